Source: an optimization exercise on an open RTL-to-GDS flow (aim: small area). Production flows keep margins and buffers that such runs may drop. RTL that was checked went through simulation tests only; none was proved equivalent to the original. Order is by start time. A run may have started before the one above it ended, and the first run may already hold edits. Some runs may be left out. An edit can pass the tests and still lose a function that they never use. The RTL of runs 1 to 7 was laid out without a check of its function. The clock port is modelled as an ideal driver; clocking choices that lean on that would not hold on a real chip. Power figures rest on the tool's default switching activity, not on a simulated workload.

===== design.v =====
`default_nettype none
module processor( input         clk, reset,
                  output [31:0] PC,
                  input  [31:0] instruction,
                  output        WE,
                  output [31:0] address_to_mem,
                  output [31:0] data_to_mem,
                  input  [31:0] data_from_mem
                );
	wire branchJalr_w, branchJal_w, branchBeq_w, branchBne_w, regWrite_w, memToReg_w, memWrite_w, aluSrc_w, auiControl_w;
	wire[2:0] immControl_w;
	wire[3:0] aluControl_w;
	wire[31:0] immOp_w;
	wire[31:0] srcA_w, srcB_w;
	wire[31:0] rs2_w;
	wire zero_w;
	wire[31:0] aluOut_w;
	wire[31:0] wd3_w;
	wire[31:0] pc_plus_4_w, pc_plus_imm_w;
	wire[31:0] branchmux_to_datamux_w;
	wire[31:0] PCn_w, PC_w;
	wire[31:0] auimuxout_w;
	control_unit CONTROL_UNIT(instruction, branchJalr_w, branchJal_w, branchBeq_w, branchBne_w, regWrite_w, memToReg_w, 					  memWrite_w, aluSrc_w, auiControl_w,aluControl_w, immControl_w);
	imm_decoder IMM_DECODER( instruction[31:7], immControl_w, immOp_w);
	mux2_1 ALU_MUX(rs2_w, immOp_w, aluSrc_w, srcB_w);
	ALU ALU_3000(srcA_w, srcB_w, aluControl_w, zero_w, aluOut_w);
	GPR_set GPR_SET(instruction[19:15], instruction[24:20], instruction[11:7], wd3_w, regWrite_w, srcA_w, rs2_w, clk);
	assign address_to_mem = auimuxout_w;
	assign data_to_mem = rs2_w;
	assign WE = memWrite_w;
	mux2_1 BRANCH_WRITE_MUX(auimuxout_w, pc_plus_4_w, branchJalr_w | branchJal_w, branchmux_to_datamux_w);
	mux2_1 DATA_MUX(branchmux_to_datamux_w, data_from_mem, memToReg_w, wd3_w);
	mux2_1 AUIPC_MUX(aluOut_w, pc_plus_imm_w, auiControl_w, auimuxout_w);
	mux3_1 PC_MUX(pc_plus_4_w, aluOut_w, pc_plus_imm_w, (branchBeq_w & zero_w) | (branchBne_w & ~zero_w) | branchJal_w, branchJalr_w, PCn_w);
	pc_passer PC_PASSER(PCn_w, clk, reset, PC_w);
	assign PC = PC_w;
	adder_4 PC_4_ADDER(PC_w, pc_plus_4_w);
	adder_32 PC_IMM_ADDER(immOp_w, PC_w, pc_plus_imm_w);
endmodule
`default_nettype wire
module mux2_1(input[31:0] d0, d1,input s, output[31:0] y);
  assign y = s ? d1 : d0;
endmodule
module mux3_1(input[31:0] d0, d1, d2, input s1, s0, output[31:0] y);
	wire[31:0] w0;
	mux2_1 A(d0, d2, s1, w0);
	mux2_1 B(w0, d1, s0, y);
endmodule 
module GPR_set(input[4:0] a1, a2, a3, input[31:0] wd3, input we3, output reg[31:0] rd1, rd2, input clk);
	reg [31:0] regs[31:0];
	always@(*) begin	
		rd1 = (a1 == 0) ? 32'b0 : regs[a1];
		rd2 = (a2 == 0) ? 32'b0 : regs[a2];
	end
	always@(posedge clk) begin
		if(we3) regs[a3]<=wd3;	
	end
endmodule
module adder_32(input[31:0] a1, a2, output [31:0] y);
	assign y = a1 + a2;
endmodule
module adder_4(input[31:0] a1, output [31:0] y);
	assign y = a1 + 4;
endmodule
module ALU(input signed [31:0] srcA, srcB, input[3:0] ALUControl, output reg zero, output reg[31:0] ALUOut);
	always@(*) begin
		case(ALUControl)
			4'b0000:  ALUOut = srcA + srcB;
			4'b0001:  ALUOut = srcA - srcB;
			4'b0010:  ALUOut = (srcA < srcB) ? 1 : 0 ;
			4'b0011:  ALUOut = srcA & srcB;
			4'b0100:  ALUOut = { srcA[31:24] + srcB[31:24], srcA[23:16] + srcB[23:16], srcA[15:8] + srcB[15:8], srcA[7:0] + srcB[7:0]};
			4'b0101:  ALUOut = { srcB[31:12], 12'b0};
			4'b0110:  ALUOut = srcA << srcB[4:0];
			4'b0111:  ALUOut = ( $unsigned(srcA) >> (srcB[4:0]) );
			4'b1000:  ALUOut = ( $signed(srcA) >>> (srcB[4:0]) );
		default:
			ALUOut = 32'b11111111111111111111111111111111;
		endcase
		if(ALUOut == 0) zero = 1;
		else zero = 0;
	end
endmodule
module imm_decoder(input[31:7] imm, input[2:0] immControl, output reg[31:0] immOp);
	always@(*) begin
		case(immControl)
			3'b000: immOp = { {20{imm[31]}}, imm[31:20] };
			3'b001: immOp = { {20{imm[31]}}, imm[31:25], imm[11:7] };
			3'b010: immOp = { {19{imm[31]}}, imm[31], imm[7], imm[30:25], imm[11:8], 1'b0 };
			3'b011: immOp = { imm[31:12], 12'b0 };
			3'b100: immOp = { {11{imm[31]}}, imm[31], imm[19:12], imm[20], imm[30:21], 1'b0 };
		default:
			immOp = 32'b0;
		endcase
	end
endmodule
module control_unit(input[31:0] instr, output reg branchJalr, branchJal, branchBeq, branchBne, regWrite, memToReg, memWrite, aluSrc, auiControl_w 						,output reg[3:0] aluControl, output reg[2:0] immControl);
	always@(*)begin
		immControl = 3'b111;
		aluSrc = 0;
		aluControl = 4'b0000;
		memWrite = 0;
		memToReg = 0;
		regWrite = 0;
		branchBeq = 0;
		branchBne = 0;
		branchJal = 0;
		branchJalr = 0;
		auiControl_w = 0;
		case(instr[6:0])
			7'b0110011: begin
				case(instr[14:12])
					3'b000: begin
						case(instr[31:25])
							7'b0000000: begin
								immControl = 3'b000;
								aluSrc = 0;
								aluControl = 4'b0000;
								memWrite = 0;
								memToReg = 0;
								regWrite = 1;
								branchBeq = 0;
								branchJal = 0;
								branchJalr = 0;
								auiControl_w = 0;
							end
							7'b0100000: begin
								immControl = 3'b000;
								aluSrc = 0;
								aluControl = 4'b0001;
								memWrite = 0;
								memToReg = 0;
								regWrite = 1;
								branchBeq = 0;
								branchJal = 0;
								branchJalr = 0;
								auiControl_w = 0;
							end
						default: immControl = 3'b111;
						endcase
					end
					3'b111: begin
						immControl = 3'b000;
						aluSrc = 0;
						aluControl = 4'b0011;
						memWrite = 0;
						memToReg = 0;
						regWrite = 1;
						branchBeq = 0;
						branchJal = 0;
						branchJalr = 0;
						auiControl_w = 0;
					end
					3'b010: begin
						immControl = 3'b000;
						aluSrc = 0;
						aluControl = 4'b0010;
						memWrite = 0;
						memToReg = 0;
						regWrite = 1;
						branchBeq = 0;
						branchJal = 0;
						branchJalr = 0;
						auiControl_w = 0;
					end
					3'b001: begin
						immControl = 3'b000;
						aluSrc = 0;
						aluControl = 4'b0110;
						memWrite = 0;
						memToReg = 0;
						regWrite = 1;
						branchBeq = 0;
						branchJal = 0;
						branchJalr = 0;
						auiControl_w = 0;
					end
					3'b101: begin
						case(instr[31:25])
							7'b0000000: begin
								immControl = 3'b000;
								aluSrc = 0;
								aluControl = 4'b0111;
								memWrite = 0;
								memToReg = 0;
								regWrite = 1;
								branchBeq = 0;
								branchJal = 0;
								branchJalr = 0;
								auiControl_w = 0;
							end
							7'b0100000: begin
								immControl = 3'b000;
								aluSrc = 0;
								aluControl = 4'b1000;
								memWrite = 0;
								memToReg = 0;
								regWrite = 1;
								branchBeq = 0;
								branchJal = 0;
								branchJalr = 0;
								auiControl_w = 0;
							end
						default: immControl = 3'b111;
						endcase
					end
				default: immControl = 3'b111;
				endcase
			end
			7'b0010011: begin
				immControl = 3'b000;
				aluSrc = 1;
				aluControl = 4'b0000;
				memWrite = 0;
				memToReg = 0;
				regWrite = 1;
				branchBeq = 0;
				branchJal = 0;
				branchJalr = 0;
				auiControl_w = 0;
				case(instr[14:12])
					3'b001: aluControl = 4'b0110;
					3'b101: begin
						case(instr[31:25])
							7'b0000000: aluControl = 4'b0111;
							7'b0100000: aluControl = 4'b1000;
						default: regWrite = 0;
						endcase
					end
				default: ;
				endcase
			end
			7'b0000011: begin
				immControl = 3'b000;
				aluSrc = 1;
				aluControl = 4'b0000;
				memWrite = 0;
				memToReg = 1;
				regWrite = 1;
				branchBeq = 0;
				branchJal = 0;
				branchJalr = 0;
				auiControl_w = 0;
			end
			7'b1100111: begin
				immControl = 3'b000;
				aluSrc = 1;
				aluControl = 4'b0000;
				memWrite = 0;
				memToReg = 0;
				regWrite = 1;
				branchBeq = 0;
				branchJal = 0;
				branchJalr = 1;
				auiControl_w = 0;
			end
			7'b1100011: begin
				immControl = 3'b010;
				aluSrc = 0;
				aluControl = 4'b0001;
				memWrite = 0;
				memToReg = 0;
				regWrite = 0;
				branchBeq = (instr[14:12] != 3'b001);
				branchBne = (instr[14:12] == 3'b001);
				branchJal = 0;
				branchJalr = 0;
				auiControl_w = 0;
			end
			7'b0100011: begin
				immControl = 3'b001;
				aluSrc = 1;
				aluControl = 4'b0000;
				memWrite = 1;
				memToReg = 1;
				regWrite = 0;
				branchBeq = 0;
				branchJal = 0;
				branchJalr = 0;
				auiControl_w = 0;
			end
			7'b0110111: begin
				immControl = 3'b011;
				aluSrc = 1;
				aluControl = 4'b0101;
				memWrite = 0;
				memToReg = 0;
				regWrite = 1;
				branchBeq = 0;
				branchJal = 0;
				branchJalr = 0;
				auiControl_w = 0;	
			end
			7'b1101111: begin
				immControl = 3'b100;
				aluSrc = 0;
				aluControl = 4'b0000;
				memWrite = 0;
				memToReg = 0;
				regWrite = 1;
				branchBeq = 0;
				branchJal = 1;
				branchJalr = 0;
				auiControl_w = 0;
			end
			7'b0001011: begin
				immControl = 3'b000;
				aluSrc = 0;
				aluControl = 4'b0100;
				memWrite = 0;
				memToReg = 0;
				regWrite = 1;
				branchBeq = 0;
				branchJal = 0;
				branchJalr = 0;
				auiControl_w = 0;
			end
			7'b0010111: begin
				immControl = 3'b011;
				aluSrc = 1;
				aluControl = 4'b0100;
				memWrite = 0;
				memToReg = 0;
				regWrite = 1;
				branchBeq = 0;
				branchJal = 0;
				branchJalr = 0;
				auiControl_w = 1;
			end
		default: immControl = 3'b111;	
		endcase
	end
endmodule
module pc_passer(input[31:0] PCn, input clk, input reset, output reg[31:0] PC);
	always@(posedge clk) begin
		if(reset == 1) PC <= 32'b0;
		else PC <= PCn;
	end
endmodule

===== run.sh =====
#!/bin/bash
# synth_recipe.tcl (not shown) runs the flow's synth.tcl, then flattens the netlist and writes it again
# the make line also repeats each setting of config.mk as NAME=value (left out here)
make -C /OpenROAD-flow-scripts/flow DESIGN_CONFIG=/design/flow/config.mk WORK_HOME=/design/flow/orfs CLKGATE_MAP_FILE= SYNTH_SCRIPT=/design/flow/synth_recipe.tcl finish

===== config.mk =====
export PLATFORM = sky130hd
export DESIGN_NAME = processor
export DESIGN_NICKNAME = processor
export VERILOG_FILES = /design/flow/design.v
export SDC_FILE = /design/flow/constraint.sdc
export NUM_CORES = 8
export LEC_CHECK = 0
export CAP_MARGIN = 20
export CORE_MARGIN = 2
export CORE_UTILIZATION = 40
export PLACE_DENSITY = 0.6
export SETUP_SLACK_MARGIN = 0.5
export SLEW_MARGIN = 20

===== constraint.sdc =====
create_clock -name core_clock -period 10.0 [get_ports {clk}]
set_input_delay 2.0000 -clock core_clock [delete_from_list [all_inputs] [get_ports {clk}]]
set_output_delay 2.0000 -clock core_clock [all_outputs]
set_load 0.01 [all_outputs]

==> summary.txt, run 1 <==
Job
  • Max-Cap Viols: 0

Placement
  • I/O Buffers: 162
  • DP Area: 72500 um2
  • RePlAce Congestion: 1.02
  • Placement Setup Slack: -0.577 ns
  • Hpwl dp: 192 mm

Detailed routing
  • Pre-antenna DRT Iters: 7
  • Avg WL per Cell: ~35 um
  • DRC viols: 0
  • Via density per instance: ~6.5
  • Post-route antenna net violation count: 0
  • DR iter-0 viols: 6284
  • Routed WL: 269 mm
  • Via count: just under 50000

Cells and area
  • Post-route design area: ~78000 um2
  • NumNets Final: approximately 5600
  • Layout area overhead: 25.6%
  • Most frequent cells in the layout: edfxtp_1 (1024), buf_4 (832), mux4_2 (485)
  • Register area: around 31000 um2
  • Footprint of the multi-input gates: between 30000 and 40000 um2
  • Layout cells sized above 1: 0.359
  • Fillers: 13100
  • Most common cell after layout, fill and taps aside: edfxtp_1

Synth
  • Seq/Total Area, Yosys: 0.503
  • Ys async rst share: 0
  • Ys Warns: 5
  • EDFF count, synth: 1024
  • Synth cell types: 113
  • Syn Inst Count: ~4600
  • Cell area after synthesis: 62400 um2
  • Mean Syn Cell Area: roughly 14 um2
  • Synth Register Bits: 1056
  • Synth Flop Type: edfxtp_1

Setup path
  • Worst-path fanout max: 8
  • Type of origin of the critical path: input pin
  • Worst path required time: around 8 ns
  • CP delay by family, top: compound AO/OA/AOI/OAI gates
  • CP peak stage delay: about 0.5 ns
  • Crit path DAT: approximately 7.4 ns
  • Worst setup path class: in2out
  • Crit path max-delay cell type: mux4_2
  • Most frequent CP cell: buf_4
  • CP Capture Type: output pin
  • CP Buf/Inv Count: 10

Clock tree
  • Worst-Skew Late Latency: around 0.75 ns
  • CTS Buf Count: between 100 and 150
  • CTS tree: yes
  • Clock slew at reported path FFs: approximately 0.060 ns
  • Hold buffers post-CTS: 0
  • Root Buffer: clkbuf_16
  • CTS max path bufs: 3
  • Sink Count: roughly 1100
  • H-tree Lvls: 3

Timing
  • Pins Over Slew Limit: 0
  • RSZ-0062 raised after global routing: true
  • FMAX: approximately 110 MHz
  • Clock Skew: about 0.084 ns
  • Final Hold Fails: 0
  • Hold WS: around 0.75 ns
  • Setup violations, final: 0
  • Max-slew headroom: 0.184
  • Tightest Pin Transition: between 1 and 1.5 ns
  • Setup TNS: 0 ns
  • Worst setup margin: roughly 0.56 ns
  • Final period utilization: 0.944
  • Final Critical Period: between 9 and 10 ns

Global routing
  • Vias in the first global route: approximately 48000
  • Tot GR Track Use: 0.333
  • Largest net degree at the start of global routing: 63
  • Initial antenna violation count: 13
  • Global route overflow: 0
  • Global-route wire length before repair: about 370 mm

Min path
  • Hold Crit Class: reg2reg

Floorplan
  • DIE WIDTH: between 300 and 400 um
  • # rows: around 140
  • Die area: 159000 um2
  • Core area: ~150000 um2
  • IO Pins: around 160
  • Die boundary height: 399 um
  • Starting Density: 0.404

Power and ir drop
  • Pwr per Cell Area: 180 nW/um2
  • Leakage: ~0.028 uW
  • Peak VDD IR: 0.173 mV
  • Power Total: approximately 14000 uW

Status
  • Outcome: no timing/DRC/antenna violations
==> through the flow <==
step / util / std cells
after floorplan: - / 4555
after global placement: 0.470 / 7287
after detailed placement: 0.470 / 7287
after CTS: 0.500 / 7520
after global routing: 0.508 / 7572
final: 0.508 / 7574
==> synth_stat cells, types with 17 or more instances <==
library cell / count / area (um2)
dfxtp_1: 32 / 641
nand3_1: 65 / 325
o22ai_1: 62 / 388
o31ai_1: 17 / 128
o221ai_1: 47 / 412
a31oi_1: 32 / 200
buf_6: 22 / 248
and3_1: 32 / 200
ha_1: 97 / 1210
nor2_1: 291 / 1090
and2_1: 20 / 125
nand2b_1: 22 / 138
o21ai_0: 139 / 696
a211oi_1: 64 / 480
a22oi_1: 43 / 323
xor2_1: 28 / 245
nor2b_1: 78 / 488
mux2_2: 28 / 315
nor3_1: 51 / 255
inv_1: 94 / 353
edfxtp_1: 1024 / 30700
clkbuf_1: 165 / 619
buf_2: 83 / 415
xnor2_1: 61 / 534
buf_4: 20 / 150
o211ai_1: 34 / 255
nor4b_2: 24 / 360
a21o_1: 68 / 510
a21oi_1: 245 / 1230
nand2_1: 301 / 1130
buf_1: 37 / 139
mux2i_1: 298 / 2980
mux4_2: 485 / 10900
a211o_1: 69 / 604
==> what timing repair did <==
item,4_1_cts,5_1_grt
pin swaps,45,87
endpoints found under the setup margin,27,28
gates cloned,0,4
buffers inserted,25,46
resized for setup,207,190
==> layout make-up <==
| type | instances | area share |
|---|---|---|
| antenna | 3 | 0.0000958 |
| clock buffer | 138 | 0.0381 |
| clock inverter | 70 | 0.00983 |
| inverter | 100 | 0.00482 |
| multi-input combinational | 3051 | 0.387 |
| sequential | 1056 | 0.400 |
| tap | 2044 | 0.0326 |
| timing repair buffer | 1112 | 0.127 |
==> worst register-to-register path, delay by kind of cell, from the launching register on <==
family | cells | cell delay, ns
flops | 1 | 0.39
fa+ha+maj | 2 | 0.44
simple gates | 8 | 1.86
compound gates | 10 | 2.15
xor+xnor | 1 | 0.16
buf+inv | 8 | 1.24
mux | 2 | 0.94
==> path summary, 6_finish.rpt <==
check,from,end,slack [ns],depth (start not counted)
setup / recovery,instruction[20],address_to_mem[31],0.56,28
setup reg to reg,GPR_SET.regs[2][0],PC_PASSER.PC[0],2.81,31
hold reg to reg,PC_PASSER.PC[31],PC_PASSER.PC[31],0.75,3
hold / removal,PC_PASSER.PC[31],PC_PASSER.PC[31],0.75,3
==> per-layer routing <==
layer,vias to the layer above,global-route usage,share of wire
met1,25100,0.436,0.38
met5,-,0,0.00038
met4,16,0.163,0.058
met2,2941,0.525,0.46
met3,647,0.0729,0.10
li1,20200,-,-
==> sequential cells by signal (all words and copies together) (netlist names) <==
name and cells:
PC_PASSER.PC 32, GPR_SET.regs 1024
==> report_power, final <==
part | total [uW] | internal (uW) | switching, uW
Clock | 4280 | 2460 | 1820
Sequential | 5420 | 5410 | 10.3
Combinational | 4390 | 1690 | 2700
Total | 14100 | 9560 | 4530
==> cell families after synthesis <==
group	synth area share
fa+ha+maj	0.0214
xor+xnor	0.0125
mux	0.231
simple gates	0.0827
compound gates	0.113
flops	0.503
buf+inv	0.0367
==> run 2: changes to the inputs <==
==> design.v (replaced) <==
`default_nettype none
module processor( input         clk, reset,
                  output [31:0] PC,
                  input  [31:0] instruction,
                  output        WE,
                  output [31:0] address_to_mem,
                  output [31:0] data_to_mem,
                  input  [31:0] data_from_mem
                );
	wire [31:0] I = instruction;
	wire [6:0]  op = I[6:0];
	wire [2:0]  f3 = I[14:12];
	wire isOP     = (op == 7'b0110011);
	wire isOPIMM  = (op == 7'b0010011);
	wire isLOAD   = (op == 7'b0000011);
	wire isSTORE  = (op == 7'b0100011);
	wire isBRANCH = (op == 7'b1100011);
	wire isJAL    = (op == 7'b1101111);
	wire isJALR   = (op == 7'b1100111);
	wire isLUI    = (op == 7'b0110111);
	wire isAUIPC  = (op == 7'b0010111);
	wire isQB     = (op == 7'b0001011);
	wire f7zero = (I[31:25] == 7'b0000000);
	wire f7sub  = (I[31:25] == 7'b0100000);
	wire f7ok   = f7zero | f7sub;
	wire opValid = (f3 == 3'b001) | (f3 == 3'b010) | (f3 == 3'b111) |
	               (((f3 == 3'b000) | (f3 == 3'b101)) & f7ok);
	wire opimmValid = (f3 != 3'b101) | f7ok;
	wire regWrite = (isOP & opValid) | (isOPIMM & opimmValid) | isLOAD | isJAL |
	                isJALR | isLUI | isAUIPC | isQB;
	wire isShift = (isOP | isOPIMM) & (f3[1:0] == 2'b01);      
	wire isSlt   = isOP & (f3 == 3'b010);
	wire isAnd   = isOP & (f3 == 3'b111);
	wire isLink  = isJAL | isJALR;
	wire useSum  = ~(isShift | isSlt | isAnd | isLink | isLOAD);
	wire [31:0] immI = {{20{I[31]}}, I[31:20]};
	wire [31:0] immS = {{20{I[31]}}, I[31:25], I[11:7]};
	wire [31:0] immB = {{19{I[31]}}, I[31], I[7], I[30:25], I[11:8], 1'b0};
	wire [31:0] immU = {I[31:12], 12'b0};
	wire [31:0] immJ = {{11{I[31]}}, I[31], I[19:12], I[20], I[30:21], 1'b0};
	wire [31:0] imm = isSTORE ? immS :
	                  isBRANCH ? immB :
	                  isJAL ? immJ :
	                  (isLUI | isAUIPC) ? immU : immI;
	reg p;
	always @(posedge clk) p <= ~p;
	wire [31:0] wd;
	wire [31:0] x = wd ^ {32{p}};
	reg  [31:0] rf [1:31];
	wire [31:1] we, sel1, sel2;
	rf_dec DEC_W (I[11:7],  regWrite, we);
	rf_dec DEC_1 (I[19:15], 1'b1,     sel1);
	rf_dec DEC_2 (I[24:20], 1'b1,     sel2);
	genvar r, b;
	generate
		for (r = 1; r < 32; r = r + 1) begin : g_rf
			wire wen_r = ~we[r];
			wire [31:0] d_r;
			for (b = 0; b < 32; b = b + 1) begin : g_bit
				rf_nxt NXT (rf[r][b], x[b], we[r], wen_r, d_r[b]);
			end
			always @(posedge clk) rf[r] <= d_r;
		end
	endgenerate
	wire pc1 = p & (I[19:15] != 5'd0);
	wire pc2 = p & (I[24:20] != 5'd0);
	wire [31:0] rdata1, rdata2;
	generate
		for (b = 0; b < 32; b = b + 1) begin : g_rd
			wire [31:1] col;
			for (r = 1; r < 32; r = r + 1) begin : g_col
				assign col[r] = rf[r][b];
			end
			rf_rmux RM1 (col, sel1, pc1, rdata1[b]);
			rf_rmux RM2 (col, sel2, pc2, rdata2[b]);
		end
	endgenerate
	reg  [31:0] PCr;
	wire selPC  = isBRANCH | isJAL | isAUIPC;
	wire selRS1 = ~(selPC | isLUI);
	wire useRs2 = isOP | isQB;
	wire sub    = isOP & (I[13] | I[30]);
	wire [31:0] A = selPC ? PCr : (selRS1 ? rdata1 : 32'b0);
	wire [31:0] B = useRs2 ? (rdata2 ^ {32{sub}}) : imm;
	wire [31:0] sum;
	add32 ADD (A, B, sub, isQB, sum);
	wire lt = (rdata1[31] ^ rdata2[31]) ? rdata1[31] : sum[31];
	wire eq = (rdata1 == rdata2);
	wire [4:0] shamt = isOPIMM ? I[24:20] : rdata2[4:0];
	wire left  = ~f3[2];
	wire fill  = I[30] & rdata1[31] & ~left;
	wire [31:0] shin;
	generate
		for (b = 0; b < 32; b = b + 1) begin : g_rev_in
			assign shin[b] = left ? rdata1[31-b] : rdata1[b];
		end
	endgenerate
	wire [31:0] sh0 = shamt[0] ? {fill, shin[31:1]} : shin;
	wire [31:0] sh1 = shamt[1] ? {{2{fill}}, sh0[31:2]} : sh0;
	wire [31:0] sh2 = shamt[2] ? {{4{fill}}, sh1[31:4]} : sh1;
	wire [31:0] sh3 = shamt[3] ? {{8{fill}}, sh2[31:8]} : sh2;
	wire [31:0] sh4 = shamt[4] ? {{16{fill}}, sh3[31:16]} : sh3;
	wire [31:0] shrev;
	generate
		for (b = 0; b < 32; b = b + 1) begin : g_rev_out
			assign shrev[b] = sh4[31-b];
		end
	endgenerate
	wire [31:0] pc4 = {PCr[31:2] + 30'd1, PCr[1:0]};
	wire shR = isShift & ~left;
	wire shL = isShift & left;
	assign wd = ({32{useSum}} & sum) |
	            ({32{shR}} & sh4) |
	            ({32{shL}} & shrev) |
	            ({32{isAnd}} & (rdata1 & rdata2)) |
	            {31'b0, isSlt & lt} |
	            ({32{isLink}} & pc4) |
	            ({32{isLOAD}} & data_from_mem);
	wire taken = isLink | (isBRANCH & (eq ^ (f3 == 3'b001)));
	always @(posedge clk) begin
		if (reset) PCr <= 32'b0;
		else PCr <= taken ? sum : pc4;
	end
	assign PC = PCr;
	assign WE = isSTORE;
	assign address_to_mem = sum;
	assign data_to_mem = rdata2;
endmodule
module rf_nxt(input s, x, we, wen, output d);
	assign d = ~((wen | x) & (we | s));
endmodule
module rf_dec(input [4:0] a, input en, output [31:1] y);
	genvar r;
	generate
		for (r = 1; r < 32; r = r + 1) begin : g
			assign y[r] = en & (a == r);
		end
	endgenerate
endmodule
module rf_rmux(input [31:1] d, input [31:1] sel, input pc, output y);
	assign y = (|(d & sel)) ^ pc;
endmodule
module add32(input [31:0] a, input [31:0] b, input cin, input kill, output [31:0] s);
	wire [31:0] p = a ^ b;
	wire [31:0] g = a & b;
	wire [31:0] gp, pp;
	genvar i;
	generate
		for (i = 0; i < 32; i = i + 1) begin : g_in
			if (i == 7 || i == 15 || i == 23) begin : cut
				assign gp[i] = g[i] & ~kill;
				assign pp[i] = p[i] & ~kill;
			end else if (i == 0) begin : c0
				assign gp[i] = g[i] | (p[i] & cin);
				assign pp[i] = p[i];
			end else begin : n
				assign gp[i] = g[i];
				assign pp[i] = p[i];
			end
		end
	endgenerate
	reg [31:0] G, P;
	integer k, lvl, step;
	always @(*) begin
		G = gp; P = pp;
		for (lvl = 0; lvl < 5; lvl = lvl + 1) begin
			step = 1 << lvl;
			for (k = 0; k < 32; k = k + 1)
				if ((k % (2*step)) == (2*step - 1)) begin
					G[k] = G[k] | (P[k] & G[k-step]);
					P[k] = P[k] & P[k-step];
				end
		end
		for (lvl = 3; lvl >= 0; lvl = lvl - 1) begin
			step = 1 << lvl;
			for (k = 0; k < 32; k = k + 1)
				if ((k % (2*step)) == (step - 1) && k >= 2*step) begin
					G[k] = G[k] | (P[k] & G[k-step]);
					P[k] = P[k] & P[k-step];
				end
		end
	end
	assign s = p ^ {G[30:0], cin};
endmodule
`default_nettype wire
--- a/config.mk
+++ b/config.mk
@@ -13 +13,2 @@
 export SLEW_MARGIN = 20
+export SYNTH_HIERARCHICAL = 1
==> run 2 against run 1 <==
Total power is 15% lower; non-clock buffer count is 311 lower; flip-flop and latch count is 31 lower; global-route usage is 7.9 points higher; synthesized area is 23% lower; clock-buffer cell count is 11 higher; first-iteration DRC count is 37% higher; fmax hardly changed; combinational power is 41% lower; clock skew is 0.0045 ns lower.
==> summary.txt, run 2 <==
Setup path
  • Type of origin of the critical path: input pin (unchanged)
  • Most frequent CP cell: buf_4 (unchanged)
  • CP Capture Type: output pin (unchanged)
  • Crit path max-delay cell type: clkdlybuf4s50_1 (was mux4_2)
  • Worst setup path class: in2out (unchanged)
  • Worst path required time: 8.00 ns (about the same)
  • Crit path DAT: 7.44 ns (about the same)
  • CP peak stage delay: 0.46 ns (was 0.49 ns)
  • Worst-path fanout max: 32 (was 8)

Timing
  • Final Hold Fails: 0 (unchanged)
  • Setup violations, final: 0 (unchanged)
  • Pins Over Slew Limit: 0 (unchanged)
  • Final period utilization: 0.944 (about the same)
  • Setup TNS: 0 ns (unchanged)
  • Tightest Pin Transition: 1.21 ns (was 1.22 ns)
  • FMAX: 106 MHz (about the same)
  • Final Critical Period: 9.44 ns (about the same)
  • RSZ-0062 raised after global routing: false (was true)
  • Clock Skew: 0.0791 ns (was 0.0837 ns)
  • Max-slew headroom: 0.192 (was 0.184)
  • Hold WS: 0.472 ns (was 0.754 ns)

Detailed routing
  • DR iter-0 viols: 8586 (was 6284)
  • Post-route antenna net violation count: 0 (unchanged)
  • Pre-antenna DRT Iters: 10 (was 7)
  • Avg WL per Cell: 36.5 um (was 35.5 um)
  • DRC viols: 0 (unchanged)
  • Routed WL: 262 mm (was 269 mm)
  • Via density per instance: 7.35 (was 6.46)
  • Via count: 52800 (was 49000)

Global routing
  • Global route overflow: 0 (unchanged)
  • Tot GR Track Use: 0.412 (was 0.333)
  • Initial antenna violation count: 4 (was 13)
  • Vias in the first global route: 49100 (was 48000)
  • Largest net degree at the start of global routing: 68 (was 63)
  • Global-route wire length before repair: 367 mm (was 372 mm)

Floorplan
  • Starting Density: 0.404 (about the same)
  • IO Pins: 163 (unchanged)
  • Die boundary height: 350 um (was 399 um)
  • DIE WIDTH: 350 um (was 399 um)
  • # rows: 126 (was 144)
  • Die area: 122000 um2 (was 159000 um2)
  • Core area: 118000 um2 (was 154000 um2)

Placement
  • RePlAce Congestion: 1.05 (was 1.02)
  • Hpwl dp: 170 mm (was 192 mm)
  • Placed insts: 6924 (was 7287)
  • I/O Buffers: 162 (unchanged)

Power and ir drop
  • Peak VDD IR: 0.158 mV (was 0.173 mV)
  • Internal: 8070 uW (was 9560 uW)
  • Switching Power: 3890 uW (was 4530 uW)
  • Pwr per Cell Area: 191 nW/um2 (was 180 nW/um2)
  • Logic pwr share: 0.217 (was 0.311)
  • Clock share of power: 0.378 (was 0.304)
  • Seq pwr share: 0.405 (was 0.385)
  • Net Sw Frac: 0.325 (was 0.322)
  • Leakage: 0.0227 uW (was 0.0283 uW)

Cells and area
  • Post-Layout Cell Count: 7179 (was 7574)
  • Largest Register: rf (was GPR_SET.regs)
  • Most frequent cells in the layout: dfxtp_1 (1024), o22ai_1 (1002), a22oi_1 (529) (was edfxtp_1 (1024), buf_4 (832), mux4_2 (485))
  • Largest register FFs: 992 (was 1024)
  • Most common cell after layout, fill and taps aside: dfxtp_1 (was edfxtp_1)
  • Layout area overhead: 30.7% (was 25.6%)
  • Layout cells sized above 1: 0.242 (was 0.359)
  • NumNets Final: 5691 (was 5603)
  • Fillers: 10700 (was 13100)
  • Largest regs: rf (992), PCr (32), p (1) (was GPR_SET.regs (1024), PC_PASSER.PC (32))

Synth
  • Largest cells by area after synthesis: dfxtp_1 (43%), o22ai_1 (13%), a22oi_1 (8.3%) (was edfxtp_1 (49%), mux4_2 (18%), mux2i_1 (4.8%))
  • Synth top area share: 0.429 (was 0.493)
  • Synth cell types: 94 (was 113)
  • Seq/Total Area, Yosys: 0.429 (was 0.503)
  • Syn Inst Count: 4715 (was 4555)
  • Synth Flop Type: dfxtp_1 (was edfxtp_1)
  • Cell area after synthesis: 47800 um2 (was 62400 um2)
  • Commonest cells in the netlist: dfxtp_1 (1025), o22ai_1 (1004), a22oi_1 (529) (was edfxtp_1 (1024), mux4_2 (485), nand2_1 (301))
  • Mean Syn Cell Area: 10.1 um2 (was 13.7 um2)
  • Yosys top cell by area: dfxtp_1 (was edfxtp_1)
  • Most common cell in the netlist: dfxtp_1 (was edfxtp_1)
  • Ys async rst share: 0 (unchanged)
  • EDFF count, synth: 0 (was 1024)
  • Ys Warns: 10 (was 5)
  • Synth Register Bits: 1025 (was 1056)

Status
  • Outcome: no timing/DRC/antenna violations (unchanged)

Min path
  • Hold Crit Class: reg2reg (unchanged)

Clock tree
  • Root Buffer: clkbuf_16 (unchanged)
  • Clock slew at reported path FFs: 0.06 ns (about the same)
  • CTS tree: yes (unchanged)
  • Hold buffers post-CTS: 0 (unchanged)
  • CTS Buf Count: 109 (was 113)
  • H-tree Lvls: 3 (unchanged)
  • CTS max path bufs: 3 (unchanged)
  • Sink Count: 1025 (was 1056)
  • Worst-Skew Late Latency: 0.80 ns (was 0.75 ns)

Job
  • Max-Cap Viols: 0 (unchanged)
[run 2: changes by cell type after synthesis, sizes merged, moves of 102 or more]
cell    previous run  this run
edfxtp          1024         0
dfxtp             32      1025
o22ai             62      1004
a22oi             43       529
mux4             485        16
mux2i            305        40
a22o               6       241
a221oi            18       221
nand2            302       102
nand4             14       207
a21oi            246        90
buf              181        42
clkbuf           167        65
[run 2: cells by family after synthesis]
family	synth area share
buffers and inverters	0.0143
muxes	0.0209
xor gates and xnor gates	0.0319
other	0.0000785
DFF	0.429
and+or+nand+nor	0.0903
AOI/OAI and AO/OA	0.390
adders and majority gates	0.0233
[run 2: cell type report]
| type | instances | area [um2] | share of cell area |
|---|---|---|---|
| flip-flops and latches | 1025 | 20500 | 0.328 |
| clock inverters | 55 | 890 | 0.0142 |
| clock buffers | 149 | 3130 | 0.0501 |
| diodes | 3 | 7.51 | 0.000120 |
| inverters | 64 | 240 | 0.00385 |
| multi-input cells | 3546 | 28100 | 0.450 |
| repair buffers | 801 | 7650 | 0.122 |
| well taps | 1536 | 1920 | 0.0308 |
[run 2: timing repair]
action	in CTS	in global routing
setup buffers	26	10
endpoints found under the hold margin	0	0
gates resized for setup	98	65
pin swaps	43	30
setup endpoints to repair	27	27
cloned	12	0
[run 2: worst paths after layout]
path                                      endpoint             from  cells after the start  slack [ns]
worst min register to register           rf[19][8]        rf[19][8]                      1        0.47
worst max register to register          rf[16][23]         rf[9][7]                     28        3.26
worst max-delay path            address_to_mem[27]  instruction[16]                     25        0.56
worst min-delay path                     rf[19][8]        rf[19][8]                      1        0.47
[run 2: power groups by stage]
stage | clock network (uW) | registers, uW | logic [uW]
global placement | 0 | 4900 | 2400
finish | 4520 | 4840 | 2590
global route | 4690 | 4890 | 2630
detailed placement | 0 | 4910 | 2420
CTS | 4520 | 4830 | 2440
floorplan | 0 | 4840 | 1030
[run 2: through the flow]
| stage | worst slack (ns) | util | power, uW | area, um2 |
|---|---|---|---|---|
| after floorplan | 0.559 | - | 5860 | 47900 |
| after global placement | -0.250 | 0.486 | 7300 | 57400 |
| after detailed placement | -0.220 | 0.486 | 7320 | 57400 |
| after CTS | 0.376 | 0.526 | 11800 | 62200 |
| after global routing | 0.517 | 0.528 | 12200 | 62500 |
| final | 0.562 | 0.528 | 12000 | 62500 |
[run 2: worst max-delay path: cells and delay by family]
| family | cells | cell delay (ns) |
|---|---|---|
| compound gates | 8 | 1.53 |
| simple gates | 4 | 0.95 |
| fa+ha+maj | 2 | 0.69 |
| buf+inv | 9 | 1.91 |
| xor+xnor | 2 | 0.31 |
[run 2: layer usage]
layer  share of wire  routed length [um]  vias up  global-route usage
met4           0.081               21200        4               0.269
met1            0.37               96500    25700               0.526
met3            0.15               40500      890               0.162
met5        0.000084                  22        -                   0
met2            0.40              103000     4280               0.572
li1                -                   -    21900                   -
[run 2: Yosys stat by module, one instance, submodules excluded]
module,cell area (um2),flip-flops and latches,times used
rf_dec,230,0,3
add32,1280,0,1
rf_rmux,179,0,64
processor,28200,1025,1
rf_nxt,6.26,0,992
==> run 3: changes to the inputs <==
==> design.v (replaced) <==
`default_nettype none
module processor( input         clk, reset,
                  output [31:0] PC,
                  input  [31:0] instruction,
                  output        WE,
                  output [31:0] address_to_mem,
                  output [31:0] data_to_mem,
                  input  [31:0] data_from_mem
                );
	reg         p;
	reg  [31:0] PCr;
	reg  [31:0] rf [1:31];
	wire regWrite, isSTORE, isOPIMM, isQB, selPC, selRS1, useRs2, sub;
	wire useSum, shR, shL, isAnd, isSlt, isLink, isLOAD, isBRANCH, isBNE;
	wire left, arith;
	wire [8:0] immsel;
	ctrl CTRL (instruction, regWrite, isSTORE, isOPIMM, isQB, selPC, selRS1, useRs2, sub,
	           useSum, shR, shL, isAnd, isSlt, isLink, isLOAD, isBRANCH, isBNE,
	           left, arith, immsel);
	always @(posedge clk) p <= ~p;
	wire [31:0] x;
	wire [31:1] we, sel1, sel2;
	rf_dec DEC_W (instruction[11:7],  regWrite, we);
	rf_dec DEC_1 (instruction[19:15], 1'b1,     sel1);
	rf_dec DEC_2 (instruction[24:20], 1'b1,     sel2);
	genvar r, b;
	generate
		for (r = 1; r < 32; r = r + 1) begin : g_rf
			wire wen_r = ~we[r];
			wire [31:0] d_r;
			for (b = 0; b < 32; b = b + 1) begin : g_bit
				rf_nxt NXT (rf[r][b], x[b], we[r], wen_r, d_r[b]);
			end
			always @(posedge clk) rf[r] <= d_r;
		end
	endgenerate
	wire pc1 = p & (instruction[19:15] != 5'd0);
	wire pc2 = (p & (instruction[24:20] != 5'd0)) ^ sub;
	wire [31:0] rd1, rd2;    
	generate
		for (b = 0; b < 32; b = b + 1) begin : g_rd
			wire [31:1] col;
			for (r = 1; r < 32; r = r + 1) begin : g_col
				assign col[r] = rf[r][b];
			end
			rf_rmux RM1 (col, sel1, pc1, rd1[b]);
			rf_rmux RM2 (col, sel2, pc2, rd2[b]);
		end
	endgenerate
	wire [31:0] An, Bn, sum, gand;
	opmux OPMUX (PCr, rd1, rd2, instruction, selPC, selRS1, useRs2, immsel, An, Bn);
	add32 ADD (An, Bn, sub, isQB, sum, gand);
	wire [31:0] shr;
	shifter SH (rd1, isOPIMM ? instruction[24:20] : rd2[4:0], left, arith, shr);
	wire [31:0] pc4 = {PCr[31:2] + 30'd1, PCr[1:0]};
	wire lt = (rd1[31] ^ ~rd2[31]) ? rd1[31] : sum[31];
	wbmux WB (useSum, sum, shR, shr, shL, isAnd, gand, isLink, pc4, isLOAD, data_from_mem,
	          isSlt & lt, p, x);
	wire eq = (rd1 == rd2);
	wire taken = isLink | (isBRANCH & (eq ^ isBNE));
	wire [31:0] PCn;
	pcmux PCMUX (taken, sum, pc4, reset, PCn);
	always @(posedge clk) PCr <= PCn;
	assign PC = PCr;
	assign WE = isSTORE;
	assign address_to_mem = sum;
	assign data_to_mem = rd2;
endmodule
module ctrl(input [31:0] I,
            output regWrite, isSTORE, isOPIMM, isQB, selPC, selRS1, useRs2, sub,
            output useSum, shR, shL, isAnd, isSlt, isLink, isLOAD, isBRANCH, isBNE,
            output left, arith,
            output [8:0] immsel);
	wire [6:0] op = I[6:0];
	wire [2:0] f3 = I[14:12];
	wire isOP   = (op == 7'b0110011);
	assign isOPIMM = (op == 7'b0010011);
	assign isLOAD  = (op == 7'b0000011);
	assign isSTORE = (op == 7'b0100011);
	assign isBRANCH = (op == 7'b1100011);
	wire isJAL  = (op == 7'b1101111);
	wire isJALR = (op == 7'b1100111);
	wire isLUI  = (op == 7'b0110111);
	wire isAUIPC = (op == 7'b0010111);
	assign isQB = (op == 7'b0001011);
	wire f7zero = (I[31:25] == 7'b0000000);
	wire f7sub  = (I[31:25] == 7'b0100000);
	wire f7ok   = f7zero | f7sub;
	wire opValid = (f3 == 3'b001) | (f3 == 3'b010) | (f3 == 3'b111) |
	               (((f3 == 3'b000) | (f3 == 3'b101)) & f7ok);
	wire opimmValid = (f3 != 3'b101) | f7ok;
	assign regWrite = (isOP & opValid) | (isOPIMM & opimmValid) | isLOAD | isJAL |
	                  isJALR | isLUI | isAUIPC | isQB;
	wire isShift = (isOP | isOPIMM) & (f3[1:0] == 2'b01);      
	assign isSlt  = isOP & (f3 == 3'b010);
	assign isAnd  = isOP & (f3 == 3'b111);
	assign isLink = isJAL | isJALR;
	assign useSum = ~(isShift | isSlt | isAnd | isLink | isLOAD);
	assign left   = ~f3[2];
	assign arith  = I[30];
	assign shR    = isShift & f3[2];
	assign shL    = isShift & ~f3[2];
	assign isBNE  = (f3 == 3'b001);
	assign selPC  = isBRANCH | isJAL | isAUIPC;
	assign selRS1 = ~(selPC | isLUI);
	assign useRs2 = isOP | isQB;
	assign sub    = isOP & ~f3[2] & ~f3[0] & (f3[1] | I[30]);
	wire tU = isLUI | isAUIPC;
	wire tI = ~(useRs2 | isSTORE | isBRANCH | isJAL | tU);
	assign immsel[0] = tI;
	assign immsel[1] = isSTORE;
	assign immsel[2] = tI | isJAL;
	assign immsel[3] = isSTORE | isBRANCH;
	assign immsel[4] = tI | isSTORE | isBRANCH | isJAL;
	assign immsel[5] = tI | isSTORE | isBRANCH;
	assign immsel[6] = isBRANCH;
	assign immsel[7] = isJAL;
	assign immsel[8] = tU;
endmodule
module opmux(input [31:0] pc, rs1, rs2, I, input selPC, selRS1, useRs2,
             input [8:0] immsel, output [31:0] An, Bn);
	wire useImm = ~useRs2;
	wire tUJ = immsel[8] | immsel[7];
	genvar b;
	generate
		for (b = 0; b < 32; b = b + 1) begin : g
			c_aoi22 AM (selPC, pc[b], selRS1, rs1[b], An[b]);
			if (b == 0) begin : b0
				c_aoi222 BM (useRs2, rs2[b], immsel[0], I[20], immsel[1], I[7], Bn[b]);
			end else if (b < 5) begin : b1
				c_aoi222 BM (useRs2, rs2[b], immsel[2], I[20+b], immsel[3], I[7+b], Bn[b]);
			end else if (b < 11) begin : b5
				c_aoi22 BM (useRs2, rs2[b], immsel[4], I[20+b], Bn[b]);
			end else if (b == 11) begin : b11
				wire t1, t2;
				c_aoi22 BM1 (useRs2, rs2[b], immsel[5], I[31], t1);
				c_aoi22 BM2 (immsel[6], I[7], immsel[7], I[20], t2);
				c_and2 BM (t1, t2, Bn[b]);
			end else if (b < 20) begin : b12
				c_aoi222 BM (useRs2, rs2[b], immsel[5], I[31], tUJ, I[b], Bn[b]);
			end else if (b < 31) begin : b20
				c_aoi222 BM (useRs2, rs2[b], immsel[4], I[31], immsel[8], I[b], Bn[b]);
			end else begin : b31
				c_aoi22 BM (useRs2, rs2[b], useImm, I[31], Bn[b]);
			end
		end
	endgenerate
endmodule
module wbmux(input useSum, input [31:0] sum, input shR, input [31:0] sh, input shL,
             input isAnd, input [31:0] gand, input isLink, input [31:0] pc4,
             input isLOAD, input [31:0] mem, input slt, input p, output [31:0] x);
	genvar b;
	generate
		for (b = 0; b < 32; b = b + 1) begin : g
			wire g1, g2, wd;
			c_aoi222 M1 (useSum, sum[b], shR, sh[b], shL, sh[31-b], g1);
			c_aoi222 M2 (isAnd, gand[b], isLink, pc4[b], isLOAD, mem[b], g2);
			if (b == 0) begin : b0
				c_nand3 N (g1, g2, ~slt, wd);
			end else begin : bn
				c_nand2 N (g1, g2, wd);
			end
			c_xor2 X (wd, p, x[b]);
		end
	endgenerate
endmodule
module pcmux(input taken, input [31:0] sum, pc4, input reset, output [31:0] y);
	wire nt = ~taken;
	genvar b;
	generate
		for (b = 0; b < 32; b = b + 1) begin : g
			wire t;
			c_aoi22 M (taken, sum[b], nt, pc4[b], t);
			c_nor2 R (t, reset, y[b]);
		end
	endgenerate
endmodule
module shifter(input [31:0] a, input [4:0] s, input left, input arith, output [31:0] y);
	wire right = ~left;
	wire fill = arith & a[31] & right;
	wire filln = ~fill;
	wire [4:0] sn = ~s;
	wire [31:0] i0, l0, l1, l2, l3;    
	genvar b;
	generate
		for (b = 0; b < 32; b = b + 1) begin : g
			c_aoi22 R (left, a[31-b], right, a[b], i0[b]);
			if (b < 31) begin : s0a c_aoi22 S0 (s[0], i0[b+1], sn[0], i0[b], l0[b]); end
			else        begin : s0b c_aoi22 S0 (s[0], filln,   sn[0], i0[b], l0[b]); end
			if (b < 30) begin : s1a c_aoi22 S1 (s[1], l0[b+2], sn[1], l0[b], l1[b]); end
			else        begin : s1b c_aoi22 S1 (s[1], fill,    sn[1], l0[b], l1[b]); end
			if (b < 28) begin : s2a c_aoi22 S2 (s[2], l1[b+4], sn[2], l1[b], l2[b]); end
			else        begin : s2b c_aoi22 S2 (s[2], filln,   sn[2], l1[b], l2[b]); end
			if (b < 24) begin : s3a c_aoi22 S3 (s[3], l2[b+8], sn[3], l2[b], l3[b]); end
			else        begin : s3b c_aoi22 S3 (s[3], fill,    sn[3], l2[b], l3[b]); end
			if (b < 16) begin : s4a c_aoi22 S4 (s[4], l3[b+16], sn[4], l3[b], y[b]); end
			else        begin : s4b c_aoi22 S4 (s[4], filln,    sn[4], l3[b], y[b]); end
		end
	endgenerate
endmodule
module rf_nxt(input s, x, we, wen, output d);
	assign d = ~((wen | x) & (we | s));
endmodule
module rf_dec(input [4:0] a, input en, output [31:1] y);
	genvar r;
	generate
		for (r = 1; r < 32; r = r + 1) begin : g
			assign y[r] = en & (a == r);
		end
	endgenerate
endmodule
module rf_rmux(input [31:1] d, input [31:1] sel, input pc, output y);
	wire [10:0] g;
	wire [2:0] h;
	wire n;
	genvar k;
	generate
		for (k = 0; k < 10; k = k + 1) begin : g_aoi
			c_aoi222 A (d[3*k+1], sel[3*k+1], d[3*k+2], sel[3*k+2], d[3*k+3], sel[3*k+3], g[k]);
		end
	endgenerate
	c_nand2 N31 (d[31], sel[31], g[10]);
	c_nand4 H0 (g[0], g[1], g[2], g[3], h[0]);
	c_nand4 H1 (g[4], g[5], g[6], g[7], h[1]);
	c_nand3 H2 (g[8], g[9], g[10], h[2]);
	c_nor3  NO (h[0], h[1], h[2], n);
	c_xnor2 XO (n, pc, y);
endmodule
module add32(input [31:0] an, input [31:0] bn, input cin, input kill,
             output [31:0] s, output [31:0] g);
	wire p0, p1, p2, p3, p4, p5, p6, pn7;
	wire pp7, p8, p9, p10, p11, p12, p13, p14;
	wire pn15, pp15, p16, p17, p18, p19, p20, p21;
	wire p22, pn23, pp23, p24, p25, p26, p27, p28;
	wire p29, p30, p31, g0c, i_g0c, G1, G2, P2;
	wire G3, P3, G4, P4, G5, P5, G6, P6;
	wire G7, P7, G8, P8, G9, P9, G10, P10;
	wire G11, P11, G12, P12, G13, P13, G14, P14;
	wire G15, P15, G16, P16, G17, G18, P18, G19;
	wire P19, G20, P20, G21, P21, G22, P22, G23;
	wire P23, G24, P24, G25, G26, P26, G27, P27;
	wire G28, P28, G29, G30, P30, G31, i_G29, G32;
	wire i_G25, G33, G34, G35, i_G17, G36, G37, G38;
	wire G39, G40, i_G32, G41, G42, i_G1, G43, G44;
	wire G45, G46, G47, i_G33, G48, G49, G50, G51;
	wire i_G34, G52, G53, G54, G55, i_G35, G56, G57;
	c_xor2 XP0 (an[0], bn[0], p0);
	c_nor2 NG0 (an[0], bn[0], g[0]);
	c_xor2 XP1 (an[1], bn[1], p1);
	c_nor2 NG1 (an[1], bn[1], g[1]);
	c_xor2 XP2 (an[2], bn[2], p2);
	c_nor2 NG2 (an[2], bn[2], g[2]);
	c_xor2 XP3 (an[3], bn[3], p3);
	c_nor2 NG3 (an[3], bn[3], g[3]);
	c_xor2 XP4 (an[4], bn[4], p4);
	c_nor2 NG4 (an[4], bn[4], g[4]);
	c_xor2 XP5 (an[5], bn[5], p5);
	c_nor2 NG5 (an[5], bn[5], g[5]);
	c_xor2 XP6 (an[6], bn[6], p6);
	c_nor2 NG6 (an[6], bn[6], g[6]);
	c_xnor2 XP7 (an[7], bn[7], pn7);
	c_nor2 KP7 (pn7, kill, pp7);
	c_nor3 KG7 (an[7], bn[7], kill, g[7]);
	c_xor2 XP8 (an[8], bn[8], p8);
	c_nor2 NG8 (an[8], bn[8], g[8]);
	c_xor2 XP9 (an[9], bn[9], p9);
	c_nor2 NG9 (an[9], bn[9], g[9]);
	c_xor2 XP10 (an[10], bn[10], p10);
	c_nor2 NG10 (an[10], bn[10], g[10]);
	c_xor2 XP11 (an[11], bn[11], p11);
	c_nor2 NG11 (an[11], bn[11], g[11]);
	c_xor2 XP12 (an[12], bn[12], p12);
	c_nor2 NG12 (an[12], bn[12], g[12]);
	c_xor2 XP13 (an[13], bn[13], p13);
	c_nor2 NG13 (an[13], bn[13], g[13]);
	c_xor2 XP14 (an[14], bn[14], p14);
	c_nor2 NG14 (an[14], bn[14], g[14]);
	c_xnor2 XP15 (an[15], bn[15], pn15);
	c_nor2 KP15 (pn15, kill, pp15);
	c_nor3 KG15 (an[15], bn[15], kill, g[15]);
	c_xor2 XP16 (an[16], bn[16], p16);
	c_nor2 NG16 (an[16], bn[16], g[16]);
	c_xor2 XP17 (an[17], bn[17], p17);
	c_nor2 NG17 (an[17], bn[17], g[17]);
	c_xor2 XP18 (an[18], bn[18], p18);
	c_nor2 NG18 (an[18], bn[18], g[18]);
	c_xor2 XP19 (an[19], bn[19], p19);
	c_nor2 NG19 (an[19], bn[19], g[19]);
	c_xor2 XP20 (an[20], bn[20], p20);
	c_nor2 NG20 (an[20], bn[20], g[20]);
	c_xor2 XP21 (an[21], bn[21], p21);
	c_nor2 NG21 (an[21], bn[21], g[21]);
	c_xor2 XP22 (an[22], bn[22], p22);
	c_nor2 NG22 (an[22], bn[22], g[22]);
	c_xnor2 XP23 (an[23], bn[23], pn23);
	c_nor2 KP23 (pn23, kill, pp23);
	c_nor3 KG23 (an[23], bn[23], kill, g[23]);
	c_xor2 XP24 (an[24], bn[24], p24);
	c_nor2 NG24 (an[24], bn[24], g[24]);
	c_xor2 XP25 (an[25], bn[25], p25);
	c_nor2 NG25 (an[25], bn[25], g[25]);
	c_xor2 XP26 (an[26], bn[26], p26);
	c_nor2 NG26 (an[26], bn[26], g[26]);
	c_xor2 XP27 (an[27], bn[27], p27);
	c_nor2 NG27 (an[27], bn[27], g[27]);
	c_xor2 XP28 (an[28], bn[28], p28);
	c_nor2 NG28 (an[28], bn[28], g[28]);
	c_xor2 XP29 (an[29], bn[29], p29);
	c_nor2 NG29 (an[29], bn[29], g[29]);
	c_xor2 XP30 (an[30], bn[30], p30);
	c_nor2 NG30 (an[30], bn[30], g[30]);
	c_xor2 XP31 (an[31], bn[31], p31);
	c_nor2 NG31 (an[31], bn[31], g[31]);
	c_a21oi CI (p0, cin, g[0], g0c);
	c_inv IV_i_g0c (g0c, i_g0c);
	c_a21oi BG1 (p1, i_g0c, g[1], G1);
	c_a21oi BG2 (p3, g[2], g[3], G2);
	c_nand2 BP2 (p3, p2, P2);
	c_a21oi BG3 (p5, g[4], g[5], G3);
	c_nand2 BP3 (p5, p4, P3);
	c_a21oi BG4 (pp7, g[6], g[7], G4);
	c_nand2 BP4 (pp7, p6, P4);
	c_a21oi BG5 (p9, g[8], g[9], G5);
	c_nand2 BP5 (p9, p8, P5);
	c_a21oi BG6 (p11, g[10], g[11], G6);
	c_nand2 BP6 (p11, p10, P6);
	c_a21oi BG7 (p13, g[12], g[13], G7);
	c_nand2 BP7 (p13, p12, P7);
	c_a21oi BG8 (pp15, g[14], g[15], G8);
	c_nand2 BP8 (pp15, p14, P8);
	c_a21oi BG9 (p17, g[16], g[17], G9);
	c_nand2 BP9 (p17, p16, P9);
	c_a21oi BG10 (p19, g[18], g[19], G10);
	c_nand2 BP10 (p19, p18, P10);
	c_a21oi BG11 (p21, g[20], g[21], G11);
	c_nand2 BP11 (p21, p20, P11);
	c_a21oi BG12 (pp23, g[22], g[23], G12);
	c_nand2 BP12 (pp23, p22, P12);
	c_a21oi BG13 (p25, g[24], g[25], G13);
	c_nand2 BP13 (p25, p24, P13);
	c_a21oi BG14 (p27, g[26], g[27], G14);
	c_nand2 BP14 (p27, p26, P14);
	c_a21oi BG15 (p29, g[28], g[29], G15);
	c_nand2 BP15 (p29, p28, P15);
	c_a21oi BG16 (p31, g[30], g[31], G16);
	c_nand2 BP16 (p31, p30, P16);
	c_o21ai BG17 (P2, G1, G2, G17);
	c_o21ai BG18 (P4, G3, G4, G18);
	c_nor2 BP18 (P4, P3, P18);
	c_o21ai BG19 (P6, G5, G6, G19);
	c_nor2 BP19 (P6, P5, P19);
	c_o21ai BG20 (P8, G7, G8, G20);
	c_nor2 BP20 (P8, P7, P20);
	c_o21ai BG21 (P10, G9, G10, G21);
	c_nor2 BP21 (P10, P9, P21);
	c_o21ai BG22 (P12, G11, G12, G22);
	c_nor2 BP22 (P12, P11, P22);
	c_o21ai BG23 (P14, G13, G14, G23);
	c_nor2 BP23 (P14, P13, P23);
	c_o21ai BG24 (P16, G15, G16, G24);
	c_nor2 BP24 (P16, P15, P24);
	c_a21oi BG25 (P18, G17, G18, G25);
	c_a21oi BG26 (P20, G19, G20, G26);
	c_nand2 BP26 (P20, P19, P26);
	c_a21oi BG27 (P22, G21, G22, G27);
	c_nand2 BP27 (P22, P21, P27);
	c_a21oi BG28 (P24, G23, G24, G28);
	c_nand2 BP28 (P24, P23, P28);
	c_o21ai BG29 (P26, G25, G26, G29);
	c_o21ai BG30 (P28, G27, G28, G30);
	c_nor2 BP30 (P28, P27, P30);
	c_a21oi BG31 (P30, G29, G30, G31);
	c_inv IV_i_G29 (G29, i_G29);
	c_o21ai BG32 (P27, i_G29, G27, G32);
	c_inv IV_i_G25 (G25, i_G25);
	c_a21oi BG33 (P19, i_G25, G19, G33);
	c_a21oi BG34 (P21, G29, G21, G34);
	c_a21oi BG35 (P23, G32, G23, G35);
	c_inv IV_i_G17 (G17, i_G17);
	c_o21ai BG36 (P3, i_G17, G3, G36);
	c_o21ai BG37 (P5, G25, G5, G37);
	c_o21ai BG38 (P7, G33, G7, G38);
	c_o21ai BG39 (P9, i_G29, G9, G39);
	c_o21ai BG40 (P11, G34, G11, G40);
	c_inv IV_i_G32 (G32, i_G32);
	c_o21ai BG41 (P13, i_G32, G13, G41);
	c_o21ai BG42 (P15, G35, G15, G42);
	c_inv IV_i_G1 (G1, i_G1);
	c_a21oi BG43 (p2, i_G1, g[2], G43);
	c_a21oi BG44 (p4, G17, g[4], G44);
	c_a21oi BG45 (p6, G36, g[6], G45);
	c_a21oi BG46 (p8, i_G25, g[8], G46);
	c_a21oi BG47 (p10, G37, g[10], G47);
	c_inv IV_i_G33 (G33, i_G33);
	c_a21oi BG48 (p12, i_G33, g[12], G48);
	c_a21oi BG49 (p14, G38, g[14], G49);
	c_a21oi BG50 (p16, G29, g[16], G50);
	c_a21oi BG51 (p18, G39, g[18], G51);
	c_inv IV_i_G34 (G34, i_G34);
	c_a21oi BG52 (p20, i_G34, g[20], G52);
	c_a21oi BG53 (p22, G40, g[22], G53);
	c_a21oi BG54 (p24, G32, g[24], G54);
	c_a21oi BG55 (p26, G41, g[26], G55);
	c_inv IV_i_G35 (G35, i_G35);
	c_a21oi BG56 (p28, i_G35, g[28], G56);
	c_a21oi BG57 (p30, G42, g[30], G57);
	c_xor2 XS0 (p0, cin, s[0]);
	c_xnor2 XS1 (p1, g0c, s[1]);
	c_xnor2 XS2 (p2, G1, s[2]);
	c_xnor2 XS3 (p3, G43, s[3]);
	c_xor2 XS4 (p4, G17, s[4]);
	c_xnor2 XS5 (p5, G44, s[5]);
	c_xor2 XS6 (p6, G36, s[6]);
	c_xor2 XS7 (pn7, G45, s[7]);
	c_xnor2 XS8 (p8, G25, s[8]);
	c_xnor2 XS9 (p9, G46, s[9]);
	c_xor2 XS10 (p10, G37, s[10]);
	c_xnor2 XS11 (p11, G47, s[11]);
	c_xnor2 XS12 (p12, G33, s[12]);
	c_xnor2 XS13 (p13, G48, s[13]);
	c_xor2 XS14 (p14, G38, s[14]);
	c_xor2 XS15 (pn15, G49, s[15]);
	c_xor2 XS16 (p16, G29, s[16]);
	c_xnor2 XS17 (p17, G50, s[17]);
	c_xor2 XS18 (p18, G39, s[18]);
	c_xnor2 XS19 (p19, G51, s[19]);
	c_xnor2 XS20 (p20, G34, s[20]);
	c_xnor2 XS21 (p21, G52, s[21]);
	c_xor2 XS22 (p22, G40, s[22]);
	c_xor2 XS23 (pn23, G53, s[23]);
	c_xor2 XS24 (p24, G32, s[24]);
	c_xnor2 XS25 (p25, G54, s[25]);
	c_xor2 XS26 (p26, G41, s[26]);
	c_xnor2 XS27 (p27, G55, s[27]);
	c_xnor2 XS28 (p28, G35, s[28]);
	c_xnor2 XS29 (p29, G56, s[29]);
	c_xor2 XS30 (p30, G42, s[30]);
	c_xnor2 XS31 (p31, G57, s[31]);
endmodule
module c_aoi222(input a1, a2, b1, b2, c1, c2, output y);
	assign y = ~(a1 & a2 | b1 & b2 | c1 & c2);
endmodule
module c_nand2(input a, b, output y);
	assign y = ~(a & b);
endmodule
module c_nand3(input a, b, c, output y);
	assign y = ~(a & b & c);
endmodule
module c_nand4(input a, b, c, d, output y);
	assign y = ~(a & b & c & d);
endmodule
module c_nor3(input a, b, c, output y);
	assign y = ~(a | b | c);
endmodule
module c_xnor2(input a, b, output y);
	assign y = ~(a ^ b);
endmodule
module c_aoi22(input a1, a2, b1, b2, output y);
	assign y = ~(a1 & a2 | b1 & b2);
endmodule
module c_and2(input a, b, output y);
	assign y = a & b;
endmodule
module c_nor2(input a, b, output y);
	assign y = ~(a | b);
endmodule
module c_xor2(input a, b, output y);
	assign y = a ^ b;
endmodule
module c_a21oi(input a1, a2, b1, output y);
	assign y = ~(a1 & a2 | b1);
endmodule
module c_o21ai(input a1, a2, b1, output y);
	assign y = ~((a1 | a2) & b1);
endmodule
module c_inv(input a, output y);
	assign y = ~a;
endmodule
`default_nettype wire
==> flow/run.sh (new file) <==
#!/bin/bash
# Own layout flow: the standard synthesis unchanged, then the standard ORFS
# steps with these changes:
#  - before floorplanning, every combinational cell is swapped to the
#    smallest-area variant of its function (flow/downsize.tcl); the repair
#    steps size up only what timing or slew needs;
#  - ports get buf_1 buffers instead of the default delay buffers;
#  - the clock tree uses clkbuf_8 and no dummy loads;
#  - after global routing, gates on paths with positive slack are sized down.
set -euo pipefail
here=$(pwd)
bash standard.sh synth > synth.log 2>&1
bash standard.sh \
  "PRE_FLOORPLAN_TCL=$here/flow/downsize.tcl" \
  "BUFFER_PORTS_ARGS=-buffer_cell sky130_fd_sc_hd__buf_1" \
  "CTS_ARGS=-sink_clustering_enable -repair_clock_nets -dont_use_dummy_load -buf_list sky130_fd_sc_hd__clkbuf_8 -sink_clustering_size 16 -sink_clustering_max_diameter 60" \
  "RECOVER_POWER=100" \
  finish > layout.log 2>&1
==> flow/downsize.tcl (new file) <==
# Swap every combinational cell to the smallest-area variant of its function.
# Synthesis maps each small module on its own and sizes its cells for an
# unknown load; the repair steps later size up only the cells that need it.
source [file join [file dirname [info script]] downsize_map.tcl]
array set dmap $downsize_map
set db [ord::get_db]
set n 0
foreach inst [[ord::get_db_block] getInsts] {
  set m [[$inst getMaster] getName]
  if { [info exists dmap($m)] } {
    $inst swapMaster [$db findMaster $dmap($m)]
    incr n
  }
}
puts "downsize: swapped $n instances to smaller variants"
==> flow/downsize_map.tcl (new file) <==
# larger drive strengths and their smallest-area variant (same function)
set downsize_map {
  sky130_fd_sc_hd__a2111o_2 sky130_fd_sc_hd__a2111o_1
  sky130_fd_sc_hd__a2111o_4 sky130_fd_sc_hd__a2111o_1
  sky130_fd_sc_hd__a2111oi_1 sky130_fd_sc_hd__a2111oi_0
  sky130_fd_sc_hd__a2111oi_2 sky130_fd_sc_hd__a2111oi_0
  sky130_fd_sc_hd__a2111oi_4 sky130_fd_sc_hd__a2111oi_0
  sky130_fd_sc_hd__a211o_2 sky130_fd_sc_hd__a211o_1
  sky130_fd_sc_hd__a211o_4 sky130_fd_sc_hd__a211o_1
  sky130_fd_sc_hd__a211oi_2 sky130_fd_sc_hd__a211oi_1
  sky130_fd_sc_hd__a211oi_4 sky130_fd_sc_hd__a211oi_1
  sky130_fd_sc_hd__a21bo_4 sky130_fd_sc_hd__a21bo_2
  sky130_fd_sc_hd__a21boi_2 sky130_fd_sc_hd__a21boi_1
  sky130_fd_sc_hd__a21boi_4 sky130_fd_sc_hd__a21boi_1
  sky130_fd_sc_hd__a21o_2 sky130_fd_sc_hd__a21o_1
  sky130_fd_sc_hd__a21o_4 sky130_fd_sc_hd__a21o_1
  sky130_fd_sc_hd__a21oi_2 sky130_fd_sc_hd__a21oi_1
  sky130_fd_sc_hd__a21oi_4 sky130_fd_sc_hd__a21oi_1
  sky130_fd_sc_hd__a221o_2 sky130_fd_sc_hd__a221o_1
  sky130_fd_sc_hd__a221o_4 sky130_fd_sc_hd__a221o_1
  sky130_fd_sc_hd__a221oi_2 sky130_fd_sc_hd__a221oi_1
  sky130_fd_sc_hd__a221oi_4 sky130_fd_sc_hd__a221oi_1
  sky130_fd_sc_hd__a22o_2 sky130_fd_sc_hd__a22o_1
  sky130_fd_sc_hd__a22o_4 sky130_fd_sc_hd__a22o_1
  sky130_fd_sc_hd__a22oi_2 sky130_fd_sc_hd__a22oi_1
  sky130_fd_sc_hd__a22oi_4 sky130_fd_sc_hd__a22oi_1
  sky130_fd_sc_hd__a2bb2o_2 sky130_fd_sc_hd__a2bb2o_1
  sky130_fd_sc_hd__a2bb2o_4 sky130_fd_sc_hd__a2bb2o_1
  sky130_fd_sc_hd__a2bb2oi_2 sky130_fd_sc_hd__a2bb2oi_1
  sky130_fd_sc_hd__a2bb2oi_4 sky130_fd_sc_hd__a2bb2oi_1
  sky130_fd_sc_hd__a311o_2 sky130_fd_sc_hd__a311o_1
  sky130_fd_sc_hd__a311o_4 sky130_fd_sc_hd__a311o_1
  sky130_fd_sc_hd__a311oi_2 sky130_fd_sc_hd__a311oi_1
  sky130_fd_sc_hd__a311oi_4 sky130_fd_sc_hd__a311oi_1
  sky130_fd_sc_hd__a31o_4 sky130_fd_sc_hd__a31o_2
  sky130_fd_sc_hd__a31oi_2 sky130_fd_sc_hd__a31oi_1
  sky130_fd_sc_hd__a31oi_4 sky130_fd_sc_hd__a31oi_1
  sky130_fd_sc_hd__a32o_2 sky130_fd_sc_hd__a32o_1
  sky130_fd_sc_hd__a32o_4 sky130_fd_sc_hd__a32o_1
  sky130_fd_sc_hd__a32oi_2 sky130_fd_sc_hd__a32oi_1
  sky130_fd_sc_hd__a32oi_4 sky130_fd_sc_hd__a32oi_1
  sky130_fd_sc_hd__a41o_2 sky130_fd_sc_hd__a41o_1
  sky130_fd_sc_hd__a41o_4 sky130_fd_sc_hd__a41o_1
  sky130_fd_sc_hd__a41oi_2 sky130_fd_sc_hd__a41oi_1
  sky130_fd_sc_hd__a41oi_4 sky130_fd_sc_hd__a41oi_1
  sky130_fd_sc_hd__and2_2 sky130_fd_sc_hd__and2_1
  sky130_fd_sc_hd__and2_4 sky130_fd_sc_hd__and2_1
  sky130_fd_sc_hd__and2b_2 sky130_fd_sc_hd__and2b_1
  sky130_fd_sc_hd__and2b_4 sky130_fd_sc_hd__and2b_1
  sky130_fd_sc_hd__and3_2 sky130_fd_sc_hd__and3_1
  sky130_fd_sc_hd__and3_4 sky130_fd_sc_hd__and3_1
  sky130_fd_sc_hd__and3b_2 sky130_fd_sc_hd__and3b_1
  sky130_fd_sc_hd__and3b_4 sky130_fd_sc_hd__and3b_1
  sky130_fd_sc_hd__and4_2 sky130_fd_sc_hd__and4_1
  sky130_fd_sc_hd__and4_4 sky130_fd_sc_hd__and4_1
  sky130_fd_sc_hd__and4b_2 sky130_fd_sc_hd__and4b_1
  sky130_fd_sc_hd__and4b_4 sky130_fd_sc_hd__and4b_1
  sky130_fd_sc_hd__and4bb_4 sky130_fd_sc_hd__and4bb_2
  sky130_fd_sc_hd__buf_12 sky130_fd_sc_hd__buf_1
  sky130_fd_sc_hd__buf_16 sky130_fd_sc_hd__buf_1
  sky130_fd_sc_hd__buf_2 sky130_fd_sc_hd__buf_1
  sky130_fd_sc_hd__buf_4 sky130_fd_sc_hd__buf_1
  sky130_fd_sc_hd__buf_6 sky130_fd_sc_hd__buf_1
  sky130_fd_sc_hd__buf_8 sky130_fd_sc_hd__buf_1
  sky130_fd_sc_hd__ebufn_2 sky130_fd_sc_hd__ebufn_1
  sky130_fd_sc_hd__ebufn_4 sky130_fd_sc_hd__ebufn_1
  sky130_fd_sc_hd__ebufn_8 sky130_fd_sc_hd__ebufn_1
  sky130_fd_sc_hd__einvn_1 sky130_fd_sc_hd__einvn_0
  sky130_fd_sc_hd__einvn_2 sky130_fd_sc_hd__einvn_0
  sky130_fd_sc_hd__einvn_4 sky130_fd_sc_hd__einvn_0
  sky130_fd_sc_hd__einvn_8 sky130_fd_sc_hd__einvn_0
  sky130_fd_sc_hd__einvp_2 sky130_fd_sc_hd__einvp_1
  sky130_fd_sc_hd__einvp_4 sky130_fd_sc_hd__einvp_1
  sky130_fd_sc_hd__einvp_8 sky130_fd_sc_hd__einvp_1
  sky130_fd_sc_hd__fa_2 sky130_fd_sc_hd__fa_1
  sky130_fd_sc_hd__fa_4 sky130_fd_sc_hd__fa_1
  sky130_fd_sc_hd__ha_2 sky130_fd_sc_hd__ha_1
  sky130_fd_sc_hd__ha_4 sky130_fd_sc_hd__ha_1
  sky130_fd_sc_hd__inv_12 sky130_fd_sc_hd__inv_2
  sky130_fd_sc_hd__inv_16 sky130_fd_sc_hd__inv_2
  sky130_fd_sc_hd__inv_4 sky130_fd_sc_hd__inv_2
  sky130_fd_sc_hd__inv_6 sky130_fd_sc_hd__inv_2
  sky130_fd_sc_hd__inv_8 sky130_fd_sc_hd__inv_2
  sky130_fd_sc_hd__maj3_2 sky130_fd_sc_hd__maj3_1
  sky130_fd_sc_hd__maj3_4 sky130_fd_sc_hd__maj3_1
  sky130_fd_sc_hd__mux2_4 sky130_fd_sc_hd__mux2_2
  sky130_fd_sc_hd__mux2_8 sky130_fd_sc_hd__mux2_2
  sky130_fd_sc_hd__mux2i_2 sky130_fd_sc_hd__mux2i_1
  sky130_fd_sc_hd__mux2i_4 sky130_fd_sc_hd__mux2i_1
  sky130_fd_sc_hd__mux4_1 sky130_fd_sc_hd__mux4_2
  sky130_fd_sc_hd__mux4_4 sky130_fd_sc_hd__mux4_2
  sky130_fd_sc_hd__nand2_2 sky130_fd_sc_hd__nand2_1
  sky130_fd_sc_hd__nand2_4 sky130_fd_sc_hd__nand2_1
  sky130_fd_sc_hd__nand2_8 sky130_fd_sc_hd__nand2_1
  sky130_fd_sc_hd__nand2b_2 sky130_fd_sc_hd__nand2b_1
  sky130_fd_sc_hd__nand2b_4 sky130_fd_sc_hd__nand2b_1
  sky130_fd_sc_hd__nand3_2 sky130_fd_sc_hd__nand3_1
  sky130_fd_sc_hd__nand3_4 sky130_fd_sc_hd__nand3_1
  sky130_fd_sc_hd__nand3b_2 sky130_fd_sc_hd__nand3b_1
  sky130_fd_sc_hd__nand3b_4 sky130_fd_sc_hd__nand3b_1
  sky130_fd_sc_hd__nand4_2 sky130_fd_sc_hd__nand4_1
  sky130_fd_sc_hd__nand4_4 sky130_fd_sc_hd__nand4_1
  sky130_fd_sc_hd__nand4b_2 sky130_fd_sc_hd__nand4b_1
  sky130_fd_sc_hd__nand4b_4 sky130_fd_sc_hd__nand4b_1
  sky130_fd_sc_hd__nand4bb_2 sky130_fd_sc_hd__nand4bb_1
  sky130_fd_sc_hd__nand4bb_4 sky130_fd_sc_hd__nand4bb_1
  sky130_fd_sc_hd__nor2_2 sky130_fd_sc_hd__nor2_1
  sky130_fd_sc_hd__nor2_4 sky130_fd_sc_hd__nor2_1
  sky130_fd_sc_hd__nor2_8 sky130_fd_sc_hd__nor2_1
  sky130_fd_sc_hd__nor2b_2 sky130_fd_sc_hd__nor2b_1
  sky130_fd_sc_hd__nor2b_4 sky130_fd_sc_hd__nor2b_1
  sky130_fd_sc_hd__nor3_2 sky130_fd_sc_hd__nor3_1
  sky130_fd_sc_hd__nor3_4 sky130_fd_sc_hd__nor3_1
  sky130_fd_sc_hd__nor3b_2 sky130_fd_sc_hd__nor3b_1
  sky130_fd_sc_hd__nor3b_4 sky130_fd_sc_hd__nor3b_1
  sky130_fd_sc_hd__nor4_2 sky130_fd_sc_hd__nor4_1
  sky130_fd_sc_hd__nor4_4 sky130_fd_sc_hd__nor4_1
  sky130_fd_sc_hd__nor4b_2 sky130_fd_sc_hd__nor4b_1
  sky130_fd_sc_hd__nor4b_4 sky130_fd_sc_hd__nor4b_1
  sky130_fd_sc_hd__nor4bb_2 sky130_fd_sc_hd__nor4bb_1
  sky130_fd_sc_hd__nor4bb_4 sky130_fd_sc_hd__nor4bb_1
  sky130_fd_sc_hd__o2111a_2 sky130_fd_sc_hd__o2111a_1
  sky130_fd_sc_hd__o2111a_4 sky130_fd_sc_hd__o2111a_1
  sky130_fd_sc_hd__o2111ai_2 sky130_fd_sc_hd__o2111ai_1
  sky130_fd_sc_hd__o2111ai_4 sky130_fd_sc_hd__o2111ai_1
  sky130_fd_sc_hd__o211a_4 sky130_fd_sc_hd__o211a_2
  sky130_fd_sc_hd__o211ai_2 sky130_fd_sc_hd__o211ai_1
  sky130_fd_sc_hd__o211ai_4 sky130_fd_sc_hd__o211ai_1
  sky130_fd_sc_hd__o21a_2 sky130_fd_sc_hd__o21a_1
  sky130_fd_sc_hd__o21a_4 sky130_fd_sc_hd__o21a_1
  sky130_fd_sc_hd__o21ai_2 sky130_fd_sc_hd__o21ai_1
  sky130_fd_sc_hd__o21ai_4 sky130_fd_sc_hd__o21ai_1
  sky130_fd_sc_hd__o21ba_4 sky130_fd_sc_hd__o21ba_2
  sky130_fd_sc_hd__o21bai_2 sky130_fd_sc_hd__o21bai_1
  sky130_fd_sc_hd__o21bai_4 sky130_fd_sc_hd__o21bai_1
  sky130_fd_sc_hd__o221a_4 sky130_fd_sc_hd__o221a_2
  sky130_fd_sc_hd__o221ai_2 sky130_fd_sc_hd__o221ai_1
  sky130_fd_sc_hd__o221ai_4 sky130_fd_sc_hd__o221ai_1
  sky130_fd_sc_hd__o22a_2 sky130_fd_sc_hd__o22a_1
  sky130_fd_sc_hd__o22a_4 sky130_fd_sc_hd__o22a_1
  sky130_fd_sc_hd__o22ai_2 sky130_fd_sc_hd__o22ai_1
  sky130_fd_sc_hd__o22ai_4 sky130_fd_sc_hd__o22ai_1
  sky130_fd_sc_hd__o2bb2a_2 sky130_fd_sc_hd__o2bb2a_1
  sky130_fd_sc_hd__o2bb2a_4 sky130_fd_sc_hd__o2bb2a_1
  sky130_fd_sc_hd__o2bb2ai_2 sky130_fd_sc_hd__o2bb2ai_1
  sky130_fd_sc_hd__o2bb2ai_4 sky130_fd_sc_hd__o2bb2ai_1
  sky130_fd_sc_hd__o311a_2 sky130_fd_sc_hd__o311a_1
  sky130_fd_sc_hd__o311a_4 sky130_fd_sc_hd__o311a_1
  sky130_fd_sc_hd__o311ai_2 sky130_fd_sc_hd__o311ai_1
  sky130_fd_sc_hd__o311ai_4 sky130_fd_sc_hd__o311ai_1
  sky130_fd_sc_hd__o31a_2 sky130_fd_sc_hd__o31a_1
  sky130_fd_sc_hd__o31a_4 sky130_fd_sc_hd__o31a_1
  sky130_fd_sc_hd__o31ai_2 sky130_fd_sc_hd__o31ai_1
  sky130_fd_sc_hd__o31ai_4 sky130_fd_sc_hd__o31ai_1
  sky130_fd_sc_hd__o32a_2 sky130_fd_sc_hd__o32a_1
  sky130_fd_sc_hd__o32a_4 sky130_fd_sc_hd__o32a_1
  sky130_fd_sc_hd__o32ai_2 sky130_fd_sc_hd__o32ai_1
  sky130_fd_sc_hd__o32ai_4 sky130_fd_sc_hd__o32ai_1
  sky130_fd_sc_hd__o41a_2 sky130_fd_sc_hd__o41a_1
  sky130_fd_sc_hd__o41a_4 sky130_fd_sc_hd__o41a_1
  sky130_fd_sc_hd__o41ai_2 sky130_fd_sc_hd__o41ai_1
  sky130_fd_sc_hd__o41ai_4 sky130_fd_sc_hd__o41ai_1
  sky130_fd_sc_hd__or2_4 sky130_fd_sc_hd__or2_2
  sky130_fd_sc_hd__or2b_2 sky130_fd_sc_hd__or2b_1
  sky130_fd_sc_hd__or2b_4 sky130_fd_sc_hd__or2b_1
  sky130_fd_sc_hd__or3_2 sky130_fd_sc_hd__or3_1
  sky130_fd_sc_hd__or3_4 sky130_fd_sc_hd__or3_1
  sky130_fd_sc_hd__or3b_4 sky130_fd_sc_hd__or3b_2
  sky130_fd_sc_hd__or4_2 sky130_fd_sc_hd__or4_1
  sky130_fd_sc_hd__or4_4 sky130_fd_sc_hd__or4_1
  sky130_fd_sc_hd__or4b_4 sky130_fd_sc_hd__or4b_2
  sky130_fd_sc_hd__or4bb_2 sky130_fd_sc_hd__or4bb_1
  sky130_fd_sc_hd__or4bb_4 sky130_fd_sc_hd__or4bb_1
  sky130_fd_sc_hd__sdlclkp_2 sky130_fd_sc_hd__sdlclkp_1
  sky130_fd_sc_hd__sdlclkp_4 sky130_fd_sc_hd__sdlclkp_1
  sky130_fd_sc_hd__xnor2_2 sky130_fd_sc_hd__xnor2_1
  sky130_fd_sc_hd__xnor2_4 sky130_fd_sc_hd__xnor2_1
  sky130_fd_sc_hd__xnor3_2 sky130_fd_sc_hd__xnor3_1
  sky130_fd_sc_hd__xnor3_4 sky130_fd_sc_hd__xnor3_1
  sky130_fd_sc_hd__xor2_2 sky130_fd_sc_hd__xor2_1
  sky130_fd_sc_hd__xor2_4 sky130_fd_sc_hd__xor2_1
  sky130_fd_sc_hd__xor3_2 sky130_fd_sc_hd__xor3_1
  sky130_fd_sc_hd__xor3_4 sky130_fd_sc_hd__xor3_1
}
==> standard.sh (new file) <==
#!/bin/bash
# synth_recipe.tcl (not shown) runs the flow's synth.tcl, then flattens the netlist and writes it again
# the make line also repeats each setting of config.mk as NAME=value (left out here)
make -C /OpenROAD-flow-scripts/flow DESIGN_CONFIG=/design/flow/config.mk WORK_HOME=/design/flow/orfs CLKGATE_MAP_FILE= SYNTH_SCRIPT=/design/flow/synth_recipe.tcl "${@:-finish}"
--- a/config.mk
+++ b/config.mk
@@ -9,5 +9,8 @@
 export CORE_MARGIN = 2
-export CORE_UTILIZATION = 40
-export PLACE_DENSITY = 0.6
-export SETUP_SLACK_MARGIN = 0.5
+export CORE_UTILIZATION = 50
+export CTS_BUF_LIST = sky130_fd_sc_hd__clkbuf_8
+export CTS_CLUSTER_DIAMETER = 60
+export CTS_CLUSTER_SIZE = 16
+export PLACE_DENSITY = 0.62
+export SETUP_SLACK_MARGIN = 0.1
 export SLEW_MARGIN = 20
removed: run.sh
==> run 3 against run 2 <==
The layout now fails its checks (max-capacitance violations, max-slew violations, negative setup slack); largest power group unchanged; worst setup slack worse by 0.56 ns; critical path depth is 4 lower; clock power is 52% lower; core utilization is 6.8 points higher.
==> summary.txt, run 3 <==
Status
  • Outcome: failed layout checks (was no timing/DRC/antenna violations)
  • Fail Reasons: max-capacitance violations, max-slew violations, negative setup slack

Setup path
  • Crit path DAT: 10.58 ns (was 7.44 ns)
  • CP Capture Type: flip-flop (was output pin)
  • Worst-path fanout max: 33 (was 32)
  • Worst path required time: 10.58 ns (was 8.00 ns)
  • Type of origin of the critical path: input pin (unchanged)
  • Worst setup path class: in2reg (was in2out)

Floorplan
  • Core area: 83600 um2 (was 118000 um2)
  • Die area: 86500 um2 (was 122000 um2)
  • # rows: 106 (was 126)
  • IO Pins: 163 (unchanged)
  • Die boundary height: 294 um (was 350 um)
  • Starting Density: 0.504 (was 0.404)
  • DIE WIDTH: 294 um (was 350 um)

Power and ir drop
  • Peak VDD IR: 0.232 mV (was 0.158 mV)
  • Internal: 6160 uW (was 8070 uW)
  • Switching Power: 3770 uW (was 3890 uW)
  • Logic pwr share: 0.262 (was 0.217)
  • Seq pwr share: 0.520 (was 0.405)
  • Net Sw Frac: 0.380 (was 0.325)
  • Pwr per Cell Area: 199 nW/um2 (was 191 nW/um2)
  • Clock share of power: 0.218 (was 0.378)
  • Leakage: 0.0177 uW (was 0.0227 uW)

Timing
  • Hold WS: 0.477 ns (was 0.472 ns)
  • Worst setup margin: -0.00187 ns (was 0.562 ns)
  • Final Hold Fails: 0 (unchanged)
  • Tightest Pin Transition: 2.44 ns (was 1.21 ns)
  • Final period utilization: 1.00 (was 0.944)
  • Clock Skew: 0.0901 ns (was 0.0791 ns)
  • RSZ-0062 raised after global routing: false (unchanged)
  • Max-slew headroom: -0.627 (was 0.192)
  • FMAX: 100 MHz (was 106 MHz)
  • Setup violations, final: 1 (was 0)
  • Pins Over Slew Limit: 427 (was 0)
  • Final Critical Period: 10.00 ns (was 9.44 ns)

Placement
  • Hpwl dp: 153 mm (was 170 mm)
  • RePlAce Congestion: 1.11 (was 1.05)
  • DP Area: 48400 um2 (was 57400 um2)
  • I/O Buffers: 162 (unchanged)

Detailed routing
  • Avg WL per Cell: 40.7 um (was 36.5 um)
  • Pre-antenna DRT Iters: 17 (was 10)
  • Via density per instance: 8.49 (was 7.35)
  • DRC viols: 0 (unchanged)
  • Routed WL: 238 mm (was 262 mm)
  • Via count: 49600 (was 52800)
  • Post-route antenna net violation count: 0 (unchanged)
  • DR iter-0 viols: 13700 (was 8586)

Global routing
  • Initial antenna violation count: 35 (was 4)
  • Tot GR Track Use: 0.517 (was 0.412)
  • Largest net degree at the start of global routing: 40 (was 68)
  • Global route overflow: 0 (unchanged)
  • Vias in the first global route: 44100 (was 49100)
  • Global-route wire length before repair: 326 mm (was 367 mm)

Min path
  • Hold Crit Class: reg2reg (unchanged)

Cells and area
  • Largest Register: rf (unchanged)
  • Layout cells sized above 1: 0.135 (was 0.242)
  • Post-route design area: 49800 um2 (was 62500 um2)
  • Largest register FFs: 992 (unchanged)
  • Most frequent cells in the layout: dfxtp_1 (1024), o22ai_1 (992), a222oi_1 (728) (was dfxtp_1 (1024), o22ai_1 (1002), a22oi_1 (529))
  • Largest regs: rf (992), PCr (32), p (1) (unchanged)
  • Most common cell after layout, fill and taps aside: dfxtp_1 (unchanged)
  • NumNets Final: 4808 (was 5691)

Clock tree
  • Worst-Skew Late Latency: 0.82 ns (was 0.80 ns)
  • CTS tree: yes (unchanged)
  • Root Buffer: clkbuf_8 (was clkbuf_16)
  • Sink Count: 1025 (unchanged)
  • CTS Buf Count: 86 (was 109)
  • Clock slew at reported path FFs: 0.10 ns (was 0.06 ns)
  • CTS max path bufs: 3 (unchanged)
  • H-tree Lvls: 3 (unchanged)

Synth
  • Ys Warns: 9 (was 10)
  • Syn Inst Count: 4069 (was 4715)

Job
  • Max-Cap Viols: 15 (was 0)
## run 3: critical path: stages
cell,delay (ns)
clkbuf_1,0.33
nand2b_1,0.17
buf_4,0.39
nor2_1,0.21
buf_12,0.22
a222oi_1,0.37
nand3_1,0.42
nor3_1,0.25
clkbuf_1,0.28
xnor2_2,0.23
mux2_1,0.92
inv_1,0.74
a22oi_1,0.49
a22oi_1,0.24
a22oi_1,0.32
a22oi_1,0.17
a222oi_1,0.33
nand2_1,0.18
xor2_4,0.21
clkbuf_1,1.75
o22ai_1,0.28
## run 3: metal layers
layer	vias to the layer above	wire length (um)	global-route usage
li1	19700	-	-
met1	23400	81000	0.648
met2	5108	91000	0.711
met3	1290	42100	0.229
met4	36	23100	0.346
met5	-	296	0
## run 3: final timing paths
| path | startpoint | to | slack (ns) | cells after the start |
|---|---|---|---|---|
| worst max register to register | p | rf[26][23] | 1.33 | 22 |
| worst min register to register | rf[30][0] | rf[30][0] | 0.48 | 1 |
| worst max-delay path | instruction[21] | rf[26][23] | -0.002 | 21 |
| worst min-delay path | rf[30][0] | rf[30][0] | 0.48 | 1 |
## run 3: per-stage QoR
| stage | TNS [ns] | power (uW) | utilization | instances | setup WS, ns |
|---|---|---|---|---|---|
| 2_1_floorplan | 0 | 6330 | - | 4084 | 0.528 |
| 3_3_place_gp | 0 | 7690 | 0.580 | 5694 | 0.245 |
| 3_5_place_dp | 0 | 7720 | 0.580 | 5694 | 0.185 |
| 4_1_cts | 0 | 9780 | 0.594 | 5780 | 0.155 |
| 5_1_grt | 0 | 10100 | 0.596 | 5827 | 0.0476 |
| 6_report | -0.00187 | 9930 | 0.597 | 5840 | -0.00187 |
## run 3: timing repair
| item | CTS | global route |
|---|---|---|
| gates resized for setup | 0 | 23 |
| buffers inserted | 0 | 27 |
| hold buffers | 0 | 0 |
| setup endpoints to repair | 0 | 17 |
## run 3: final cells by class
| type | count | area [um2] |
|---|---|---|
| Antenna cell | 21 | 52.6 |
| Clock buffer | 86 | 1180 |
| Fill cell | 7378 | 33700 |
| Inverter | 56 | 210 |
| Multi-Input combinational cell | 2993 | 22700 |
| Sequential cell | 1025 | 20500 |
| Tap cell | 1080 | 1350 |
| Timing Repair Buffer | 579 | 3790 |
## run 3: power groups by stage
stage	Clock (uW)	Sequential, uW	Combinational [uW]
after floorplan	0	5110	1230
after global placement	0	5220	2480
after detailed placement	0	5220	2510
after CTS	2140	5140	2500
after global routing	2280	5230	2640
final	2170	5170	2600
==> run 4: changes to the inputs <==
--- a/design.v
+++ b/design.v
@@ -54,3 +54,16 @@
 	shifter SH (rd1, isOPIMM ? instruction[24:20] : rd2[4:0], left, arith, shr);
-	wire [31:0] pc4 = {PCr[31:2] + 30'd1, PCr[1:0]};
+	wire [31:0] pc4;
+	wire [31:2] pcc;    
+	assign pc4[1:0] = PCr[1:0];
+	assign pc4[2] = ~PCr[2];
+	assign pcc[3] = PCr[2];
+	generate
+		for (b = 3; b < 32; b = b + 1) begin : g_inc
+			if (b < 31) begin : h
+				c_ha HA (PCr[b], pcc[b], pc4[b], pcc[b+1]);
+			end else begin : t
+				assign pc4[b] = PCr[b] ^ pcc[b];
+			end
+		end
+	endgenerate
 	wire lt = (rd1[31] ^ ~rd2[31]) ? rd1[31] : sum[31];
@@ -478,2 +491,6 @@
 endmodule
+module c_ha(input a, b, output s, c);
+	assign s = a ^ b;
+	assign c = a & b;
+endmodule
 `default_nettype wire
--- a/flow/run.sh
+++ b/flow/run.sh
@@ -7,4 +7,7 @@
 #  - ports get buf_1 buffers instead of the default delay buffers;
+#  - repair steps may use only buf_1/buf_2 as buffers (flow/dontuse.tcl);
+#  - placement is not timing-driven (its built-in repair buffers heavily);
 #  - the clock tree uses clkbuf_8 and no dummy loads;
 #  - after global routing, gates on paths with positive slack are sized down.
+# Each tool's output is in synth.log / layout.log here and in orfs/logs/.
 set -euo pipefail
@@ -14,2 +17,6 @@
   "PRE_FLOORPLAN_TCL=$here/flow/downsize.tcl" \
+  "PRE_GLOBAL_PLACE_TCL=$here/flow/dontuse.tcl" \
+  "PRE_RESIZE_TCL=$here/flow/dontuse.tcl" \
+  "PRE_CTS_TCL=$here/flow/dontuse_cts.tcl" \
+  "PRE_GLOBAL_ROUTE_TCL=$here/flow/dontuse.tcl" \
   "BUFFER_PORTS_ARGS=-buffer_cell sky130_fd_sc_hd__buf_1" \
==> flow/dontuse.tcl (new file) <==
# Keep the repair steps to small buffers: with the large ones allowed they buffer
# the high-fanout register-file nets with buf_16/clkbuf_16 trees.
set_dont_use {
  sky130_fd_sc_hd__buf_4 sky130_fd_sc_hd__buf_6 sky130_fd_sc_hd__buf_8
  sky130_fd_sc_hd__buf_12 sky130_fd_sc_hd__buf_16
  sky130_fd_sc_hd__bufbuf_8 sky130_fd_sc_hd__bufbuf_16
  sky130_fd_sc_hd__bufinv_8 sky130_fd_sc_hd__bufinv_16
  sky130_fd_sc_hd__clkbuf_1 sky130_fd_sc_hd__clkbuf_2 sky130_fd_sc_hd__clkbuf_4
  sky130_fd_sc_hd__clkbuf_16
  sky130_fd_sc_hd__clkdlybuf4s15_1 sky130_fd_sc_hd__clkdlybuf4s15_2
  sky130_fd_sc_hd__clkdlybuf4s18_1 sky130_fd_sc_hd__clkdlybuf4s18_2
  sky130_fd_sc_hd__clkdlybuf4s25_1 sky130_fd_sc_hd__clkdlybuf4s25_2
  sky130_fd_sc_hd__clkdlybuf4s50_1 sky130_fd_sc_hd__clkdlybuf4s50_2
  sky130_fd_sc_hd__dlygate4sd1_1 sky130_fd_sc_hd__dlygate4sd2_1 sky130_fd_sc_hd__dlygate4sd3_1
  sky130_fd_sc_hd__dlymetal6s2s_1 sky130_fd_sc_hd__dlymetal6s4s_1 sky130_fd_sc_hd__dlymetal6s6s_1
}
if { ![info exists ::my_cts_step] } {
  set_dont_use {sky130_fd_sc_hd__clkbuf_8}
}
==> flow/dontuse_cts.tcl (new file) <==
# The clock tree step: same restriction, except clkbuf_8, which the tree uses.
set ::my_cts_step 1
source [file join [file dirname [info script]] dontuse.tcl]
--- a/config.mk
+++ b/config.mk
@@ -7,3 +7,3 @@
 export LEC_CHECK = 0
-export CAP_MARGIN = 20
+export CAP_MARGIN = 10
 export CORE_MARGIN = 2
@@ -13,5 +13,6 @@
 export CTS_CLUSTER_SIZE = 16
+export GPL_TIMING_DRIVEN = 0
 export PLACE_DENSITY = 0.62
 export SETUP_SLACK_MARGIN = 0.1
-export SLEW_MARGIN = 20
+export SLEW_MARGIN = 10
 export SYNTH_HIERARCHICAL = 1
==> run 4 against run 3 <==
Still fails the layout checks on max-capacitance violations, max-slew violations, negative setup slack; hold slack gained 0.0010 ns; sequential share of layout area grew 0.74 points; via count shrank 1.8%; fmax shrank 1.5%; clock skew grew 0.065 ns; sequential power shrank 7.2%; worst setup slack lost 0.15 ns; critical path depth shrank 2; flip-flop and latch count is the same; register-to-register slack lost 0.04 ns; combinational power shrank 23%.
==> summary.txt, run 4 <==
Detailed routing
  • Avg WL per Cell: 40.6 um (was 40.7 um)
  • Via count: 48700 (was 49600)
  • Pre-antenna DRT Iters: 21 (was 17)
  • DRC viols: 0 (unchanged)
  • Via density per instance: 8.50 (was 8.49)
  • DR iter-0 viols: 13200 (was 13700)
  • Post-route antenna net violation count: 0 (unchanged)
  • Routed WL: 232 mm (was 238 mm)

Cells and area
  • NumNets Final: 4732 (was 4808)
  • Most common cell after layout, fill and taps aside: dfxtp_1 (unchanged)
  • Largest register FFs: 992 (unchanged)
  • Most frequent cells in the layout: dfxtp_1 (1025), o22ai_1 (992), a222oi_1 (728) (was dfxtp_1 (1024), o22ai_1 (992), a222oi_1 (728))
  • Layout cells sized above 1: 0.140 (was 0.135)
  • Largest Register: rf (unchanged)
  • Largest regs: rf (992), PCr (32), p (1) (unchanged)
  • Fillers: 7273 (was 7378)

Global routing
  • Tot GR Track Use: 0.507 (was 0.517)
  • Largest net degree at the start of global routing: 39 (was 40)
  • Initial antenna violation count: 16 (was 35)
  • Vias in the first global route: 43600 (was 44100)
  • Global-route wire length before repair: 318 mm (was 326 mm)
  • Global route overflow: 0 (unchanged)

Clock tree
  • Sink Count: 1025 (unchanged)
  • Clock slew at reported path FFs: 0.11 ns (was 0.10 ns)
  • Worst-Skew Late Latency: 0.81 ns (was 0.82 ns)
  • CTS tree: yes (unchanged)
  • CTS Buf Count: 85 (was 86)

Power and ir drop
  • Leakage: 0.0177 uW (about the same)
  • Pwr per Cell Area: 183 nW/um2 (was 199 nW/um2)
  • Peak VDD IR: 0.130 mV (was 0.232 mV)

Placement
  • Hpwl dp: 151 mm (was 153 mm)
  • RePlAce Congestion: 1.11 (about the same)
  • Placement Setup Slack: -2.71 ns (was 0.185 ns)
  • I/O Buffers: 161 (was 162)

Floorplan
  • Starting Density: 0.503 (was 0.504)
  • Die area: 86300 um2 (was 86500 um2)
  • DIE WIDTH: 294 um (about the same)
  • Die boundary height: 294 um (about the same)
  • IO Pins: 163 (unchanged)
  • # rows: 106 (unchanged)
  • Core area: 83400 um2 (was 83600 um2)

Synth
  • Ys Warns: 9 (unchanged)
  • Syn Inst Count: 4030 (was 4069)

Timing
  • Max-slew headroom: -0.0734 (was -0.627)
  • FMAX: 98.5 MHz (was 100 MHz)
  • Setup TNS: -4.36 ns (was -0.00187 ns)
  • Pins Over Slew Limit: 34 (was 427)
  • Clock Skew: 0.155 ns (was 0.0901 ns)
  • Hold WS: 0.478 ns (was 0.477 ns)
  • Tightest Pin Transition: 1.61 ns (was 2.44 ns)
  • Setup violations, final: 70 (was 1)
  • Worst setup margin: -0.150 ns (was -0.00187 ns)
  • Final Hold Fails: 0 (unchanged)
  • RSZ-0062 raised after global routing: true (was false)
  • Final Critical Period: 10.15 ns (was 10.00 ns)
  • Final period utilization: 1.01 (was 1.00)

Job
  • Max-Cap Viols: 1 (was 15)

Setup path
  • RR Startpoint: PCr[3] (was p)
  • Worst-path fanout max: 21 (was 33)
  • Worst setup path class: in2reg (unchanged)
  • Crit path DAT: 10.73 ns (was 10.58 ns)
  • Critical path startpoint: instruction[19] (was instruction[21])
  • CP Capture Type: flip-flop (unchanged)
  • Worst path required time: 10.58 ns (about the same)
  • R2r worst-path depth: 34 (was 22)
  • Type of origin of the critical path: input pin (unchanged)

Status
  • Outcome: failed layout checks (unchanged)
  • Fail Reasons: max-capacitance violations, max-slew violations, negative setup slack (unchanged)

Min path
  • Hold Path Stages: 1 (unchanged)
  • Hold Crit Class: reg2reg (unchanged)
  • Worst hold start: rf[19][30] (was rf[30][0])
==> run 4: where the power goes <==
group | switching, uW | leakage (uW) | total [uW] | internal, uW
registers | 307 | 0.00924 | 4800 | 4490
logic | 1510 | 0.00781 | 2010 | 501
clock network | 1400 | 0.000611 | 2160 | 759
total | 3210 | 0.0177 | 8960 | 5750
==> run 4: repair_timing <==
| item | in CTS | in global routing |
|---|---|---|
| resized for setup | 81 | 69 |
| hold buffers | 0 | 0 |
| pin swaps | 22 | 49 |
| cloned | 11 | 7 |
| buffers inserted | 47 | 130 |
| setup endpoints to repair | 690 | 36 |
==> run 4: critical path, stage by stage <==
cell	delay (ns)
buf_2	0.22
or4b_2	0.83
nor2_4	0.51
buf_2	0.57
a222oi_1	0.19
nand4_1	0.36
nor3_1	0.25
xnor2_1	1.17
nand3b_1	0.96
a22oi_1	0.45
a22oi_1	0.16
a22oi_1	0.24
a22oi_1	0.18
a22oi_1	0.35
a222oi_1	0.12
nand2_1	0.12
xor2_1	1.11
buf_2	0.70
o22ai_1	0.19
==> run 4: area by class of cell <==
type                    instances  area [um2]  share of cell area
clock buffers                  85        1170              0.0239
diodes                          8        20.0            0.000409
repair buffers                508        2290              0.0468
multi-input cells            2942       23300               0.476
flip-flops and latches       1025       20500               0.419
plain buffers                  21        78.8             0.00161
inverters                      55         206             0.00422
well taps                    1080        1350              0.0276
==> run 4: layer usage <==
| metal | wire length (um) | share of wire | vias up | global-route usage |
|---|---|---|---|---|
| met5 | 329 | 0.0014 | - | 0.0182 |
| met4 | 21900 | 0.094 | 20 | 0.357 |
| met3 | 40500 | 0.17 | 1167 | 0.218 |
| met2 | 90000 | 0.39 | 4871 | 0.699 |
| met1 | 79700 | 0.34 | 23100 | 0.630 |
| li1 | - | - | 19500 | - |
==> run 4: worst paths after layout <==
| check | to | slack [ns] |
|---|---|---|
| max | rf[29][7] | -0.15 |
| min | rf[19][30] | 0.48 |
| max reg2reg | rf[31][31] | 1.29 |
| min reg2reg | rf[19][30] | 0.48 |
==> run 4: through the flow <==
step                cell area [um2]  power (uW)  instances   util
global route                  48900        9150       5718  0.587
detailed placement            46200        6670       5441  0.553
CTS                           48000        8750       5580  0.575
global placement              44000        6530       5286  0.527
floorplan                     42000        5770       4045      -
finish                        49000        8960       5724  0.587
==> run 5: changes to the inputs <==
--- a/flow/run.sh
+++ b/flow/run.sh
@@ -10,3 +10,2 @@
 #  - the clock tree uses clkbuf_8 and no dummy loads;
-#  - after global routing, gates on paths with positive slack are sized down.
 # Each tool's output is in synth.log / layout.log here and in orfs/logs/.
@@ -23,3 +22,2 @@
   "CTS_ARGS=-sink_clustering_enable -repair_clock_nets -dont_use_dummy_load -buf_list sky130_fd_sc_hd__clkbuf_8 -sink_clustering_size 16 -sink_clustering_max_diameter 60" \
-  "RECOVER_POWER=100" \
   finish > layout.log 2>&1
==> run 5 against run 4 <==
Critical path type is now in2out; the layout fails its checks (negative setup slack); core utilization up 0.16 points; clock skew down 0.0029 ns; via count up 0.41%; routed wire length about the same; largest power group unchanged; largest cell class unchanged.
==> summary.txt, run 5 <==
Cells and area
  • Register area: 20500 um2 (about the same)
  • Most common cell after layout, fill and taps aside: dfxtp_1 (unchanged)
  • NumNets Final: 4732 (unchanged)
  • Fillers: 7243 (was 7273)
  • Largest register FFs: 992 (unchanged)
  • Layout cells sized above 1: 0.143 (was 0.140)
  • Largest Register: rf (unchanged)
  • Most frequent cells in the layout: dfxtp_1 (1024), o22ai_1 (992), a222oi_1 (728) (was dfxtp_1 (1025), o22ai_1 (992), a222oi_1 (728))
  • Largest regs: rf (992), PCr (32), p (1) (unchanged)
  • Footprint of the multi-input gates: 23400 um2 (was 23300 um2)

Power and ir drop
  • Power Total: 8980 uW (was 8960 uW)
  • Leakage: 0.0177 uW (about the same)
  • Pwr per Cell Area: 183 nW/um2 (about the same)
  • Peak VDD IR: 0.129 mV (was 0.130 mV)

Clock tree
  • Clock slew at reported path FFs: 0.06 ns (was 0.11 ns)
  • CTS Buf Count: 85 (unchanged)
  • Sink Count: 1025 (unchanged)
  • Hold buffers post-CTS: 0 (unchanged)
  • Worst-Skew Late Latency: 0.80 ns (was 0.81 ns)
  • CTS tree: yes (unchanged)

Placement
  • RePlAce Congestion: 1.11 (unchanged)
  • Placement Setup Slack: -2.71 ns (unchanged)
  • I/O Buffers: 161 (unchanged)
  • Hpwl dp: 151 mm (unchanged)

Global routing
  • Tot GR Track Use: 0.507 (unchanged)
  • Largest net degree at the start of global routing: 39 (unchanged)
  • Vias in the first global route: 43600 (unchanged)
  • Global-route wire length before repair: 318 mm (unchanged)
  • Initial antenna violation count: 16 (unchanged)
  • Global route overflow: 0 (unchanged)

Detailed routing
  • Routed WL: 232 mm (about the same)
  • DRC viols: 0 (unchanged)
  • Pre-antenna DRT Iters: 15 (was 21)
  • Via density per instance: 8.53 (was 8.50)
  • Via count: 48900 (was 48700)
  • Avg WL per Cell: 40.6 um (about the same)
  • DR iter-0 viols: 13400 (was 13200)
  • Post-route antenna net violation count: 0 (unchanged)

Setup path
  • Type of origin of the critical path: input pin (unchanged)
  • Worst path required time: 8.00 ns (was 10.58 ns)
  • Worst setup path class: in2out (was in2reg)
  • Critical path cell sequence: buf_2, nand2b_1, clkbuf_1, buf_2, buf_2, nor2_4, buf_1, a222oi_1, nand4_1, nor3_2, xnor2_4, a22oi_1, xor2_1, nand2_1, nor2_1, nand2_1, o21ai_4, inv_1, o21ai_4, inv_1, o21ai_1, xor2_1, buf_1 (was buf_2, or4b_2, nor2_4, buf_2, a222oi_1, nand4_1, nor3_1, xnor2_1, nand3b_1, a22oi_1, a22oi_1, a22oi_1, a22oi_1, a22oi_1, a222oi_1, nand2_1, xor2_1, buf_2, o22ai_1)
  • Most frequent CP cell: buf_2 (was a22oi_1)
  • Crit path max-delay cell type: nor3_2 (was xnor2_1)
  • CP Capture Type: output pin (was flip-flop)
  • Crit path DAT: 8.13 ns (was 10.73 ns)
  • CP Buf/Inv Count: 8 (was 3)
  • CP delay by family, top: simple AND/OR/NAND/NOR gates (unchanged)
  • Worst-path fanout max: 15 (was 21)
  • CP peak stage delay: 0.71 ns (was 1.17 ns)

Timing
  • Tightest Pin Transition: 1.46 ns (was 1.61 ns)
  • Final Critical Period: 10.13 ns (was 10.15 ns)
  • FMAX: 98.7 MHz (was 98.5 MHz)
  • Max-slew headroom: 0.0188 (was -0.0734)
  • Final Hold Fails: 0 (unchanged)
  • Worst setup margin: -0.131 ns (was -0.150 ns)
  • Final period utilization: 1.01 (about the same)
  • Setup violations, final: 6 (was 70)
  • Pins Over Slew Limit: 0 (was 34)
  • Hold WS: 0.476 ns (was 0.478 ns)
  • Clock Skew: 0.152 ns (was 0.155 ns)
  • RSZ-0062 raised after global routing: true (unchanged)

Floorplan
  • Die boundary height: 294 um (unchanged)
  • Die area: 86300 um2 (unchanged)
  • Starting Density: 0.503 (unchanged)
  • Core area: 83400 um2 (unchanged)
  • DIE WIDTH: 294 um (unchanged)
  • # rows: 106 (unchanged)
  • IO Pins: 163 (unchanged)

Min path
  • Hold Crit Class: reg2reg (unchanged)

Status
  • Fail Reasons: negative setup slack (was max-capacitance violations, max-slew violations, negative setup slack)
  • Outcome: failed layout checks (unchanged)

Synth
  • Ys Warns: 9 (unchanged)
  • Syn Inst Count: 4030 (unchanged)

Job
  • Max-Cap Viols: 1 (unchanged)
-- run 5: final timing paths --
| check | start | endpoint | slack (ns) | cells after the start |
|---|---|---|---|---|
| max | instruction[20] | address_to_mem[26] | -0.13 | 23 |
| min | rf[19][30] | rf[19][30] | 0.48 | 1 |
| max reg2reg | p | rf[30][0] | 1.76 | 27 |
| min reg2reg | rf[19][30] | rf[19][30] | 0.48 | 1 |
-- run 5: repair_timing --
action                                  4_1_cts  5_1_grt
pin swaps                                    22       49
buffers inserted                             47      130
cloned                                       11        7
endpoints found under the setup margin      690       36
gates resized for setup                      81       69
-- run 5: power by group --
group / switching (uW) / internal [uW]
clock: 1400 / 759
sequential: 307 / 4490
combinational: 1520 / 507
total: 3220 / 5750
-- run 5: layer usage --
layer  GRT usage  vias to the layer above  wire length, um
met1       0.630                    23100            78700
met5      0.0182                        -              212
met2       0.699                     5045            90000
met4       0.357                       20            22100
met3       0.218                     1235            41400
li1            -                    19400                -
-- run 5: stage by stage --
stage | util | instance area, um2 | TNS [ns] | instances
after floorplan | - | 42000 | 0 | 4045
after global placement | 0.527 | 44000 | -4312.08 | 5286
after detailed placement | 0.553 | 46200 | -1032.65 | 5441
after CTS | 0.575 | 48000 | 0 | 5580
after global routing | 0.588 | 49100 | 0 | 5717
final | 0.588 | 49100 | -0.581 | 5726
-- run 5: area by class of cell --
class	instances	share of cell area
antenna	10	0.000510
buffer	21	0.00161
clock buffer	85	0.0238
inverter	55	0.00421
multi-input combinational	2942	0.478
sequential	1025	0.418
tap	1080	0.0275
timing repair buffer	508	0.0466
-- run 5: worst reg2reg max path, stage by stage (launching register included) --
cell	delay, ns
dfxtp_4	0.51
buf_2	0.86
o21ai_0	0.50
xnor2_4	0.33
buf_2	0.29
buf_1	0.28
xnor2_1	0.23
a222oi_1	0.43
buf_2	0.23
xor2_1	0.29
nand2_1	0.14
o21ai_4	0.22
a21oi_4	0.12
o21ai_4	0.24
inv_1	0.14
o21ai_4	0.23
a21oi_4	0.11
o21ai_1	0.25
a21oi_2	0.12
xnor2_2	0.18
buf_1	0.35
o21ai_0	0.13
a21boi_0	0.20
inv_1	0.06
nand3_1	0.25
xor2_4	0.56
buf_2	0.65
o22ai_1	0.20
==> run 6: changes to the inputs <==
--- a/design.v
+++ b/design.v
@@ -23,4 +23,4 @@
 	rf_dec DEC_W (instruction[11:7],  regWrite, we);
-	rf_dec DEC_1 (instruction[19:15], 1'b1,     sel1);
-	rf_dec DEC_2 (instruction[24:20], 1'b1,     sel2);
+	rf_dec_r DEC_1 (instruction[19:15], sel1);
+	rf_dec_r DEC_2 (instruction[24:20], sel2);
 	genvar r, b;
@@ -192,4 +192,7 @@
 	wire right = ~left;
-	wire fill = arith & a[31] & right;
-	wire filln = ~fill;
+	wire ar = arith & right;
+	wire fill, filln, filln4;
+	c_and2  F1 (ar, a[31], fill);       
+	c_nand2 F0 (ar, a[31], filln);      
+	c_nand2 F4 (ar, a[31], filln4);     
 	wire [4:0] sn = ~s;
@@ -209,3 +212,3 @@
 			if (b < 16) begin : s4a c_aoi22 S4 (s[4], l3[b+16], sn[4], l3[b], y[b]); end
-			else        begin : s4b c_aoi22 S4 (s[4], filln,    sn[4], l3[b], y[b]); end
+			else        begin : s4b c_aoi22 S4 (s[4], filln4,   sn[4], l3[b], y[b]); end
 		end
@@ -217,6 +220,40 @@
 module rf_dec(input [4:0] a, input en, output [31:1] y);
-	genvar r;
+	wire [4:0] an;
+	wire [3:0] lon;
+	wire [7:0] hin;
+	genvar i, r;
+	generate
+		for (i = 0; i < 5; i = i + 1) begin : g_inv
+			c_inv I (a[i], an[i]);
+		end
+		for (i = 0; i < 4; i = i + 1) begin : g_lo
+			c_nand2 L ((i % 2) ? a[0] : an[0], ((i / 2) % 2) ? a[1] : an[1], lon[i]);
+		end
+		for (i = 0; i < 8; i = i + 1) begin : g_hi
+			c_nand4 H (en, (i % 2) ? a[2] : an[2], ((i / 2) % 2) ? a[3] : an[3],
+			           ((i / 4) % 2) ? a[4] : an[4], hin[i]);
+		end
+		for (r = 1; r < 32; r = r + 1) begin : g
+			c_nor2 N (lon[r % 4], hin[r / 4], y[r]);
+		end
+	endgenerate
+endmodule
+module rf_dec_r(input [4:0] a, output [31:1] y);
+	wire [4:0] an;
+	wire [3:0] lon;
+	wire [7:0] hin;
+	genvar i, r;
 	generate
+		for (i = 0; i < 5; i = i + 1) begin : g_inv
+			c_inv I (a[i], an[i]);
+		end
+		for (i = 0; i < 4; i = i + 1) begin : g_lo
+			c_nand2 L ((i % 2) ? a[0] : an[0], ((i / 2) % 2) ? a[1] : an[1], lon[i]);
+		end
+		for (i = 0; i < 8; i = i + 1) begin : g_hi
+			c_nand3 H ((i % 2) ? a[2] : an[2], ((i / 2) % 2) ? a[3] : an[3],
+			           ((i / 4) % 2) ? a[4] : an[4], hin[i]);
+		end
 		for (r = 1; r < 32; r = r + 1) begin : g
-			assign y[r] = en & (a == r);
+			c_nor2 N (lon[r % 4], hin[r / 4], y[r]);
 		end
--- a/flow/run.sh
+++ b/flow/run.sh
@@ -21,3 +21,3 @@
   "BUFFER_PORTS_ARGS=-buffer_cell sky130_fd_sc_hd__buf_1" \
-  "CTS_ARGS=-sink_clustering_enable -repair_clock_nets -dont_use_dummy_load -buf_list sky130_fd_sc_hd__clkbuf_8 -sink_clustering_size 16 -sink_clustering_max_diameter 60" \
+  "CTS_ARGS=-sink_clustering_enable -repair_clock_nets -dont_use_dummy_load -buf_list sky130_fd_sc_hd__clkbuf_8 -sink_clustering_size 14 -sink_clustering_max_diameter 50" \
   finish > layout.log 2>&1
==> config.mk (replaced) <==
export PLATFORM = sky130hd
export DESIGN_NAME = processor
export DESIGN_NICKNAME = processor
export VERILOG_FILES = /design/flow/design.v
export SDC_FILE = /design/flow/constraint.sdc
export NUM_CORES = 8
export LEC_CHECK = 0
export CAP_MARGIN = 20
export CORE_MARGIN = 2
export CORE_UTILIZATION = 45
export CTS_BUF_LIST = sky130_fd_sc_hd__clkbuf_8
export CTS_CLUSTER_DIAMETER = 50
export CTS_CLUSTER_SIZE = 14
export GPL_TIMING_DRIVEN = 0
export PLACE_DENSITY = 0.55
export SETUP_SLACK_MARGIN = 0.45
export SLEW_MARGIN = 20
export SYNTH_HIERARCHICAL = 1
==> run 6 against run 5 <==
The run now finishes clean; synthesized cell count rose by 0.17%; total power up 12%; routed wire length up 5.4%; critical path type unchanged.
==> summary.txt, run 6 <==
Status
  • Outcome: no timing/DRC/antenna violations (was failed layout checks)

Floorplan
  • Die area: 95500 um2 (was 86300 um2)
  • Starting Density: 0.456 (was 0.503)
  • DIE WIDTH: 309 um (was 294 um)
  • Core area: 91900 um2 (was 83400 um2)
  • Die boundary height: 309 um (was 294 um)
  • # rows: 111 (was 106)
  • IO Pins: 163 (unchanged)

Global routing
  • Largest net degree at the start of global routing: 38 (was 39)
  • Global-route wire length before repair: 334 mm (was 318 mm)
  • Vias in the first global route: 44200 (was 43600)
  • Initial antenna violation count: 8 (was 16)
  • Global route overflow: 0 (unchanged)
  • Tot GR Track Use: 0.487 (was 0.507)

Cells and area
  • Most common cell after layout, fill and taps aside: dfxtp_1 (unchanged)
  • Layout cells sized above 1: 0.162 (was 0.143)
  • Register area: 20500 um2 (unchanged)
  • Fillers: 8538 (was 7243)
  • NumNets Final: 4849 (was 4732)
  • Post-Layout Cell Count: 6002 (was 5726)
  • Largest Register: rf (unchanged)
  • Most frequent cells in the layout: dfxtp_1 (1024), o22ai_1 (992), a222oi_1 (728) (unchanged)
  • Footprint of the multi-input gates: 23600 um2 (was 23400 um2)
  • Largest regs: rf (992), PCr (32), p (1) (unchanged)
  • Largest register FFs: 992 (unchanged)

Detailed routing
  • Pre-antenna DRT Iters: 14 (was 15)
  • Post-route antenna net violation count: 0 (unchanged)
  • DRC viols: 0 (unchanged)
  • Routed WL: 245 mm (was 232 mm)
  • Via density per instance: 8.11 (was 8.53)
  • Avg WL per Cell: 40.8 um (was 40.6 um)
  • Via count: 48700 (was 48900)
  • DR iter-0 viols: 11800 (was 13400)

Placement
  • I/O Buffers: 161 (unchanged)
  • Placed insts: 5610 (was 5441)
  • Hpwl dp: 161 mm (was 151 mm)
  • RePlAce Congestion: 1.02 (was 1.11)

Timing
  • FMAX: 102 MHz (was 98.7 MHz)
  • Clock Skew: 0.0871 ns (was 0.152 ns)
  • Setup violations, final: 0 (was 6)
  • Tightest Pin Transition: 1.35 ns (was 1.46 ns)
  • Final Hold Fails: 0 (unchanged)
  • Final Critical Period: 9.80 ns (was 10.13 ns)
  • Pins Over Slew Limit: 0 (unchanged)
  • RSZ-0062 raised after global routing: false (was true)
  • Final period utilization: 0.980 (was 1.01)
  • Max-slew headroom: 0.0911 (was 0.0188)
  • Hold WS: 0.476 ns (about the same)

Power and ir drop
  • Pwr per Cell Area: 200 nW/um2 (was 183 nW/um2)
  • Leakage: 0.0182 uW (was 0.0177 uW)
  • Power Total: 10000 uW (was 8980 uW)
  • Peak VDD IR: 0.110 mV (was 0.129 mV)

Synth
  • Ys Warns: 9 (unchanged)
  • Syn Inst Count: 4037 (was 4030)

Clock tree
  • Sink Count: 1025 (unchanged)
  • Clock slew at reported path FFs: 0.06 ns (about the same)
  • Worst-Skew Late Latency: 0.85 ns (was 0.80 ns)
  • CTS Buf Count: 113 (was 85)
  • CTS tree: yes (unchanged)

Setup path
  • RR Startpoint: PCr[2] (was p)
  • Crit path DAT: 7.80 ns (was 8.13 ns)
  • RR Endpoint: rf[16][31] (was rf[30][0])
  • R2r worst-path depth: 34 (was 27)
  • Worst-path fanout max: 13 (was 15)
  • Worst path required time: 8.00 ns (about the same)
  • Worst setup path end: address_to_mem[29] (was address_to_mem[26])
  • Worst setup path class: in2out (unchanged)
  • Reg2reg setup slack: 1.85 ns (was 1.76 ns)
  • CP Capture Type: output pin (unchanged)
  • Type of origin of the critical path: input pin (unchanged)
  • Critical path startpoint: instruction[17] (was instruction[20])

Min path
  • Hold Crit Class: reg2reg (unchanged)

Job
  • Max-Cap Viols: 0 (was 1)
## run 6: cell count changes in the layout (fill, tap and decap cells not counted), sizes merged, moves of 6 or more
cell     before  now
buf         520  612
conb         16    0
nand2b        7    1
clkbuf       94  115
nand3        70   86
nand4bb       9    0
nand2       123  134
inv          55   69
nand4b        9    0
## run 6: critical path, cell delays in order
cell,delay [ns]
buf_2,0.21
inv_1,0.20
nand3_2,0.24
nor2_4,0.51
buf_1,0.80
a222oi_1,0.16
nand4_1,0.60
nor3_2,0.28
xnor2_1,0.98
a22oi_1,0.24
xor2_1,0.25
a21oi_1,0.27
o21ai_1,0.14
a21oi_4,0.24
inv_1,0.09
a21oi_2,0.19
xnor2_2,0.17
buf_2,0.18
## run 6: per-layer routing
metal  GRT usage  vias to the layer above  part of all wire
met1       0.612                    23400              0.36
met5     0.00152                        -           0.00011
li1            -                    19700                 -
met3       0.196                     1007              0.16
met4       0.335                        4             0.086
met2       0.678                     4563              0.39
## run 6: worst min path at each step
stage | end | start | slack (ns) | cells after the start
floorplan | rf[11][0] | rf[11][0] | 0.44 | 1
global placement | rf[20][12] | rf[20][12] | 0.45 | 1
detailed placement | rf[16][6] | rf[16][6] | 0.46 | 1
CTS | rf[17][24] | rf[17][24] | 0.47 | 1
global route | rf[22][20] | rf[22][20] | 0.48 | 1
finish | rf[20][27] | rf[20][27] | 0.48 | 1
## run 6: what timing repair did
action / in CTS / in global routing
buffers inserted: 111 / 134
endpoints found under the setup margin: 791 / 20
hold buffers: 0 / 0
resized for setup: 137 / 76
cloned: 23 / 5
pin swaps: 57 / 52
## run 6: final cells by class
type                       instances  area share
multi-input combinational       2931       0.470
sequential                      1025       0.408
timing repair buffer             600      0.0530
clock buffer                     113      0.0309
tap                             1243      0.0309
inverter                          70     0.00538
buffer                            14     0.00105
antenna                            6    0.000299
## run 6: where the power goes
| part | internal, uW | switching (uW) |
|---|---|---|
| registers | 4490 | 307 |
| logic | 675 | 2100 |
| clock network | 993 | 1470 |
| total | 6160 | 3880 |
## run 6: per-stage QoR
| step | TNS, ns | cell area (um2) | setup slack (ns) | utilization |
|---|---|---|---|---|
| floorplan | 0 | 41900 | 0.609 | - |
| global placement | -4220.97 | 44100 | -5.12 | 0.479 |
| detailed placement | -799.46 | 46400 | -2.32 | 0.504 |
| CTS | 0 | 49200 | 0.451 | 0.536 |
| global route | 0 | 50300 | 0.358 | 0.547 |
| finish | 0 | 50300 | 0.200 | 0.547 |
==> run 7: changes to the inputs <==
--- a/flow/run.sh
+++ b/flow/run.sh
@@ -8,3 +8,4 @@
 #  - repair steps may use only buf_1/buf_2 as buffers (flow/dontuse.tcl);
-#  - placement is not timing-driven (its built-in repair buffers heavily);
+#  - timing-driven placement keeps none of its own repair changes (they buffer heavily);
+#  - wire capacitance estimates are scaled up (flow/setRC_scaled.tcl) to match extraction;
 #  - the clock tree uses clkbuf_8 and no dummy loads;
@@ -20,2 +21,4 @@
   "PRE_GLOBAL_ROUTE_TCL=$here/flow/dontuse.tcl" \
+  "GPL_KEEP_OVERFLOW=0" \
+  "LAYER_PARASITICS_FILE=$here/flow/setRC_scaled.tcl" \
   "BUFFER_PORTS_ARGS=-buffer_cell sky130_fd_sc_hd__buf_1" \
==> flow/setRC_scaled.tcl (new file) <==
# The platform's setRC.tcl with every wire capacitance scaled by 1.15, so that the
# repair steps see wire loads closer to what extraction finds after detailed routing.
# correlateRC.py gcd,ibex,aes,jpeg,chameleon,riscv32i,chameleon_hier
# cap units pf/um
set_layer_rc -layer li1 -capacitance 1.723850e-04 -resistance 7.176e-02
set_layer_rc -layer met1 -capacitance 1.982312e-04 -resistance 8.929e-04
set_layer_rc -layer met2 -capacitance 1.566680e-04 -resistance 8.929e-04
set_layer_rc -layer met3 -capacitance 2.472063e-04 -resistance 1.567e-04
set_layer_rc -layer met4 -capacitance 1.703472e-04 -resistance 1.567e-04
set_layer_rc -layer met5 -capacitance 1.772000e-04 -resistance 1.781e-05
# end correlate

set_layer_rc -via mcon -resistance 9.249146E-3
set_layer_rc -via via -resistance 4.5E-3
set_layer_rc -via via2 -resistance 3.368786E-3
set_layer_rc -via via3 -resistance 0.376635E-3
set_layer_rc -via via4 -resistance 0.00580E-3

set_wire_rc -signal -layer met1
set_wire_rc -clock -layer met3
--- a/config.mk
+++ b/config.mk
@@ -13,5 +13,5 @@
 export CTS_CLUSTER_SIZE = 14
-export GPL_TIMING_DRIVEN = 0
+export GPL_TIMING_DRIVEN = 1
 export PLACE_DENSITY = 0.55
-export SETUP_SLACK_MARGIN = 0.45
+export SETUP_SLACK_MARGIN = 0.15
 export SLEW_MARGIN = 20
==> run 7 against run 6 <==
Die area unchanged; clock skew increased by 0.021 ns; core utilization decreased by 0.36 points; non-clock buffer count decreased by 8; still clean on timing, DRC and antenna.
==> summary.txt, run 7 <==
Cells and area
  • Layout cells sized above 1: 0.158 (was 0.162)
  • Largest Register: rf (unchanged)
  • Most frequent cells in the layout: dfxtp_1 (1024), o22ai_1 (992), a222oi_1 (728) (unchanged)
  • Largest regs: rf (992), PCr (32), p (1) (unchanged)
  • Final Util: 0.543 (was 0.547)
  • Largest register FFs: 992 (unchanged)
  • Fillers: 8368 (was 8538)
  • Most common cell after layout, fill and taps aside: dfxtp_1 (unchanged)
  • Register area: 20500 um2 (unchanged)
  • NumNets Final: 4840 (was 4849)
  • Footprint of the multi-input gates: 23300 um2 (was 23600 um2)

Placement
  • I/O Buffers: 162 (was 161)
  • Hpwl dp: 165 mm (was 161 mm)
  • RePlAce Congestion: 1.03 (was 1.02)

Timing
  • Pins Over Slew Limit: 0 (unchanged)
  • Clock Skew: 0.108 ns (was 0.0871 ns)
  • Setup violations, final: 0 (unchanged)
  • Hold WS: 0.475 ns (was 0.476 ns)
  • Max-slew headroom: 0.210 (was 0.0911)
  • Final Hold Fails: 0 (unchanged)
  • Final Critical Period: 9.66 ns (was 9.80 ns)
  • RSZ-0062 raised after global routing: true (was false)
  • Tightest Pin Transition: 1.18 ns (was 1.35 ns)
  • Final period utilization: 0.966 (was 0.980)
  • FMAX: 104 MHz (was 102 MHz)

Clock tree
  • Sink Count: 1025 (unchanged)
  • CTS Buf Count: 114 (was 113)
  • Worst-Skew Late Latency: 0.86 ns (was 0.85 ns)
  • Clock slew at reported path FFs: 0.06 ns (about the same)
  • Hold buffers post-CTS: 0 (unchanged)
  • CTS tree: yes (unchanged)

Global routing
  • Global-route wire length before repair: 330 mm (was 334 mm)
  • Tot GR Track Use: 0.477 (was 0.487)
  • Global route overflow: 0 (unchanged)
  • Largest net degree at the start of global routing: 38 (unchanged)
  • Initial antenna violation count: 14 (was 8)
  • Vias in the first global route: 43900 (was 44200)

Synth
  • Syn Inst Count: 4037 (unchanged)
  • Ys Warns: 9 (unchanged)

Detailed routing
  • Post-route antenna net violation count: 0 (unchanged)
  • Pre-antenna DRT Iters: 14 (unchanged)
  • Avg WL per Cell: 40.0 um (was 40.8 um)
  • DR iter-0 viols: 12300 (was 11800)
  • Via density per instance: 8.13 (was 8.11)
  • DRC viols: 0 (unchanged)
  • Routed WL: 240 mm (was 245 mm)
  • Via count: 48700 (about the same)

Setup path
  • Worst-path fanout max: 14 (was 13)
  • Type of origin of the critical path: input pin (unchanged)
  • Worst path required time: 8.00 ns (about the same)
  • CP Capture Type: output pin (unchanged)
  • Crit path DAT: 7.66 ns (was 7.80 ns)
  • Worst setup path class: in2out (unchanged)

Power and ir drop
  • Pwr per Cell Area: 201 nW/um2 (was 200 nW/um2)
  • Leakage: 0.0181 uW (was 0.0182 uW)
  • Peak VDD IR: 0.130 mV (was 0.110 mV)
  • Power Total: 10000 uW (about the same)

Floorplan
  • # rows: 111 (unchanged)
  • Die area: 95500 um2 (unchanged)
  • DIE WIDTH: 309 um (unchanged)
  • Starting Density: 0.456 (unchanged)
  • IO Pins: 163 (unchanged)
  • Die boundary height: 309 um (unchanged)
  • Core area: 91900 um2 (unchanged)

Status
  • Outcome: no timing/DRC/antenna violations (unchanged)

Min path
  • Hold Crit Class: reg2reg (unchanged)

Job
  • Max-Cap Viols: 0 (unchanged)
run 7: area by class of cell:
cell class                 instances  area share
timing repair buffer             606      0.0545
inverter                          70     0.00526
tap                             1243      0.0311
clock buffer                     114      0.0314
multi-input combinational       2929       0.466
sequential                      1025       0.411
antenna                           10    0.000501
run 7: final timing paths:
path | startpoint | endpoint | slack (ns) | cells past startpoint
worst max register to register | PCr[2] | rf[28][31] | 1.68 | 34
worst min register to register | rf[18][13] | rf[18][13] | 0.47 | 1
worst max-delay path | instruction[21] | address_to_mem[31] | 0.34 | 19
worst min-delay path | rf[18][13] | rf[18][13] | 0.47 | 1
run 7: critical path, cell delays in order:
cell,delay [ns]
buf_2,0.22
buf_1,0.26
nand2_8,0.20
nor2_4,0.57
buf_2,0.48
buf_2,0.24
a222oi_1,0.09
nand4_1,0.62
nor3_2,0.20
xnor2_1,0.87
a222oi_1,0.31
xor2_1,0.42
nand2_1,0.14
nor2_1,0.20
a21oi_4,0.11
o21ai_2,0.23
a21oi_2,0.10
xnor2_2,0.18
buf_1,0.18
run 7: where the power goes:
part	total (uW)	leakage, uW	internal, uW	switching, uW
logic	2730	0.00807	651	2080
registers	4810	0.00924	4490	317
clock network	2480	0.000820	1000	1470
run 7: metrics by stage:
| stage | setup TNS, ns | worst slack (ns) | instance area [um2] | cells |
|---|---|---|---|---|
| CTS | 0 | 0.169 | 49000 | 5851 |
| global route | 0 | 0.0264 | 49900 | 5991 |
| finish | 0 | 0.345 | 50000 | 5997 |
| global placement | -5032.53 | -5.98 | 44000 | 5428 |
| floorplan | 0 | 0.609 | 41900 | 4037 |
| detailed placement | -450.54 | -1.85 | 46400 | 5613 |
run 7: timing repair:
action | 4_1_cts | 5_1_grt
setup endpoints to repair | 573 | 15
pin swaps | 47 | 46
cloned | 10 | 8
resized for setup | 95 | 53
buffers inserted | 114 | 129
run 7: layer usage:
metal  part of all wire  up-vias  global-route usage  wire length (um)
met4              0.085       12               0.327             20400
met1               0.36    23700               0.601             86600
li1                   -    19700                   -                 -
met5            0.00032        -                   0                77
met2               0.39     4420               0.661             94300
met3               0.16      928               0.193             38400
==> run 8: changes to the inputs <==
--- a/design.v
+++ b/design.v
@@ -15,3 +15,3 @@
 	wire left, arith;
-	wire [8:0] immsel;
+	wire [9:0] immsel;
 	ctrl CTRL (instruction, regWrite, isSTORE, isOPIMM, isQB, selPC, selRS1, useRs2, sub,
@@ -85,3 +85,3 @@
             output left, arith,
-            output [8:0] immsel);
+            output [9:0] immsel);
 	wire [6:0] op = I[6:0];
@@ -131,5 +131,6 @@
 	assign immsel[8] = tU;
+	assign immsel[9] = tI | isSTORE;
 endmodule
 module opmux(input [31:0] pc, rs1, rs2, I, input selPC, selRS1, useRs2,
-             input [8:0] immsel, output [31:0] An, Bn);
+             input [9:0] immsel, output [31:0] An, Bn);
 	wire useImm = ~useRs2;
@@ -148,3 +149,3 @@
 				wire t1, t2;
-				c_aoi22 BM1 (useRs2, rs2[b], immsel[5], I[31], t1);
+				c_aoi22 BM1 (useRs2, rs2[b], immsel[9], I[31], t1);
 				c_aoi22 BM2 (immsel[6], I[7], immsel[7], I[20], t2);
--- a/flow/run.sh
+++ b/flow/run.sh
@@ -8,4 +8,3 @@
 #  - repair steps may use only buf_1/buf_2 as buffers (flow/dontuse.tcl);
-#  - timing-driven placement keeps none of its own repair changes (they buffer heavily);
-#  - wire capacitance estimates are scaled up (flow/setRC_scaled.tcl) to match extraction;
+#  - placement is not timing-driven (its built-in repair buffers heavily);
 #  - the clock tree uses clkbuf_8 and no dummy loads;
@@ -21,4 +20,2 @@
   "PRE_GLOBAL_ROUTE_TCL=$here/flow/dontuse.tcl" \
-  "GPL_KEEP_OVERFLOW=0" \
-  "LAYER_PARASITICS_FILE=$here/flow/setRC_scaled.tcl" \
   "BUFFER_PORTS_ARGS=-buffer_cell sky130_fd_sc_hd__buf_1" \
--- a/config.mk
+++ b/config.mk
@@ -13,5 +13,5 @@
 export CTS_CLUSTER_SIZE = 14
-export GPL_TIMING_DRIVEN = 1
+export GPL_TIMING_DRIVEN = 0
 export PLACE_DENSITY = 0.55
-export SETUP_SLACK_MARGIN = 0.15
+export SETUP_SLACK_MARGIN = 0.45
 export SLEW_MARGIN = 20
removed: flow/setRC_scaled.tcl
==> run 8 against run 7 <==
Combinational power increased by 33%; synthesized cell count is essentially flat; via count rose by 0.30%; clock skew increased by 0.036 ns; first-iteration DRC count fell by 1.4%; fmax down 2.3%; total power increased by 12%; critical path type unchanged; largest power group unchanged; highest routed layer unchanged.
==> summary.txt, run 8 <==
Clock tree
  • Worst-Skew Late Latency: 0.86 ns (about the same)
  • Clock slew at reported path FFs: 0.04 ns (was 0.06 ns)
  • Hold buffers post-CTS: 0 (unchanged)
  • CTS Buf Count: 113 (was 114)
  • Sink Count: 1025 (unchanged)
  • CTS tree: yes (unchanged)

Timing
  • Hold WS: 0.470 ns (was 0.475 ns)
  • Tightest Pin Transition: 1.36 ns (was 1.18 ns)
  • Clock Skew: 0.144 ns (was 0.108 ns)
  • Max-slew headroom: 0.0885 (was 0.210)
  • Setup violations, final: 0 (unchanged)
  • Pins Over Slew Limit: 0 (unchanged)
  • FMAX: 101 MHz (was 104 MHz)
  • RSZ-0062 raised after global routing: true (unchanged)
  • Final period utilization: 0.988 (was 0.966)
  • Final Hold Fails: 0 (unchanged)
  • Final Critical Period: 9.88 ns (was 9.66 ns)

Min path
  • Hold Path Stages: 1 (unchanged)
  • Worst hold start: rf[25][0] (was rf[18][13])
  • Hold Crit Class: reg2reg (unchanged)

Global routing
  • Tot GR Track Use: 0.476 (was 0.477)
  • Vias in the first global route: 43600 (was 43900)
  • Largest net degree at the start of global routing: 39 (was 38)
  • Global-route wire length before repair: 327 mm (was 330 mm)
  • Initial antenna violation count: 12 (was 14)
  • Global route overflow: 0 (unchanged)

Floorplan
  • Die boundary height: 309 um (about the same)
  • Starting Density: 0.456 (about the same)
  • Die area: 95500 um2 (about the same)
  • Core area: 91900 um2 (unchanged)
  • # rows: 111 (unchanged)
  • IO Pins: 163 (unchanged)
  • DIE WIDTH: 309 um (about the same)

Cells and area
  • Most frequent cells in the layout: dfxtp_1 (1024), o22ai_1 (992), a222oi_1 (728) (unchanged)
  • Largest Register: rf (unchanged)
  • Largest regs: rf (992), PCr (32), p (1) (unchanged)
  • Most common cell after layout, fill and taps aside: dfxtp_1 (unchanged)
  • NumNets Final: 4920 (was 4840)
  • Largest register FFs: 992 (unchanged)
  • Layout cells sized above 1: 0.179 (was 0.158)

Detailed routing
  • Via density per instance: 8.05 (was 8.13)
  • DR iter-0 viols: 12100 (was 12300)
  • Post-route antenna net violation count: 0 (unchanged)
  • Pre-antenna DRT Iters: 14 (unchanged)
  • Via count: 48900 (was 48700)
  • DRC viols: 0 (unchanged)
  • Routed WL: 243 mm (was 240 mm)
  • Avg WL per Cell: 40.0 um (about the same)

Power and ir drop
  • Power Total: 11200 uW (was 10000 uW)
  • Pwr per Cell Area: 222 nW/um2 (was 201 nW/um2)
  • Peak VDD IR: 0.144 mV (was 0.130 mV)
  • Leakage: 0.0186 uW (was 0.0181 uW)

Setup path
  • Worst-path fanout max: 16 (was 14)
  • Critical path startpoint: instruction[24] (was instruction[21])
  • CP Capture Type: output pin (unchanged)
  • Worst setup path class: in2out (unchanged)
  • Crit path DAT: 7.88 ns (was 7.66 ns)
  • Crit path max-delay cell type: nor3_2 (was xnor2_1)
  • Worst path required time: 8.00 ns (about the same)
  • Most frequent CP cell: buf_1 (was buf_2)
  • Type of origin of the critical path: input pin (unchanged)
  • CP peak stage delay: 0.66 ns (was 0.87 ns)
  • R2r worst-path depth: 34 (unchanged)
  • RR Startpoint: PCr[2] (unchanged)
  • Critical path cell sequence: buf_2, clkinvlp_4, buf_1, nand3_4, nor2_4, buf_2, buf_1, buf_2, buf_1, a222oi_1, nand4_1, nor3_2, xnor2_2, a222oi_1, xor2_1, a21oi_1, o21ai_1, a21oi_1, o21ai_4, a21oi_4, o21ai_2, a21oi_1, xnor2_2, buf_1 (was buf_2, buf_1, nand2_8, nor2_4, buf_2, buf_2, a222oi_1, nand4_1, nor3_2, xnor2_1, a222oi_1, xor2_1, nand2_1, nor2_1, a21oi_4, o21ai_2, a21oi_2, xnor2_2, buf_1)

Placement
  • Hpwl dp: 161 mm (was 165 mm)
  • RePlAce Congestion: 1.02 (was 1.03)
  • I/O Buffers: 161 (was 162)

Synth
  • Syn Inst Count: 4035 (was 4037)
  • Ys Warns: 9 (unchanged)

Job
  • Max-Cap Viols: 0 (unchanged)

Status
  • Outcome: no timing/DRC/antenna violations (unchanged)
run 8: timing repair:
action | in CTS | in global routing
pin swaps | 45 | 76
buffers inserted | 87 | 240
gates resized for setup | 128 | 83
endpoints found under the setup margin | 681 | 44
endpoints found under the hold margin | 0 | 0
cloned | 12 | 9
run 8: layout make-up:
cell class,count,area [um2]
timing repair buffer,672,3050
sequential,1025,20500
antenna,4,10.0
tap,1243,1560
inverter,69,270
multi-input combinational,2929,23700
clock buffer,113,1560
buffer,16,60.1
fill,8354,41300
run 8: worst max-delay path, delay by kind of cell:
kind	cells	cell delay [ns]
buffers and inverters	8	1.41
AND/OR/NAND/NOR	4	1.37
AO/OA/AOI/OAI	9	2.31
XOR/XNOR	3	0.74
run 8: where the power goes:
group / leakage [uW] / total, uW / internal (uW) / switching (uW)
registers: 0.00916 / 5140 / 4690 / 453
clock network: 0.000812 / 2480 / 993 / 1490
logic: 0.00861 / 3620 / 909 / 2710
total: 0.0186 / 11200 / 6590 / 4650
run 8: through the flow:
step                      std cells   util  setup WS [ns]  area [um2]  TNS [ns]
after floorplan                4035      -          0.568       41900         0
after global placement         5439  0.479          -5.19       44100  -4223.43
after detailed placement       5605  0.505          -2.28       46400   -782.11
after CTS                      5817  0.534          0.447       49100         0
after global routing           6070  0.551          0.287       50700         0
final                          6071  0.551          0.122       50700         0
run 8: final timing paths:
| path | end | slack, ns |
|---|---|---|
| max | address_to_mem[31] | 0.12 |
| min | rf[25][0] | 0.47 |
| max reg2reg | rf[15][31] | 1.91 |
| min reg2reg | rf[25][0] | 0.47 |
run 8: metal layers:
layer	up-vias	global-route usage	part of all wire
met5	-	0	0.00020
met4	8	0.319	0.082
met3	935	0.181	0.17
met2	4606	0.664	0.40
met1	23500	0.606	0.35
li1	19800	-	-
==> run 9: changes to the inputs <==
--- a/flow/run.sh
+++ b/flow/run.sh
@@ -8,3 +8,4 @@
 #  - repair steps may use only buf_1/buf_2 as buffers (flow/dontuse.tcl);
-#  - placement is not timing-driven (its built-in repair buffers heavily);
+#  - timing-driven placement keeps none of its own repair changes (they buffer heavily);
+#  - wire capacitance estimates are scaled up (flow/setRC_scaled.tcl) to match extraction;
 #  - the clock tree uses clkbuf_8 and no dummy loads;
@@ -20,4 +21,6 @@
   "PRE_GLOBAL_ROUTE_TCL=$here/flow/dontuse.tcl" \
+  "GPL_KEEP_OVERFLOW=0" \
+  "LAYER_PARASITICS_FILE=$here/flow/setRC_scaled.tcl" \
   "BUFFER_PORTS_ARGS=-buffer_cell sky130_fd_sc_hd__buf_1" \
-  "CTS_ARGS=-sink_clustering_enable -repair_clock_nets -dont_use_dummy_load -buf_list sky130_fd_sc_hd__clkbuf_8 -sink_clustering_size 14 -sink_clustering_max_diameter 50" \
+  "CTS_ARGS=-sink_clustering_enable -repair_clock_nets -dont_use_dummy_load -buf_list sky130_fd_sc_hd__clkbuf_8 -sink_clustering_size 14 -sink_clustering_max_diameter 70" \
   finish > layout.log 2>&1
--- a/flow/dontuse.tcl
+++ b/flow/dontuse.tcl
@@ -19 +19,2 @@
 }
+set_dont_use {sky130_fd_sc_hd__xor2_4 sky130_fd_sc_hd__xnor2_4}
==> flow/setRC_scaled.tcl (new file) <==
# The platform's setRC.tcl with every wire capacitance scaled by 1.15, so that the
# repair steps see wire loads closer to what extraction finds after detailed routing.
# correlateRC.py gcd,ibex,aes,jpeg,chameleon,riscv32i,chameleon_hier
# cap units pf/um
set_layer_rc -layer li1 -capacitance 1.723850e-04 -resistance 7.176e-02
set_layer_rc -layer met1 -capacitance 1.982312e-04 -resistance 8.929e-04
set_layer_rc -layer met2 -capacitance 1.566680e-04 -resistance 8.929e-04
set_layer_rc -layer met3 -capacitance 2.472063e-04 -resistance 1.567e-04
set_layer_rc -layer met4 -capacitance 1.703472e-04 -resistance 1.567e-04
set_layer_rc -layer met5 -capacitance 1.772000e-04 -resistance 1.781e-05
# end correlate

set_layer_rc -via mcon -resistance 9.249146E-3
set_layer_rc -via via -resistance 4.5E-3
set_layer_rc -via via2 -resistance 3.368786E-3
set_layer_rc -via via3 -resistance 0.376635E-3
set_layer_rc -via via4 -resistance 0.00580E-3

set_wire_rc -signal -layer met1
set_wire_rc -clock -layer met3
--- a/config.mk
+++ b/config.mk
@@ -11,7 +11,7 @@
 export CTS_BUF_LIST = sky130_fd_sc_hd__clkbuf_8
-export CTS_CLUSTER_DIAMETER = 50
+export CTS_CLUSTER_DIAMETER = 70
 export CTS_CLUSTER_SIZE = 14
-export GPL_TIMING_DRIVEN = 0
+export GPL_TIMING_DRIVEN = 1
 export PLACE_DENSITY = 0.55
-export SETUP_SLACK_MARGIN = 0.45
+export SETUP_SLACK_MARGIN = 0.1
 export SLEW_MARGIN = 20
==> run 9 against run 8 <==
Sequential share of layout area is 1.6 points higher; critical path type unchanged; non-clock buffer count is 159 lower; total power is 3.6% lower; via count is 2.1% lower; die area stayed put; hold slack better by 0.0074 ns; still clean on timing, DRC and antenna; worst setup slack better by 0.12 ns; final cell count is 3.0% lower; synthesized cell count stayed put; clock power is 12% lower.
==> summary.txt, run 9 <==
Status
  • Outcome: no timing/DRC/antenna violations (unchanged)

Cells and area
  • Layout cells sized above 1: 0.150 (was 0.179)
  • Post-route design area: 48700 um2 (was 50700 um2)
  • Largest regs: rf (992), PCr (32), p (1) (unchanged)
  • Largest Register: rf (unchanged)
  • NumNets Final: 4730 (was 4920)
  • Largest register FFs: 992 (unchanged)
  • Fillers: 8464 (was 8354)
  • Most frequent cells in the layout: dfxtp_1 (1024), o22ai_1 (992), a222oi_1 (728) (unchanged)
  • Final Util: 0.530 (was 0.551)
  • Most common cell after layout, fill and taps aside: dfxtp_1 (unchanged)

Detailed routing
  • Routed WL: 236 mm (was 243 mm)
  • Pre-antenna DRT Iters: 15 (was 14)
  • Via count: 47900 (was 48900)
  • DR iter-0 viols: 12300 (was 12100)
  • Avg WL per Cell: 40.0 um (about the same)
  • Via density per instance: 8.13 (was 8.05)
  • Post-route antenna net violation count: 0 (unchanged)
  • DRC viols: 0 (unchanged)

Global routing
  • Global-route wire length before repair: 327 mm (about the same)
  • Global route overflow: 0 (unchanged)
  • Vias in the first global route: 43400 (was 43600)
  • Largest net degree at the start of global routing: 39 (unchanged)
  • Initial antenna violation count: 17 (was 12)
  • Tot GR Track Use: 0.471 (was 0.476)

Placement
  • I/O Buffers: 162 (was 161)
  • DP Area: 46300 um2 (was 46400 um2)
  • RePlAce Congestion: 1.03 (was 1.02)
  • Hpwl dp: 166 mm (was 161 mm)

Power and ir drop
  • Pwr per Cell Area: 222 nW/um2 (about the same)
  • Leakage: 0.0176 uW (was 0.0186 uW)
  • Peak VDD IR: 0.147 mV (was 0.144 mV)

Min path
  • Hold Crit Class: reg2reg (unchanged)

Setup path
  • Type of origin of the critical path: input pin (unchanged)
  • R2r worst-path depth: 35 (was 34)
  • Worst setup path class: in2out (unchanged)
  • Worst setup path end: address_to_mem[31] (unchanged)
  • Crit path DAT: 7.76 ns (was 7.88 ns)
  • RR Endpoint: rf[30][31] (was rf[15][31])
  • CP Capture Type: output pin (unchanged)
  • RR Startpoint: PCr[2] (unchanged)
  • Critical path startpoint: instruction[16] (was instruction[24])
  • Worst-path fanout max: 15 (was 16)
  • Reg2reg setup slack: 2.24 ns (was 1.91 ns)
  • Worst path required time: 8.00 ns (about the same)

Timing
  • RSZ-0062 raised after global routing: false (was true)
  • Final Critical Period: 9.76 ns (was 9.88 ns)
  • Hold WS: 0.478 ns (was 0.470 ns)
  • Setup violations, final: 0 (unchanged)
  • Final period utilization: 0.976 (was 0.988)
  • Clock Skew: 0.115 ns (was 0.144 ns)
  • Pins Over Slew Limit: 0 (unchanged)
  • Max-slew headroom: 0.177 (was 0.0885)
  • FMAX: 102 MHz (was 101 MHz)
  • Setup TNS: 0 ns (unchanged)
  • Tightest Pin Transition: 1.23 ns (was 1.36 ns)
  • Final Hold Fails: 0 (unchanged)

Floorplan
  • Starting Density: 0.456 (unchanged)
  • # rows: 111 (unchanged)
  • Die area: 95500 um2 (unchanged)
  • Die boundary height: 309 um (unchanged)
  • IO Pins: 163 (unchanged)
  • Core area: 91900 um2 (unchanged)
  • DIE WIDTH: 309 um (unchanged)

Clock tree
  • Hold buffers post-CTS: 0 (unchanged)
  • Sink Count: 1025 (unchanged)
  • CTS Buf Count: 86 (was 113)
  • Worst-Skew Late Latency: 0.83 ns (was 0.86 ns)
  • CTS tree: yes (unchanged)
  • Clock slew at reported path FFs: 0.08 ns (was 0.04 ns)

Synth
  • Syn Inst Count: 4035 (unchanged)
  • Ys Warns: 9 (unchanged)

Job
  • Max-Cap Viols: 0 (unchanged)
run 9: layer usage:
| layer | wire (um) | track usage | share of wire | vias up |
|---|---|---|---|---|
| li1 | - | - | - | 19400 |
| met5 | 92 | 0 | 0.00039 | - |
| met4 | 19100 | 0.313 | 0.081 | 14 |
| met2 | 93700 | 0.658 | 0.40 | 4303 |
| met3 | 37200 | 0.180 | 0.16 | 880 |
| met1 | 85500 | 0.600 | 0.36 | 23200 |
run 9: final cells by class:
| cell class | count | area, um2 | share of cell area |
|---|---|---|---|
| flip-flops and latches | 1025 | 20500 | 0.421 |
| repair buffers | 529 | 2400 | 0.0493 |
| clock buffers | 86 | 1180 | 0.0243 |
| inverters | 69 | 259 | 0.00531 |
| well taps | 1243 | 1560 | 0.0319 |
| multi-input cells | 2925 | 22800 | 0.468 |
| diodes | 11 | 27.5 | 0.000565 |
run 9: report_power, final:
part	switching (uW)	leakage [uW]	total (uW)	internal, uW
clock	1410	0.000618	2180	767
sequential	466	0.00916	5150	4690
combinational	2610	0.00781	3510	892
total	4490	0.0176	10800	6340
run 9: through the flow:
step / setup slack (ns) / power [uW] / cells
floorplan: 0.568 / 6760 / 4035
global route: 0.0368 / 11500 / 5881
finish: 0.240 / 10800 / 5888
global placement: -6.07 / 8390 / 5424
detailed placement: -1.60 / 8410 / 5660
CTS: 0.136 / 10900 / 5801
run 9: worst max-delay path, stage by stage:
cell and delay, ns:
buf_2 0.27, inv_1 0.18, nand2_4 0.26, nor2_4 0.18, buf_2 0.32, buf_1 0.19, a222oi_1 0.44, nand4_1 0.47
nor3_1 0.82, xnor2_1 0.44, a22oi_1 0.33, xor2_1 0.32, nand2_1 0.12, nor2_1 0.16, nand2_1 0.11, o21ai_4 0.26
a21oi_4 0.12, o21ai_2 0.18, a21oi_1 0.12, xnor2_2 0.25, buf_1 0.19
run 9: what timing repair did:
item | CTS | global route
endpoints found under the setup margin | 304 | 22
cloned | 1 | 2
setup buffers | 56 | 75
pin swaps | 42 | 52
gates resized for setup | 70 | 45
run 9: worst min path at each step:
stage	from	endpoint	slack (ns)	depth (start not counted)
after floorplan	rf[11][0]	rf[11][0]	0.44	1
after global placement	rf[29][14]	rf[29][14]	0.45	1
after detailed placement	rf[11][20]	rf[11][20]	0.46	1
after CTS	rf[4][13]	rf[4][13]	0.48	1
after global routing	rf[24][21]	rf[24][21]	0.50	1
final	rf[31][4]	rf[31][4]	0.48	1
==> run 10: changes to the inputs <==
--- a/flow/run.sh
+++ b/flow/run.sh
@@ -11,2 +11,4 @@
 #  - the clock tree uses clkbuf_8 and no dummy loads;
+#  - after global routing, cells the repairs sized up are sized down again
+#    where timing, slew and capacitance allow (flow/arecover.tcl);
 # Each tool's output is in synth.log / layout.log here and in orfs/logs/.
@@ -21,2 +23,3 @@
   "PRE_GLOBAL_ROUTE_TCL=$here/flow/dontuse.tcl" \
+  "POST_GLOBAL_ROUTE_TCL=$here/flow/post_grt.tcl" \
   "GPL_KEEP_OVERFLOW=0" \
==> flow/arecover.tcl (new file) <==
# Area recovery after global routing: the repair steps only ever size cells up,
# so try each sized-up combinational cell again at every smaller drive strength
# of the same function (smallest first) and keep the first one with which the
# worst setup slack stays at least the margin and no slew or capacitance limit
# is exceeded (with a tighter slew limit). Connectivity does not change; the
# wire parasitics are estimated again from the global routes after every swap.
proc my_area_recover { margin max_slew } {
  set db [ord::get_db]
  set block [ord::get_db_block]
  set_max_transition $max_slew [current_design]
  set fam {}
  foreach lib [$db getLibs] {
    foreach m [$lib getMasters] {
      if {[regexp {^(sky130_fd_sc_hd__[a-z0-9]+)_([0-9]+)$} [$m getName] -> base sz]} {
        dict lappend fam $base [list [expr {[$m getWidth] * [$m getHeight]}] [$m getName]]
      }
    }
  }
  set cands {}
  foreach inst [$block getInsts] {
    set n [[$inst getMaster] getName]
    if {![regexp {^(sky130_fd_sc_hd__[a-z0-9]+)_([0-9]+)$} $n -> base sz]} continue
    if {[regexp {df|dl|clk|tap|fill|decap|diode|conb} $base]} continue
    set a [expr {[[$inst getMaster] getWidth] * [[$inst getMaster] getHeight]}]
    set smaller {}
    foreach v [lsort -index 0 -integer [dict get $fam $base]] {
      if {[lindex $v 0] < $a} { lappend smaller [lindex $v 1] }
    }
    if {[llength $smaller]} { lappend cands [list $inst $a $smaller] }
  }
  set ws0 [sta::worst_slack -max]
  set sv0 [sta::max_slew_violation_count]
  set cv0 [sta::max_capacitance_violation_count]
  # never let the worst slack drop below the margin, or below where it is now
  if {$ws0 < $margin} { set margin $ws0 }
  puts "area_recover: [llength $cands] candidates, worst slack $ws0, slew/cap violations $sv0/$cv0"
  set saved 0
  set n 0
  foreach c [lsort -index 1 -integer -decreasing $cands] {
    lassign $c inst a smaller
    set orig [$inst getMaster]
    foreach s $smaller {
      $inst swapMaster [$db findMaster $s]
      estimate_parasitics -global_routing
      if {[sta::worst_slack -max] >= $margin
          && [sta::max_slew_violation_count] <= $sv0
          && [sta::max_capacitance_violation_count] <= $cv0} {
        incr n
        set m [$db findMaster $s]
        set saved [expr {$saved + $a - [$m getWidth] * [$m getHeight]}]
        break
      }
      $inst swapMaster $orig
    }
  }
  estimate_parasitics -global_routing
  puts "area_recover: downsized $n instances, saved [expr {$saved / 1e6}] um2,\
    worst slack [sta::worst_slack -max]"
  # back to the library limit for the steps after this one
  set_max_transition 1.5 [current_design]
}
==> flow/post_grt.tcl (new file) <==
# after global routing and its repairs (parasitics already estimated from the
# global routes with flow/setRC_scaled.tcl)
source [file join [file dirname [info script]] arecover.tcl]
my_area_recover 0.05 1.25
==> run 10 against run 9 <==
Largest cell class unchanged; synthesized cell count unchanged; clock-buffer cell count stayed put; core utilization is 0.96 points lower; still clean; sequential share of layout area up 0.78 points; total power decreased by 0.87%; critical endpoint unchanged; fmax grew 0.14%; clock skew decreased by 0.0014 ns.
==> summary.txt, run 10 <==
Status
  • Outcome: no timing/DRC/antenna violations (unchanged)

Clock tree
  • Setup Fix Bufs, Post-CTS: 56 (unchanged)
  • Cts repair resizes: 70 (unchanged)
  • Worst-Skew Late Latency: 0.83 ns (about the same)
  • Clock slew at reported path FFs: 0.08 ns (about the same)
  • CTS Buf Count: 86 (unchanged)
  • CTS tree: yes (unchanged)
  • Hold buffers post-CTS: 0 (unchanged)
  • Sink Count: 1025 (unchanged)

Cells and area
  • Most frequent cells in the layout: dfxtp_1 (1024), o22ai_1 (992), a222oi_1 (728) (unchanged)
  • Layout cells sized above 1: 0.0982 (was 0.150)
  • Largest Register: rf (unchanged)
  • Largest regs: rf (992), PCr (32), p (1) (unchanged)
  • Most common cell after layout, fill and taps aside: dfxtp_1 (unchanged)
  • Post-Layout Cell Count: 5890 (was 5888)
  • Largest register FFs: 992 (unchanged)
  • NumNets Final: 4730 (unchanged)

Timing
  • Max-slew headroom: 0.140 (was 0.177)
  • Clock Skew: 0.113 ns (was 0.115 ns)
  • Final period utilization: 0.975 (was 0.976)
  • Final Critical Period: 9.75 ns (was 9.76 ns)
  • Worst setup margin: 0.253 ns (was 0.240 ns)
  • Setup violations, final: 0 (unchanged)
  • FMAX: 103 MHz (was 102 MHz)
  • Pins Over Slew Limit: 0 (unchanged)
  • Tightest Pin Transition: 1.29 ns (was 1.23 ns)
  • Setup TNS: 0 ns (unchanged)
  • Final Hold Fails: 0 (unchanged)

Floorplan
  • Die boundary height: 309 um (unchanged)
  • # rows: 111 (unchanged)
  • Die area: 95500 um2 (unchanged)
  • Core area: 91900 um2 (unchanged)
  • IO Pins: 163 (unchanged)
  • Starting Density: 0.456 (unchanged)
  • DIE WIDTH: 309 um (unchanged)

Detailed routing
  • Pre-antenna DRT Iters: 22 (was 15)
  • Via count: 48100 (was 47900)
  • Routed WL: 235 mm (was 236 mm)
  • DR iter-0 viols: 12000 (was 12300)
  • Post-route antenna net violation count: 0 (unchanged)
  • DRC viols: 0 (unchanged)
  • Avg WL per Cell: 40.0 um (about the same)
  • Via density per instance: 8.16 (was 8.13)

Global routing
  • Global-route wire length before repair: 327 mm (unchanged)
  • Largest net degree at the start of global routing: 39 (unchanged)
  • Tot GR Track Use: 0.471 (unchanged)
  • Vias in the first global route: 43400 (unchanged)
  • Initial antenna violation count: 17 (unchanged)
  • Global route overflow: 0 (unchanged)

Placement
  • RePlAce Congestion: 1.03 (unchanged)
  • Placement Setup Slack: -1.60 ns (unchanged)
  • Hpwl dp: 166 mm (unchanged)
  • I/O Buffers: 162 (unchanged)
  • Placed insts: 5660 (unchanged)

Setup path
  • Crit path DAT: 7.75 ns (was 7.76 ns)
  • CP Capture Type: output pin (unchanged)
  • CP Depth: 22 (was 21)
  • Type of origin of the critical path: input pin (unchanged)
  • Critical path cell sequence: buf_2, inv_1, nand3_2, nor2_4, buf_2, buf_1, a222oi_1, nand4_1, nor3_1, xnor2_1, a222oi_1, buf_2, xor2_1, a21oi_1, o21ai_1, a21oi_1, o21ai_4, a21oi_4, o21ai_2, a21oi_1, xnor2_2, buf_1 (was buf_2, inv_1, nand2_4, nor2_4, buf_2, buf_1, a222oi_1, nand4_1, nor3_1, xnor2_1, a22oi_1, xor2_1, nand2_1, nor2_1, nand2_1, o21ai_4, a21oi_4, o21ai_2, a21oi_1, xnor2_2, buf_1)
  • CP peak stage delay: 0.74 ns (was 0.82 ns)
  • CP delay by family, top: buffers and inverters (was simple AND/OR/NAND/NOR gates)
  • Worst setup path class: in2out (unchanged)
  • Crit path max-delay cell type: xnor2_1 (was nor3_1)
  • CP Buf/Inv Count: 6 (was 5)
  • Worst path required time: 8.00 ns (about the same)
  • R2r worst-path depth: 35 (unchanged)
  • Worst-path fanout max: 15 (unchanged)

Synth
  • Ys Warns: 9 (unchanged)
  • Syn Inst Count: 4035 (unchanged)

Power and ir drop
  • Leakage: 0.0169 uW (was 0.0176 uW)
  • Pwr per Cell Area: 225 nW/um2 (was 222 nW/um2)
  • Peak VDD IR: 0.150 mV (was 0.147 mV)

Job
  • Max-Cap Viols: 0 (unchanged)

Min path
  • Hold Crit Class: reg2reg (unchanged)
  • Hold Path Stages: 1 (unchanged)
==> run 10: worst paths after layout <==
kind,startpoint,slack [ns],end
worst max-delay path,instruction[24],0.25,address_to_mem[31]
worst min register to register,rf[31][4],0.48,rf[31][4]
worst min-delay path,rf[31][4],0.48,rf[31][4]
worst max register to register,PCr[3],1.59,rf[26][31]
==> run 10: where the power goes <==
group | switching (uW) | total [uW] | internal, uW
logic | 2590 | 3410 | 816
clock network | 1420 | 2180 | 767
registers | 466 | 5150 | 4690
total | 4480 | 10700 | 6270
==> run 10: layout make-up <==
class | instances | area, um2
diodes | 13 | 32.5
clock buffers | 86 | 1180
fillers | 8663 | 44100
inverters | 69 | 259
multi-input cells | 2925 | 22100
flip-flops and latches | 1025 | 20500
well taps | 1243 | 1560
repair buffers | 529 | 2190
==> run 10: routing by layer <==
metal	GRT usage	share of wire
met4	0.313	0.080
met5	0	0.00039
met3	0.180	0.16
met1	0.600	0.36
met2	0.658	0.40
==> run 10: stage by stage <==
stage / utilization / cell area [um2] / power (uW) / hold WS [ns]
finish: 0.520 / 47800 / 10700 / 0.478
CTS: 0.523 / 48100 / 10900 / 0.483
detailed placement: 0.504 / 46300 / 8410 / 0.459
global placement: 0.479 / 44000 / 8390 / 0.451
floorplan: - / 41900 / 6760 / 0.441
==> run 11: changes to the inputs <==
--- a/design.v
+++ b/design.v
@@ -21,4 +21,4 @@
 	wire [31:0] x;
-	wire [31:1] we, sel1, sel2;
-	rf_dec DEC_W (instruction[11:7],  regWrite, we);
+	wire [31:1] we, wen, sel1, sel2;
+	rf_dec DEC_W (instruction[11:7],  regWrite, we, wen);
 	rf_dec_r DEC_1 (instruction[19:15], sel1);
@@ -28,6 +28,5 @@
 		for (r = 1; r < 32; r = r + 1) begin : g_rf
-			wire wen_r = ~we[r];
 			wire [31:0] d_r;
 			for (b = 0; b < 32; b = b + 1) begin : g_bit
-				rf_nxt NXT (rf[r][b], x[b], we[r], wen_r, d_r[b]);
+				rf_nxt NXT (rf[r][b], x[b], we[r], wen[r], d_r[b]);
 			end
@@ -176,3 +175,5 @@
 			end
-			c_xor2 X (wd, p, x[b]);
+			wire xn;
+			c_xnor2 X (wd, p, xn);
+			c_inv XD (xn, x[b]);    
 		end
@@ -220,6 +221,7 @@
 endmodule
-module rf_dec(input [4:0] a, input en, output [31:1] y);
+module rf_dec(input [4:0] a, input en, output [31:1] y, output [31:1] yn);
 	wire [4:0] an;
-	wire [3:0] lon;
-	wire [7:0] hin;
+	wire enn;
+	wire [3:0] lo;
+	wire [7:0] hi;
 	genvar i, r;
@@ -229,11 +231,13 @@
 		end
+		c_inv IE (en, enn);
 		for (i = 0; i < 4; i = i + 1) begin : g_lo
-			c_nand2 L ((i % 2) ? a[0] : an[0], ((i / 2) % 2) ? a[1] : an[1], lon[i]);
+			c_nor2 L ((i % 2) ? an[0] : a[0], ((i / 2) % 2) ? an[1] : a[1], lo[i]);
 		end
 		for (i = 0; i < 8; i = i + 1) begin : g_hi
-			c_nand4 H (en, (i % 2) ? a[2] : an[2], ((i / 2) % 2) ? a[3] : an[3],
-			           ((i / 4) % 2) ? a[4] : an[4], hin[i]);
+			c_nor4 H (enn, (i % 2) ? an[2] : a[2], ((i / 2) % 2) ? an[3] : a[3],
+			          ((i / 4) % 2) ? an[4] : a[4], hi[i]);
 		end
 		for (r = 1; r < 32; r = r + 1) begin : g
-			c_nor2 N (lon[r % 4], hin[r / 4], y[r]);
+			c_nand2 N (lo[r % 4], hi[r / 4], yn[r]);
+			c_inv D (yn[r], y[r]);
 		end
@@ -243,4 +247,4 @@
 	wire [4:0] an;
-	wire [3:0] lon;
-	wire [7:0] hin;
+	wire [3:0] lo;
+	wire [7:0] hi;
 	genvar i, r;
@@ -251,10 +255,12 @@
 		for (i = 0; i < 4; i = i + 1) begin : g_lo
-			c_nand2 L ((i % 2) ? a[0] : an[0], ((i / 2) % 2) ? a[1] : an[1], lon[i]);
+			c_nor2 L ((i % 2) ? an[0] : a[0], ((i / 2) % 2) ? an[1] : a[1], lo[i]);
 		end
 		for (i = 0; i < 8; i = i + 1) begin : g_hi
-			c_nand3 H ((i % 2) ? a[2] : an[2], ((i / 2) % 2) ? a[3] : an[3],
-			           ((i / 4) % 2) ? a[4] : an[4], hin[i]);
+			c_nor3 H ((i % 2) ? an[2] : a[2], ((i / 2) % 2) ? an[3] : a[3],
+			          ((i / 4) % 2) ? an[4] : a[4], hi[i]);
 		end
 		for (r = 1; r < 32; r = r + 1) begin : g
-			c_nor2 N (lon[r % 4], hin[r / 4], y[r]);
+			wire yn;
+			c_nand2 N (lo[r % 4], hi[r / 4], yn);
+			c_inv D (yn, y[r]);
 		end
@@ -502,2 +508,5 @@
 endmodule
+module c_nor4(input a, b, c, d, output y);
+	assign y = ~(a | b | c | d);
+endmodule
 module c_nor3(input a, b, c, output y);
--- a/flow/downsize_map.tcl
+++ b/flow/downsize_map.tcl
@@ -1,2 +1,2 @@
-# larger drive strengths and their smallest-area variant (same function)
+# drive strengths and their smallest-area variant (same function; the strongest of that area)
 set downsize_map {
@@ -11,3 +11,5 @@
   sky130_fd_sc_hd__a211oi_4 sky130_fd_sc_hd__a211oi_1
+  sky130_fd_sc_hd__a21bo_1 sky130_fd_sc_hd__a21bo_2
   sky130_fd_sc_hd__a21bo_4 sky130_fd_sc_hd__a21bo_2
+  sky130_fd_sc_hd__a21boi_0 sky130_fd_sc_hd__a21boi_1
   sky130_fd_sc_hd__a21boi_2 sky130_fd_sc_hd__a21boi_1
@@ -34,2 +36,3 @@
   sky130_fd_sc_hd__a311oi_4 sky130_fd_sc_hd__a311oi_1
+  sky130_fd_sc_hd__a31o_1 sky130_fd_sc_hd__a31o_2
   sky130_fd_sc_hd__a31o_4 sky130_fd_sc_hd__a31o_2
@@ -45,2 +48,3 @@
   sky130_fd_sc_hd__a41oi_4 sky130_fd_sc_hd__a41oi_1
+  sky130_fd_sc_hd__and2_0 sky130_fd_sc_hd__and2_1
   sky130_fd_sc_hd__and2_2 sky130_fd_sc_hd__and2_1
@@ -57,2 +61,3 @@
   sky130_fd_sc_hd__and4b_4 sky130_fd_sc_hd__and4b_1
+  sky130_fd_sc_hd__and4bb_1 sky130_fd_sc_hd__and4bb_2
   sky130_fd_sc_hd__and4bb_4 sky130_fd_sc_hd__and4bb_2
@@ -78,2 +83,3 @@
   sky130_fd_sc_hd__ha_4 sky130_fd_sc_hd__ha_1
+  sky130_fd_sc_hd__inv_1 sky130_fd_sc_hd__inv_2
   sky130_fd_sc_hd__inv_12 sky130_fd_sc_hd__inv_2
@@ -85,2 +91,3 @@
   sky130_fd_sc_hd__maj3_4 sky130_fd_sc_hd__maj3_1
+  sky130_fd_sc_hd__mux2_1 sky130_fd_sc_hd__mux2_2
   sky130_fd_sc_hd__mux2_4 sky130_fd_sc_hd__mux2_2
@@ -125,2 +132,3 @@
   sky130_fd_sc_hd__o2111ai_4 sky130_fd_sc_hd__o2111ai_1
+  sky130_fd_sc_hd__o211a_1 sky130_fd_sc_hd__o211a_2
   sky130_fd_sc_hd__o211a_4 sky130_fd_sc_hd__o211a_2
@@ -130,4 +138,6 @@
   sky130_fd_sc_hd__o21a_4 sky130_fd_sc_hd__o21a_1
+  sky130_fd_sc_hd__o21ai_0 sky130_fd_sc_hd__o21ai_1
   sky130_fd_sc_hd__o21ai_2 sky130_fd_sc_hd__o21ai_1
   sky130_fd_sc_hd__o21ai_4 sky130_fd_sc_hd__o21ai_1
+  sky130_fd_sc_hd__o21ba_1 sky130_fd_sc_hd__o21ba_2
   sky130_fd_sc_hd__o21ba_4 sky130_fd_sc_hd__o21ba_2
@@ -135,2 +145,3 @@
   sky130_fd_sc_hd__o21bai_4 sky130_fd_sc_hd__o21bai_1
+  sky130_fd_sc_hd__o221a_1 sky130_fd_sc_hd__o221a_2
   sky130_fd_sc_hd__o221a_4 sky130_fd_sc_hd__o221a_2
@@ -148,2 +159,3 @@
   sky130_fd_sc_hd__o311a_4 sky130_fd_sc_hd__o311a_1
+  sky130_fd_sc_hd__o311ai_0 sky130_fd_sc_hd__o311ai_1
   sky130_fd_sc_hd__o311ai_2 sky130_fd_sc_hd__o311ai_1
@@ -162,2 +174,4 @@
   sky130_fd_sc_hd__o41ai_4 sky130_fd_sc_hd__o41ai_1
+  sky130_fd_sc_hd__or2_0 sky130_fd_sc_hd__or2_2
+  sky130_fd_sc_hd__or2_1 sky130_fd_sc_hd__or2_2
   sky130_fd_sc_hd__or2_4 sky130_fd_sc_hd__or2_2
@@ -167,2 +181,3 @@
   sky130_fd_sc_hd__or3_4 sky130_fd_sc_hd__or3_1
+  sky130_fd_sc_hd__or3b_1 sky130_fd_sc_hd__or3b_2
   sky130_fd_sc_hd__or3b_4 sky130_fd_sc_hd__or3b_2
@@ -170,2 +185,3 @@
   sky130_fd_sc_hd__or4_4 sky130_fd_sc_hd__or4_1
+  sky130_fd_sc_hd__or4b_1 sky130_fd_sc_hd__or4b_2
   sky130_fd_sc_hd__or4b_4 sky130_fd_sc_hd__or4b_2
==> run 11 against run 10 <==
Still clean; die area rose by 0.84%; register-to-register slack improved by 0.67 ns; sequential power barely moved; global-route usage fell by 0.80 points; routed wire length fell by 0.60%; non-clock buffer count fell by 296; first-iteration DRC count rose by 0.42%; worst setup slack improved by 0.15 ns; clock-buffer cell count did not move; critical path depth fell by 1; largest power group unchanged.
==> summary.txt, run 11 <==
Setup path
  • Type of origin of the critical path: input pin (unchanged)
  • Worst setup path class: in2out (unchanged)
  • CP Capture Type: output pin (unchanged)
  • Worst-path fanout max: 32 (was 15)
  • Worst path required time: 8.00 ns (about the same)
  • Crit path DAT: 7.60 ns (was 7.75 ns)

Timing
  • Final Critical Period: 9.60 ns (was 9.75 ns)
  • FMAX: 104 MHz (was 103 MHz)
  • Clock Skew: 0.103 ns (was 0.113 ns)
  • Setup violations, final: 0 (unchanged)
  • Final period utilization: 0.960 (was 0.975)
  • Final Hold Fails: 0 (unchanged)
  • Pins Over Slew Limit: 0 (unchanged)
  • Max-slew headroom: 0.148 (was 0.140)
  • Tightest Pin Transition: 1.27 ns (was 1.29 ns)

Cells and area
  • Most frequent cells in the layout: dfxtp_1 (1024), o22ai_1 (992), a222oi_1 (728) (unchanged)
  • Fillers: 8848 (was 8663)
  • Largest Register: rf (unchanged)
  • Post-Layout Cell Count: 5697 (was 5890)
  • Largest regs: rf (992), PCr (32), p (1) (unchanged)
  • Register area: 20500 um2 (unchanged)
  • Layout cells sized above 1: 0.0889 (was 0.0982)
  • Largest register FFs: 992 (unchanged)
  • Most common cell after layout, fill and taps aside: dfxtp_1 (unchanged)
  • Footprint of the multi-input gates: 21500 um2 (was 22100 um2)
  • NumNets Final: 4529 (was 4730)

Clock tree
  • Sink Count: 1025 (unchanged)
  • CTS tree: yes (unchanged)
  • Worst-Skew Late Latency: 0.82 ns (was 0.83 ns)
  • Hold buffers post-CTS: 0 (unchanged)
  • CTS Buf Count: 86 (unchanged)
  • Setup Fix Bufs, Post-CTS: 7 (was 56)
  • Clock slew at reported path FFs: 0.09 ns (was 0.08 ns)
  • Cts repair resizes: 131 (was 70)

Floorplan
  • # rows: 112 (was 111)
  • Die boundary height: 310 um (was 309 um)
  • DIE WIDTH: 310 um (was 309 um)
  • Starting Density: 0.453 (was 0.456)
  • Die area: 96300 um2 (was 95500 um2)
  • Core area: 93200 um2 (was 91900 um2)
  • IO Pins: 163 (unchanged)

Global routing
  • Largest net degree at the start of global routing: 39 (unchanged)
  • Global-route wire length before repair: 321 mm (was 327 mm)
  • Global route overflow: 0 (unchanged)
  • Vias in the first global route: 41500 (was 43400)
  • Tot GR Track Use: 0.463 (was 0.471)
  • Initial antenna violation count: 17 (unchanged)

Placement
  • Placed insts: 5583 (was 5660)
  • Hpwl dp: 145 mm (was 166 mm)
  • I/O Buffers: 162 (unchanged)
  • RePlAce Congestion: 1.05 (was 1.03)

Detailed routing
  • Via count: 46800 (was 48100)
  • Pre-antenna DRT Iters: 14 (was 22)
  • Via density per instance: 8.22 (was 8.16)
  • Routed WL: 234 mm (was 235 mm)
  • Avg WL per Cell: 41.1 um (was 40.0 um)
  • DRC viols: 0 (unchanged)
  • Post-route antenna net violation count: 0 (unchanged)
  • DR iter-0 viols: 12100 (was 12000)

Synth
  • Syn Inst Count: 4130 (was 4035)
  • Ys Warns: 9 (unchanged)

Power and ir drop
  • Power Total: 10600 uW (was 10700 uW)
  • Seq pwr share: 0.485 (was 0.479)
  • Pwr per Cell Area: 228 nW/um2 (was 225 nW/um2)
  • Leakage: 0.0166 uW (was 0.0169 uW)
  • Peak VDD IR: 0.127 mV (was 0.150 mV)
  • Clock share of power: 0.206 (was 0.203)
  • Logic pwr share: 0.309 (was 0.317)
  • Switching Power: 4420 uW (was 4480 uW)
  • Net Sw Frac: 0.416 (was 0.417)
  • Internal: 6210 uW (was 6270 uW)

Min path
  • Hold Crit Class: reg2reg (unchanged)

Status
  • Outcome: no timing/DRC/antenna violations (unchanged)

Job
  • Max-Cap Viols: 0 (unchanged)
## run 11: cell types whose count changed in the layout (fill, tap and decap cells not counted), moves of 32 or more
cell / change
buf_1: -195
buf_2: -101
nand2_1: +88
inv_2: +66
inv_4: +53
nor2_4: -48
xnor2_1: +36
inv_1: -32
## run 11: worst paths after layout
check / start / endpoint / slack (ns) / cells past startpoint
hold reg to reg: rf[28][12] / rf[28][12] / 0.48 / 1
setup reg to reg: PCr[2] / rf[21][31] / 2.26 / 34
setup / recovery: instruction[15] / address_to_mem[31] / 0.40 / 21
hold / removal: rf[28][12] / rf[28][12] / 0.48 / 1
## run 11: layer usage
metal | share of wire | track usage
met1 | 0.37 | 0.606
met3 | 0.15 | 0.163
met5 | 0.00028 | 0
met4 | 0.075 | 0.297
met2 | 0.40 | 0.643
## run 11: final cells by class
type,count,share of cell area
multi-input combinational,2925,0.462
sequential,1025,0.441
tap,1254,0.0337
clock buffer,86,0.0254
timing repair buffer,233,0.0204
inverter,164,0.0169
antenna,10,0.000538
## run 11: power by group through the flow
stage / combinational, uW / clock, uW / sequential (uW)
floorplan: 1720 / 0 / 5110
global placement: 3220 / 0 / 5230
detailed placement: 3050 / 0 / 5210
CTS: 3270 / 2290 / 5140
finish: 3280 / 2190 / 5150
## run 11: critical path, stage by stage
cell      delay, ns
buf_2          0.22
nor2_1         0.23
nand2_1        0.17
inv_4          0.21
a222oi_1       0.50
nand4_1        0.48
nor3_2         0.75
xnor2_2        0.34
a22oi_1        0.30
xor2_1         0.33
nand2_1        0.12
nor2_1         0.15
a21oi_2        0.13
o21ai_2        0.26
inv_2          0.08
o21ai_4        0.28
a21oi_2        0.16
o21ai_1        0.23
a21oi_1        0.13
xnor2_2        0.29
buf_1          0.20
## run 11: per-stage QoR
step	instance area, um2	worst slack (ns)	utilization	setup TNS (ns)	hold slack (ns)
after floorplan	42300	0.416	-	0	0.441
after global placement	44400	-4.23	0.476	-2900.26	0.452
after detailed placement	44900	-1.19	0.481	-59.51	0.458
after CTS	46600	0.164	0.500	0	0.483
final	46500	0.399	0.499	0	0.481
==> run 12: changes to the inputs <==
--- a/flow/run.sh
+++ b/flow/run.sh
@@ -27,3 +27,3 @@
   "BUFFER_PORTS_ARGS=-buffer_cell sky130_fd_sc_hd__buf_1" \
-  "CTS_ARGS=-sink_clustering_enable -repair_clock_nets -dont_use_dummy_load -buf_list sky130_fd_sc_hd__clkbuf_8 -sink_clustering_size 14 -sink_clustering_max_diameter 70" \
+  "CTS_ARGS=-sink_clustering_enable -repair_clock_nets -dont_use_dummy_load -buf_list sky130_fd_sc_hd__clkbuf_8 -sink_clustering_size 16 -sink_clustering_max_diameter 70" \
   finish > layout.log 2>&1
--- a/flow/post_grt.tcl
+++ b/flow/post_grt.tcl
@@ -3,2 +3,2 @@
 source [file join [file dirname [info script]] arecover.tcl]
-my_area_recover 0.05 1.25
+my_area_recover 0.0 1.25
--- a/config.mk
+++ b/config.mk
@@ -12,3 +12,3 @@
 export CTS_CLUSTER_DIAMETER = 70
-export CTS_CLUSTER_SIZE = 14
+export CTS_CLUSTER_SIZE = 16
 export GPL_TIMING_DRIVEN = 1
==> run 12 against run 11 <==
Flip-flop and latch count is the same; fmax shrank 0.82%; sequential share of layout area grew 0.12 points; clock skew grew 0.0097 ns; hold slack lost 0.0021 ns; clock power shrank 4%; register-to-register slack lost 0.13 ns; final cell count is essentially flat; die area is the same; core utilization shrank 0.13 points; non-clock buffer count grew 3; clock-buffer cell count shrank 8.
==> summary.txt, run 12 <==
Status
  • Outcome: no timing/DRC/antenna violations (unchanged)

Power and ir drop
  • Leakage: 0.0165 uW (was 0.0166 uW)
  • Pwr per Cell Area: 228 nW/um2 (about the same)
  • Peak VDD IR: 0.129 mV (was 0.127 mV)

Global routing
  • Vias in the first global route: 41400 (was 41500)
  • Global-route wire length before repair: 320 mm (was 321 mm)
  • Initial antenna violation count: 18 (was 17)
  • Tot GR Track Use: 0.463 (about the same)
  • Largest net degree at the start of global routing: 39 (unchanged)
  • Global route overflow: 0 (unchanged)

Setup path
  • CP Capture Type: output pin (unchanged)
  • Crit path DAT: 7.68 ns (was 7.60 ns)
  • Worst setup path class: in2out (unchanged)
  • Reg2reg setup slack: 2.13 ns (was 2.26 ns)
  • Worst-path fanout max: 32 (unchanged)
  • Worst path required time: 8.00 ns (about the same)
  • Type of origin of the critical path: input pin (unchanged)
  • R2r worst-path depth: 34 (unchanged)
  • RR Endpoint: rf[16][31] (was rf[21][31])
  • RR Startpoint: PCr[3] (was PCr[2])

Cells and area
  • Layout cells sized above 1: 0.0865 (was 0.0889)
  • Post-route design area: 46400 um2 (was 46500 um2)
  • Largest register FFs: 992 (unchanged)
  • Most common cell after layout, fill and taps aside: dfxtp_1 (unchanged)
  • Most frequent cells in the layout: dfxtp_1 (1024), o22ai_1 (992), a222oi_1 (728) (unchanged)
  • NumNets Final: 4524 (was 4529)
  • Fillers: 8872 (was 8848)
  • Largest regs: rf (992), PCr (32), p (1) (unchanged)
  • Largest Register: rf (unchanged)

Clock tree
  • Cts repair resizes: 131 (unchanged)
  • CTS Buf Count: 78 (was 86)
  • Setup Fix Bufs, Post-CTS: 7 (unchanged)
  • Sink Count: 1025 (unchanged)
  • Clock slew at reported path FFs: 0.06 ns (was 0.09 ns)
  • CTS tree: yes (unchanged)
  • Worst-Skew Late Latency: 0.83 ns (was 0.82 ns)
  • Hold buffers post-CTS: 0 (unchanged)

Placement
  • RePlAce Congestion: 1.05 (unchanged)
  • I/O Buffers: 162 (unchanged)
  • Hpwl dp: 145 mm (unchanged)
  • DP Area: 44900 um2 (unchanged)

Min path
  • Hold Crit Class: reg2reg (unchanged)
  • Worst hold start: rf[18][29] (was rf[28][12])
  • Hold Path Stages: 1 (unchanged)
  • Worst Hold Path EP: rf[18][29] (was rf[28][12])

Timing
  • Final Critical Period: 9.68 ns (was 9.60 ns)
  • Setup TNS: 0 ns (unchanged)
  • Final period utilization: 0.968 (was 0.960)
  • Setup violations, final: 0 (unchanged)
  • Tightest Pin Transition: 1.23 ns (was 1.27 ns)
  • Max-slew headroom: 0.177 (was 0.148)
  • Clock Skew: 0.113 ns (was 0.103 ns)
  • Final Hold Fails: 0 (unchanged)
  • FMAX: 103 MHz (was 104 MHz)
  • Pins Over Slew Limit: 0 (unchanged)

Synth
  • Syn Inst Count: 4130 (unchanged)
  • Ys Warns: 9 (unchanged)

Floorplan
  • Starting Density: 0.453 (unchanged)
  • Core area: 93200 um2 (unchanged)
  • # rows: 112 (unchanged)
  • DIE WIDTH: 310 um (unchanged)
  • IO Pins: 163 (unchanged)
  • Die boundary height: 310 um (unchanged)
  • Die area: 96300 um2 (unchanged)

Detailed routing
  • Pre-antenna DRT Iters: 14 (unchanged)
  • Via density per instance: 8.22 (about the same)
  • DRC viols: 0 (unchanged)
  • Via count: 46800 (about the same)
  • Avg WL per Cell: 41.1 um (about the same)
  • Routed WL: 234 mm (about the same)
  • DR iter-0 viols: 12200 (was 12100)
  • Post-route antenna net violation count: 0 (unchanged)

Job
  • Max-Cap Viols: 0 (unchanged)
-- run 12: changes by cell type in the layout (fill, tap and decap cells not counted), sizes merged --
cell    change
clkbuf      -8
buf         +3
-- run 12: worst max path at each step --
stage	depth (start not counted)	to	slack, ns	from
4_1_cts	24	address_to_mem[31]	0.16	instruction[22]
2_1_floorplan	20	address_to_mem[31]	0.42	instruction[6]
6_report	21	address_to_mem[31]	0.32	instruction[15]
3_3_place_gp	19	address_to_mem[31]	-4.23	instruction[5]
3_5_place_dp	22	address_to_mem[31]	-1.19	instruction[22]
-- run 12: layer usage --
layer | GRT usage | up-vias | share of wire
met5 | 0 | - | 0.00020
met4 | 0.309 | 8 | 0.078
met3 | 0.149 | 743 | 0.15
met2 | 0.641 | 4072 | 0.40
met1 | 0.611 | 22900 | 0.37
li1 | - | 19100 | -
-- run 12: area by class of cell --
type,instances,area [um2],share of cell area
multi-input combinational,2925,21500,0.462
sequential,1025,20500,0.442
timing repair buffer,236,958,0.0207
clock buffer,78,1070,0.0231
antenna,10,25.0,0.000539
inverter,164,798,0.0172
tap,1254,1570,0.0338
-- run 12: power breakdown --
group / internal [uW] / switching, uW
Sequential: 4690 / 467
Clock: 700 / 1410
Combinational: 753 / 2540
-- run 12: worst max-delay path, stage by stage --
cell	delay, ns
buf_2	0.23
nor2_1	0.22
nand2_1	0.17
inv_4	0.20
a222oi_1	0.52
nand4_1	0.52
nor3_2	0.76
xnor2_2	0.32
a22oi_1	0.30
xor2_1	0.32
nand2_1	0.13
nor2_1	0.15
a21oi_2	0.13
o21ai_2	0.26
inv_2	0.08
o21ai_4	0.29
a21oi_2	0.16
o21ai_1	0.23
a21oi_1	0.14
xnor2_2	0.31
buf_1	0.20
-- run 12: per-stage QoR --
step                      cells   util  hold WS, ns  setup slack (ns)  power (uW)
final                      5692  0.498        0.479             0.320       10600
after CTS                  5668  0.498        0.481             0.164       10600
after detailed placement   5583  0.481        0.458             -1.19        8260
after global placement     5530  0.476        0.452             -4.23        8460
after floorplan            4130      -        0.441             0.416        6830
==> run 13: changes to the inputs <==
--- a/design.v
+++ b/design.v
@@ -240,4 +240,6 @@
 		for (r = 1; r < 32; r = r + 1) begin : g
-			c_nand2 N (lo[r % 4], hi[r / 4], yn[r]);
-			c_inv D (yn[r], y[r]);
+			wire n;
+			c_nand2 N (lo[r % 4], hi[r / 4], n);
+			c_inv D (n, y[r]);
+			c_inv E (y[r], yn[r]);
 		end
--- a/flow/run.sh
+++ b/flow/run.sh
@@ -11,4 +11,4 @@
 #  - the clock tree uses clkbuf_8 and no dummy loads;
-#  - after global routing, cells the repairs sized up are sized down again
-#    where timing, slew and capacitance allow (flow/arecover.tcl);
+#  - after placement repair and after global routing, cells the repairs sized up
+#    are sized down again where timing, slew and capacitance allow (flow/arecover.tcl);
 # Each tool's output is in synth.log / layout.log here and in orfs/logs/.
@@ -24,2 +24,3 @@
   "POST_GLOBAL_ROUTE_TCL=$here/flow/post_grt.tcl" \
+  "POST_RESIZE_TCL=$here/flow/post_resize.tcl" \
   "GPL_KEEP_OVERFLOW=0" \
--- a/flow/arecover.tcl
+++ b/flow/arecover.tcl
@@ -6,3 +6,3 @@
 # wire parasitics are estimated again from the global routes after every swap.
-proc my_area_recover { margin max_slew } {
+proc my_area_recover { margin max_slew {est -global_routing} } {
   set db [ord::get_db]
@@ -43,3 +43,3 @@
       $inst swapMaster [$db findMaster $s]
-      estimate_parasitics -global_routing
+      estimate_parasitics $est
       if {[sta::worst_slack -max] >= $margin
@@ -55,3 +55,3 @@
   }
-  estimate_parasitics -global_routing
+  estimate_parasitics $est
   puts "area_recover: downsized $n instances, saved [expr {$saved / 1e6}] um2,\
==> flow/post_resize.tcl (new file) <==
# after placement and its slew/capacitance repair
source [file join [file dirname [info script]] dontuse.tcl]
source [file join [file dirname [info script]] arecover.tcl]
estimate_parasitics -placement
my_area_recover 0.1 1.25 -placement
==> run 13 against run 12 <==
Largest power group unchanged; non-clock buffer count decreased by 37; first-iteration DRC count fell by 2.4%; final cell count down 0.18%; critical path depth up 2; still clean on timing, DRC and antenna; die area increased by 0.27%; via count decreased by 0.21%.
==> summary.txt, run 13 <==
Status
  • Outcome: no timing/DRC/antenna violations (unchanged)

Setup path
  • Worst setup path end: address_to_mem[31] (unchanged)
  • Worst setup path class: in2out (unchanged)
  • CP Depth: 23 (was 21)
  • Critical path startpoint: instruction[23] (was instruction[15])
  • RR Endpoint: rf[1][31] (was rf[16][31])
  • RR Startpoint: PCr[2] (was PCr[3])
  • Worst path required time: 8.00 ns (about the same)
  • CP Capture Type: output pin (unchanged)
  • CP delay by family, top: compound AO/OA/AOI/OAI gates (unchanged)
  • Type of origin of the critical path: input pin (unchanged)
  • CP peak stage delay: 0.67 ns (was 0.76 ns)
  • Critical path cell sequence: buf_2, inv_2, nor3_2, nand2_1, inv_4, a222oi_1, nand4_1, nor3_4, xnor2_2, a222oi_1, buf_2, xor2_1, nand2_1, o21ai_2, a21oi_4, o21ai_4, inv_2, o21ai_4, a21oi_2, o21ai_1, a21oi_1, xnor2_2, buf_1 (was buf_2, nor2_1, nand2_1, inv_4, a222oi_1, nand4_1, nor3_2, xnor2_2, a22oi_1, xor2_1, nand2_1, nor2_1, a21oi_2, o21ai_2, inv_2, o21ai_4, a21oi_2, o21ai_1, a21oi_1, xnor2_2, buf_1)
  • CP Buf/Inv Count: 6 (was 4)
  • Reg2reg setup slack: 2.29 ns (was 2.13 ns)
  • Crit path max-delay cell type: nand4_1 (was nor3_2)
  • R2r worst-path depth: 34 (unchanged)
  • Crit path DAT: 7.79 ns (was 7.68 ns)
  • Worst-path fanout max: 32 (unchanged)

Detailed routing
  • DR iter-0 viols: 11900 (was 12200)
  • Avg WL per Cell: 41.3 um (was 41.1 um)
  • DRC viols: 0 (unchanged)
  • Routed WL: 235 mm (was 234 mm)
  • Via count: 46700 (was 46800)
  • Via density per instance: 8.22 (about the same)
  • Pre-antenna DRT Iters: 16 (was 14)
  • Post-route antenna net violation count: 0 (unchanged)

Synth
  • Ys Warns: 9 (unchanged)
  • Syn Inst Count: 4161 (was 4130)

Timing
  • Pins Over Slew Limit: 0 (unchanged)
  • Max-slew headroom: 0.200 (was 0.177)
  • Final period utilization: 0.979 (was 0.968)
  • Final Critical Period: 9.79 ns (was 9.68 ns)
  • Clock Skew: 0.0939 ns (was 0.113 ns)
  • Setup violations, final: 0 (unchanged)
  • Tightest Pin Transition: 1.19 ns (was 1.23 ns)
  • Worst setup margin: 0.208 ns (was 0.320 ns)
  • Final Hold Fails: 0 (unchanged)
  • FMAX: 102 MHz (was 103 MHz)

Global routing
  • Global-route wire length before repair: 328 mm (was 320 mm)
  • Tot GR Track Use: 0.461 (was 0.463)
  • Global route overflow: 0 (unchanged)
  • Largest net degree at the start of global routing: 39 (unchanged)
  • Initial antenna violation count: 20 (was 18)
  • Vias in the first global route: 42900 (was 41400)

Clock tree
  • CTS Buf Count: 77 (was 78)
  • Hold buffers post-CTS: 0 (unchanged)
  • Cts repair resizes: 121 (was 131)
  • Worst-Skew Late Latency: 0.82 ns (was 0.83 ns)
  • CTS tree: yes (unchanged)
  • Setup Fix Bufs, Post-CTS: 6 (was 7)
  • Sink Count: 1025 (unchanged)
  • Clock slew at reported path FFs: 0.10 ns (was 0.06 ns)

Floorplan
  • IO Pins: 163 (unchanged)
  • DIE WIDTH: 311 um (was 310 um)
  • Starting Density: 0.454 (was 0.453)
  • Core area: 93300 um2 (was 93200 um2)
  • # rows: 112 (unchanged)
  • Die boundary height: 311 um (was 310 um)
  • Die area: 96600 um2 (was 96300 um2)

Cells and area
  • Largest regs: rf (992), PCr (32), p (1) (unchanged)
  • Largest register FFs: 992 (unchanged)
  • Most frequent cells in the layout: dfxtp_1 (1024), o22ai_1 (992), a222oi_1 (728) (unchanged)
  • NumNets Final: 4517 (was 4524)
  • Largest Register: rf (unchanged)
  • Post-route design area: 46200 um2 (was 46400 um2)
  • Fillers: 8868 (was 8872)
  • Most common cell after layout, fill and taps aside: dfxtp_1 (unchanged)
  • Layout cells sized above 1: 0.0823 (was 0.0865)
  • Final Util: 0.495 (was 0.498)

Power and ir drop
  • Clock share of power: 0.198 (was 0.200)
  • Logic pwr share: 0.313 (was 0.312)
  • Power Total: 10600 uW (about the same)
  • Net Sw Frac: 0.419 (about the same)
  • Switching Power: 4420 uW (about the same)
  • Leakage: 0.0164 uW (was 0.0165 uW)
  • Seq pwr share: 0.489 (was 0.488)
  • Internal: 6130 uW (was 6140 uW)
  • Peak VDD IR: 0.142 mV (was 0.129 mV)
  • Pwr per Cell Area: 228 nW/um2 (about the same)

Placement
  • DP Area: 44700 um2 (was 44900 um2)
  • Placement Setup Slack: -1.66 ns (was -1.19 ns)
  • Hpwl dp: 142 mm (was 145 mm)
  • RePlAce Congestion: 1.03 (was 1.05)
  • I/O Buffers: 162 (unchanged)

Job
  • Max-Cap Viols: 0 (unchanged)

Min path
  • Hold Crit Class: reg2reg (unchanged)
-- run 13: changes by cell type in the layout (fill, tap and decap cells not counted), moves of 3 or more --
cell,delta
inv_2,+34
diode_2,-3
xnor2_2,-4
inv_6,-3
buf_2,-29
nor3_1,+12
nor3_2,-14
xnor2_1,+4
buf_1,-8
-- run 13: area by class of cell --
cell class              instances  area [um2]  area share
diodes                          7        17.5    0.000379
well taps                    1254        1570      0.0339
clock buffers                  77        1060      0.0229
multi-input cells            2925       21400       0.462
inverters                     195         898      0.0194
repair buffers                199         783      0.0169
flip-flops and latches       1025       20500       0.444
-- run 13: worst register-to-register path, delay by kind of cell, from the launching register on --
kind / cells / cell delay (ns)
compound gates: 2 / 0.45
xor+xnor: 2 / 0.34
fa+ha+maj: 28 / 5.53
buf+inv: 1 / 0.70
flops: 1 / 0.38
simple gates: 1 / 0.18
-- run 13: metrics by stage --
step                      hold slack, ns  setup TNS [ns]  std cells
after floorplan                    0.441               0       4161
after global placement             0.449        -2664.34       5561
after detailed placement           0.433         -262.49       5587
after CTS                          0.463               0       5670
final                              0.459               0       5682
-- run 13: how the worst min path moves through the flow --
stage	depth (start not counted)	start	end
after floorplan	1	rf[11][0]	rf[11][0]
final	1	p	p
after CTS	1	p	p
after detailed placement	1	p	p
after global placement	1	rf[11][6]	rf[11][6]
-- run 13: power groups by stage --
stage	Sequential, uW	Clock [uW]	Combinational, uW
2_1_floorplan	5110	0	1720
3_5_place_dp	5210	0	3070
4_1_cts	5140	2180	3280
3_3_place_gp	5240	0	3240
6_report	5160	2090	3300
-- run 13: routing by layer --
layer	vias to the layer above	track usage	routed length [um]
li1	19100	-	-
met1	22600	0.593	87100
met2	4215	0.628	92000
met3	817	0.181	36400
met4	22	0.317	18800
met5	-	0	265

[what the ideal ports hide]
No port has a modelled driver above. Below, the same layouts with a new extraction and two added sets of constraints. Step 1 (the two cells are an assumption about what drives the block):
set clk [get_ports {clk}]
set_driving_cell -lib_cell sky130_fd_sc_hd__clkbuf_16 $clk
set_driving_cell -lib_cell sky130_fd_sc_hd__buf_2 [delete_from_list [all_inputs] $clk]
Step 2 adds t to the input delays and takes it off the output delays; t is the mean of the earliest and latest rising clock arrival at the registers after step 1. Input paths then give back, and output paths get back, about the clock's delay inside the block. a / b / c = ideal / step 1 / step 2; a / b = the first two.
run | t (ns) | setup WS [ns] | hold slack, ns | latest minus earliest clock arrival (ns) | worst data-port slew with drivers (ns)
run 1 | 0.796 | 0.557 / 0.432 / 0.432 | 0.754 / 0.754 / 0.754 | 0.084 / 0.084 | 0.16
run 2 | 0.837 | 0.562 / 0.528 / 0.376 | 0.472 / 0.472 / 0.472 | 0.079 / 0.079 | 0.16
run 3 | 0.852 | -0.002 / -0.013 / -0.865 | 0.477 / 0.477 / 0.477 | 0.090 / 0.090 | 0.19
run 4 | 0.796 | -0.150 / -0.191 / -0.898 | 0.478 / 0.478 / 0.478 | 0.155 / 0.155 | 0.16
run 5 | 0.794 | -0.131 / -0.163 / -0.517 | 0.476 / 0.476 / 0.476 | 0.151 / 0.152 | 0.15
run 6 | 0.879 | 0.200 / 0.181 / 0.135 | 0.476 / 0.476 / 0.476 | 0.087 / 0.087 | 0.13
run 7 | 0.879 | 0.345 / 0.239 / 0.118 | 0.475 / 0.475 / 0.475 | 0.108 / 0.107 | 0.14
run 8 | 0.858 | 0.122 / 0.095 / -0.227 | 0.470 / 0.470 / 0.470 | 0.144 / 0.143 | 0.14
run 9 | 0.845 | 0.240 / 0.135 / 0.057 | 0.478 / 0.478 / 0.478 | 0.114 / 0.114 | 0.16
run 10 | 0.849 | 0.253 / 0.231 / -0.467 | 0.478 / 0.478 / 0.478 | 0.113 / 0.114 | 0.15
run 11 | 0.848 | 0.399 / 0.370 / 0.370 | 0.481 / 0.481 / 0.481 | 0.103 / 0.102 | 0.13
run 12 | 0.839 | 0.320 / 0.246 / 0.246 | 0.479 / 0.479 / 0.479 | 0.112 / 0.113 | 0.13
run 13 | 0.838 | 0.208 / 0.172 / 0.172 | 0.459 / 0.459 / 0.459 | 0.093 / 0.093 | 0.14
With both steps, setup timing fails in run 8 and run 10, where it was met with ideal ports. The setup slack of run 3, which loses most, moves by -0.011 ns with the drivers and by -0.863 ns with both steps.
